Source: an optimization exercise on an open RTL-to-GDS flow (aim: small area). Production flows keep margins and buffers that such runs may drop. RTL that was checked went through simulation tests only; none was proved equivalent to the original. The runs stand in the order in which they began. Some may have run side by side, so a run need not build on the results above it, and the first need not be the original design. The series may have gaps, and a smaller design here may also do less where the tests do not look. Function not checked in runs 3 to 6: the RTL went through the layout flow alone. No driver is modelled on the clock port, so clocking that relies on it looks cheaper here than on a real chip. No activity file was given, so power comes from the tool's default toggle rates.

==> flow/design.v <==
module RandomGen (
    input        clk,
    input        reset_n,    
    output reg [31:0] rnd_out
);
    reg [31:0] lfsr;
    always @(posedge clk) begin
        if (!reset_n) begin
            lfsr <= 32'hA5A5_A5A5;  
            rnd_out <= 32'hA5A5_A5A5;
        end else begin
            lfsr <= { lfsr[30:0], lfsr[31] ^ lfsr[21] ^ lfsr[1] ^ lfsr[0] };
            rnd_out <= lfsr;
        end
    end
endmodule
module GameController(
    input clk,
    input run_enable,
    input [31:0] rnd,
    input [1:0] key_edge,
    input [1:0] key_state,
    output reg [7:0] score,
    output reg [1:0] led_out,
    output reg [1:0] led_flashing_out
);
    localparam S_IDLE    = 3'd0;
    localparam S_PREPARE = 3'd1;
    localparam S_ACTIVE  = 3'd2;
    localparam S_RESULT  = 3'd3;
    reg [2:0] state;
    reg [31:0] main_counter;
    reg [31:0] active_target;
    reg [31:0] off_target;
    reg [31:0] idle_target;
    reg [22:0] flash_ctr;
    reg flash_state;
    reg [1:0] chosen_led;
	 reg [1:0] idle_off_select;
    wire any_key_edge = |key_edge;
	 localparam MIN_ACTIVE = 32'd300;    
	 localparam MAX_ACTIVE = 32'd1500;   
	 localparam OFF_0 = 32'd250;      
  	 localparam OFF_1 = 32'd500;      
	 localparam OFF_2 = 32'd1000;     
	 localparam OFF_3 = 32'd1500;     
    always @(*) begin
        active_target = (score >= 33) ? MIN_ACTIVE : MIN_ACTIVE + ((MAX_ACTIVE - MIN_ACTIVE) * (99 - score) / 99);
		  case (rnd[1:0])
			  2'b00: off_target = OFF_0;
			  2'b01: off_target = OFF_1;
			  2'b10: off_target = OFF_2;
			  2'b11: off_target = OFF_3;
		 endcase
    end
    always @(posedge clk) begin
        if (!run_enable) begin
            state <= S_IDLE;
            score <= 8'd0;
            led_out <= 2'b00;
            led_flashing_out <= 2'b00;
            main_counter <= 32'd0;
            flash_ctr <= 23'd0;
            flash_state <= 1'b0;
            chosen_led <= 2'b00;
        end 
		  else begin
            case(state)
						S_IDLE: begin
							 led_out <= 2'b00;
							 led_flashing_out <= 2'b00;
							 main_counter <= main_counter + 1;
							 if (main_counter == 0) begin
								  idle_off_select <= rnd[1:0];
							 end
							 case (idle_off_select)
								  2'b00: idle_target = OFF_0;
								  2'b01: idle_target = OFF_1;
								  2'b10: idle_target = OFF_2;
								  2'b11: idle_target = OFF_3;
							 endcase
							 if (main_counter >= idle_target) begin
								  chosen_led <= rnd[0] ? 2'b10 : 2'b01;
								  main_counter <= active_target;
								  state <= S_ACTIVE;
							 end
						end
                S_ACTIVE: begin
                    led_out <= chosen_led;
                    led_flashing_out <= chosen_led;
                    if ((chosen_led==2'b01 && key_edge[0]) || (chosen_led==2'b10 && key_edge[1])) begin
                        if (score < 99) score <= score + 1;
                        main_counter <= 0;
                        state <= S_RESULT;
                    end
                    else if (any_key_edge) begin
                        if (score > 0) score <= score - 1;
                        main_counter <= 0;
                        state <= S_RESULT;
                    end
                    else if (main_counter == 0) begin
                        if (score > 0) score <= score - 1;
                        state <= S_RESULT;
                    end else begin
                        main_counter <= main_counter - 1;
                    end
                end
                S_RESULT: begin
                    led_out <= 2'b00;
                    led_flashing_out <= 2'b00;
                    main_counter <= 0;
                    state <= S_IDLE;
                end
                default: state <= S_IDLE;
            endcase
        end
    end
endmodule
module bin2bcd(
    input  [7:0] bin,
    output reg [3:0] tens,
    output reg [3:0] ones
);
    integer i;
    reg [19:0] shift;
    always @(*) begin
        shift = 20'd0;
        shift[7:0] = bin;
        for (i=0; i<8; i=i+1) begin
            if (shift[11:8] >= 5)
                shift[11:8] = shift[11:8] + 3;
            if (shift[15:12] >= 5)
                shift[15:12] = shift[15:12] + 3;
            shift = shift << 1;
        end
        tens = shift[15:12];
        ones = shift[11:8];
    end
endmodule
module lab2 (
input wire [3:0] x,
output wire [6:0] seg
);
	wire x3 = x[3];
	wire x2 = x[2];
	wire x1 = x[1];
	wire x0 = x[0];
	wire a_on = (x1 & x2) | (x1 & ~x3) | (x3 & ~x0) | (~x0 & ~x2) | (x0 & x2 & ~x3) | (x3 & ~x1 & ~x2);
	wire b_on = (~x0 & ~x2) | (~x2 & ~x3) | (x0 & x1 & ~x3) | (x0 & x3 & ~x1) | (~x0 & ~x1 & ~x3);
	wire c_on = (x0 & ~x1) | (x0 & ~x3) | (x2 & ~x3) | (x3 & ~x2) | (~x1 & ~x3);
	wire d_on = (x3 & ~x1) | (x0 & x1 & ~x2) | (x0 & x2 & ~x1) | (x1 & x2 & ~x0) | (~x0 & ~x2 & ~x3);
	wire e_on = (x3 & (x1 | x2)) | (~x0 & (x1 | ~x2));
	wire f_on = (x1 & x3) | (x2 & ~x0) | (x3 & ~x2) | (~x0 & ~x1) | (x2 & ~x1 & ~x3);
	wire g_on = (x0 & x3) | (x1 & ~x0) | (x1 & ~x2) | (x3 & ~x2) | (x2 & ~x1 & ~x3);
	assign seg[6] = ~g_on;
	assign seg[5] = ~f_on;
	assign seg[4] = ~e_on;
	assign seg[3] = ~d_on;
	assign seg[2] = ~c_on;
	assign seg[1] = ~b_on;
	assign seg[0] = ~a_on;
endmodule
module ReactionGame(
    input        CLOCK_50,    
    input        reset,       
    input  [1:0] KEY,         
    output [9:0] LEDR,        
    output [6:0] HEX0,        
    output [6:0] HEX1         
);
    wire run_enable = ~reset;
    reg [1:0] key_s1, key_s2, key_prev;
    always @(posedge CLOCK_50) begin
        if (!run_enable) begin
            key_s1   <= 2'b00;
            key_s2   <= 2'b00;
            key_prev <= 2'b00;
        end else begin
            key_s1   <= ~KEY;       
            key_s2   <= key_s1;
            key_prev <= key_s2;
        end
    end
    wire [1:0] key_edge = key_s2 & ~key_prev;  
    wire any_key_edge = |key_edge;
    wire [1:0] key_state = key_s2;  
    wire [31:0] rnd;
    RandomGen rng (
        .clk(CLOCK_50),
        .reset_n(run_enable),  
        .rnd_out(rnd)
    );
    wire [7:0] score;
    wire [1:0] led_out;           
    wire [1:0] led_flashing_out;  
	 assign LEDR[9:2] = 8'b0;              
    GameController ctrl (
        .clk(CLOCK_50),
        .run_enable(run_enable),
        .rnd(rnd),
        .key_edge(key_edge),
        .key_state(key_state),
        .score(score),
        .led_out(led_out),
        .led_flashing_out(led_flashing_out)
    );
    assign LEDR[1:0] = run_enable ? led_flashing_out : 2'b00;
    wire [3:0] tens, ones;
    bin2bcd b2b(.bin(score), .tens(tens), .ones(ones));
    lab2 seg0(.x(ones), .seg(HEX0));
    lab2 seg1(.x(tens), .seg(HEX1));
endmodule
==> flow/run.sh <==
#!/bin/bash
# synth_recipe.tcl (not shown) runs the flow's synth.tcl, then flattens the netlist and writes it again
# the make line also repeats each setting of config.mk as NAME=value (left out here)
make -C /OpenROAD-flow-scripts/flow DESIGN_CONFIG=/design/flow/config.mk WORK_HOME=/design/flow/orfs CLKGATE_MAP_FILE= SYNTH_SCRIPT=/design/flow/synth_recipe.tcl finish
==> flow/config.mk <==
export PLATFORM = sky130hd
export DESIGN_NAME = ReactionGame
export DESIGN_NICKNAME = ReactionGame
export VERILOG_FILES = /design/flow/design.v
export SDC_FILE = /design/flow/constraint.sdc
export NUM_CORES = 4
export LEC_CHECK = 0
export CAP_MARGIN = 20
export CORE_MARGIN = 2
export CORE_UTILIZATION = 40
export SLEW_MARGIN = 20
==> flow/constraint.sdc <==
create_clock -name core_clock -period 25.0 [get_ports {CLOCK_50}]
set_input_delay 5.0000 -clock core_clock [delete_from_list [all_inputs] [get_ports {CLOCK_50}]]
set_output_delay 5.0000 -clock core_clock [all_outputs]
set_load 0.01 [all_outputs]
==> summary.md, run 1 <==
| Metric | Value |
|---|---|
| Commonest cells post-synth | `nor2_1, nand2_1, a21oi_1` |
| Status | `complete, no violations` |
| Setup TNS | `0 ps` |
| CTS H-tree lvls | `3` |
| Syn Inst Count | `1713` |
| # DRC | `0` |
| CTS buffer count | `9` |
| Critical Path Source Type | `register` |
| Pin count of the biggest net entering global routing | `47` |
| Wire per inst | `between 15 and 20 um` |
| Mean number of vias per cell | `6.01` |
| WP depth | `65` |
| CP max stage delay | `670 ps` |
| Global-route wire length before repair | `56500 um` |
| Post-CTS Setup Inserts | `0` |
| Initial DRC Count | `955` |
| #FFs+latches synth | `88` |
| Worst EP arrival | `about 22000 ps` |
| Crit path buffers/inverters | `4` |
| RD Place Congestion | `0.890` |
| Final Cell Area | `13300 um^2` |
| GR Overflow Total | `0` |
| Cts hold-fix bufs | `0` |
| Top-count cell post-synth | `nor2_1` |
| Clock transition at the registers of the reported paths | `~70 ps` |
| Number of synthesized flops with an enable pin | `2` |
| Root buf cell | `clkbuf_16` |
| Share of synthesized flip-flops with an asynchronous set or reset | `0%` |
| Final Instance Count excl. Fillers | `2083` |
| Crit. End Element | `register` |
| Final Hold Viols | `0` |
| Nets | `around 1800` |
| Leading area contributor after synthesis | `dfxtp_1` |
| Pre-antenna DRT Iters | `5` |
| Dpl cells | `approximately 2100` |
| Finish-stage setup viols | `0` |
| Max Fclk | `0.0467 GHz` |
| RSZ-0062 raised after global routing | `false` |
| Most used cell along the critical path | `ha_1` |
| Worst slew pin tran | `approximately 1100 ps` |
| Final Hold Slack | `~410 ps` |
| Dominant cells by area after synthesis | `dfxtp_1, ha_1, xnor2_1` |
| DP Area | `13000 um^2` |
| Total wire length | `roughly 34000 um` |
| Max-slew violation count | `0` |
| FP Rows | `65` |
| Die Footprint | `approximately 33000 um^2` |
| CTS Buffer Depth | `2` |
| Layout cells sized above 1 | `7.26%` |
| Top cell type's share of synthesized area | `13.6%` |
| Initial Utilization | `40.4%` |
| Min cycle time layout | `21420 ps` |
| Antenna cells | `0` |
| GR Util All Layers | `20.0%` |
| HPWL Detailed | `between 20000 and 30000 um` |
| Die X | `182 um` |
| Slew HR | `27.6%` |
| Register area share after synthesis | `14.1%` |
| Routed Antenna Nets | `0` |
| Io pins | `28` |
| Number of port buffers | `19` |
| CP top delay family | `compound AO/OA/AOI/OAI gates` |
| Worst EP required | `25220 ps` |
| Post-cts resize count | `0` |
| Die Span Y | `182 um` |
| Clock Latency Late Sink | `350 ps` |
| Synth warn | `4` |
| Via count | `12500` |
| Core area | `31300 um^2` |
| Top fanout value on the critical path | `23` |
| Mapped Avg Cell Area | `7.39 um^2` |
| Post-synthesis instance area | `12700 um^2` |
| Critical path's slowest cell | `a221o_1` |
| Clock tree sinks | `88` |
| Max_cap viols | `0` |
| CTS tree | `done` |
| WHS Path Cells | `1` |
| Synthesis-to-finish area growth | `5.20%` |
| Min-Delay Path Class | `register to register` |
| Crit Path Class | `register to register` |
| Top FF cell, synth | `dfxtp_1` |
| Yosys cell types | `118` |
| Vias in the first global route | `about 11000` |
| Antenna violations before repair | `0` |
| Fin crit share | `85.7%` |
| FF-to-FF path depth | `65` |
| Final clock skew | `a little under 8 ps` |
cell type report:
| cell class | instances | area, um^2 |
|---|---|---|
| clock buffers | 10 | 229 |
| clock inverters | 6 | 48.8 |
| fillers | 3209 | 18000 |
| inverters | 79 | 297 |
| multi-input cells | 1471 | 10200 |
| flip-flops and latches | 88 | 1780 |
| well taps | 402 | 503 |
| repair buffers | 27 | 243 |
registers in the layout, indices dropped and copies added (netlist names):
signal,cells
ctrl.main_counter,32
ctrl.state,2
ctrl.score,8
rng.lfsr,32
key_s1,2
rng.rnd_out,2
ctrl.idle_off_select,2
key_prev,2
key_s2,2
ctrl.chosen_led,2
ctrl.led_flashing_out,2
per-layer routing:
| metal | global-route usage (%) | routed length (um) | up-vias |
|---|---|---|---|
| li1 | - | - | 6300 |
| met1 | 28.0 | 16700 | 5884 |
| met2 | 33.5 | 15700 | 298 |
| met3 | 1.52 | 1180 | 33 |
| met4 | 4.20 | 454 | 0 |
| met5 | 0 | 0 | - |
final timing paths:
kind	start	to	slack (ps)
hold / removal	rng.lfsr[17]	rng.lfsr[18]	410
setup / recovery	ctrl.score[5]	ctrl.main_counter[14]	3580
setup reg to reg	ctrl.score[5]	ctrl.main_counter[14]	3580
hold reg to reg	rng.lfsr[17]	rng.lfsr[18]	410
metrics by stage:
step                      setup slack, ps  utilization (%)
after floorplan                      7620                -
after global placement               3810             41.6
after detailed placement             3140             41.6
after CTS                            3120             42.4
after global routing                 1690             42.5
final                                3580             42.5
cell families after synthesis:
family,Yosys count,synth area share (%)
multiplexers,50,4.26
AO/OA/AOI/OAI,572,32.5
buffers and inverters,161,5.62
AND/OR/NAND/NOR,635,25.2
adder cells (fa/ha/maj),99,10.6
XOR/XNOR,107,7.67
flip-flops,88,14.1
other,1,0.0296
worst register-to-register path: cells and delay by family (launching register included):
| family | cells | cell delay, ps |
|---|---|---|
| AO/OA/AOI/OAI | 32 | 10950 |
| XOR/XNOR | 5 | 1110 |
| adder cells (fa/ha/maj) | 10 | 3300 |
| buffers and inverters | 4 | 560 |
| flip-flops | 1 | 610 |
| multiplexers | 5 | 2170 |
| AND/OR/NAND/NOR | 9 | 2610 |
cell usage in the layout (no fill, tap or decap), types with 9 or more instances in the layout:
master	synthesis	final
a211o_1	10	10
a211oi_1	21	21
a21o_1	38	38
a21oi_1	115	114
a221oi_1	10	10
a22oi_1	14	14
a31oi_1	32	30
and2_1	27	27
and3_1	21	21
clkbuf_16	0	9
clkdlybuf4s50_1	0	18
dfxtp_1	86	86
fa_1	14	14
ha_1	83	83
inv_1	76	76
mux2_2	12	12
mux2i_1	33	33
nand2_1	121	121
nand2b_1	20	20
nand3_1	51	51
nand4_1	21	21
nor2_1	173	173
nor2b_1	32	32
nor3_1	62	62
nor3b_1	9	9
nor4_1	18	18
o211ai_1	19	19
o21a_1	16	16
o21ai_0	85	85
o21ai_1	18	18
o22ai_1	18	18
o31ai_1	19	19
or2_2	25	25
or3_1	21	21
xnor2_1	82	82
xor2_1	22	22
Power of run 1 is not shown: default switching activity piles up to over one toggle a cycle in this logic, so the estimate is an artifact.
==> run 2: changes to the inputs <==
==> flow/design.v (replaced) <==
module lab2 (
input wire [3:0] x,
output wire [6:0] seg
);
	wire x3 = x[3];
	wire x2 = x[2];
	wire x1 = x[1];
	wire x0 = x[0];
	wire a_on = (x1 & x2) | (x1 & ~x3) | (x3 & ~x0) | (~x0 & ~x2) | (x0 & x2 & ~x3) | (x3 & ~x1 & ~x2);
	wire b_on = (~x0 & ~x2) | (~x2 & ~x3) | (x0 & x1 & ~x3) | (x0 & x3 & ~x1) | (~x0 & ~x1 & ~x3);
	wire c_on = (x0 & ~x1) | (x0 & ~x3) | (x2 & ~x3) | (x3 & ~x2) | (~x1 & ~x3);
	wire d_on = (x3 & ~x1) | (x0 & x1 & ~x2) | (x0 & x2 & ~x1) | (x1 & x2 & ~x0) | (~x0 & ~x2 & ~x3);
	wire e_on = (x3 & (x1 | x2)) | (~x0 & (x1 | ~x2));
	wire f_on = (x1 & x3) | (x2 & ~x0) | (x3 & ~x2) | (~x0 & ~x1) | (x2 & ~x1 & ~x3);
	wire g_on = (x0 & x3) | (x1 & ~x0) | (x1 & ~x2) | (x3 & ~x2) | (x2 & ~x1 & ~x3);
	assign seg[6] = ~g_on;
	assign seg[5] = ~f_on;
	assign seg[4] = ~e_on;
	assign seg[3] = ~d_on;
	assign seg[2] = ~c_on;
	assign seg[1] = ~b_on;
	assign seg[0] = ~a_on;
endmodule
module ReactionGame(
    input        CLOCK_50,
    input        reset,
    input  [1:0] KEY,
    output [9:0] LEDR,
    output [6:0] HEX0,
    output [6:0] HEX1
);
    reg [1:0] key_s1, key_s2, key_prev;
    always @(posedge CLOCK_50) begin
        key_s1   <= ~KEY;
        key_s2   <= key_s1;
        key_prev <= key_s2;
    end
    wire [1:0] key_edge = key_s2 & ~key_prev;
    reg [31:0] lfsr;
    always @(posedge CLOCK_50) begin
        if (reset) lfsr <= 32'hA5A5_A5A5;
        else       lfsr <= {lfsr[30:0], lfsr[31] ^ lfsr[21] ^ lfsr[1] ^ lfsr[0]};
    end
    localparam S_IDLE = 2'd0, S_AF = 2'd1, S_A = 2'd3, S_R = 2'd2;
    reg [1:0] state;
    reg       chosen;         
    reg [3:0] tens, ones;     
    reg [3:0] hi_t, hi_o, lo;
    wire lo_z = (lo == 4'd0);
    wire zero = lo_z && hi_t == 4'd12 && hi_o == 4'd5;
    wire correct  = chosen ? key_edge[1] : key_edge[0];
    wire any_edge = |key_edge;
    wire s99  = (tens == 4'd9) && (ones == 4'd9);
    wire s0   = (tens == 4'd0) && (ones == 4'd0);
    wire ge33 = (tens > 4'd3) || (tens == 4'd3 && ones >= 4'd3);
    wire [3:0] inc_t = (ones == 4'd9) ? tens + 4'd1 : tens;
    wire [3:0] inc_o = (ones == 4'd9) ? 4'd0 : ones + 4'd1;
    wire [3:0] dec_t = (ones == 4'd0) ? tens - 4'd1 : tens;
    wire [3:0] dec_o = (ones == 4'd0) ? 4'd9 : ones - 4'd1;
    reg [3:0] win_lo;
    always @(*) begin
        if (tens == 4'd0 && ones == 4'd0)                    win_lo = 4'd12;
        else if (tens == 4'd0 && ones <= 4'd8)               win_lo = 4'd11;
        else if (tens == 4'd0 || (tens == 4'd1 && ones <= 4'd6)) win_lo = 4'd10;
        else if (tens == 4'd1 || (tens == 4'd2 && ones <= 4'd4)) win_lo = 4'd9;
        else                                                 win_lo = 4'd8;
    end
    reg [11:0] idle_v;
    always @(*) begin
        case (reset ? 2'b01 : lfsr[1:0])
            2'b00:   idle_v = {4'd10, 4'd5, 4'd10};    
            2'b01:   idle_v = {4'd8,  4'd4, 4'd8};     
            2'b10:   idle_v = {4'd4,  4'd2, 4'd4};     
            default: idle_v = {4'd0,  4'd0, 4'd0};     
        endcase
    end
    always @(posedge CLOCK_50) begin
        if (reset || state == S_R) begin
            hi_t <= idle_v[11:8];
            hi_o <= idle_v[7:4];
            lo   <= idle_v[3:0];
        end else if (state == S_IDLE && zero) begin
            if (ge33) begin
                hi_t <= 4'd10; hi_o <= 4'd0; lo <= 4'd0;
            end else begin
                hi_t <= inc_t; hi_o <= inc_o; lo <= win_lo;
            end
        end else if (lo_z) begin
            lo <= 4'd11;
            if (hi_o == 4'd9) begin hi_o <= 4'd0; hi_t <= hi_t + 4'd1; end
            else hi_o <= hi_o + 4'd1;
        end else begin
            lo <= lo - 4'd1;
        end
        if (state == S_IDLE && zero)
            chosen <= lfsr[1];
        if (reset) begin
            state <= S_IDLE;
            tens <= 4'd0;
            ones <= 4'd0;
        end else begin
            case (state)
                S_IDLE: if (zero) state <= S_AF;
                S_R:    state <= S_IDLE;
                default: begin
                    if (correct) begin
                        if (!s99) begin tens <= inc_t; ones <= inc_o; end
                    end else if (any_edge || zero) begin
                        if (!s0) begin tens <= dec_t; ones <= dec_o; end
                    end
                    state <= (correct || any_edge || zero) ? S_R : S_A;
                end
            endcase
        end
    end
    wire lit = ~reset & state[1];    
    assign LEDR[9:2] = 8'b0;
    assign LEDR[1] = lit & chosen;
    assign LEDR[0] = lit & ~chosen;
    lab2 seg0(.x(ones), .seg(HEX0));
    lab2 seg1(.x(tens), .seg(HEX1));
endmodule
==> summary.md, run 2 <==
| Metric | Value |
|---|---|
| Max Fclk | `0.0857 GHz (+84%)` |
| Layout fillers | `746 (-77%)` |
| Slew HR | `52.5% (+25 points)` |
| Footprint of the multi-input gates | `1610 um^2 (-84%)` |
| Max FFs per register | `32` |
| Mean number of vias per cell | `5.12 (-15%)` |
| Top fanout value on the critical path | `47 (+100%)` |
| Number of port buffers | `19 (unchanged)` |
| Core area | `7650 um^2 (-76%)` |
| Io pins | `28 (unchanged)` |
| Max-slew violation count | `0 (unchanged)` |
| Top cell type's share of synthesized area | `33.4% (+20 points)` |
| Number of synthesized flops with an enable pin | `9 (+7)` |
| Utilization after layout | `46.2% (+3.7 points)` |
| Worst slew pin tran | `711 ps (-375 ps)` |
| Mapped Avg Cell Area | `9.00 um^2 (+22%)` |
| Top FF cell, synth | `dfxtp_1` |
| Min cycle time layout | `11670 ps (-9750 ps)` |
| HPWL Detailed | `4400 um (-83%)` |
| Syn Inst Count | `346 (-80%)` |
| Die X | `92.3 um (-49%)` |
| Wire per inst | `13.5 um (-17%)` |
| Post-synthesis instance area | `3120 um^2 (-75%)` |
| Initial DRC Count | `98 (-90%)` |
| Crit Path Class | `primary input to output pin` |
| Leading area contributor after synthesis | `dfxtp_1` |
| GR Overflow Total | `0 (unchanged)` |
| Routed Antenna Nets | `0 (unchanged)` |
| Crit. End Element | `output pin` |
| Antenna cells | `0 (unchanged)` |
| Worst EP required | `20000 ps (-5220 ps)` |
| #FFs+latches synth | `61 (-31%)` |
| Via count | `2377 (-81%)` |
| Synth warn | `1 (-3)` |
| Most used cell along the critical path | `clkdlybuf4s50_1` |
| Critical path's slowest cell | `clkdlybuf4s50_1` |
| Setup TNS | `0 ps (unchanged)` |
| Fin crit share | `46.7% (-39 points)` |
| Clock Latency Late Sink | `340 ps (about the same)` |
| CP top delay family | `buffers and inverters` |
| Yosys cell types | `66 (-44%)` |
| Xor/xnor share of the synthesized area | `2.81% (-4.9 points)` |
| Global-route wire length before repair | `10700 um (-81%)` |
| Clock transition at the registers of the reported paths | `70 ps (about the same)` |
| GR Util All Layers | `15.9% (-4.1 points)` |
| Mux cell area share after synthesis | `1.49% (-2.8 points)` |
| Most flops, register | `lfsr` |
| Largest family of logic cells by synthesized area | `simple AND/OR/NAND/NOR gates` |
| Initial Utilization | `40.7% (+0.34 points)` |
| Status | `complete, no violations` |
| Worst IR Drop VDD | `~40 uV` |
| Share of synthesized flip-flops with an asynchronous set or reset | `0% (unchanged)` |
| Crit path buffers/inverters | `4 (unchanged)` |
| Most common cell after layout, fill and taps aside | `dfxtp_1` |
| # DRC | `0 (unchanged)` |
| RD Place Congestion | `0.811 (-8.9%)` |
| Final Hold Viols | `0 (unchanged)` |
| Root buf cell | `clkbuf_8` |
| Pre-antenna DRT Iters | `5 (unchanged)` |
| Top-count cell post-synth | `dfxtp_1` |
| Nets | `371 (-79%)` |
| Register area share after synthesis | `42.1% (+28 points)` |
| CTS buffer count | `9 (unchanged)` |
| Die Span Y | `92.3 um (-49%)` |
| Final Hold Slack | `329 ps (-79.5 ps)` |
| Min-Delay Path Class | `register to register` |
| Total wire length | `6290 um (-82%)` |
| LEAKAGE | `1.36 nW` |
| Simple-gate portion of the synthesized area | `21.6% (-3.6 points)` |
| CTS tree | `done` |
| Post-CTS Setup Inserts | `0 (unchanged)` |
| CTS H-tree lvls | `3 (unchanged)` |
| Cts hold-fix bufs | `0 (unchanged)` |
| Pin count of the biggest net entering global routing | `48 (+2.1%)` |
| Synth Area in Adders | `4.02% (-6.6 points)` |
| Worst EP arrival | `6670 ps (-14970 ps)` |
| Max_cap viols | `0 (unchanged)` |
| FP Rows | `32 (-51%)` |
| Post-cts resize count | `0 (unchanged)` |
| Final clock skew | `9.46 ps (+1.57 ps)` |
| Finish-stage setup viols | `0 (unchanged)` |
| Commonest cells post-synth | `dfxtp_1, nor2_1, nor2b_1, o21ai_0, inv_1` |
| CP max stage delay | `470 ps (-200 ps)` |
| Critical Path Source Type | `primary input` |
| Commonest non-fill, non-tap cells in the layout | `dfxtp_1, nor2_1, nor2b_1, o21ai_0` |
| Register area | `1310 um^2 (-26%)` |
| RSZ-0062 raised after global routing | `false` |
| CP Cell Sequence | `clkdlybuf4s50_1 -> buf_4 -> inv_1 -> and3_1 -> clkdlybuf4s50_1` |
| CTS Buffer Depth | `2 (unchanged)` |
| Antenna violations before repair | `0 (unchanged)` |
| Pre-CTS WS | `13310 ps (+10170 ps)` |
| Layout cells sized above 1 | `13.3% (+6.0 points)` |
| Synthesis-to-finish area growth | `13.3%` |
| Compound-gate portion of the synthesized area | `20.7% (-12 points)` |
| Dominant cells by area after synthesis | `dfxtp_1, edfxtp_1, nor2b_1` |
| Clock tree sinks | `61 (-31%)` |
| Final setup margin | `13330 ps (+9750 ps)` |
| Vias in the first global route | `2235 (-80%)` |
| PwrDens | `61.4 nW/um^2` |
| Die Footprint | `8510 um^2 (-74%)` |
==> run 2: cell types whose count changed after synthesis, sizes merged, moves of 59 or more <==
cell   previous run  this run
o21ai           103        23
nand2           122        19
nor3             64         3
inv              78        19
nor2            173        26
xnor2            84         8
ha               83        10
a21oi           121        17
==> run 2: final timing paths <==
check / startpoint / to / slack (ps) / cells after the start
worst max-delay path: reset / LEDR[1] / 13330 / 5
worst min-delay path: key_s1[1] / key_s2[1] / 330 / 0
worst max register to register: lo[0] / tens[3] / 22350 / 7
worst min register to register: key_s1[1] / key_s2[1] / 330 / 0
==> run 2: final cells by class <==
class                           instances  share of cell area (%)
Clock buffer                            9                    3.51
Timing Repair Buffer                   22                    6.02
Inverter                               20                    2.13
Multi-Input combinational cell        243                    45.5
Tap cell                              102                    3.61
Clock inverter                          7                    2.06
Sequential cell                        61                    37.1
==> run 2: cell families (layout without fill, tap and decap cells) <==
logic type	count (synthesis)	count (layout)
compound gates	91	91
other cells	1	8
xor+xnor	10	10
simple gates	120	120
mux	4	4
flops	61	61
buf+inv	49	58
fa+ha+maj	10	10
==> run 2: where the power goes <==
| group | leakage (nW) | internal [mW] | total, mW | switching, mW |
|---|---|---|---|---|
| registers | 0.521 | 0.107 | 0.111 | 0.00389 |
| logic | 0.737 | 0.00945 | 0.0192 | 0.00970 |
| clock network | 0.100 | 0.0464 | 0.0866 | 0.0402 |
| total | 1.36 | 0.163 | 0.217 | 0.0538 |
==> run 2: metal layers <==
metal  vias up  part of all wire (%)  global-route usage (%)
met4         0                   2.1                    7.09
li1       1225                     -                       -
met1      1090                    50                    22.2
met3        13                   3.6                    3.37
met2        49                    44                    23.5
met5         -                     0                       0
==> run 2: through the flow <==
step | area, um^2 | power, mW | cells
floorplan | 3140 | 0.129 | 353
global placement | 3330 | 0.132 | 448
detailed placement | 3330 | 0.133 | 448
CTS | 3530 | 0.220 | 464
global route | 3530 | 0.227 | 464
finish | 3530 | 0.217 | 464
==> run 3: changes to the inputs <==
--- a/flow/design.v
+++ b/flow/design.v
@@ -36,10 +36,13 @@
         key_prev <= key_s2;
     end
     wire [1:0] key_edge = key_s2 & ~key_prev;
-    reg [31:0] lfsr;
+    localparam [31:0] SEED = 32'hA5A5_A5A5;
+    reg  [31:0] lfsr_q;
+    wire [31:0] lfsr = lfsr_q ^ SEED;
+    wire        fb = lfsr[31] ^ lfsr[21] ^ lfsr[1] ^ lfsr[0];
     always @(posedge CLOCK_50) begin
-        if (reset) lfsr <= 32'hA5A5_A5A5;
-        else       lfsr <= {lfsr[30:0], lfsr[31] ^ lfsr[21] ^ lfsr[1] ^ lfsr[0]};
+        if (reset) lfsr_q <= 32'd0;
+        else       lfsr_q <= {lfsr[30:0], fb} ^ SEED;
     end
     localparam S_IDLE = 2'd0, S_AF = 2'd1, S_A = 2'd3, S_R = 2'd2;
     reg [1:0] state;
@@ -47,7 +50,7 @@
     reg [3:0] tens, ones;     
     reg [3:0] hi_t, hi_o, lo;
     wire lo_z = (lo == 4'd0);
-    wire zero = lo_z && hi_t == 4'd12 && hi_o == 4'd5;
+    wire zero = lo_z && hi_t == 4'd12 && hi_o == 4'd4;
     wire correct  = chosen ? key_edge[1] : key_edge[0];
     wire any_edge = |key_edge;
     wire s99  = (tens == 4'd9) && (ones == 4'd9);
@@ -68,10 +71,10 @@
     reg [11:0] idle_v;
     always @(*) begin
         case (reset ? 2'b01 : lfsr[1:0])
-            2'b00:   idle_v = {4'd10, 4'd5, 4'd10};    
-            2'b01:   idle_v = {4'd8,  4'd4, 4'd8};     
-            2'b10:   idle_v = {4'd4,  4'd2, 4'd4};     
-            default: idle_v = {4'd0,  4'd0, 4'd0};     
+            2'b00:   idle_v = {4'd10, 4'd4, 4'd10};    
+            2'b01:   idle_v = {4'd8,  4'd3, 4'd8};     
+            2'b10:   idle_v = {4'd4,  4'd1, 4'd4};     
+            default: idle_v = {4'd0,  4'd0, 4'd12};    
         endcase
     end
     always @(posedge CLOCK_50) begin
@@ -81,9 +84,9 @@
             lo   <= idle_v[3:0];
         end else if (state == S_IDLE && zero) begin
             if (ge33) begin
-                hi_t <= 4'd10; hi_o <= 4'd0; lo <= 4'd0;
+                hi_t <= 4'd9; hi_o <= 4'd9; lo <= 4'd0;
             end else begin
-                hi_t <= inc_t; hi_o <= inc_o; lo <= win_lo;
+                hi_t <= tens; hi_o <= ones; lo <= win_lo;
             end
         end else if (lo_z) begin
             lo <= 4'd11;
==> flow/flow/run.sh (new file) <==
#!/bin/bash
# Own layout flow: the standard synthesis, an area re-mapping of its
# combinational logic (flip-flops untouched), then the standard layout.
set -euo pipefail
W=$(pwd)
F=$W/flow
R=$W/orfs/results/$FLOW_PLATFORM/ReactionGame/base
LIB=$FLOW_HOME/platforms/$FLOW_PLATFORM/lib/sky130_fd_sc_hd__tt_025C_1v80.lib
DONTUSE=$(cat "$F/dontuse.txt")

bash standard.sh synth > "$W/log_synth.txt" 2>&1
cp "$R/1_2_yosys.v" "$W/std.v"

subst() { sed -e "s|@LIB@|$LIB|g" -e "s|@TOP@|$FLOW_TOP|g" -e "s|@ABC@|$F/abc.script|g" -e "s|@DONTUSE@|$DONTUSE|g" "$1"; }
subst "$F/reopt.ys" > "$W/reopt.ys"
subst "$F/equiv.ys" > "$W/equiv.ys"
if yosys -s "$W/reopt.ys" > "$W/log_reopt.txt" 2>&1 &&
   yosys -s "$W/equiv.ys" > "$W/log_equiv.txt" 2>&1; then
  cp "$W/out.v" "$R/1_2_yosys.v"
else
  echo "re-mapping not proven; keeping the standard netlist" >> "$W/log_equiv.txt"
fi
rm -f "$R/1_synth.odb" "$R/1_synth.sdc"
bash standard.sh BUFFER_PORTS_ARGS="-buffer_cell sky130_fd_sc_hd__buf_1" finish > "$W/log_finish.txt" 2>&1
==> flow/flow/abc.script (new file) <==
strash
&get -n
&deepsyn -T 60
&put
dch
amap
topo
==> flow/flow/dontuse.txt (new file) <==
-dont_use sky130_fd_sc_hd__lpflow_bleeder_1 -dont_use sky130_fd_sc_hd__lpflow_clkbufkapwr_1 -dont_use sky130_fd_sc_hd__lpflow_clkbufkapwr_16 -dont_use sky130_fd_sc_hd__lpflow_clkbufkapwr_2 -dont_use sky130_fd_sc_hd__lpflow_clkbufkapwr_4 -dont_use sky130_fd_sc_hd__lpflow_clkbufkapwr_8 -dont_use sky130_fd_sc_hd__lpflow_clkinvkapwr_1 -dont_use sky130_fd_sc_hd__lpflow_clkinvkapwr_16 -dont_use sky130_fd_sc_hd__lpflow_clkinvkapwr_2 -dont_use sky130_fd_sc_hd__lpflow_clkinvkapwr_4 -dont_use sky130_fd_sc_hd__lpflow_clkinvkapwr_8 -dont_use sky130_fd_sc_hd__lpflow_decapkapwr_12 -dont_use sky130_fd_sc_hd__lpflow_decapkapwr_3 -dont_use sky130_fd_sc_hd__lpflow_decapkapwr_4 -dont_use sky130_fd_sc_hd__lpflow_decapkapwr_6 -dont_use sky130_fd_sc_hd__lpflow_decapkapwr_8 -dont_use sky130_fd_sc_hd__lpflow_inputiso0n_1 -dont_use sky130_fd_sc_hd__lpflow_inputiso0p_1 -dont_use sky130_fd_sc_hd__lpflow_inputiso1n_1 -dont_use sky130_fd_sc_hd__lpflow_inputiso1p_1 -dont_use sky130_fd_sc_hd__lpflow_inputisolatch_1 -dont_use sky130_fd_sc_hd__lpflow_isobufsrc_1 -dont_use sky130_fd_sc_hd__lpflow_isobufsrc_16 -dont_use sky130_fd_sc_hd__lpflow_isobufsrc_2 -dont_use sky130_fd_sc_hd__lpflow_isobufsrc_4 -dont_use sky130_fd_sc_hd__lpflow_isobufsrc_8 -dont_use sky130_fd_sc_hd__lpflow_isobufsrckapwr_16 -dont_use sky130_fd_sc_hd__lpflow_lsbuf_lh_hl_isowell_tap_1 -dont_use sky130_fd_sc_hd__lpflow_lsbuf_lh_hl_isowell_tap_2 -dont_use sky130_fd_sc_hd__lpflow_lsbuf_lh_hl_isowell_tap_4 -dont_use sky130_fd_sc_hd__lpflow_lsbuf_lh_isowell_4 -dont_use sky130_fd_sc_hd__lpflow_lsbuf_lh_isowell_tap_1 -dont_use sky130_fd_sc_hd__lpflow_lsbuf_lh_isowell_tap_2 -dont_use sky130_fd_sc_hd__lpflow_lsbuf_lh_isowell_tap_4 -dont_use sky130_fd_sc_hd__probe_p_8 -dont_use sky130_fd_sc_hd__probec_p_8 
==> flow/flow/equiv.ys (new file) <==
# Check that out.v computes what std.v computes, with the flip-flops paired
# by instance name (a combinational proof between the registers).
read_liberty -ignore_miss_func @LIB@
read_verilog std.v
rename @TOP@ gold
read_verilog out.v
rename @TOP@ gate
hierarchy -check
flatten gold gate
delete t:$scopeinfo
rename -hide gold/w:_* gate/w:_*
opt_clean
equiv_make gold gate eq
hierarchy -top eq
equiv_simple
equiv_status -assert
==> flow/flow/reopt.ys (new file) <==
# Re-map the combinational logic of the standard synthesis for area. The
# flip-flop instances (names and cell types) are kept as they are.
read_liberty -ignore_miss_func @LIB@
read_verilog std.v
hierarchy -top @TOP@
setattr -mod -set keep_hierarchy 1 sky130_fd_sc_hd__*df* sky130_fd_sc_hd__*dl*
flatten
delete t:$scopeinfo
opt_clean -purge
select @TOP@
opt -full
abc -liberty @LIB@ @DONTUSE@ -script @ABC@
opt_clean -purge
hilomap -singleton -hicell sky130_fd_sc_hd__conb_1 HI -locell sky130_fd_sc_hd__conb_1 LO
splitnets
opt_clean -purge
write_verilog -noattr -nohex -nodec -selected out.v
==> flow/standard.sh (new file) <==
#!/bin/bash
# synth_recipe.tcl (not shown) runs the flow's synth.tcl, then flattens the netlist and writes it again
# the make line also repeats each setting of config.mk as NAME=value (left out here)
make -C /OpenROAD-flow-scripts/flow DESIGN_CONFIG=/design/flow/config.mk WORK_HOME=/design/flow/orfs CLKGATE_MAP_FILE= SYNTH_SCRIPT=/design/flow/synth_recipe.tcl "${@:-finish}"
removed: flow/run.sh
==> summary.md, run 3 <==
| Metric | Value |
|---|---|
| Status | `complete, no violations` |
| Final setup margin | `13870 ps (+537 ps)` |
| CP startpoint | `reset` |
| Syn Inst Count | `284 (-18%)` |
| RD Place Congestion | `0.858 (+5.8%)` |
| Layout fillers | `558 (-25%)` |
| Antenna violations before repair | `0 (unchanged)` |
| Synthesis-to-finish area growth | `17.0%` |
| Footprint of the multi-input gates | `966 um^2 (-40%)` |
| PwrDens | `74.9 nW/um^2 (+22%)` |
| Routed Antenna Nets | `0 (unchanged)` |
| Reg-to-reg endpoint | `tens[3]` |
| Final Cell Area | `2800 um^2 (-21%)` |
| Max-slew violation count | `0 (unchanged)` |
| Worst EP required | `20000 ps (about the same)` |
| Mean number of vias per cell | `5.01 (-2.2%)` |
| Max FFs per register | `32 (unchanged)` |
| Pin count of the biggest net entering global routing | `42 (-13%)` |
| GR Util All Layers | `16.0% (+0.18 points)` |
| DP Area | `2590 um^2 (-22%)` |
| Crit path buffers/inverters | `4 (unchanged)` |
| Final clock skew | `5.26 ps (-4.20 ps)` |
| Pre-CTS WS | `13850 ps (+536 ps)` |
| Commonest non-fill, non-tap cells in the layout | `nor2_1, dfxtp_1, clkinv_1, buf_1, o21ai_0` |
| CP max stage delay | `360 ps (-110 ps)` |
| Initial DRC Count | `132 (+35%)` |
| CTS tree | `done` |
| Number of port buffers | `19 (unchanged)` |
| Wire per inst | `11.9 um (-12%)` |
| HPWL Detailed | `3430 um (-22%)` |
| Total wire length | `4750 um (-24%)` |
| RSZ-0062 raised after global routing | `false` |
| Global-route wire length before repair | `7910 um (-26%)` |
| CP top delay family | `buffers and inverters` |
| FP Rows | `28 (-13%)` |
| Nets | `326 (-12%)` |
| Vias in the first global route | `1745 (-22%)` |
| FF-to-FF path depth | `15 (+8)` |
| Clock tree sinks | `61 (unchanged)` |
| Io pins | `28 (unchanged)` |
| CTS Buffer Depth | `2 (unchanged)` |
| Final Hold Viols | `0 (unchanged)` |
| Worst EP arrival | `6130 ps (-540 ps)` |
| Critical path's slowest cell | `buf_4` |
| WHS Endpoint | `key_s2[0]` |
| Mapped Avg Cell Area | `8.43 um^2 (-6.4%)` |
| Critical Path Source Type | `primary input` |
| Most used cell along the critical path | `buf_1` |
| # DRC | `0 (unchanged)` |
| Finish-stage setup viols | `0 (unchanged)` |
| Min cycle time layout | `11130 ps (-537 ps)` |
| Die X | `81.4 um (-12%)` |
| Layout cells sized above 1 | `4.60% (-8.7 points)` |
| Post-synthesis instance area | `2390 um^2 (-23%)` |
| Register area | `1310 um^2 (unchanged)` |
| Crit. End Element | `output pin` |
| Cts hold-fix bufs | `0 (unchanged)` |
| GR Overflow Total | `0 (unchanged)` |
| Die Footprint | `6620 um^2 (-22%)` |
| Synth warn | `1 (unchanged)` |
| Max Fclk | `0.0898 GHz (+4.8%)` |
| Max_cap viols | `0 (unchanged)` |
| Worst IR Drop VDD | `50.8 uV (+24%)` |
| Root buf cell | `clkbuf_8` |
| Die Span Y | `81.4 um (-12%)` |
| Most common cell after layout, fill and taps aside | `nor2_1` |
| Top fanout value on the critical path | `41 (-13%)` |
| Via count | `2009 (-15%)` |
| Final Hold Slack | `330 ps (+0.666 ps)` |
| Fin crit share | `44.5% (-2.1 points)` |
| CP Cell Sequence | `buf_1 -> buf_4 -> clkinv_1 -> nand2_1 -> nor2_1 -> buf_1` |
| Pre-antenna DRT Iters | `4 (-1)` |
| Initial Utilization | `40.9% (+0.17 points)` |
| Clock Latency Late Sink | `330 ps (about the same)` |
| Crit Path Class | `primary input to output pin` |
| WHS Path Cells | `0 (unchanged)` |
| Clock transition at the registers of the reported paths | `60 ps (about the same)` |
| Post-cts resize count | `0 (unchanged)` |
| Antenna cells | `0 (unchanged)` |
| Total power draw | `210 uW (-3.3%)` |
| LEAKAGE | `1.07 nW (-21%)` |
| Slew HR | `62.1% (+9.6 points)` |
| Core area | `5850 um^2 (-23%)` |
| Min-Delay Path Class | `register to register` |
| Reg2Reg Launch Point | `lo[0]` |
| CTS H-tree lvls | `3 (unchanged)` |
| Post-CTS Setup Inserts | `0 (unchanged)` |
| CTS buffer count | `9 (unchanged)` |
| Setup TNS | `0 ps (unchanged)` |
| Min-delay src | `key_s1[0]` |
| Most flops, register | `lfsr_q` |
| Register-to-register setup slack | `21730 ps (-620 ps)` |
| Worst slew pin tran | `563 ps (-148 ps)` |
run 3: area by class of cell:
| type | instances | share of cell area (%) |
|---|---|---|
| repair buffers | 20 | 2.82 |
| flip-flops and latches | 61 | 46.8 |
| inverters | 38 | 5.09 |
| clock inverters | 3 | 1.47 |
| multi-input cells | 192 | 34.5 |
| clock buffers | 12 | 5.94 |
| well taps | 75 | 3.35 |
run 3: worst reg2reg max path: cells and delay by family, from the launching register on:
| family | cells | cell delay, ps |
|---|---|---|
| compound gates | 4 | 930 |
| flops | 1 | 320 |
| simple gates | 7 | 1470 |
| buf+inv | 4 | 480 |
run 3: worst max path at each step:
stage / to / depth (start not counted)
after floorplan: LEDR[0] / 3
after global placement: LEDR[0] / 6
after detailed placement: LEDR[0] / 6
after CTS: LEDR[0] / 6
after global routing: LEDR[0] / 6
final: LEDR[0] / 6
run 3: metal layers:
| layer | share of wire, % | GRT usage (%) | vias up |
|---|---|---|---|
| met5 | 0 | 0 | - |
| met4 | 1.9 | 5.76 | 0 |
| met3 | 5.6 | 6.67 | 10 |
| met2 | 44 | 23.4 | 39 |
| met1 | 48 | 21.2 | 920 |
| li1 | - | - | 1040 |
run 3: stage by stage:
stage          util [%]  instances
3_5_place_dp       44.3        386
3_3_place_gp       44.3        386
6_report           47.9        401
5_1_grt            47.9        401
4_1_cts            47.9        401
2_1_floorplan         -        291
run 3: power by group:
group | internal (mW) | switching [mW]
clock | 0.0542 | 0.0358
sequential | 0.106 | 0.00251
combinational | 0.00420 | 0.00727
total | 0.164 | 0.0456
==> run 4: changes to the inputs <==
==> flow/design.v (replaced) <==
module lab2 (
    input  wire [3:0] x,
    output wire [6:0] seg
);
    wire x3 = x[3];
    wire x2 = x[2];
    wire x1 = x[1];
    wire x0 = x[0];
    assign seg[0] = (~x3 & ~x2 & ~x1 & x0) | (x2 & ~x1 & ~x0);                  
    assign seg[1] = x2 & (x1 ^ x0);                                             
    assign seg[2] = ~x2 & x1 & ~x0;                                             
    assign seg[3] = (~x3 & ~x2 & ~x1 & x0) | (x2 & ~x1 & ~x0) | (x2 & x1 & x0);  
    assign seg[4] = x0 | (x2 & ~x1);                                            
    assign seg[5] = (~x2 & x1) | (~x3 & ~x2 & x0) | (x2 & x1 & x0);              
    assign seg[6] = (~x3 & ~x2 & ~x1) | (x2 & x1 & x0);                          
endmodule
module ReactionGame(
    input        CLOCK_50,
    input        reset,
    input  [1:0] KEY,
    output [9:0] LEDR,
    output [6:0] HEX0,
    output [6:0] HEX1
);
    reg [1:0] key_s1, key_s2, key_prev;
    always @(posedge CLOCK_50) begin
        key_s1   <= ~KEY;
        key_s2   <= key_s1;
        key_prev <= key_s2;
    end
    wire [1:0] key_edge = key_s2 & ~key_prev;
    localparam [31:0] SEED = 32'hA5A5_A5A5;
    reg  [31:0] lfsr_q;
    wire [31:0] lfsr = lfsr_q ^ SEED;
    wire        fb = lfsr[31] ^ lfsr[21] ^ lfsr[1] ^ lfsr[0];
    always @(posedge CLOCK_50) begin
        if (reset) lfsr_q <= 32'd0;
        else       lfsr_q <= {lfsr[30:0], fb} ^ SEED;
    end
    localparam S_IDLE = 2'd0, S_AF = 2'd1, S_A = 2'd3, S_R = 2'd2;
    reg [1:0] state;
    reg       chosen;         
    reg [3:0] tens, ones;     
    reg [3:0] hi_t, hi_o, lo;
    wire lo_wrap = (lo == 4'd11);
    wire zero = (lo == 4'd0) && hi_t == 4'd12 && hi_o == 4'd5;
    wire active   = state[0];
    wire idle     = (state == S_IDLE);
    wire correct  = chosen ? key_edge[1] : key_edge[0];
    wire any_edge = |key_edge;
    wire done     = any_edge || zero;
    wire s99  = (tens == 4'd9) && (ones == 4'd9);
    wire s0   = (tens == 4'd0) && (ones == 4'd0);
    wire ge33 = (tens > 4'd3) || (tens == 4'd3 && ones >= 4'd3);
    reg [3:0] win_lo;
    always @(*) begin
        if (tens == 4'd0 && ones == 4'd0)                        win_lo = 4'd0;
        else if (tens == 4'd0 && ones <= 4'd8)                   win_lo = 4'd1;
        else if (tens == 4'd0 || (tens == 4'd1 && ones <= 4'd6)) win_lo = 4'd2;
        else if (tens == 4'd1 || (tens == 4'd2 && ones <= 4'd4)) win_lo = 4'd3;
        else                                                     win_lo = 4'd4;
    end
    reg [11:0] idle_v;
    always @(*) begin
        case (reset ? 2'b01 : lfsr[1:0])
            2'b00:   idle_v = {4'd10, 4'd4, 4'd2};     
            2'b01:   idle_v = {4'd8,  4'd3, 4'd4};     
            2'b10:   idle_v = {4'd4,  4'd1, 4'd8};     
            default: idle_v = {4'd0,  4'd0, 4'd0};     
        endcase
    end
    always @(posedge CLOCK_50) begin
        if (reset || state == S_R) begin
            hi_t <= idle_v[11:8];
            hi_o <= idle_v[7:4];
            lo   <= idle_v[3:0];
        end else if (idle && zero) begin
            if (ge33) begin
                hi_t <= 4'd10; hi_o <= 4'd0; lo <= 4'd0;
            end else begin
                hi_t <= tens; hi_o <= ones; lo <= win_lo;
            end
        end else if (lo_wrap) begin
            lo <= 4'd0;
            if (hi_o == 4'd9) begin hi_o <= 4'd0; hi_t <= hi_t + 4'd1; end
            else hi_o <= hi_o + 4'd1;
        end else begin
            lo <= lo + 4'd1;
        end
        if (idle && zero)
            chosen <= lfsr[1];
        if (reset) begin
            state <= S_IDLE;
            tens <= 4'd0;
            ones <= 4'd0;
        end else begin
            if (active && correct) begin
                if (!s99) begin
                    if (ones == 4'd9) begin ones <= 4'd0; tens <= tens + 4'd1; end
                    else ones <= ones + 4'd1;
                end
            end else if (active && done) begin
                if (!s0) begin
                    if (ones == 4'd0) begin ones <= 4'd9; tens <= tens - 4'd1; end
                    else ones <= ones - 4'd1;
                end
            end
            state[1] <= active;
            state[0] <= active ? !done : (idle && zero);
        end
    end
    wire lit = ~reset & state[1];    
    assign LEDR[9:2] = 8'b0;
    assign LEDR[1] = lit & chosen;
    assign LEDR[0] = lit & ~chosen;
    lab2 seg0(.x(ones), .seg(HEX0));
    lab2 seg1(.x(tens), .seg(HEX1));
endmodule
--- a/flow/flow/run.sh
+++ b/flow/flow/run.sh
@@ -21,4 +21,4 @@
   echo "re-mapping not proven; keeping the standard netlist" >> "$W/log_equiv.txt"
 fi
 rm -f "$R/1_synth.odb" "$R/1_synth.sdc"
-bash standard.sh BUFFER_PORTS_ARGS="-buffer_cell sky130_fd_sc_hd__buf_1" finish > "$W/log_finish.txt" 2>&1
+bash standard.sh BUFFER_PORTS_ARGS="-buffer_cell sky130_fd_sc_hd__buf_1" SKIP_REPAIR_TIE_FANOUT=1 CTS_ARGS="-sink_clustering_enable -repair_clock_nets -dont_use_dummy_load -buf_list sky130_fd_sc_hd__clkbuf_4 -sink_clustering_size 20 -sink_clustering_max_diameter 60" finish > "$W/log_finish.txt" 2>&1
==> summary.md, run 4 <==
| Metric | Value |
|---|---|
| Worst EP arrival | `6270 ps (+140 ps)` |
| Min cycle time layout | `11270 ps (+141 ps)` |
| Reg2Reg Launch Point | `chosen` |
| Clock Latency Late Sink | `390 ps (+60 ps)` |
| Setup TNS | `0 ps (unchanged)` |
| Final clock skew | `29.2 ps (+24.0 ps)` |
| Initial DRC Count | `175 (+33%)` |
| Global-route wire length before repair | `7470 um (-5.6%)` |
| PwrDens | `64.6 nW/um^2 (-14%)` |
| Clock tree sinks | `61 (unchanged)` |
| Layout cells sized above 1 | `3.47% (-1.1 points)` |
| Most common cell after layout, fill and taps aside | `nor2_1` |
| Critical path's slowest cell | `clkbuf_2` |
| Io pins | `28 (unchanged)` |
| CP max stage delay | `590 ps (+230 ps)` |
| Worst EP required | `20000 ps (about the same)` |
| Min-delay src | `key_s1[0]` |
| Max-slew violation count | `0 (unchanged)` |
| Clock transition at the registers of the reported paths | `90 ps (+30 ps)` |
| Cts hold-fix bufs | `0 (unchanged)` |
| Slew HR | `48.1% (-14 points)` |
| FP Rows | `27 (-3.6%)` |
| Crit path buffers/inverters | `3 (-1)` |
| Post-CTS Setup Inserts | `0 (unchanged)` |
| RSZ-0062 raised after global routing | `false` |
| Utilization after layout | `45.4% (-2.4 points)` |
| Min-Delay Path Class | `register to register` |
| DP Area | `2430 um^2 (-6.1%)` |
| CTS H-tree lvls | `3 (unchanged)` |
| Pre-antenna DRT Iters | `4 (unchanged)` |
| Core area | `5510 um^2 (-5.9%)` |
| CTS buffer count | `9 (unchanged)` |
| CP Cell Sequence | `clkbuf_2 -> clkinv_1 -> nand2_1 -> nor2_1 -> buf_1` |
| Die X | `79.3 um (-2.5%)` |
| Max FFs per register | `32 (unchanged)` |
| Synthesis-to-finish area growth | `10.1%` |
| Fin crit share | `45.1% (+0.56 points)` |
| Routed Antenna Nets | `0 (unchanged)` |
| Commonest non-fill, non-tap cells in the layout | `nor2_1, dfxtp_1, clkinv_1, buf_1, nand2_1` |
| Nets | `294 (-9.8%)` |
| WHS Endpoint | `key_s2[0]` |
| Top fanout value on the critical path | `42 (+2.4%)` |
| HPWL Detailed | `3310 um (-3.6%)` |
| GR Overflow Total | `0 (unchanged)` |
| Post-synthesis instance area | `2270 um^2 (-5.1%)` |
| Die Span Y | `79.3 um (-2.5%)` |
| Root buf cell | `clkbuf_4` |
| # DRC | `0 (unchanged)` |
| Total wire length | `4550 um (-4.3%)` |
| Worst slew pin tran | `778 ps (+215 ps)` |
| Die Footprint | `6300 um^2 (-4.9%)` |
| Status | `complete, no violations` |
| Synth warn | `1 (unchanged)` |
| Wire per inst | `12.6 um (+6.6%)` |
| Mapped Avg Cell Area | `8.73 um^2 (+3.6%)` |
| CP top delay family | `buffers and inverters` |
| Final Cell Area | `2500 um^2 (-11%)` |
| Antenna violations before repair | `0 (unchanged)` |
| WHS Path Cells | `0 (unchanged)` |
| LEAKAGE | `0.928 nW (-13%)` |
| GR Util All Layers | `15.9% (-0.11 points)` |
| Final Hold Viols | `0 (unchanged)` |
| Crit. End Element | `output pin` |
| Register-to-register setup slack | `22070 ps (+340 ps)` |
| Antenna cells | `0 (unchanged)` |
| Syn Inst Count | `260 (-8.5%)` |
| FF-to-FF path depth | `16 (+1)` |
| Crit Path Class | `primary input to output pin` |
| Most flops, register | `lfsr_q` |
| Number of port buffers | `19 (unchanged)` |
| Post-cts resize count | `0 (unchanged)` |
| Mean number of vias per cell | `5.00 (-0.20%)` |
| Worst IR Drop VDD | `36.8 uV (-28%)` |
| Max_cap viols | `0 (unchanged)` |
| Via count | `1800 (-10%)` |
| Initial Utilization | `41.2% (+0.33 points)` |
| Finish-stage setup viols | `0 (unchanged)` |
| Critical Path Source Type | `primary input` |
| Pin count of the biggest net entering global routing | `43 (+2.4%)` |
| Max Fclk | `0.0887 GHz (-1.2%)` |
| CTS tree | `done` |
| Vias in the first global route | `1615 (-7.4%)` |
| Reg-to-reg endpoint | `tens[3]` |
| RD Place Congestion | `0.803 (-6.4%)` |
| CTS Buffer Depth | `2 (unchanged)` |
## run 4: final cells by class
class,count,area (um^2)
clock buffer,9,67.6
multi-input combinational,175,870
inverter,24,90.1
fill,564,3010
tap,72,90.1
timing repair buffer,19,72.6
sequential,61,1310
## run 4: how the worst max path moves through the flow
| stage | start | to | slack, ps | cells after the start |
|---|---|---|---|---|
| after global placement | reset | LEDR[0] | 13720 | 5 |
| after global routing | reset | LEDR[0] | 13520 | 5 |
| final | reset | LEDR[1] | 13730 | 5 |
| after detailed placement | reset | LEDR[1] | 13700 | 5 |
| after floorplan | reset | LEDR[0] | 14690 | 3 |
| after CTS | reset | LEDR[1] | 13700 | 5 |
## run 4: metrics by stage
step           instances  setup WS [ps]  hold slack (ps)  total power, mW
2_1_floorplan        260          14690              310            0.115
3_3_place_gp         351          13720              310            0.118
3_5_place_dp         351          13700              314            0.118
4_1_cts              360          13700              338            0.164
5_1_grt              360          13520              340            0.169
6_report             360          13730              337            0.162
## run 4: routing by layer
layer | track usage, % | wire length, um | vias up
li1 | - | - | 943
met1 | 22.4 | 2290 | 808
met2 | 21.3 | 1910 | 45
met3 | 5.45 | 309 | 4
met4 | 8.45 | 35 | 0
met5 | 0 | 0 | -
## run 4: report_power, final
part / leakage (nW) / total (mW) / internal (mW) / switching [mW]
clock: 0.0414 / 0.0457 / 0.0167 / 0.0291
combinational: 0.369 / 0.00861 / 0.00316 / 0.00544
sequential: 0.517 / 0.107 / 0.105 / 0.00227
total: 0.928 / 0.162 / 0.125 / 0.0368
## run 4: worst register-to-register path, stage by stage (launching register included)
cell and delay [ps]:
edfxtp_1 430, clkinv_1 80, o22ai_1 140, clkinv_1 90
nor2_1 40, and3_1 190, a31oi_1 130, nor3_1 60
nor3_1 260, clkinv_1 140, nor2_1 260, clkinv_1 180
nor2_1 180, o21ai_0 220, nor2_1 190, nor2_1 50
a211oi_1 190
==> run 5: changes to the inputs <==
--- a/flow/flow/run.sh
+++ b/flow/flow/run.sh
@@ -21,4 +21,4 @@
   echo "re-mapping not proven; keeping the standard netlist" >> "$W/log_equiv.txt"
 fi
 rm -f "$R/1_synth.odb" "$R/1_synth.sdc"
-bash standard.sh BUFFER_PORTS_ARGS="-buffer_cell sky130_fd_sc_hd__buf_1" SKIP_REPAIR_TIE_FANOUT=1 CTS_ARGS="-sink_clustering_enable -repair_clock_nets -dont_use_dummy_load -buf_list sky130_fd_sc_hd__clkbuf_4 -sink_clustering_size 20 -sink_clustering_max_diameter 60" finish > "$W/log_finish.txt" 2>&1
+bash standard.sh BUFFER_PORTS_ARGS="-buffer_cell sky130_fd_sc_hd__buf_1" SKIP_REPAIR_TIE_FANOUT=1 CTS_ARGS="-sink_clustering_enable -repair_clock_nets -dont_use_dummy_load -buf_list sky130_fd_sc_hd__clkbuf_4 -sink_clustering_size 32 -sink_clustering_max_diameter 150" finish > "$W/log_finish.txt" 2>&1
==> summary.md, run 5 <==
| Metric | Value |
|---|---|
| # DRC | `0 (unchanged)` |
| Slew HR | `48.1% (unchanged)` |
| Final Hold Slack | `337 ps (unchanged)` |
| GR Util All Layers | `15.9% (unchanged)` |
| Post-synthesis instance area | `2270 um^2 (unchanged)` |
| RD Place Congestion | `0.803 (unchanged)` |
| Register-to-register setup slack | `22070 ps (about the same)` |
| Switching share of power | `22.8% (unchanged)` |
| Layout fillers | `564 (unchanged)` |
| Crit Path Class | `primary input to output pin` |
| GR Overflow Total | `0 (unchanged)` |
| CTS H-tree lvls | `3 (unchanged)` |
| Synth warn | `1 (unchanged)` |
| FP Rows | `27 (unchanged)` |
| Mapped Avg Cell Area | `8.73 um^2 (unchanged)` |
| Reg-to-reg endpoint | `tens[3]` |
| Via count | `1800 (unchanged)` |
| Wire per inst | `12.6 um (unchanged)` |
| Layout cells sized above 1 | `3.47% (unchanged)` |
| Io pins | `28 (unchanged)` |
| CTS Buffer Depth | `2 (unchanged)` |
| Cts hold-fix bufs | `0 (unchanged)` |
| Nets | `294 (unchanged)` |
| Post-cts resize count | `0 (unchanged)` |
| Max Fclk | `0.0887 GHz (unchanged)` |
| Antenna cells | `0 (unchanged)` |
| Flop pwr share | `66.4% (about the same)` |
| Fin crit share | `45.1% (unchanged)` |
| Crit. End Element | `output pin` |
| FF-to-FF path depth | `16 (unchanged)` |
| Max FFs per register | `32 (unchanged)` |
| Most common cell after layout, fill and taps aside | `nor2_1` |
| PwrDens | `64.6 nW/um^2 (unchanged)` |
| Root buf cell | `clkbuf_4` |
| Int Pwr | `125 uW (unchanged)` |
| Pin count of the biggest net entering global routing | `43 (unchanged)` |
| Critical Path Source Type | `primary input` |
| Most flops, register | `lfsr_q` |
| Worst EP required | `20000 ps (about the same)` |
| Clock network fraction of total power | `28.3% (about the same)` |
| Core area | `5510 um^2 (unchanged)` |
| Die Span Y | `79.3 um (unchanged)` |
| Global-route wire length before repair | `7470 um (unchanged)` |
| Initial DRC Count | `175 (unchanged)` |
| Clock transition at the registers of the reported paths | `90 ps (about the same)` |
| HPWL Detailed | `3310 um (unchanged)` |
| Max-slew violation count | `0 (unchanged)` |
| Number of port buffers | `19 (unchanged)` |
| Reg2Reg Launch Point | `chosen` |
| Die Footprint | `6300 um^2 (unchanged)` |
| Clock tree sinks | `61 (unchanged)` |
| Comb power frac | `5.3% (about the same)` |
| Min-Delay Path Class | `register to register` |
| Synthesis-to-finish area growth | `10.1% (unchanged)` |
| CP max stage delay | `590 ps (about the same)` |
| Clock Latency Late Sink | `390 ps (about the same)` |
| Setup TNS | `0 ps (unchanged)` |
| Status | `complete, no violations` |
| Min cycle time layout | `11270 ps (unchanged)` |
| Max_cap viols | `0 (unchanged)` |
| Mean number of vias per cell | `5.00 (unchanged)` |
| Worst EP arrival | `6270 ps (about the same)` |
| LEAKAGE | `0.928 nW (unchanged)` |
| CTS buffer count | `9 (unchanged)` |
| Syn Inst Count | `260 (unchanged)` |
| Vias in the first global route | `1615 (unchanged)` |
| CP startpoint | `reset` |
| Critical path's slowest cell | `clkbuf_2` |
| Net Switching | `36.8 uW (unchanged)` |
| Post-CTS Setup Inserts | `0 (unchanged)` |
| CTS tree | `done` |
| Worst Setup EP | `LEDR[1]` |
| CP Cell Sequence | `clkbuf_2 -> clkinv_1 -> nand2_1 -> nor2_1 -> buf_1` |
| Total power draw | `162 uW (unchanged)` |
| Top fanout value on the critical path | `42 (unchanged)` |
| Final Hold Viols | `0 (unchanged)` |
| Total wire length | `4550 um (unchanged)` |
| Worst IR Drop VDD | `36.8 uV (unchanged)` |
| RSZ-0062 raised after global routing | `false` |
| Antenna violations before repair | `0 (unchanged)` |
| Routed Antenna Nets | `0 (unchanged)` |
| Worst slew pin tran | `778 ps (unchanged)` |
| Finish-stage setup viols | `0 (unchanged)` |
| Die X | `79.3 um (unchanged)` |
| Final clock skew | `29.2 ps (unchanged)` |
| Initial Utilization | `41.2% (unchanged)` |
| Commonest non-fill, non-tap cells in the layout | `nor2_1, dfxtp_1, clkinv_1, buf_1, nand2_1` |
| Pre-antenna DRT Iters | `4 (unchanged)` |
[run 5: power by group through the flow]
stage,Sequential [mW],Clock [mW],Combinational [mW]
2_1_floorplan,0.109,0,0.00630
4_1_cts,0.107,0.0478,0.00876
3_5_place_dp,0.110,0,0.00870
6_report,0.107,0.0457,0.00861
5_1_grt,0.108,0.0513,0.0100
3_3_place_gp,0.109,0,0.00856
[run 5: critical path: cells and delay by family]
family | cells | cell delay, ps
simple gates | 2 | 240
buf+inv | 3 | 1020
[run 5: cell type report]
class / instances / area, um^2 / area share [%]
sequential: 61 / 1310 / 52.4
multi-input combinational: 175 / 870 / 34.8
inverter: 24 / 90.1 / 3.60
tap: 72 / 90.1 / 3.60
timing repair buffer: 19 / 72.6 / 2.90
clock buffer: 9 / 67.6 / 2.70
[run 5: through the flow]
step | utilization, % | cell area (um^2) | cells | worst slack [ps]
final | 45.4 | 2500 | 360 | 13730
after CTS | 45.4 | 2500 | 360 | 13700
after floorplan | - | 2270 | 260 | 14690
after global routing | 45.4 | 2500 | 360 | 13520
after global placement | 44.2 | 2430 | 351 | 13720
after detailed placement | 44.2 | 2430 | 351 | 13700
[run 5: worst min path at each step]
stage	from	end	slack, ps	cells past startpoint
after floorplan	key_s1[0]	key_s2[0]	310	0
after global placement	key_s1[1]	key_s2[1]	310	0
after detailed placement	key_s1[0]	key_s2[0]	310	0
after CTS	key_s1[0]	key_s2[0]	340	0
after global routing	key_s1[0]	key_s2[0]	340	0
final	key_s1[0]	key_s2[0]	340	0
[run 5: metal layers]
layer  share of wire (%)  track usage (%)  vias up
met5                   0                0        -
met3                 6.8             5.45        4
met4                0.77             8.45        0
li1                    -                -      943
met2                  42             21.3       45
met1                  50             22.4      808
==> run 6: changes to the inputs <==
--- a/flow/flow/run.sh
+++ b/flow/flow/run.sh
@@ -21,4 +21,4 @@
   echo "re-mapping not proven; keeping the standard netlist" >> "$W/log_equiv.txt"
 fi
 rm -f "$R/1_synth.odb" "$R/1_synth.sdc"
-bash standard.sh BUFFER_PORTS_ARGS="-buffer_cell sky130_fd_sc_hd__buf_1" SKIP_REPAIR_TIE_FANOUT=1 CTS_ARGS="-sink_clustering_enable -repair_clock_nets -dont_use_dummy_load -buf_list sky130_fd_sc_hd__clkbuf_4 -sink_clustering_size 32 -sink_clustering_max_diameter 150" finish > "$W/log_finish.txt" 2>&1
+bash standard.sh BUFFER_PORTS_ARGS="-buffer_cell sky130_fd_sc_hd__buf_1" SKIP_REPAIR_TIE_FANOUT=1 CTS_ARGS="-sink_clustering_enable -repair_clock_nets -dont_use_dummy_load -buf_list {sky130_fd_sc_hd__clkbuf_4 sky130_fd_sc_hd__clkbuf_8} -sink_clustering_size 64 -sink_clustering_max_diameter 300" finish > "$W/log_finish.txt" 2>&1
==> summary.md, run 6 <==
| Metric | Value |
|---|---|
| Mean number of vias per cell | `5.00 (unchanged)` |
| Final Hold Viols | `0 (unchanged)` |
| Pre-antenna DRT Iters | `4 (unchanged)` |
| Commonest non-fill, non-tap cells in the layout | `nor2_1, dfxtp_1, clkinv_1, buf_1, nand2_1` |
| Nets | `294 (unchanged)` |
| Flop pwr share | `60.0% (-6.4 points)` |
| Finish-stage setup viols | `0 (unchanged)` |
| Final clock skew | `15.9 ps (-13.4 ps)` |
| Clock Latency Late Sink | `330 ps (-60 ps)` |
| Syn Inst Count | `260 (unchanged)` |
| Root buf cell | `clkbuf_8` |
| Max-slew violation count | `0 (unchanged)` |
| Number of port buffers | `19 (unchanged)` |
| Via count | `1800 (unchanged)` |
| Comb power frac | `4.8% (-0.5 points)` |
| Fin crit share | `45.1% (about the same)` |
| Max Fclk | `0.0887 GHz (about the same)` |
| Post-cts resize count | `0 (unchanged)` |
| Vias in the first global route | `1617 (+0.12%)` |
| Worst IR Drop VDD | `47.3 uV (+28%)` |
| Antenna cells | `0 (unchanged)` |
| Worst EP arrival | `6280 ps (about the same)` |
| Routed Antenna Nets | `0 (unchanged)` |
| Clock network fraction of total power | `35.1% (+6.8 points)` |
| Switching share of power | `21.7% (-1.1 points)` |
| Final setup margin | `13730 ps (-2.50 ps)` |
| CP startpoint | `reset` |
| Most flops, register | `lfsr_q` |
| Worst slew pin tran | `797 ps (+19.2 ps)` |
| Net Switching | `38.8 uW (+5.6%)` |
| Io pins | `28 (unchanged)` |
| Int Pwr | `140 uW (+12%)` |
| CTS tree | `done` |
| Synth warn | `1 (unchanged)` |
| Initial Utilization | `41.2% (unchanged)` |
| Clock transition at the registers of the reported paths | `60 ps (-30 ps)` |
| Die X | `79.3 um (unchanged)` |
| PwrDens | `70.0 nW/um^2 (+8.4%)` |
| LEAKAGE | `0.951 nW (+2.5%)` |
| Most common cell after layout, fill and taps aside | `nor2_1` |
| Global-route wire length before repair | `7590 um (+1.6%)` |
| Cts hold-fix bufs | `0 (unchanged)` |
| Status | `complete, no violations` |
| FP Rows | `27 (unchanged)` |
| Pre-CTS WS | `13700 ps (unchanged)` |
| RD Place Congestion | `0.803 (unchanged)` |
| Crit Path Class | `primary input to output pin` |
| CTS H-tree lvls | `3 (unchanged)` |
| Initial DRC Count | `162 (-7.4%)` |
| Post-CTS Setup Inserts | `0 (unchanged)` |
| Setup TNS | `0 ps (unchanged)` |
| CTS Buffer Depth | `2 (unchanged)` |
| Reg2Reg Launch Point | `key_s2[0]` |
| Post-synthesis instance area | `2270 um^2 (unchanged)` |
| Mapped Avg Cell Area | `8.73 um^2 (unchanged)` |
| Core area | `5510 um^2 (unchanged)` |
| Max_cap viols | `0 (unchanged)` |
| Critical Path Source Type | `primary input` |
| Clock tree sinks | `61 (unchanged)` |
| Wire per inst | `12.8 um (+1.0%)` |
| Worst EP required | `20000 ps (about the same)` |
| Pin count of the biggest net entering global routing | `43 (unchanged)` |
| Max FFs per register | `32 (unchanged)` |
| GR Util All Layers | `16.3% (+0.34 points)` |
| HPWL Detailed | `3310 um (unchanged)` |
| Min cycle time layout | `11280 ps (+2.50 ps)` |
| Crit. End Element | `output pin` |
| Top fanout value on the critical path | `42 (unchanged)` |
| Die Footprint | `6300 um^2 (unchanged)` |
| Slew HR | `46.9% (-1.3 points)` |
| Total wire length | `4600 um (+1.0%)` |
| Min-Delay Path Class | `register to register` |
| Min-delay src | `key_s1[0]` |
| # DRC | `0 (unchanged)` |
| Synthesis-to-finish area growth | `12.6%` |
| CTS buffer count | `9 (unchanged)` |
| Layout cells sized above 1 | `3.47% (unchanged)` |
| GR Overflow Total | `0 (unchanged)` |
| RSZ-0062 raised after global routing | `false` |
| Die Span Y | `79.3 um (unchanged)` |
| Antenna violations before repair | `0 (unchanged)` |
[run 6: metrics by stage]
stage	hold slack [ps]	instance area (um^2)	cells	util, %	power (mW)
after floorplan	310	2270	260	-	0.115
after global placement	310	2430	351	44.2	0.118
after detailed placement	314	2430	351	44.2	0.118
after CTS	330	2560	360	46.4	0.181
after global routing	331	2560	360	46.4	0.188
final	330	2560	360	46.4	0.179
[run 6: final cells by class]
type,count,area [um^2]
well taps,72,90.1
inverters,24,90.1
multi-input cells,175,870
flip-flops and latches,61,1310
fillers,552,2950
repair buffers,19,72.6
clock buffers,9,124
[run 6: final timing paths]
path,to,slack (ps),cells after the start
setup / recovery,LEDR[1],13730,5
hold reg to reg,key_s2[0],330,0
setup reg to reg,tens[3],22050,16
hold / removal,key_s2[0],330,0
[run 6: critical path, cell delays in order]
cell and delay (ps):
clkbuf_2 590, clkinv_1 320, nand2_1 180, nor2_1 50, buf_1 120
[run 6: power groups by stage]
stage               clock [mW]  combinational [mW]  sequential [mW]
finish                  0.0629             0.00865            0.108
global route            0.0695              0.0100            0.108
CTS                     0.0651             0.00876            0.108
detailed placement           0             0.00870            0.110
global placement             0             0.00856            0.109
floorplan                    0             0.00630            0.109
[run 6: routing by layer]
| layer | vias to the layer above | track usage [%] | part of all wire [%] |
|---|---|---|---|
| met3 | 6 | 4.77 | 6.5 |
| met1 | 812 | 22.7 | 50 |
| met5 | - | 0 | 0 |
| li1 | 942 | - | - |
| met4 | 0 | 10.5 | 1.4 |
| met2 | 40 | 21.6 | 42 |
==> run 7: changes to the inputs <==
==> flow/design.v (replaced) <==
module ReactionGame(
    input        CLOCK_50,
    input        reset,
    input  [1:0] KEY,
    output [9:0] LEDR,
    output [6:0] HEX0,
    output [6:0] HEX1
);
    reg [1:0] key_s1, key_s2, key_prev;
    always @(posedge CLOCK_50) begin
        key_s1   <= ~KEY;
        key_s2   <= key_s1;
        key_prev <= key_s2;
    end
    wire [1:0] key_edge = key_s2 & ~key_prev;
    localparam [31:0] SEED = 32'hA5A5_A5A5;
    reg  [31:0] lfsr_q;
    wire [31:0] lfsr = lfsr_q ^ SEED;
    wire        fb = lfsr[31] ^ lfsr[21] ^ lfsr[1] ^ lfsr[0];
    always @(posedge CLOCK_50) begin
        if (reset) lfsr_q <= 32'd0;
        else       lfsr_q <= {lfsr[30:0], fb} ^ SEED;
    end
    localparam S_IDLE = 2'd0, S_AF = 2'd1, S_A = 2'd3, S_R = 2'd2;
    reg [1:0] state;
    reg       chosen;         
    reg [3:0] tens, ones;     
    reg [3:0] hi_t, hi_o, lo;
    wire [3:0] o_inc, o_dec, t_inc, t_dec, ho_inc, ht_inc, lo_inc, lo_w;
    wire [6:0] seg_o, seg_t;
    wire ge33;
    assign o_inc[0] = (~ones[0]);
    assign o_inc[1] = (ones[1] & ~ones[0]) | (~ones[3] & ~ones[1] & ones[0]);
    assign o_inc[2] = (ones[2] & ~ones[0]) | (ones[2] & ~ones[1]) | (~ones[2] & ones[1] & ones[0]);
    assign o_inc[3] = (ones[3] & ~ones[0]) | (ones[2] & ones[1] & ones[0]);
    assign o_dec[0] = (~ones[0]);
    assign o_dec[1] = (ones[1] & ones[0]) | (ones[3] & ~ones[0]) | (ones[2] & ~ones[1] & ~ones[0]);
    assign o_dec[2] = (ones[2] & ones[0]) | (ones[3] & ~ones[0]) | (ones[2] & ones[1]);
    assign o_dec[3] = (ones[3] & ones[0]) | (~ones[3] & ~ones[2] & ~ones[1] & ~ones[0]);
    assign t_inc[0] = (~tens[0]);
    assign t_inc[1] = (~tens[1] & tens[0]) | (tens[1] & ~tens[0]);
    assign t_inc[2] = (tens[2] & ~tens[0]) | (tens[2] & ~tens[1]) | (~tens[2] & tens[1] & tens[0]);
    assign t_inc[3] = (tens[3]) | (tens[2] & tens[1] & tens[0]);
    assign t_dec[0] = (~tens[0]);
    assign t_dec[1] = (~tens[1] & ~tens[0]) | (tens[1] & tens[0]);
    assign t_dec[2] = (tens[2] & tens[0]) | (tens[3] & ~tens[0]) | (tens[2] & tens[1]);
    assign t_dec[3] = (tens[3] & tens[0]);
    assign ho_inc[0] = (~hi_o[0]);
    assign ho_inc[1] = (hi_o[1] & ~hi_o[0]) | (~hi_o[3] & ~hi_o[1] & hi_o[0]);
    assign ho_inc[2] = (hi_o[2] & ~hi_o[0]) | (hi_o[2] & ~hi_o[1]) | (~hi_o[2] & hi_o[1] & hi_o[0]);
    assign ho_inc[3] = (hi_o[3] & ~hi_o[0]) | (hi_o[2] & hi_o[1] & hi_o[0]);
    assign ht_inc[0] = (~hi_t[0]);
    assign ht_inc[1] = (~hi_t[1] & hi_t[0]) | (hi_t[1] & ~hi_t[0]);
    assign ht_inc[2] = (hi_t[2] & ~hi_t[0]) | (~hi_t[2] & hi_t[1] & hi_t[0]) | (hi_t[2] & ~hi_t[1]);
    assign ht_inc[3] = (hi_t[3]) | (hi_t[2] & hi_t[1] & hi_t[0]);
    assign lo_inc[0] = (~lo[0]);
    assign lo_inc[1] = (~lo[1] & lo[0]) | (lo[1] & ~lo[0]);
    assign lo_inc[2] = (lo[2] & ~lo[1]) | (lo[2] & ~lo[0]) | (~lo[3] & ~lo[2] & lo[1] & lo[0]);
    assign lo_inc[3] = (lo[3] & ~lo[1]) | (lo[3] & ~lo[0]) | (lo[2] & lo[1] & lo[0]);
    assign seg_o[0] = (ones[2] & ~ones[1] & ~ones[0]) | (~ones[3] & ~ones[2] & ~ones[1] & ones[0]);
    assign seg_o[1] = (ones[2] & ones[1] & ~ones[0]) | (ones[2] & ~ones[1] & ones[0]);
    assign seg_o[2] = (~ones[2] & ones[1] & ~ones[0]);
    assign seg_o[3] = (ones[2] & ~ones[1] & ~ones[0]) | (ones[2] & ones[1] & ones[0]) | (~ones[3] & ~ones[2] & ~ones[1] & ones[0]);
    assign seg_o[4] = (ones[0]) | (ones[2] & ~ones[1]);
    assign seg_o[5] = (~ones[2] & ones[1]) | (ones[1] & ones[0]) | (~ones[3] & ~ones[2] & ones[0]);
    assign seg_o[6] = (~ones[3] & ~ones[2] & ~ones[1]) | (ones[2] & ones[1] & ones[0]);
    assign seg_t[0] = (tens[2] & ~tens[1] & ~tens[0]) | (~tens[3] & ~tens[2] & ~tens[1] & tens[0]);
    assign seg_t[1] = (tens[2] & tens[1] & ~tens[0]) | (tens[2] & ~tens[1] & tens[0]);
    assign seg_t[2] = (~tens[2] & tens[1] & ~tens[0]);
    assign seg_t[3] = (tens[2] & ~tens[1] & ~tens[0]) | (tens[2] & tens[1] & tens[0]) | (~tens[3] & ~tens[2] & ~tens[1] & tens[0]);
    assign seg_t[4] = (tens[0]) | (tens[2] & ~tens[1]);
    assign seg_t[5] = (~tens[2] & tens[1]) | (tens[1] & tens[0]) | (~tens[3] & ~tens[2] & tens[0]);
    assign seg_t[6] = (~tens[3] & ~tens[2] & ~tens[1]) | (tens[2] & tens[1] & tens[0]);
    assign ge33 = (tens[2]) | (tens[3]) | (tens[1] & tens[0] & ones[2]) | (tens[1] & tens[0] & ones[3]) | (tens[1] & tens[0] & ones[1] & ones[0]);
    assign lo_w[0] = ~((tens[2]) | (tens[3]) | (tens[1] & tens[0]) | (tens[0] & ~ones[3] & ~ones[2]) | (tens[1] & ones[3]) | (tens[0] & ones[2] & ~ones[1]) | (tens[1] & ones[2] & ones[0]) | (~tens[0] & ones[3] & ones[0]) | (tens[1] & ones[2] & ones[1]) | (tens[0] & ~ones[3] & ~ones[0]) | (~tens[1] & ~ones[3] & ~ones[2] & ~ones[1] & ~ones[0]));
    assign lo_w[1] = (~tens[3] & ~tens[2] & ~tens[1] & tens[0]) | (~tens[2] & tens[1] & ~tens[0] & ~ones[3] & ~ones[2]) | (~tens[3] & ~tens[2] & ~tens[1] & ones[3] & ones[0]) | (~tens[2] & tens[1] & ~tens[0] & ones[2] & ~ones[1] & ~ones[0]);
    assign lo_w[2] = ~((~tens[1]) | (tens[2]) | (tens[0] & ones[2]) | (~tens[0] & ~ones[3] & ~ones[2]) | (tens[0] & ones[3]) | (ones[2] & ~ones[1] & ~ones[0]) | (~ones[2] & ones[1] & ones[0]));
    assign lo_w[3] = 1'b0;
    wire o9 = (ones[3] & ones[0]);
    wire o0 = (~ones[3] & ~ones[2] & ~ones[1] & ~ones[0]);
    wire t9 = (tens[3] & tens[0]);
    wire t0 = (~tens[3] & ~tens[2] & ~tens[1] & ~tens[0]);
    wire ho9 = (hi_o[3] & hi_o[0]);
    wire ho5 = (hi_o[2] & ~hi_o[1] & hi_o[0]);
    wire ht12 = (hi_t[3] & hi_t[2]);
    wire lo11 = (lo[3] & lo[1] & lo[0]);
    wire lo0 = (~lo[3] & ~lo[2] & ~lo[1] & ~lo[0]);
    wire zero     = lo0 & ht12 & ho5;
    wire active   = state[0];
    wire idle     = (state == S_IDLE);
    wire correct  = chosen ? key_edge[1] : key_edge[0];
    wire any_edge = |key_edge;
    wire done     = any_edge || zero;
    wire s99      = t9 & o9;
    wire s0       = t0 & o0;
    reg [11:0] idle_v;
    always @(*) begin
        case (reset ? 2'b01 : lfsr[1:0])
            2'b00:   idle_v = {4'd10, 4'd4, 4'd2};
            2'b01:   idle_v = {4'd8, 4'd3, 4'd4};
            2'b10:   idle_v = {4'd4, 4'd1, 4'd8};
            default: idle_v = {4'd0, 4'd0, 4'd0};
        endcase
    end
    always @(posedge CLOCK_50) begin
        if (reset || state == S_R) begin
            hi_t <= idle_v[11:8];
            hi_o <= idle_v[7:4];
            lo   <= idle_v[3:0];
        end else if (idle && zero) begin
            hi_t <= ge33 ? 4'd10 : tens;
            hi_o <= ge33 ? 4'd0 : ones;
            lo   <= lo_w;
        end else if (lo11) begin
            lo <= 4'd0;
            hi_o <= ho_inc;
            if (ho9) hi_t <= ht_inc;
        end else begin
            lo <= lo_inc;
        end
        if (idle && zero)
            chosen <= lfsr[1];
        if (reset) begin
            state <= S_IDLE;
            tens <= 4'd0;
            ones <= 4'd0;
        end else begin
            if (active && correct) begin
                if (!s99) begin
                    ones <= o_inc;
                    if (o9) tens <= t_inc;
                end
            end else if (active && done) begin
                if (!s0) begin
                    ones <= o_dec;
                    if (o0) tens <= t_dec;
                end
            end
            state[1] <= active;
            state[0] <= active ? !done : (idle && zero);
        end
    end
    wire lit = ~reset & state[1];    
    assign LEDR[9:2] = 8'b0;
    assign LEDR[1] = lit & chosen;
    assign LEDR[0] = lit & ~chosen;
    assign HEX0 = seg_o;
    assign HEX1 = seg_t;
endmodule
--- a/flow/flow/run.sh
+++ b/flow/flow/run.sh
@@ -15,10 +15,12 @@
 subst "$F/reopt.ys" > "$W/reopt.ys"
 subst "$F/equiv.ys" > "$W/equiv.ys"
 if yosys -s "$W/reopt.ys" > "$W/log_reopt.txt" 2>&1 &&
+   python3 "$F/cutff.py" "$W/std.v" "$W/std_cut.v" > "$W/log_cut.txt" 2>&1 &&
+   python3 "$F/cutff.py" "$W/out.v" "$W/out_cut.v" >> "$W/log_cut.txt" 2>&1 &&
    yosys -s "$W/equiv.ys" > "$W/log_equiv.txt" 2>&1; then
   cp "$W/out.v" "$R/1_2_yosys.v"
 else
   echo "re-mapping not proven; keeping the standard netlist" >> "$W/log_equiv.txt"
 fi
 rm -f "$R/1_synth.odb" "$R/1_synth.sdc"
-bash standard.sh BUFFER_PORTS_ARGS="-buffer_cell sky130_fd_sc_hd__buf_1" SKIP_REPAIR_TIE_FANOUT=1 CTS_ARGS="-sink_clustering_enable -repair_clock_nets -dont_use_dummy_load -buf_list {sky130_fd_sc_hd__clkbuf_4 sky130_fd_sc_hd__clkbuf_8} -sink_clustering_size 64 -sink_clustering_max_diameter 300" finish > "$W/log_finish.txt" 2>&1
+bash standard.sh BUFFER_PORTS_ARGS="-buffer_cell sky130_fd_sc_hd__buf_1" SKIP_REPAIR_TIE_FANOUT=1 CTS_ARGS="-sink_clustering_enable -repair_clock_nets -dont_use_dummy_load -buf_list sky130_fd_sc_hd__clkbuf_4 -sink_clustering_size 20 -sink_clustering_max_diameter 60" finish > "$W/log_finish.txt" 2>&1
==> flow/flow/cutff.py (new file) <==
#!/usr/bin/env python3
"""Cut the flip-flops of a Yosys-written gate netlist: each flip-flop
instance becomes an input (its current state, named after the instance)
and an output (its next state), so that two netlists with the same
flip-flop instances can be compared combinationally.
usage: cutff.py IN.v OUT.v"""
import re, sys
src = open(sys.argv[1]).read()
inst_re = re.compile(r'^\s*(sky130_fd_sc_hd__(e?dfxtp)_\d+)\s+(\S+)\s*\((.*?)\);\s*$', re.M | re.S)
pin_re = re.compile(r'\.(\w+)\(([^()]*)\)')
ins, outs, assigns = [], [], []
def canon(name):
    return "ff_" + re.sub(r'[^A-Za-z0-9_]', '_', name)
seen = set()
def repl(m):
    kind, name, body = m.group(2), m.group(3), m.group(4)
    pins = {p: n.strip() + " " for p, n in pin_re.findall(body)}
    c = canon(name)
    assert c not in seen, c
    seen.add(c)
    ins.append(c + "_q"); outs.append(c + "_n")
    assigns.append(f"  assign {pins['Q']} = {c}_q;")
    if kind == "edfxtp":
        assigns.append(f"  assign {c}_n = {pins['DE']} ? {pins['D']} : {c}_q;")
    else:
        assigns.append(f"  assign {c}_n = {pins['D']};")
    return ""
body = inst_re.sub(repl, src)
m = re.search(r'module\s+(\w+)\s*\(([^)]*)\);', body)
ports = m.group(2).strip()
newports = ", ".join([ports] + ins + outs)
decl = "\n".join([f"  input {x};" for x in ins] + [f"  output {x};" for x in outs])
body = body[:m.start()] + f"module {m.group(1)}({newports});\n{decl}\n" + body[m.end():]
body = body.replace("endmodule", "\n".join(assigns) + "\nendmodule", 1)
open(sys.argv[2], "w").write(body)
print(len(ins), "flip-flops cut", file=sys.stderr)
==> flow/flow/equiv.ys (replaced) <==
# Check that out.v computes what std.v computes: both with their flip-flops
# cut (cutff.py) and paired by instance name, compared by SAT.
read_liberty -ignore_miss_func @LIB@
read_verilog std_cut.v
rename @TOP@ gold
read_verilog out_cut.v
rename @TOP@ gate
hierarchy -check
flatten gold gate
delete t:$scopeinfo
opt_clean
miter -equiv -flatten -make_assert gold gate miter
hierarchy -top miter
sat -verify -prove-asserts
==> summary.md, run 7 <==
| Metric | Value |
|---|---|
| Status | `complete, no violations` |
| Die X | `79.8 um (+0.58%)` |
| Synthesis-to-finish area growth | `10.3%` |
| LEAKAGE | `0.938 nW (-1.4%)` |
| Clock transition at the registers of the reported paths | `80 ps (+20 ps)` |
| Worst EP required | `20000 ps (about the same)` |
| Io pins | `28 (unchanged)` |
| # DRC | `0 (unchanged)` |
| Pin count of the biggest net entering global routing | `44 (+2.3%)` |
| Reg-to-reg endpoint | `tens[1]` |
| WHS Endpoint | `key_s2[0]` |
| Post-synthesis instance area | `2300 um^2 (+1.2%)` |
| Top fanout value on the critical path | `43 (+2.4%)` |
| Max_cap viols | `0 (unchanged)` |
| Crit Path Class | `primary input to output pin` |
| Final Hold Viols | `0 (unchanged)` |
| Max-slew violation count | `0 (unchanged)` |
| Min-Delay Path Class | `register to register` |
| Min cycle time layout | `10980 ps (-300 ps)` |
| Layout cells sized above 1 | `3.34% (-0.13 points)` |
| Pre-CTS WS | `13990 ps (+297 ps)` |
| Reg2Reg Launch Point | `ones[0]` |
| CTS buffer count | `9 (unchanged)` |
| Final Instance Count excl. Fillers | `371 (+3.1%)` |
| Max FFs per register | `32 (unchanged)` |
| DP Area | `2470 um^2 (+1.4%)` |
| GR Util All Layers | `17.0% (+0.73 points)` |
| FF-to-FF path depth | `11 (-5)` |
| Worst EP arrival | `5980 ps (-300 ps)` |
| Total wire length | `4730 um (+2.9%)` |
| Root buf cell | `clkbuf_4` |
| Cts hold-fix bufs | `0 (unchanged)` |
| Fin crit share | `43.9% (-1.2 points)` |
| Wire length on met1 | `2280 um (-1.2%)` |
| Dpl cells | `362 (+3.1%)` |
| Post-CTS Setup Inserts | `0 (unchanged)` |
| Most flops, register | `lfsr_q` |
| Routed Antenna Nets | `0 (unchanged)` |
| Commonest non-fill, non-tap cells in the layout | `nor2_1, dfxtp_1, clkinv_1, nand2_1, buf_1` |
| RD Place Congestion | `0.923 (+15%)` |
| Nets | `305 (+3.7%)` |
| Die Span Y | `79.8 um (+0.58%)` |
| Total power draw | `162 uW (-9.4%)` |
| Synth warn | `1 (unchanged)` |
| Final clock skew | `36.5 ps (+20.6 ps)` |
| Via count | `1869 (+3.8%)` |
| Worst IR Drop VDD | `34.9 uV (-26%)` |
| Routed met2 length | `2100 um (+9.0%)` |
| Clock Latency Late Sink | `400 ps (+70 ps)` |
| Register-to-register setup slack | `22180 ps (+130 ps)` |
| Antenna violations before repair | `0 (unchanged)` |
| Most common cell after layout, fill and taps aside | `nor2_1` |
| Antenna cells | `0 (unchanged)` |
| Post-cts resize count | `0 (unchanged)` |
| CTS Buffer Depth | `2 (unchanged)` |
| Number of port buffers | `19 (unchanged)` |
| Final setup margin | `14020 ps (+300 ps)` |
| CTS tree | `done` |
| Initial Utilization | `41.5% (+0.25 points)` |
| Critical Path Source Type | `primary input` |
| Final Cell Area | `2530 um^2 (-0.88%)` |
| Final Hold Slack | `330 ps (+0.566 ps)` |
| Syn Inst Count | `270 (+3.8%)` |
| Wire per inst | `12.8 um (-0.14%)` |
| FP Rows | `27 (unchanged)` |
| Utilization after layout | `45.8% (-0.69 points)` |
| Min-delay src | `key_s1[0]` |
| Met3 WL | `273 um (-8.1%)` |
| RSZ-0062 raised after global routing | `false` |
| Setup TNS | `0 ps (unchanged)` |
| Global-route wire length before repair | `8200 um (+8.0%)` |
| Vias in the first global route | `1792 (+11%)` |
| PwrDens | `64.0 nW/um^2 (-8.6%)` |
| Mean number of vias per cell | `5.04 (+0.75%)` |
| CTS H-tree lvls | `3 (unchanged)` |
| Core area | `5540 um^2 (+0.61%)` |
| Max Fclk | `0.0911 GHz (+2.7%)` |
| WHS Path Cells | `0 (unchanged)` |
| Top layer in use | `met4` |
| Clock tree sinks | `61 (unchanged)` |
| HPWL Detailed | `3430 um (+3.8%)` |
| Mapped Avg Cell Area | `8.51 um^2 (-2.5%)` |
| Die Footprint | `6370 um^2 (+1.2%)` |
| Crit. End Element | `output pin` |
| GR Overflow Total | `0 (unchanged)` |
| Initial DRC Count | `73 (-55%)` |
| Pre-antenna DRT Iters | `4 (unchanged)` |
| Finish-stage setup viols | `0 (unchanged)` |
[run 7: cell type report]
class | instances | area, um^2
Inverter | 33 | 124
Tap cell | 72 | 90.1
Timing Repair Buffer | 20 | 78.8
Fill cell | 571 | 3010
Clock buffer | 9 | 67.6
Sequential cell | 61 | 1310
Multi-Input combinational cell | 176 | 863
[run 7: report_power, final]
group,total (mW),leakage [nW],switching [mW],internal (mW)
Sequential,0.108,0.517,0.00238,0.105
Clock,0.0455,0.0414,0.0288,0.0167
Combinational,0.00937,0.379,0.00602,0.00335
[run 7: worst max-delay path by stage]
stage / startpoint / end
4_1_cts: reset / LEDR[1]
5_1_grt: reset / LEDR[0]
3_3_place_gp: reset / LEDR[0]
3_5_place_dp: reset / LEDR[1]
2_1_floorplan: reset / LEDR[0]
6_report: reset / LEDR[1]
[run 7: metal layers]
layer / vias up / track usage [%]
met2: 31 / 26.3
met4: 0 / 7.63
li1: 970 / -
met5: - / 0
met1: 858 / 21.0
met3: 10 / 6.45
[run 7: worst max-delay path: stages]
cell	delay, ps
buf_1	60
buf_4	350
clkinv_1	210
nand2_1	160
nor2_1	50
buf_1	120
==> run 8: changes to the inputs <==
==> flow/flow/run.sh (replaced) <==
#!/bin/bash
# Own layout flow: the standard synthesis, an area re-mapping of its
# combinational logic (flip-flops untouched, proven equivalent), then the
# standard layout steps.
set -euo pipefail
W=$(pwd)
F=$W/flow
R=$W/orfs/results/$FLOW_PLATFORM/ReactionGame/base
LIB=$FLOW_HOME/platforms/$FLOW_PLATFORM/lib/sky130_fd_sc_hd__tt_025C_1v80.lib
DONTUSE=$(cat "$F/dontuse.txt")

bash standard.sh synth > "$W/log_synth.txt" 2>&1
cp "$R/1_2_yosys.v" "$W/std.v"
python3 "$F/cutff.py" "$W/std.v" "$W/std_cut.v" > "$W/log_cut.txt" 2>&1

# Several seeds of ABC's deep synthesis in parallel; keep the smallest
# re-mapping that is proven equivalent to the standard netlist.
subst() { sed -e "s|@LIB@|$LIB|g" -e "s|@TOP@|$FLOW_TOP|g" -e "s|@ABC@|$2/abc.script|g" -e "s|@SEED@|$3|g" -e "s|@DONTUSE@|$DONTUSE|g" "$1"; }
for s in 1 2 3 4; do
  D=$W/reopt_$s
  mkdir -p "$D"
  subst "$F/abc.script" "$D" $s > "$D/abc.script"
  subst "$F/reopt.ys" "$D" $s > "$D/reopt.ys"
  subst "$F/equiv.ys" "$D" $s > "$D/equiv.ys"
  ( cd "$D" && yosys -s reopt.ys > log_reopt.txt 2>&1 &&
    python3 "$F/cutff.py" out.v out_cut.v > log_cut.txt 2>&1 &&
    cp "$W/std_cut.v" std_cut.v &&
    yosys -s equiv.ys > log_equiv.txt 2>&1 &&
    python3 "$F/area.py" out.v "$LIB" | tail -1 | awk '{print $2}' > area.txt ) &
done
wait
best=""; besta=""
for s in 1 2 3 4; do
  a=$(cat "$W/reopt_$s/area.txt" 2>/dev/null || true)
  [[ -n "$a" ]] || continue
  if [[ -z "$besta" ]] || awk "BEGIN{exit !($a < $besta)}"; then best=$s; besta=$a; fi
done
echo "best seed: ${best:-none} area ${besta:-none}" > "$W/log_pick.txt"
if [[ -n "$best" ]]; then
  cp "$W/reopt_$best/out.v" "$W/out.v"
  cp "$W/out.v" "$R/1_2_yosys.v"
  rm -f "$R/1_synth.odb" "$R/1_synth.sdc"
fi
bash standard.sh BUFFER_PORTS_ARGS="-buffer_cell sky130_fd_sc_hd__buf_1" SKIP_REPAIR_TIE_FANOUT=1 CTS_ARGS="-sink_clustering_enable -repair_clock_nets -dont_use_dummy_load -buf_list sky130_fd_sc_hd__clkbuf_4 -sink_clustering_size 20 -sink_clustering_max_diameter 60" finish > "$W/log_finish.txt" 2>&1
==> flow/flow/abc.script (replaced) <==
strash
&get -n
&deepsyn -T 60 -S @SEED@
&put
dch
amap
topo
==> flow/flow/area.py (new file) <==
import re,sys,collections
lib=sys.argv[2]
A={}
cur=None
for line in open(lib):
    m=re.match(r'\s*cell\s*\(\s*"?(\w+)"?\s*\)',line)
    if m: cur=m.group(1); continue
    m=re.match(r'\s*area\s*:\s*([\d.]+)',line)
    if m and cur: A[cur]=float(m.group(1)); cur=None
c=collections.Counter(re.findall(r'^\s*(sky130_fd_sc_hd__\w+)\s',open(sys.argv[1]).read(),re.M))
tot=0
rows=[]
for k,n in c.items():
    if any(x in k for x in ['fill','tap','decap']): continue
    rows.append((A[k]*n,k,n)); tot+=A[k]*n
for a,k,n in sorted(rows,reverse=True): print(f"{k[16:]:16s} {n:4d} {a:8.1f}")
print("total",tot)
--- a/flow/flow/reopt.ys
+++ b/flow/flow/reopt.ys
@@ -1,7 +1,7 @@
 # Re-map the combinational logic of the standard synthesis for area. The
 # flip-flop instances (names and cell types) are kept as they are.
 read_liberty -ignore_miss_func @LIB@
-read_verilog std.v
+read_verilog ../std.v
 hierarchy -top @TOP@
 setattr -mod -set keep_hierarchy 1 sky130_fd_sc_hd__*df* sky130_fd_sc_hd__*dl*
 flatten
==> summary.md, run 8 <==
| Metric | Value |
|---|---|
| Status | `complete, no violations` |
| Die X | `79.4 um (-0.55%)` |
| Worst slew pin tran | `732 ps` |
| Max-slew violation count | `0 (unchanged)` |
| Vias in the first global route | `1745 (-2.6%)` |
| Worst IR Drop VDD | `50.6 uV (+45%)` |
| CTS H-tree lvls | `3 (unchanged)` |
| Switching share of power | `22.9% (about the same)` |
| Antenna violations before repair | `0 (unchanged)` |
| Number of port buffers | `19 (unchanged)` |
| Nets | `292 (-4.3%)` |
| Initial DRC Count | `100 (+37%)` |
| Net Switching | `37.2 uW (about the same)` |
| Max Fclk | `0.0911 GHz (about the same)` |
| Global-route wire length before repair | `7830 um (-4.5%)` |
| Layout cells sized above 1 | `3.50% (+0.15 points)` |
| Top fanout value on the critical path | `39 (-9.3%)` |
| Critical Path Source Type | `primary input` |
| Worst EP required | `20000 ps (about the same)` |
| RD Place Congestion | `0.881 (-4.5%)` |
| Post-cts resize count | `0 (unchanged)` |
| CTS tree | `done` |
| Clock transition at the registers of the reported paths | `90 ps (about the same)` |
| Final Hold Slack | `341 ps (+10.7 ps)` |
| Slew HR | `50.7%` |
| Final Hold Viols | `0 (unchanged)` |
| Most flops, register | `lfsr_q` |
| Crit. End Element | `output pin` |
| Finish-stage setup viols | `0 (unchanged)` |
| Die Footprint | `6300 um^2 (-1.1%)` |
| Clock Latency Late Sink | `400 ps (about the same)` |
| Min cycle time layout | `10970 ps (-3.50 ps)` |
| GR Util All Layers | `16.6% (-0.42 points)` |
| Core area | `5510 um^2 (-0.61%)` |
| Syn Inst Count | `257 (-4.8%)` |
| Root buf cell | `clkbuf_4` |
| Initial Utilization | `41.3% (-0.22 points)` |
| Comb power frac | `5.7% (about the same)` |
| PwrDens | `64.7 nW/um^2 (+1.1%)` |
| Min-Delay Path Class | `register to register` |
| Int Pwr | `125 uW (about the same)` |
| Antenna cells | `0 (unchanged)` |
| Crit Path Class | `primary input to output pin` |
| Routed Antenna Nets | `0 (unchanged)` |
| # DRC | `0 (unchanged)` |
| Post-CTS Setup Inserts | `0 (unchanged)` |
| CTS Buffer Depth | `2 (unchanged)` |
| HPWL Detailed | `3260 um (-4.9%)` |
| Die Span Y | `79.4 um (-0.55%)` |
| Synth warn | `1 (unchanged)` |
| Commonest non-fill, non-tap cells in the layout | `nor2_1, dfxtp_1, clkinv_1, buf_1, nand2_1` |
| Worst EP arrival | `5970 ps (about the same)` |
| FP Rows | `27 (unchanged)` |
| Pin count of the biggest net entering global routing | `40 (-9.1%)` |
| Cts hold-fix bufs | `0 (unchanged)` |
| Mapped Avg Cell Area | `8.84 um^2 (+3.9%)` |
| LEAKAGE | `0.917 nW (-2.2%)` |
| Wire per inst | `12.6 um (-1.4%)` |
| Max FFs per register | `32 (unchanged)` |
| RSZ-0062 raised after global routing | `false` |
| Total wire length | `4500 um (-4.8%)` |
| Most common cell after layout, fill and taps aside | `nor2_1` |
| Total power draw | `162 uW (about the same)` |
| Max_cap viols | `0 (unchanged)` |
| Clock network fraction of total power | `28.1% (about the same)` |
| Pre-antenna DRT Iters | `4 (unchanged)` |
| Final clock skew | `18.6 ps (-17.9 ps)` |
| CTS buffer count | `9 (unchanged)` |
| Io pins | `28 (unchanged)` |
| Setup TNS | `0 ps (unchanged)` |
| Post-synthesis instance area | `2270 um^2 (-1.1%)` |
| Mean number of vias per cell | `5.10 (+1.2%)` |
| Clock tree sinks | `61 (unchanged)` |
| Synthesis-to-finish area growth | `10.4%` |
| Fin crit share | `43.9% (about the same)` |
| Flop pwr share | `66.2% (about the same)` |
| GR Overflow Total | `0 (unchanged)` |
| Via count | `1826 (-2.3%)` |
==> run 8: area by class of cell <==
class / instances / area, um^2
inverters: 30 / 113
repair buffers: 20 / 78.8
well taps: 72 / 90.1
multi-input cells: 166 / 848
clock buffers: 9 / 67.6
fillers: 548 / 3000
flip-flops and latches: 61 / 1310
==> run 8: layer usage <==
metal,track usage [%],wire length (um),part of all wire [%],up-vias
li1,-,-,-,937
met1,20.6,2080,46,815
met2,24.2,1910,42,58
met3,6.56,333,7.4,16
met4,9.66,180,4.0,0
met5,0,0,0,-
==> run 8: power by group through the flow <==
stage          combinational, mW  clock [mW]  sequential, mW
6_report                 0.00928      0.0457           0.107
5_1_grt                   0.0108      0.0516           0.108
4_1_cts                  0.00940      0.0485           0.107
3_5_place_dp             0.00935           0           0.110
3_3_place_gp             0.00922           0           0.110
2_1_floorplan            0.00675           0           0.109
==> run 8: stage by stage <==
stage / instance area [um^2] / std cells / util [%] / worst slack [ps]
final: 2510 / 358 / 45.6 / 14030
after global routing: 2510 / 358 / 45.6 / 13880
after CTS: 2510 / 358 / 45.6 / 14000
after detailed placement: 2440 / 349 / 44.3 / 14010
after global placement: 2440 / 349 / 44.3 / 14040
after floorplan: 2270 / 257 / - / 14700
==> run 8: final timing paths <==
| check | startpoint | endpoint | slack [ps] | cells after the start |
|---|---|---|---|---|
| max | reset | LEDR[0] | 14030 | 6 |
| min | key_s1[0] | key_s2[0] | 340 | 0 |
| max reg2reg | lo[0] | tens[3] | 21870 | 12 |
| min reg2reg | key_s1[0] | key_s2[0] | 340 | 0 |
==> run 8: critical path, cell delays in order <==
cell and delay [ps]:
buf_1 70, buf_4 330, clkinv_1 230, nand2_1 160, nor2_1 50, buf_1 120
==> run 9: changes to the inputs <==
--- a/flow/flow/run.sh
+++ b/flow/flow/run.sh
@@ -41,4 +41,4 @@
   cp "$W/out.v" "$R/1_2_yosys.v"
   rm -f "$R/1_synth.odb" "$R/1_synth.sdc"
 fi
-bash standard.sh BUFFER_PORTS_ARGS="-buffer_cell sky130_fd_sc_hd__buf_1" SKIP_REPAIR_TIE_FANOUT=1 CTS_ARGS="-sink_clustering_enable -repair_clock_nets -dont_use_dummy_load -buf_list sky130_fd_sc_hd__clkbuf_4 -sink_clustering_size 20 -sink_clustering_max_diameter 60" finish > "$W/log_finish.txt" 2>&1
+bash standard.sh BUFFER_PORTS_ARGS="-buffer_cell sky130_fd_sc_hd__buf_1" SKIP_REPAIR_TIE_FANOUT=1 PRE_CTS_TCL="$F/cts_pre.tcl" CTS_ARGS="-sink_clustering_enable -repair_clock_nets -dont_use_dummy_load -buf_list sky130_fd_sc_hd__clkbuf_4 -sink_clustering_size 20 -sink_clustering_max_diameter 60" finish > "$W/log_finish.txt" 2>&1
==> flow/flow/cts_pre.tcl (new file) <==
# Manual clock tree: the flip-flops are split into K clusters by position
# (k-means); each cluster gets a clkbuf_4 at its centre, all fed by one
# root buffer next to the clock port.
proc my_cts { K leafcell rootcell } {
  set block [ord::get_db_block]
  set pts {}
  foreach it [[$block findNet CLOCK_50] getITerms] {
    set inst [$it getInst]
    set bb [$inst getBBox]
    lappend pts [list [$inst getName]/[[$it getMTerm] getName] [expr {([$bb xMin]+[$bb xMax])/2.0}] [expr {([$bb yMin]+[$bb yMax])/2.0}]]
  }
  set n [llength $pts]
  # k-means, initial centres from the sorted x order
  set sorted [lsort -real -index 1 $pts]
  set cs {}
  for {set k 0} {$k < $K} {incr k} {
    set p [lindex $sorted [expr {int(($k + 0.5) * $n / $K)}]]
    lappend cs [list [lindex $p 1] [lindex $p 2]]
  }
  for {set iter 0} {$iter < 50} {incr iter} {
    set asg {}
    foreach p $pts {
      set best 0; set bd 1e30
      for {set k 0} {$k < $K} {incr k} {
        set c [lindex $cs $k]
        set d [expr {abs([lindex $p 1]-[lindex $c 0]) + abs([lindex $p 2]-[lindex $c 1])}]
        if {$d < $bd} { set bd $d; set best $k }
      }
      lappend asg $best
    }
    set ncs {}
    for {set k 0} {$k < $K} {incr k} {
      set sx 0; set sy 0; set m 0
      foreach p $pts a $asg { if {$a == $k} { set sx [expr {$sx+[lindex $p 1]}]; set sy [expr {$sy+[lindex $p 2]}]; incr m } }
      if {$m > 0} { lappend ncs [list [expr {$sx/$m}] [expr {$sy/$m}]] } else { lappend ncs [lindex $cs $k] }
    }
    set cs $ncs
  }
  set dbu [$block getDbUnitsPerMicron]
  set leafins {}
  for {set k 0} {$k < $K} {incr k} {
    set pins {}
    foreach p $pts a $asg { if {$a == $k} { lappend pins [get_pins [lindex $p 0]] } }
    if {[llength $pins] == 0} continue
    set c [lindex $cs $k]
    insert_buffer -buffer_cell $leafcell -net CLOCK_50 -load_pins $pins \
      -location [list [expr {[lindex $c 0]/$dbu}] [expr {[lindex $c 1]/$dbu}]] \
      -buffer_name clkleaf_$k -net_name clknet_leaf_$k
    lappend leafins [get_pins clkleaf_$k/A]
    puts "my_cts: cluster $k [llength $pins] sinks"
  }
  if {$rootcell ne ""} {
    set sx 0; set sy 0
    foreach c $cs { set sx [expr {$sx+[lindex $c 0]}]; set sy [expr {$sy+[lindex $c 1]}] }
    insert_buffer -buffer_cell $rootcell -net CLOCK_50 -load_pins $leafins \
      -location [list [expr {$sx/$K/$dbu}] [expr {$sy/$K/$dbu}]] \
      -buffer_name clkroot -net_name clknet_root
  }
}

my_cts 4 sky130_fd_sc_hd__clkbuf_8 {}
==> summary.md, run 9 <==
| Metric | Value |
|---|---|
| Gr busiest metal | `met2` |
| Wire per inst | `12.6 um (about the same)` |
| Final Cell Area | `2590 um^2 (+3.3%)` |
| Most common cell after layout, fill and taps aside | `nor2_1` |
| Critical path's slowest cell | `buf_4` |
| CP top delay family | `buffers and inverters` |
| Comb power frac | `4.7% (-1.0 points)` |
| Max Fclk | `0.0912 GHz (about the same)` |
| Clock Latency Late Sink | `680 ps (+280 ps)` |
| Die X | `79.1 um (-0.37%)` |
| LEAKAGE | `0.970 nW (+5.8%)` |
| Final Instance Count excl. Fillers | `370 (+3.4%)` |
| Pin count of the biggest net entering global routing | `41 (+2.5%)` |
| Global-route wire length before repair | `7830 um (unchanged)` |
| Synth warn | `1 (unchanged)` |
| CP startpoint | `reset` |
| RSZ-0062 raised after global routing | `false` |
| Core area | `5470 um^2 (-0.61%)` |
| Finish-stage setup viols | `0 (unchanged)` |
| Worst EP required | `20000 ps (about the same)` |
| Switching share of power | `22.8% (-0.090 points)` |
| PwrDens | `74.7 nW/um^2 (+15%)` |
| Antenna cells | `0 (unchanged)` |
| GR Util All Layers | `16.4% (-0.18 points)` |
| GR Overflow Total | `0 (unchanged)` |
| RD Place Congestion | `0.831 (-5.6%)` |
| Antenna violations before repair | `0 (unchanged)` |
| CP max stage delay | `340 ps (about the same)` |
| Io pins | `28 (unchanged)` |
| FP Rows | `27 (unchanged)` |
| Fin crit share | `43.8% (about the same)` |
| Initial DRC Count | `110 (+10%)` |
| Die Span Y | `79.1 um (-0.37%)` |
| Max FFs per register | `32 (unchanged)` |
| Layout cells sized above 1 | `6.71% (+3.2 points)` |
| Max_cap viols | `0 (unchanged)` |
| CTS tree | `done` |
| DP Area | `2420 um^2 (-0.72%)` |
| Final Hold Viols | `0 (unchanged)` |
| Min-Delay Path Class | `register to register` |
| Total wire length | `4650 um (+3.3%)` |
| # DRC | `0 (unchanged)` |
| HPWL Detailed | `3170 um (-2.9%)` |
| Top fanout value on the critical path | `40 (+2.6%)` |
| Crit path buffers/inverters | `4 (unchanged)` |
| Worst EP arrival | `5960 ps (about the same)` |
| Pre-CTS WS | `14000 ps (-1.50 ps)` |
| Post-CTS Setup Inserts | `0 (unchanged)` |
| Layout fillers | `581 (+6.0%)` |
| Min-delay src | `key_s1[0]` |
| Reg2Reg Launch Point | `lo[0]` |
| Met2 usage | `24.2% (unchanged)` |
| Post-synthesis instance area | `2250 um^2 (-0.77%)` |
| Worst IR Drop VDD | `44.5 uV (-12%)` |
| Syn Inst Count | `259 (+0.78%)` |
| CP Cell Sequence | `buf_1 -> buf_4 -> clkinv_1 -> nand2_1 -> nor2_1 -> buf_1` |
| Commonest non-fill, non-tap cells in the layout | `nor2_1, dfxtp_1, clkinv_1, o21ai_0, buf_1` |
| Min cycle time layout | `10960 ps (-9.50 ps)` |
| Final setup margin | `14040 ps (+9.50 ps)` |
| Synthesis-to-finish area growth | `14.9%` |
| Mapped Avg Cell Area | `8.71 um^2 (-1.5%)` |
| Number of port buffers | `19 (unchanged)` |
| Final clock skew | `21.8 ps (+3.19 ps)` |
| Utilization after layout | `47.3% (+1.8 points)` |
| Mean number of vias per cell | `4.97 (-2.6%)` |
| Setup TNS | `0 ps (unchanged)` |
| Worst slew pin tran | `681 ps (-50.7 ps)` |
| Nets | `304 (+4.1%)` |
| Critical Path Source Type | `primary input` |
| Clock network fraction of total power | `39.9% (+12 points)` |
| Post-cts resize count | `0 (unchanged)` |
| Status | `complete, no violations` |
| Initial Utilization | `41.2% (-0.065 points)` |
| Crit. End Element | `output pin` |
| Flop pwr share | `55.5% (-11 points)` |
| Slew HR | `54.1% (+3.4 points)` |
| Routed Antenna Nets | `0 (unchanged)` |
| Pre-antenna DRT Iters | `4 (unchanged)` |
| Int Pwr | `150 uW (+19%)` |
| Net Switching | `44.1 uW (+19%)` |
| GR Util met1 | `19.3% (-1.4 points)` |
| Die Footprint | `6250 um^2 (-0.74%)` |
| Cts hold-fix bufs | `0 (unchanged)` |
| Clock transition at the registers of the reported paths | `80 ps (about the same)` |
| Met3 usage | `7.27% (+0.71 points)` |
| Most flops, register | `lfsr_q` |
| Most used cell along the critical path | `buf_1` |
| Crit Path Class | `primary input to output pin` |
| Max-slew violation count | `0 (unchanged)` |
| Vias in the first global route | `1787 (+2.4%)` |
| Via count | `1838 (+0.66%)` |
| Dpl cells | `351 (+0.57%)` |
==> run 9: through the flow <==
step / hold slack, ps / total power, mW
after floorplan: 310 / 0.116
after global placement: 312 / 0.119
after detailed placement: 312 / 0.119
after CTS: 337 / 0.198
after global routing: 345 / 0.204
final: 331 / 0.194
==> run 9: layout make-up, without the clock buffers <==
type	instances	area [um^2]	area share [%]
Multi-Input combinational cell	168	831	32.1
Timing Repair Buffer	20	78.8	3.04
Tap cell	72	90.1	3.48
Inverter	30	113	4.35
Sequential cell	61	1310	50.6
==> run 9: path summary, 6_finish.rpt <==
kind,endpoint,slack (ps),cells past startpoint
worst max-delay path,LEDR[0],14040,6
worst min-delay path,key_s2[0],330,0
worst max register to register,tens[2],22190,10
worst min register to register,key_s2[0],330,0
==> run 9: worst reg2reg max path, delay by kind of cell (launching register included) <==
kind / cells / cell delay, ps
and+or+nand+nor: 3 / 720
AOI/OAI and AO/OA: 6 / 1550
buffers and inverters: 1 / 110
DFF: 1 / 330
==> run 9: power groups by stage <==
stage          combinational, mW  sequential (mW)  clock (mW)
6_report                 0.00902            0.107      0.0772
3_3_place_gp             0.00886            0.110           0
4_1_cts                  0.00908            0.108      0.0809
5_1_grt                   0.0105            0.108      0.0849
3_5_place_dp             0.00904            0.110           0
2_1_floorplan            0.00650            0.109           0
==> run 9: metal layers <==
metal / vias to the layer above / part of all wire [%]
li1: 960 / -
met4: 0 / 2.7
met2: 52 / 45
met3: 17 / 5.5
met5: - / 0
met1: 809 / 47
==> run 10: changes to the inputs <==
--- a/flow/flow/run.sh
+++ b/flow/flow/run.sh
@@ -41,4 +41,4 @@
   cp "$W/out.v" "$R/1_2_yosys.v"
   rm -f "$R/1_synth.odb" "$R/1_synth.sdc"
 fi
-bash standard.sh BUFFER_PORTS_ARGS="-buffer_cell sky130_fd_sc_hd__buf_1" SKIP_REPAIR_TIE_FANOUT=1 PRE_CTS_TCL="$F/cts_pre.tcl" CTS_ARGS="-sink_clustering_enable -repair_clock_nets -dont_use_dummy_load -buf_list sky130_fd_sc_hd__clkbuf_4 -sink_clustering_size 20 -sink_clustering_max_diameter 60" finish > "$W/log_finish.txt" 2>&1
+bash standard.sh BUFFER_PORTS_ARGS="-buffer_cell sky130_fd_sc_hd__buf_1" SKIP_REPAIR_TIE_FANOUT=1 PRE_CTS_TCL="$F/cts_pre.tcl" CTS_ARGS="-sink_clustering_enable -repair_clock_nets -dont_use_dummy_load -buf_list sky130_fd_sc_hd__clkbuf_8 -sink_clustering_size 20 -sink_clustering_max_diameter 60" finish > "$W/log_finish.txt" 2>&1
--- a/flow/flow/cts_pre.tcl
+++ b/flow/flow/cts_pre.tcl
@@ -1,6 +1,6 @@
 # Manual clock tree: the flip-flops are split into K clusters by position
-# (k-means); each cluster gets a clkbuf_4 at its centre, all fed by one
-# root buffer next to the clock port.
+# (k-means); each cluster gets a leaf buffer at its centre, fed by an
+# optional root buffer or straight from the clock port.
 proc my_cts { K leafcell rootcell } {
   set block [ord::get_db_block]
   set pts {}
==> summary.md, run 10 <==
| Metric | Value |
|---|---|
| Final clock skew | `27.3 ps (+5.45 ps)` |
| Max-slew violation count | `0 (unchanged)` |
| Max_cap viols | `0 (unchanged)` |
| Wire per inst | `12.3 um (-2.0%)` |
| Crit. End Element | `output pin` |
| Global-route wire length before repair | `7360 um (-6.1%)` |
| Layout cells sized above 1 | `1.77% (-4.9 points)` |
| Synth warn | `1 (unchanged)` |
| Final Hold Viols | `0 (unchanged)` |
| Routed Antenna Nets | `0 (unchanged)` |
| Min-Delay Path Class | `register to register` |
| Slew HR | `54.4% (+0.29 points)` |
| GR Util All Layers | `14.0% (-2.4 points)` |
| Finish-stage setup viols | `0 (unchanged)` |
| Io pins | `28 (unchanged)` |
| Commonest non-fill, non-tap cells in the layout | `nor2_1, dfxtp_1, clkinv_1, o21ai_0, buf_1` |
| Pin count of the biggest net entering global routing | `41 (unchanged)` |
| Utilization after layout | `45.3% (-2.1 points)` |
| Die X | `79.1 um (unchanged)` |
| Nets | `289 (-4.9%)` |
| CP Cell Sequence | `buf_1 -> buf_4 -> clkinv_1 -> nand2_1 -> nor2_1 -> buf_1` |
| HPWL Detailed | `3170 um (unchanged)` |
| Clock Latency Late Sink | `160 ps (-520 ps)` |
| Worst EP arrival | `5980 ps (+20 ps)` |
| Core area | `5470 um^2 (unchanged)` |
| Pre-CTS WS | `14000 ps (unchanged)` |
| Max Fclk | `0.0911 GHz (-0.15%)` |
| RD Place Congestion | `0.831 (unchanged)` |
| Post-cts resize count | `0 (unchanged)` |
| Top fanout value on the critical path | `40 (unchanged)` |
| FP Rows | `27 (unchanged)` |
| Status | `complete, no violations` |
| Die Footprint | `6250 um^2 (unchanged)` |
| Critical path's slowest cell | `buf_4` |
| Post-CTS Setup Inserts | `0 (unchanged)` |
| Antenna cells | `0 (unchanged)` |
| Pre-antenna DRT Iters | `4 (unchanged)` |
| Max FFs per register | `32 (unchanged)` |
| Die Span Y | `79.1 um (unchanged)` |
| Syn Inst Count | `259 (unchanged)` |
| Vias in the first global route | `1607 (-10%)` |
| Most flops, register | `lfsr_q` |
| Worst IR Drop VDD | `41.2 uV (-7.4%)` |
| Crit Path Class | `primary input to output pin` |
| Setup TNS | `0 ps (unchanged)` |
| Synthesis-to-finish area growth | `9.93%` |
| Worst slew pin tran | `677 ps (-4.24 ps)` |
| Total wire length | `4370 um (-6.0%)` |
| Antenna violations before repair | `0 (unchanged)` |
| Fin crit share | `43.9% (+0.064 points)` |
| CP max stage delay | `340 ps (about the same)` |
| Critical Path Source Type | `primary input` |
| Clock transition at the registers of the reported paths | `110 ps (+30 ps)` |
| Final Hold Slack | `342 ps (+11.4 ps)` |
| Final setup margin | `14020 ps (-16.1 ps)` |
| Via count | `1746 (-5.0%)` |
| Most used cell along the critical path | `buf_1` |
| Cts hold-fix bufs | `0 (unchanged)` |
| Mean number of vias per cell | `4.92 (-0.99%)` |
| Post-synthesis instance area | `2250 um^2 (unchanged)` |
| Worst EP required | `20000 ps (about the same)` |
| RSZ-0062 raised after global routing | `false` |
| Crit path buffers/inverters | `4 (unchanged)` |
| Min cycle time layout | `10980 ps (+16.1 ps)` |
| Number of port buffers | `19 (unchanged)` |
| # DRC | `0 (unchanged)` |
| Mapped Avg Cell Area | `8.71 um^2 (unchanged)` |
| CP top delay family | `buffers and inverters` |
| GR Overflow Total | `0 (unchanged)` |
| LEAKAGE | `0.901 nW (-7.1%)` |
| PwrDens | `62.6 nW/um^2 (-16%)` |
| Initial Utilization | `41.2% (unchanged)` |
| Initial DRC Count | `148 (+35%)` |
| Most common cell after layout, fill and taps aside | `nor2_1` |
## run 10: power breakdown
part,switching (mW),internal (mW),total [mW]
registers,0.00239,0.105,0.107
logic,0.00569,0.00330,0.00899
clock network,0.0238,0.0148,0.0386
## run 10: worst reg2reg max path: cells and delay by family (launching register included)
family                 cells  cell delay (ps)
AOI/OAI and AO/OA          6             1500
and+or+nand+nor            3              710
DFF                        1              340
buffers and inverters      1              110
## run 10: worst paths after layout
check | start | endpoint | slack (ps) | cells past startpoint
worst min-delay path | key_s1[1] | key_s2[1] | 340 | 0
worst min register to register | key_s1[1] | key_s2[1] | 340 | 0
worst max register to register | lo[0] | tens[2] | 22250 | 10
worst max-delay path | reset | LEDR[0] | 14020 | 6
## run 10: per-stage QoR
step	total power [mW]	instance area, um^2	std cells
floorplan	0.116	2250	259
global placement	0.119	2420	351
detailed placement	0.119	2420	351
CTS	0.148	2480	355
global route	0.162	2480	355
finish	0.155	2480	355
## run 10: metal layers
layer | up-vias | global-route usage, % | wire, um
met2 | 38 | 23.4 | 1960
li1 | 917 | - | -
met3 | 10 | 1.25 | 180
met4 | 0 | 3.45 | 99
met5 | - | 0 | 0
met1 | 781 | 19.7 | 2130
## run 10: area by class of cell, without the clock buffers
class                      count  area [um^2]
inverter                      30          113
fill                         585         2990
tap                           72         90.1
multi-input combinational    168          831
sequential                    61         1310
timing repair buffer          20         78.8
==> run 11: changes to the inputs <==
--- a/flow/design.v
+++ b/flow/design.v
@@ -8,11 +8,11 @@
 );
     reg [1:0] key_s1, key_s2, key_prev;
     always @(posedge CLOCK_50) begin
-        key_s1   <= ~KEY;
+        key_s1   <= KEY;
         key_s2   <= key_s1;
         key_prev <= key_s2;
     end
-    wire [1:0] key_edge = key_s2 & ~key_prev;
+    wire [1:0] key_edge = ~key_s2 & key_prev;
     localparam [31:0] SEED = 32'hA5A5_A5A5;
     reg  [31:0] lfsr_q;
     wire [31:0] lfsr = lfsr_q ^ SEED;
--- a/flow/flow/run.sh
+++ b/flow/flow/run.sh
@@ -16,7 +16,7 @@
 # Several seeds of ABC's deep synthesis in parallel; keep the smallest
 # re-mapping that is proven equivalent to the standard netlist.
 subst() { sed -e "s|@LIB@|$LIB|g" -e "s|@TOP@|$FLOW_TOP|g" -e "s|@ABC@|$2/abc.script|g" -e "s|@SEED@|$3|g" -e "s|@DONTUSE@|$DONTUSE|g" "$1"; }
-for s in 1 2 3 4; do
+for s in 1 2 3 4 5 6 7 8; do
   D=$W/reopt_$s
   mkdir -p "$D"
   subst "$F/abc.script" "$D" $s > "$D/abc.script"
@@ -27,10 +27,11 @@
     cp "$W/std_cut.v" std_cut.v &&
     yosys -s equiv.ys > log_equiv.txt 2>&1 &&
     python3 "$F/area.py" out.v "$LIB" | tail -1 | awk '{print $2}' > area.txt ) &
+  if [[ $s == 4 ]]; then wait; fi
 done
 wait
 best=""; besta=""
-for s in 1 2 3 4; do
+for s in 1 2 3 4 5 6 7 8; do
   a=$(cat "$W/reopt_$s/area.txt" 2>/dev/null || true)
   [[ -n "$a" ]] || continue
   if [[ -z "$besta" ]] || awk "BEGIN{exit !($a < $besta)}"; then best=$s; besta=$a; fi
==> flow/flow/abc.script (replaced) <==
strash
&get -n
&deepsyn -T 45 -S @SEED@
&put
dch
amap
topo
--- a/flow/flow/cts_pre.tcl
+++ b/flow/flow/cts_pre.tcl
@@ -17,16 +17,24 @@
     set p [lindex $sorted [expr {int(($k + 0.5) * $n / $K)}]]
     lappend cs [list [lindex $p 1] [lindex $p 2]]
   }
+  set cap [expr {($n + $K - 1) / $K + 1}]
   for {set iter 0} {$iter < 50} {incr iter} {
-    set asg {}
-    foreach p $pts {
-      set best 0; set bd 1e30
+    # capacitated assignment: closest (sink, cluster) pairs first
+    set pairs {}
+    for {set i 0} {$i < $n} {incr i} {
+      set p [lindex $pts $i]
       for {set k 0} {$k < $K} {incr k} {
         set c [lindex $cs $k]
-        set d [expr {abs([lindex $p 1]-[lindex $c 0]) + abs([lindex $p 2]-[lindex $c 1])}]
-        if {$d < $bd} { set bd $d; set best $k }
+        lappend pairs [list [expr {abs([lindex $p 1]-[lindex $c 0]) + abs([lindex $p 2]-[lindex $c 1])}] $i $k]
       }
-      lappend asg $best
+    }
+    set asg [lrepeat $n -1]
+    set cnt [lrepeat $K 0]
+    foreach pr [lsort -real -index 0 $pairs] {
+      lassign $pr d i k
+      if {[lindex $asg $i] >= 0 || [lindex $cnt $k] >= $cap} continue
+      lset asg $i $k
+      lset cnt $k [expr {[lindex $cnt $k] + 1}]
     }
     set ncs {}
     for {set k 0} {$k < $K} {incr k} {
==> summary.md, run 11 <==
| Metric | Value |
|---|---|
| Status | `complete, no violations` |
| Routed Antenna Nets | `0 (unchanged)` |
| Pin count of the biggest net entering global routing | `40 (-2.4%)` |
| Global-route wire length before repair | `7340 um (-0.19%)` |
| Syn Inst Count | `257 (-0.77%)` |
| FP Rows | `27 (unchanged)` |
| Clock Latency Late Sink | `150 ps (about the same)` |
| Finish-stage setup viols | `0 (unchanged)` |
| Post-cts resize count | `0 (unchanged)` |
| Die Footprint | `6230 um^2 (-0.32%)` |
| Worst IR Drop VDD | `53.7 uV (+30%)` |
| Reg-to-reg endpoint | `tens[2]` |
| Total power draw | `154 uW (-0.71%)` |
| FF-to-FF path depth | `12 (+2)` |
| Register-to-register setup slack | `21850 ps (-400 ps)` |
| Synthesis-to-finish area growth | `9.97% (about the same)` |
| Synth warn | `1 (unchanged)` |
| Layout cells sized above 1 | `1.78% (+0.013 points)` |
| Final Hold Viols | `0 (unchanged)` |
| Max_cap viols | `0 (unchanged)` |
| Max FFs per register | `32 (unchanged)` |
| Worst slew pin tran | `559 ps (-118 ps)` |
| Comb power frac | `5.7% (about the same)` |
| RSZ-0062 raised after global routing | `false` |
| WHS Endpoint | `key_s2[0]` |
| Commonest non-fill, non-tap cells in the layout | `nor2_1, dfxtp_1, clkinv_1, buf_1, nand2_1` |
| Antenna violations before repair | `0 (unchanged)` |
| RD Place Congestion | `0.859 (+3.3%)` |
| Most common cell after layout, fill and taps aside | `nor2_1` |
| Worst EP required | `20000 ps (about the same)` |
| Clock transition at the registers of the reported paths | `90 ps (-20 ps)` |
| LEAKAGE | `0.911 nW (+1.2%)` |
| Min cycle time layout | `11000 ps (+23.2 ps)` |
| Most flops, register | `lfsr_q` |
| Worst EP arrival | `6000 ps (+20 ps)` |
| PwrDens | `62.3 nW/um^2 (-0.41%)` |
| Int Pwr | `123 uW (about the same)` |
| Min-delay src | `key_s1[0]` |
| HPWL Detailed | `3270 um (+3.2%)` |
| # DRC | `0 (unchanged)` |
| Core area | `5470 um^2 (unchanged)` |
| Total wire length | `4420 um (+1.1%)` |
| Io pins | `28 (unchanged)` |
| Post-CTS Setup Inserts | `0 (unchanged)` |
| Max-slew violation count | `0 (unchanged)` |
| Initial Utilization | `41.1% (-0.14 points)` |
| Mapped Avg Cell Area | `8.74 um^2 (+0.44%)` |
| Number of port buffers | `19 (unchanged)` |
| Critical Path Source Type | `primary input` |
| GR Util All Layers | `14.3% (+0.24 points)` |
| Initial DRC Count | `176 (+19%)` |
| Post-synthesis instance area | `2250 um^2 (-0.33%)` |
| Switching share of power | `20.0% (-0.51 points)` |
| Setup TNS | `0 ps (unchanged)` |
| Die X | `79.0 um (-0.16%)` |
| Reg2Reg Launch Point | `ones[0]` |
| Crit. End Element | `output pin` |
| Via count | `1768 (+1.3%)` |
| Antenna cells | `0 (unchanged)` |
| GR Overflow Total | `0 (unchanged)` |
| Nets | `287 (-0.69%)` |
| Top fanout value on the critical path | `39 (-2.5%)` |
| Wire per inst | `12.5 um (+1.7%)` |
| Crit Path Class | `primary input to output pin` |
| Clock network fraction of total power | `24.4% (-0.5 points)` |
| Final clock skew | `8.76 ps (-18.5 ps)` |
| Slew HR | `62.3% (+7.9 points)` |
| Net Switching | `30.9 uW (-3.2%)` |
| Die Span Y | `79.0 um (-0.16%)` |
| Cts hold-fix bufs | `0 (unchanged)` |
| Fin crit share | `44.0% (+0.093 points)` |
| Max Fclk | `0.0909 GHz (-0.21%)` |
| Min-Delay Path Class | `register to register` |
| Vias in the first global route | `1552 (-3.4%)` |
| Flop pwr share | `70.0% (+0.7 points)` |
| WHS Path Cells | `0 (unchanged)` |
| Mean number of vias per cell | `5.01 (+1.8%)` |
| Pre-antenna DRT Iters | `4 (unchanged)` |
==> run 11: metrics by stage <==
stage          hold WS, ps  instance area, um^2  util (%)  instances  setup slack (ps)
2_1_floorplan          310                 2250         -        257             14680
5_1_grt                349                 2470      45.2        353             13890
3_3_place_gp           320                 2420      44.1        349             14000
6_report               336                 2470      45.2        353             14000
4_1_cts                321                 2470      45.2        353             13960
3_5_place_dp           322                 2420      44.1        349             13970
==> run 11: critical path, cell delays in order <==
cell,delay [ps]
buf_1,60
buf_4,340
clkinv_1,250
nand2_1,170
nor2_1,50
buf_1,120
==> run 11: layout make-up, without the clock buffers <==
type	instances	area (um^2)
Sequential cell	61	1310
Multi-Input combinational cell	169	835
Inverter	27	101
Tap cell	72	90.1
Timing Repair Buffer	20	78.8
Fill cell	570	3000
==> run 11: layer usage <==
| layer | track usage [%] | routed length, um | part of all wire (%) |
|---|---|---|---|
| met5 | 0 | 0 | 0 |
| met4 | 3.45 | 78 | 1.8 |
| met1 | 22.5 | 2280 | 52 |
| met3 | 0.909 | 246 | 5.6 |
| met2 | 21.3 | 1820 | 41 |
==> run 11: how the worst max path moves through the flow <==
stage | cells past startpoint | endpoint | from
2_1_floorplan | 3 | LEDR[0] | reset
3_3_place_gp | 6 | LEDR[0] | reset
3_5_place_dp | 6 | LEDR[1] | reset
4_1_cts | 6 | LEDR[0] | reset
5_1_grt | 6 | LEDR[0] | reset
6_report | 6 | LEDR[0] | reset
==> run 11: power by group through the flow <==
| stage | Sequential (mW) | Combinational [mW] | Clock (mW) |
|---|---|---|---|
| 5_1_grt | 0.108 | 0.0101 | 0.0419 |
| 2_1_floorplan | 0.109 | 0.00627 | 0 |
| 4_1_cts | 0.110 | 0.00880 | 0.0293 |
| 3_5_place_dp | 0.110 | 0.00871 | 0 |
| 6_report | 0.108 | 0.00871 | 0.0375 |
| 3_3_place_gp | 0.110 | 0.00862 | 0 |
==> run 12: changes to the inputs <==
--- a/flow/flow/run.sh
+++ b/flow/flow/run.sh
@@ -42,4 +42,4 @@
   cp "$W/out.v" "$R/1_2_yosys.v"
   rm -f "$R/1_synth.odb" "$R/1_synth.sdc"
 fi
-bash standard.sh BUFFER_PORTS_ARGS="-buffer_cell sky130_fd_sc_hd__buf_1" SKIP_REPAIR_TIE_FANOUT=1 PRE_CTS_TCL="$F/cts_pre.tcl" CTS_ARGS="-sink_clustering_enable -repair_clock_nets -dont_use_dummy_load -buf_list sky130_fd_sc_hd__clkbuf_8 -sink_clustering_size 20 -sink_clustering_max_diameter 60" finish > "$W/log_finish.txt" 2>&1
+bash standard.sh BUFFER_PORTS_ARGS="-buffer_cell sky130_fd_sc_hd__buf_1" SKIP_REPAIR_TIE_FANOUT=1 PRE_CTS_TCL="$F/cts_pre.tcl" CTS_ARGS="-sink_clustering_enable -repair_clock_nets -dont_use_dummy_load -buf_list sky130_fd_sc_hd__buf_6 -sink_clustering_size 20 -sink_clustering_max_diameter 60" finish > "$W/log_finish.txt" 2>&1
--- a/flow/flow/cts_pre.tcl
+++ b/flow/flow/cts_pre.tcl
@@ -66,4 +66,4 @@
   }
 }
 
-my_cts 4 sky130_fd_sc_hd__clkbuf_8 {}
+my_cts 4 sky130_fd_sc_hd__buf_6 {}
==> summary.md, run 12 <==
| Metric | Value |
|---|---|
| Final clock skew | `12.3 ps (+3.55 ps)` |
| Antenna violations before repair | `0 (unchanged)` |
| Layout cells sized above 1 | `1.78% (unchanged)` |
| Pre-antenna DRT Iters | `4 (unchanged)` |
| CP Cell Sequence | `buf_1 -> buf_4 -> clkinv_1 -> nand2_1 -> nor2_1 -> buf_1` |
| Max-slew violation count | `0 (unchanged)` |
| Io pins | `28 (unchanged)` |
| Synthesis-to-finish area growth | `9.52%` |
| RSZ-0062 raised after global routing | `false` |
| Die X | `79.0 um (unchanged)` |
| Min cycle time layout | `11010 ps (+11.1 ps)` |
| Most used cell along the critical path | `buf_1` |
| Worst EP required | `20000 ps (about the same)` |
| GR Util met1 | `22.5% (unchanged)` |
| Critical Path Source Type | `primary input` |
| Post-cts resize count | `0 (unchanged)` |
| CP max stage delay | `350 ps (about the same)` |
| Worst IR Drop VDD | `47.8 uV (-11%)` |
| Global-route wire length before repair | `7340 um (unchanged)` |
| Slew HR | `62.3% (about the same)` |
| Mean number of vias per cell | `5.05 (+0.90%)` |
| Fin crit share | `44.1% (+0.044 points)` |
| Clock Latency Late Sink | `130 ps (-20 ps)` |
| Finish-stage setup viols | `0 (unchanged)` |
| Max_cap viols | `0 (unchanged)` |
| Antenna cells | `0 (unchanged)` |
| LEAKAGE | `0.907 nW (-0.50%)` |
| Die Footprint | `6230 um^2 (unchanged)` |
| Post-CTS Setup Inserts | `0 (unchanged)` |
| Setup TNS | `0 ps (unchanged)` |
| Commonest non-fill, non-tap cells in the layout | `nor2_1, dfxtp_1, clkinv_1, buf_1, nand2_1` |
| Max FFs per register | `32 (unchanged)` |
| Vias in the first global route | `1552 (unchanged)` |
| PwrDens | `61.8 nW/um^2 (-0.86%)` |
| Met3 usage | `0.909% (unchanged)` |
| Crit Path Class | `primary input to output pin` |
| Wire per inst | `12.6 um (+0.81%)` |
| Worst EP arrival | `6010 ps (about the same)` |
| Pre-CTS WS | `13970 ps (unchanged)` |
| Nets | `287 (unchanged)` |
| Pin count of the biggest net entering global routing | `40 (unchanged)` |
| Final setup margin | `13990 ps (-11.1 ps)` |
| Final Hold Viols | `0 (unchanged)` |
| GR Overflow Total | `0 (unchanged)` |
| Via count | `1784 (+0.90%)` |
| Number of port buffers | `19 (unchanged)` |
| Post-synthesis instance area | `2250 um^2 (unchanged)` |
| Syn Inst Count | `257 (unchanged)` |
| Min-Delay Path Class | `register to register` |
| # DRC | `0 (unchanged)` |
| Routed Antenna Nets | `0 (unchanged)` |
| FP Rows | `27 (unchanged)` |
| Initial Utilization | `41.1% (unchanged)` |
| Most common cell after layout, fill and taps aside | `nor2_1` |
| Gr busiest metal | `met1` |
| Die Span Y | `79.0 um (unchanged)` |
| Met2 usage | `21.3% (unchanged)` |
| Clock transition at the registers of the reported paths | `90 ps (about the same)` |
| Mapped Avg Cell Area | `8.74 um^2 (unchanged)` |
| Max Fclk | `0.0908 GHz (-0.10%)` |
| Synth warn | `1 (unchanged)` |
| Most flops, register | `lfsr_q` |
| Worst slew pin tran | `560 ps (+0.558 ps)` |
| HPWL Detailed | `3270 um (unchanged)` |
| GR Util All Layers | `14.3% (unchanged)` |
| RD Place Congestion | `0.859 (unchanged)` |
| Status | `complete, no violations` |
| Crit. End Element | `output pin` |
| Critical path's slowest cell | `buf_4` |
| Cts hold-fix bufs | `0 (unchanged)` |
| Core area | `5470 um^2 (unchanged)` |
| Top fanout value on the critical path | `39 (unchanged)` |
| Total wire length | `4460 um (+0.81%)` |
| Initial DRC Count | `155 (-12%)` |
## run 12: cell count changes in the layout (fill, tap and decap cells not counted), sizes merged
cell / change
clkbuf: -4
buf: +4
## run 12: area by class of cell, without the clock buffers
type                            instances  area, um^2
Multi-Input combinational cell        169         835
Tap cell                               72        90.1
Timing Repair Buffer                   20        78.8
Sequential cell                        61        1310
Inverter                               27         101
Fill cell                             571        3010
## run 12: per-layer routing
metal	share of wire, %	wire [um]
met1	52	2310
met2	41	1830
met3	5.2	233
met4	1.9	84
met5	0	0
## run 12: power by group
| group | total (mW) | switching (mW) | internal (mW) |
|---|---|---|---|
| clock network | 0.0355 | 0.0226 | 0.0129 |
| logic | 0.00875 | 0.00560 | 0.00315 |
| registers | 0.108 | 0.00255 | 0.105 |
## run 12: critical path, delay by kind of cell
kind | cells | cell delay [ps]
buffers and inverters | 4 | 780
and+or+nand+nor | 2 | 220
## run 12: through the flow
step	hold slack, ps	std cells	instance area (um^2)	util [%]	power, mW
2_1_floorplan	310	257	2250	-	0.116
3_3_place_gp	320	349	2420	44.1	0.119
3_5_place_dp	322	349	2420	44.1	0.119
4_1_cts	321	353	2460	45.0	0.146
5_1_grt	351	353	2460	45.0	0.159
6_report	338	353	2460	45.0	0.152
## run 12: worst paths after layout
path / start / end / slack [ps] / cells after the start
max: reset / LEDR[0] / 13990 / 6
min: key_s1[0] / key_s2[0] / 340 / 0
max reg2reg: ones[0] / tens[2] / 21860 / 12
min reg2reg: key_s1[0] / key_s2[0] / 340 / 0
==> run 13: changes to the inputs <==
--- a/flow/design.v
+++ b/flow/design.v
@@ -112,13 +112,13 @@
             hi_o <= ge33 ? 4'd0 : ones;
             lo   <= lo_w;
         end else if (lo11) begin
-            lo <= 4'd0;
+            lo <= lo_inc;
             hi_o <= ho_inc;
             if (ho9) hi_t <= ht_inc;
         end else begin
             lo <= lo_inc;
         end
-        if (idle && zero)
+        if (idle)
             chosen <= lfsr[1];
         if (reset) begin
             state <= S_IDLE;
--- a/flow/flow/run.sh
+++ b/flow/flow/run.sh
@@ -15,23 +15,27 @@
 
 # Several seeds of ABC's deep synthesis in parallel; keep the smallest
 # re-mapping that is proven equivalent to the standard netlist.
-subst() { sed -e "s|@LIB@|$LIB|g" -e "s|@TOP@|$FLOW_TOP|g" -e "s|@ABC@|$2/abc.script|g" -e "s|@SEED@|$3|g" -e "s|@DONTUSE@|$DONTUSE|g" "$1"; }
-for s in 1 2 3 4 5 6 7 8; do
+# Runs 1..6 start deep synthesis from the netlist as it is, runs 7..12 from
+# a &synch2 &dc2 rewrite of it, each with its own seed.
+subst() { sed -e "s|@LIB@|$LIB|g" -e "s|@TOP@|$FLOW_TOP|g" -e "s|@ABC@|$2/abc.script|g" -e "s|@SEED@|$3|g" -e "s|@PRE@|$4|g" -e "s|@DONTUSE@|$DONTUSE|g" "$1"; }
+RUNS="1 2 3 4 5 6 7 8 9 10 11 12"
+for s in $RUNS; do
   D=$W/reopt_$s
+  if (( s > 6 )); then PRE="\&synch2; \&dc2"; SEED=$((s - 6)); else PRE=""; SEED=$s; fi
   mkdir -p "$D"
-  subst "$F/abc.script" "$D" $s > "$D/abc.script"
-  subst "$F/reopt.ys" "$D" $s > "$D/reopt.ys"
-  subst "$F/equiv.ys" "$D" $s > "$D/equiv.ys"
+  subst "$F/abc.script" "$D" $SEED "$PRE" | tr ';' '\n' > "$D/abc.script"
+  subst "$F/reopt.ys" "$D" $SEED "" > "$D/reopt.ys"
+  subst "$F/equiv.ys" "$D" $SEED "" > "$D/equiv.ys"
   ( cd "$D" && yosys -s reopt.ys > log_reopt.txt 2>&1 &&
     python3 "$F/cutff.py" out.v out_cut.v > log_cut.txt 2>&1 &&
     cp "$W/std_cut.v" std_cut.v &&
     yosys -s equiv.ys > log_equiv.txt 2>&1 &&
     python3 "$F/area.py" out.v "$LIB" | tail -1 | awk '{print $2}' > area.txt ) &
-  if [[ $s == 4 ]]; then wait; fi
+  if (( s % 4 == 0 )); then wait; fi
 done
 wait
 best=""; besta=""
-for s in 1 2 3 4 5 6 7 8; do
+for s in $RUNS; do
   a=$(cat "$W/reopt_$s/area.txt" 2>/dev/null || true)
   [[ -n "$a" ]] || continue
   if [[ -z "$besta" ]] || awk "BEGIN{exit !($a < $besta)}"; then best=$s; besta=$a; fi
==> flow/flow/abc.script (replaced) <==
strash
&get -n
@PRE@
&deepsyn -T 40 -S @SEED@
&put
dch
amap
topo
==> summary.md, run 13 <==
| Metric | Value |
|---|---|
| GR Util met1 | `19.9% (-2.6 points)` |
| Post-CTS Setup Inserts | `0 (unchanged)` |
| Finish-stage setup viols | `0 (unchanged)` |
| Top fanout value on the critical path | `42 (+7.7%)` |
| Status | `complete, no violations` |
| RSZ-0062 raised after global routing | `false` |
| Die X | `79.1 um (+0.24%)` |
| Pin count of the biggest net entering global routing | `43 (+7.5%)` |
| Post-synthesis instance area | `2260 um^2 (+0.50%)` |
| Critical path's slowest cell | `buf_4` |
| Min-delay src | `key_s1[0]` |
| Layout cells sized above 1 | `1.76% (-0.019 points)` |
| Setup TNS | `0 ps (unchanged)` |
| Crit path buffers/inverters | `4 (unchanged)` |
| FF-to-FF path depth | `8 (-4)` |
| Most flops, register | `lfsr_q` |
| Final Hold Slack | `338 ps (+0.221 ps)` |
| Min cycle time layout | `10950 ps (-61.5 ps)` |
| Min-Delay Path Class | `register to register` |
| Die Footprint | `6260 um^2 (+0.48%)` |
| Final Cell Area | `2470 um^2 (+0.46%)` |
| Slew HR | `44.7% (-18 points)` |
| Global-route wire length before repair | `7280 um (-0.84%)` |
| Initial Utilization | `41.3% (+0.21 points)` |
| CP max stage delay | `350 ps (about the same)` |
| LEAKAGE | `0.920 nW (+1.5%)` |
| CP Cell Sequence | `buf_1 -> buf_4 -> clkinv_1 -> nand2_1 -> nor2_1 -> buf_1` |
| Reg-to-reg endpoint | `hi_t[0]` |
| # DRC | `0 (unchanged)` |
| Antenna violations before repair | `0 (unchanged)` |
| Worst EP required | `20000 ps (about the same)` |
| WHS Path Cells | `0 (unchanged)` |
| Clock Latency Late Sink | `130 ps (about the same)` |
| FP Rows | `27 (unchanged)` |
| Total power draw | `159 uW (+4.5%)` |
| Routed Antenna Nets | `0 (unchanged)` |
| Met2 usage | `22.5% (+1.2 points)` |
| GR Util All Layers | `13.8% (-0.43 points)` |
| DP Area | `2430 um^2 (+0.47%)` |
| Final Hold Viols | `0 (unchanged)` |
| Via count | `1757 (-1.5%)` |
| Layout fillers | `567 (-0.70%)` |
| Mean number of vias per cell | `4.94 (-2.3%)` |
| Synthesis-to-finish area growth | `9.47% (about the same)` |
| Clock transition at the registers of the reported paths | `100 ps (about the same)` |
| HPWL Detailed | `3160 um (-3.4%)` |
| Mapped Avg Cell Area | `8.69 um^2 (-0.66%)` |
| WHS Endpoint | `key_s2[0]` |
| Core area | `5470 um^2 (unchanged)` |
| Register-to-register setup slack | `22160 ps (+300 ps)` |
| Total wire length | `4370 um (-2.0%)` |
| Crit. End Element | `output pin` |
| Crit Path Class | `primary input to output pin` |
| Gr busiest metal | `met2` |
| Reg2Reg Launch Point | `lo[0]` |
| Worst slew pin tran | `823 ps (+263 ps)` |
| Pre-antenna DRT Iters | `5 (+1)` |
| Io pins | `28 (unchanged)` |
| Worst IR Drop VDD | `44.5 uV (-6.9%)` |
| CP startpoint | `reset` |
| Nets | `290 (+1.0%)` |
| RD Place Congestion | `0.860 (+0.14%)` |
| Worst EP arrival | `5950 ps (-60 ps)` |
| Max_cap viols | `0 (unchanged)` |
| Antenna cells | `0 (unchanged)` |
| Most common cell after layout, fill and taps aside | `nor2_1` |
| Max-slew violation count | `0 (unchanged)` |
| GR Overflow Total | `0 (unchanged)` |
| Initial DRC Count | `92 (-41%)` |
| Fin crit share | `43.8% (-0.25 points)` |
| CP top delay family | `buffers and inverters` |
| Number of port buffers | `19 (unchanged)` |
| Die Span Y | `79.1 um (+0.24%)` |
| Wire per inst | `12.3 um (-2.8%)` |
| Final clock skew | `21.8 ps (+9.54 ps)` |
| Utilization after layout | `45.2% (+0.21 points)` |
| Critical Path Source Type | `primary input` |
| Syn Inst Count | `260 (+1.2%)` |
| Synth warn | `1 (unchanged)` |
| Post-cts resize count | `0 (unchanged)` |
| Vias in the first global route | `1630 (+5.0%)` |
| Met3 usage | `1.70% (+0.80 points)` |
| Max FFs per register | `32 (unchanged)` |
| Most used cell along the critical path | `buf_1` |
| Commonest non-fill, non-tap cells in the layout | `nor2_1, dfxtp_1, clkinv_1, o21ai_0, buf_1` |
| PwrDens | `64.2 nW/um^2 (+4.0%)` |
| Max Fclk | `0.0913 GHz (+0.56%)` |
| Cts hold-fix bufs | `0 (unchanged)` |
run 13: changes by cell type in the layout (fill, tap and decap cells not counted), moves of 3 or more:
cell      change
nand2_1       -6
o22ai_1       -5
o21ai_0       +4
a211oi_1      +3
nor2_1        +3
run 13: report_power, final:
part / switching [mW] / total [mW] / internal (mW)
clock network: 0.0232 / 0.0360 / 0.0129
logic: 0.00879 / 0.0134 / 0.00463
registers: 0.00322 / 0.109 / 0.106
total: 0.0352 / 0.159 / 0.124
run 13: worst max-delay path by stage:
stage                     cells past startpoint      end
final                                         6  LEDR[0]
after CTS                                     6  LEDR[0]
after detailed placement                      6  LEDR[0]
after floorplan                               3  LEDR[0]
after global routing                          6  LEDR[0]
after global placement                        6  LEDR[0]
run 13: layer usage:
metal | vias to the layer above | part of all wire (%)
li1 | 925 | -
met1 | 798 | 51
met2 | 26 | 44
met3 | 8 | 3.3
met4 | 0 | 1.6
met5 | - | 0
run 13: area by class of cell, without the clock buffers:
class	count	area, um^2	share of cell area, %
multi-input cells	170	838	33.9
flip-flops and latches	61	1310	53.0
well taps	72	90.1	3.64
repair buffers	20	78.8	3.19
inverters	29	109	4.40
run 13: through the flow:
step / instances / setup WS (ps)
after floorplan: 260 / 14710
after global placement: 352 / 14080
after detailed placement: 352 / 14060
after CTS: 356 / 14060
after global routing: 356 / 13950
final: 356 / 14050
==> run 14: changes to the inputs <==
--- a/flow/design.v
+++ b/flow/design.v
@@ -13,19 +13,23 @@
         key_prev <= key_s2;
     end
     wire [1:0] key_edge = ~key_s2 & key_prev;
+    reg [3:0] hi_t, hi_o, lo;
     localparam [31:0] SEED = 32'hA5A5_A5A5;
     reg  [31:0] lfsr_q;
-    wire [31:0] lfsr = lfsr_q ^ SEED;
-    wire        fb = lfsr[31] ^ lfsr[21] ^ lfsr[1] ^ lfsr[0];
+    wire [31:0] lfsr = lfsr_q ^ {20'd0, SEED[11:0]};
+    reg         fresh;    
+    wire        fill;
+    wire        fb = fill ? ~(lo[1] ^ lo[0])
+                          : lfsr[31] ^ lfsr[21] ^ lfsr[1] ^ lfsr[0];
     always @(posedge CLOCK_50) begin
-        if (reset) lfsr_q <= 32'd0;
-        else       lfsr_q <= {lfsr[30:0], fb} ^ SEED;
+        lfsr_q[31:12] <= lfsr[30:11];
+        if (reset) lfsr_q[11:0] <= 12'd0;
+        else       lfsr_q[11:0] <= {lfsr[10:0], fb} ^ SEED[11:0];
     end
     localparam S_IDLE = 2'd0, S_AF = 2'd1, S_A = 2'd3, S_R = 2'd2;
     reg [1:0] state;
     reg       chosen;         
     reg [3:0] tens, ones;     
-    reg [3:0] hi_t, hi_o, lo;
     wire [3:0] o_inc, o_dec, t_inc, t_dec, ho_inc, ht_inc, lo_inc, lo_w;
     wire [6:0] seg_o, seg_t;
     wire ge33;
@@ -86,6 +90,7 @@
     wire lo11 = (lo[3] & lo[1] & lo[0]);
     wire lo0 = (~lo[3] & ~lo[2] & ~lo[1] & ~lo[0]);
     wire zero     = lo0 & ht12 & ho5;
+    assign fill   = fresh & (hi_t == 4'd8) & (hi_o == 4'd3 || hi_o == 4'd4);
     wire active   = state[0];
     wire idle     = (state == S_IDLE);
     wire correct  = chosen ? key_edge[1] : key_edge[0];
@@ -120,6 +125,7 @@
         end
         if (idle)
             chosen <= lfsr[1];
+        fresh <= reset | (fresh & ~(idle & zero));
         if (reset) begin
             state <= S_IDLE;
             tens <= 4'd0;
==> summary.md, run 14 <==
| Metric | Value |
|---|---|
| Status | `complete, no violations` |
| Antenna cells | `0 (unchanged)` |
| Final Instance Count excl. Fillers | `345 (-3.1%)` |
| Most common cell after layout, fill and taps aside | `nor2_1` |
| Crit path buffers/inverters | `4 (unchanged)` |
| Finish-stage setup viols | `0 (unchanged)` |
| Commonest non-fill, non-tap cells in the layout | `nor2_1, dfxtp_1, clkinv_1, o21ai_0` |
| Io pins | `28 (unchanged)` |
| Setup TNS | `0 ps (unchanged)` |
| FP Rows | `27 (unchanged)` |
| Crit Path Class | `primary input to output pin` |
| Max FFs per register | `32 (unchanged)` |
| Mapped Avg Cell Area | `8.93 um^2 (+2.9%)` |
| Vias in the first global route | `1675 (+2.8%)` |
| Layout cells sized above 1 | `1.83% (+0.071 points)` |
| Routed Antenna Nets | `0 (unchanged)` |
| Antenna violations before repair | `0 (unchanged)` |
| Global-route wire length before repair | `7820 um (+7.5%)` |
| GR Overflow Total | `0 (unchanged)` |
| Worst EP required | `20000 ps (about the same)` |
| Clock Latency Late Sink | `130 ps (about the same)` |
| Most used cell along the critical path | `buf_1` |
| RSZ-0062 raised after global routing | `false` |
| CP max stage delay | `250 ps (-100 ps)` |
| Critical path's slowest cell | `buf_4` |
| Nets | `279 (-3.8%)` |
| Most flops, register | `lfsr_q` |
| Worst EP arrival | `5810 ps (-140 ps)` |
| LEAKAGE | `0.898 nW (-2.4%)` |
| Die X | `78.6 um (-0.71%)` |
| Min-Delay Path Class | `register to register` |
| # DRC | `0 (unchanged)` |
| HPWL Detailed | `3300 um (+4.5%)` |
| Post-synthesis instance area | `2220 um^2 (-1.5%)` |
| CP Cell Sequence | `buf_1 -> buf_4 -> clkinv_1 -> nand2_1 -> nor2_1 -> buf_1` |
| Critical Path Source Type | `primary input` |
| Min cycle time layout | `10810 ps (-142 ps)` |
| Dpl cells | `341 (-3.1%)` |
| PwrDens | `64.9 nW/um^2 (+1.0%)` |
| Worst slew pin tran | `575 ps (-247 ps)` |
| Post-CTS Setup Inserts | `0 (unchanged)` |
| Clock transition at the registers of the reported paths | `100 ps (about the same)` |
| GR Util All Layers | `15.1% (+1.3 points)` |
| Synth warn | `1 (unchanged)` |
| Die Span Y | `78.6 um (-0.71%)` |
| Slew HR | `61.2% (+17 points)` |
| Cts hold-fix bufs | `0 (unchanged)` |
| Pre-antenna DRT Iters | `4 (-1)` |
| Pin count of the biggest net entering global routing | `25 (-42%)` |
| Post-cts resize count | `0 (unchanged)` |
| Max_cap viols | `0 (unchanged)` |
| Wire per inst | `13.0 um (+5.7%)` |
| Final Hold Viols | `0 (unchanged)` |
| Max Fclk | `0.0925 GHz (+1.3%)` |
| Final clock skew | `11.3 ps (-10.6 ps)` |
| Total wire length | `4480 um (+2.5%)` |
| Synthesis-to-finish area growth | `9.62%` |
| RD Place Congestion | `0.825 (-4.1%)` |
| Worst IR Drop VDD | `44.3 uV (-0.48%)` |
| Initial DRC Count | `105 (+14%)` |
| Syn Inst Count | `249 (-4.2%)` |
| Utilization after layout | `44.8% (-0.34 points)` |
| Via count | `1745 (-0.68%)` |
| Max-slew violation count | `0 (unchanged)` |
| CP top delay family | `buffers and inverters` |
| Fin crit share | `43.2% (-0.57 points)` |
| Crit. End Element | `output pin` |
| Top fanout value on the critical path | `24 (-43%)` |
| Mean number of vias per cell | `5.06 (+2.5%)` |
| Number of port buffers | `19 (unchanged)` |
| Initial Utilization | `40.9% (-0.36 points)` |
| Core area | `5440 um^2 (-0.62%)` |
| Die Footprint | `6170 um^2 (-1.4%)` |
## run 14: changes by cell type in the layout (fill, tap and decap cells not counted), sizes merged, moves of 3 or more
cell | before | now
or3 | 3 | 0
nor2b | 9 | 6
nor2 | 71 | 58
nand2 | 12 | 19
## run 14: metrics by stage
step / total power, mW / hold slack (ps) / cell area [um^2] / worst slack (ps)
3_5_place_dp: 0.124 / 312 / 2390 / 14180
4_1_cts: 0.152 / 312 / 2440 / 14180
3_3_place_gp: 0.124 / 311 / 2390 / 14200
6_report: 0.158 / 321 / 2440 / 14190
2_1_floorplan: 0.120 / 310 / 2220 / 14710
5_1_grt: 0.167 / 332 / 2440 / 14110
## run 14: final timing paths
path	startpoint	end	slack, ps	cells past startpoint
worst max register to register	tens[0]	tens[2]	22170	10
worst min register to register	key_s1[1]	key_s2[1]	320	0
worst min-delay path	key_s1[1]	key_s2[1]	320	0
worst max-delay path	reset	LEDR[0]	14190	6
## run 14: power breakdown
part / switching, mW / leakage [nW] / total (mW) / internal, mW
sequential: 0.00327 / 0.528 / 0.111 / 0.108
combinational: 0.00683 / 0.346 / 0.0108 / 0.00397
clock: 0.0235 / 0.0242 / 0.0364 / 0.0129
total: 0.0336 / 0.898 / 0.158 / 0.125
## run 14: layout make-up, without the clock buffers
| class | instances | area (um^2) |
|---|---|---|
| fill | 544 | 3000 |
| tap | 72 | 90.1 |
| inverter | 29 | 109 |
| multi-input combinational | 158 | 785 |
| timing repair buffer | 20 | 78.8 |
| sequential | 62 | 1330 |
## run 14: layer usage
metal	track usage, %	vias to the layer above	routed length [um]
met4	2.11	0	72
met1	21.9	802	2180
met2	25.2	38	2040
met3	1.15	7	182
met5	0	-	0
li1	-	898	-
==> run 15: changes to the inputs <==
--- a/flow/design.v
+++ b/flow/design.v
@@ -14,18 +14,12 @@
     end
     wire [1:0] key_edge = ~key_s2 & key_prev;
     reg [3:0] hi_t, hi_o, lo;
-    localparam [31:0] SEED = 32'hA5A5_A5A5;
-    reg  [31:0] lfsr_q;
-    wire [31:0] lfsr = lfsr_q ^ {20'd0, SEED[11:0]};
+    reg  [31:0] lfsr;
     reg         fresh;    
-    wire        fill;
-    wire        fb = fill ? ~(lo[1] ^ lo[0])
-                          : lfsr[31] ^ lfsr[21] ^ lfsr[1] ^ lfsr[0];
-    always @(posedge CLOCK_50) begin
-        lfsr_q[31:12] <= lfsr[30:11];
-        if (reset) lfsr_q[11:0] <= 12'd0;
-        else       lfsr_q[11:0] <= {lfsr[10:0], fb} ^ SEED[11:0];
-    end
+    wire        fill, fill_bit;
+    wire        fb = fill ? fill_bit : lfsr[31] ^ lfsr[21] ^ lfsr[1] ^ lfsr[0];
+    always @(posedge CLOCK_50)
+        lfsr <= {lfsr[30:0], fb};
     localparam S_IDLE = 2'd0, S_AF = 2'd1, S_A = 2'd3, S_R = 2'd2;
     reg [1:0] state;
     reg       chosen;         
@@ -90,7 +84,8 @@
     wire lo11 = (lo[3] & lo[1] & lo[0]);
     wire lo0 = (~lo[3] & ~lo[2] & ~lo[1] & ~lo[0]);
     wire zero     = lo0 & ht12 & ho5;
-    assign fill   = fresh & (hi_t == 4'd8) & (hi_o == 4'd3 || hi_o == 4'd4);
+    assign fill     = fresh & (hi_t == 4'd8) & (hi_o == 4'd3 || hi_o == 4'd4 || hi_o == 4'd5);
+    assign fill_bit = (hi_o == 4'd5 && lo >= 4'd4) ? (lo == 4'd10) : ~(lo[1] ^ lo[0]);
     wire active   = state[0];
     wire idle     = (state == S_IDLE);
     wire correct  = chosen ? key_edge[1] : key_edge[0];
==> summary.md, run 15 <==
| Metric | Value |
|---|---|
| Final Hold Slack | `316 ps (-5.30 ps)` |
| Die X | `78.1 um (-0.59%)` |
| Comb power frac | `11.6% (+4.8 points)` |
| Layout cells sized above 1 | `1.54% (-0.29 points)` |
| Pre-antenna DRT Iters | `4 (unchanged)` |
| Fin crit share | `43.9% (+0.62 points)` |
| Io pins | `28 (unchanged)` |
| Initial Utilization | `42.2% (+1.3 points)` |
| Commonest non-fill, non-tap cells in the layout | `dfxtp_1, nor2_1, clkinv_1, buf_1, o21ai_0` |
| Syn Inst Count | `237 (-4.8%)` |
| Flop pwr share | `71.0% (+0.8 points)` |
| Post-cts resize count | `0 (unchanged)` |
| RD Place Congestion | `0.908 (+10%)` |
| Net Switching | `48.0 uW (+43%)` |
| Synthesis-to-finish area growth | `9.28%` |
| Wire per inst | `12.6 um (-2.9%)` |
| Setup TNS | `0 ps (unchanged)` |
| CP top delay family | `buffers and inverters` |
| Die Footprint | `6100 um^2 (-1.2%)` |
| Clock network fraction of total power | `17.4% (-5.6 points)` |
| Max FFs per register | `32 (unchanged)` |
| Mapped Avg Cell Area | `9.27 um^2 (+3.8%)` |
| RSZ-0062 raised after global routing | `false` |
| Int Pwr | `156 uW (+25%)` |
| Global-route wire length before repair | `7050 um (-9.9%)` |
| Finish-stage setup viols | `0 (unchanged)` |
| Switching share of power | `23.5% (+2.3 points)` |
| Worst EP arrival | `5970 ps (+160 ps)` |
| Critical Path Source Type | `primary input` |
| PwrDens | `85.0 nW/um^2 (+31%)` |
| Worst EP required | `20000 ps (about the same)` |
| Final Hold Viols | `0 (unchanged)` |
| Min cycle time layout | `10970 ps (+156 ps)` |
| Crit path buffers/inverters | `3 (-1)` |
| Layout fillers | `508 (-6.6%)` |
| Number of port buffers | `19 (unchanged)` |
| Routed Antenna Nets | `0 (unchanged)` |
| Antenna violations before repair | `0 (unchanged)` |
| Die Span Y | `78.1 um (-0.59%)` |
| Crit Path Class | `primary input to output pin` |
| Most flops, register | `lfsr` |
| LEAKAGE | `0.858 nW (-4.5%)` |
| Core area | `5200 um^2 (-4.3%)` |
| Initial DRC Count | `91 (-13%)` |
| Cts hold-fix bufs | `0 (unchanged)` |
| Crit. End Element | `output pin` |
| Final Instance Count excl. Fillers | `330 (-4.3%)` |
| Max_cap viols | `0 (unchanged)` |
| GR Overflow Total | `0 (unchanged)` |
| Most common cell after layout, fill and taps aside | `dfxtp_1` |
| Worst IR Drop VDD | `60.1 uV (+36%)` |
| FP Rows | `26 (-3.7%)` |
| Critical path's slowest cell | `buf_1` |
| Post-CTS Setup Inserts | `0 (unchanged)` |
| Max Fclk | `0.0912 GHz (-1.4%)` |
| Max-slew violation count | `0 (unchanged)` |
| Mean number of vias per cell | `4.91 (-2.9%)` |
| Most used cell along the critical path | `buf_1` |
| Dpl cells | `326 (-4.4%)` |
| Via count | `1621 (-7.1%)` |
| CP Cell Sequence | `buf_1 -> clkinv_1 -> nand2_1 -> nor2_1 -> buf_1` |
| Antenna cells | `0 (unchanged)` |
| Status | `complete, no violations` |
| Vias in the first global route | `1543 (-7.9%)` |
| Total power draw | `204 uW (+29%)` |
| Synth warn | `1 (unchanged)` |
| HPWL Detailed | `3210 um (-2.7%)` |
| Nets | `266 (-4.7%)` |
| Clock Latency Late Sink | `140 ps (about the same)` |
| Pin count of the biggest net entering global routing | `18 (-28%)` |
| Top fanout value on the critical path | `9 (-63%)` |
| Register-to-register setup slack | `21940 ps (-230 ps)` |
| Final clock skew | `18.6 ps (+7.36 ps)` |
| Post-synthesis instance area | `2200 um^2 (-1.2%)` |
| Total wire length | `4160 um (-7.1%)` |
| Clock transition at the registers of the reported paths | `100 ps (about the same)` |
| # DRC | `0 (unchanged)` |
| Min-Delay Path Class | `register to register` |
| GR Util All Layers | `13.9% (-1.2 points)` |
| CP max stage delay | `330 ps (+80 ps)` |
run 15: stage by stage:
stage,util [%],area [um^2],setup slack [ps]
global route,46.1,2400,13900
finish,46.1,2400,14030
CTS,46.1,2400,14020
global placement,45.3,2360,14110
floorplan,-,2200,14690
detailed placement,45.3,2360,14020
run 15: final cells by class, without the clock buffers:
class	instances	area, um^2	share of cell area [%]
sequential	62	1330	55.4
multi-input combinational	146	757	31.5
inverter	29	109	4.53
tap	70	87.6	3.65
timing repair buffer	19	71.3	2.97
run 15: routing by layer:
layer  routed length (um)  GRT usage (%)  vias to the layer above  share of wire, %
li1                     -              -                      864                 -
met2                 1780           22.7                       23                43
met3                  139           1.49                        2               3.3
met1                 2210           20.1                      732                53
met4                   32           2.63                        0              0.77
met5                    0              0                        -                 0
run 15: final timing paths:
kind | cells after the start | startpoint | to
setup / recovery | 5 | reset | LEDR[0]
hold / removal | 0 | lfsr[17] | lfsr[18]
setup reg to reg | 13 | hi_o[0] | tens[2]
hold reg to reg | 0 | lfsr[17] | lfsr[18]
run 15: power groups by stage:
stage | clock network [mW] | logic, mW | registers, mW
global placement | 0 | 0.0239 | 0.147
CTS | 0.0277 | 0.0238 | 0.148
floorplan | 0 | 0.0193 | 0.143
global route | 0.0404 | 0.0269 | 0.149
detailed placement | 0 | 0.0237 | 0.147
finish | 0.0355 | 0.0236 | 0.145
==> run 16: changes to the inputs <==
--- a/flow/design.v
+++ b/flow/design.v
@@ -15,7 +15,6 @@
     wire [1:0] key_edge = ~key_s2 & key_prev;
     reg [3:0] hi_t, hi_o, lo;
     reg  [31:0] lfsr;
-    reg         fresh;    
     wire        fill, fill_bit;
     wire        fb = fill ? fill_bit : lfsr[31] ^ lfsr[21] ^ lfsr[1] ^ lfsr[0];
     always @(posedge CLOCK_50)
@@ -47,9 +46,9 @@
     assign ho_inc[1] = (hi_o[1] & ~hi_o[0]) | (~hi_o[3] & ~hi_o[1] & hi_o[0]);
     assign ho_inc[2] = (hi_o[2] & ~hi_o[0]) | (hi_o[2] & ~hi_o[1]) | (~hi_o[2] & hi_o[1] & hi_o[0]);
     assign ho_inc[3] = (hi_o[3] & ~hi_o[0]) | (hi_o[2] & hi_o[1] & hi_o[0]);
-    assign ht_inc[0] = (~hi_t[0]);
-    assign ht_inc[1] = (~hi_t[1] & hi_t[0]) | (hi_t[1] & ~hi_t[0]);
-    assign ht_inc[2] = (hi_t[2] & ~hi_t[0]) | (~hi_t[2] & hi_t[1] & hi_t[0]) | (hi_t[2] & ~hi_t[1]);
+    assign ht_inc[0] = (~hi_t[0]) | (hi_t[3] & hi_t[2]);
+    assign ht_inc[1] = ~((~hi_t[1] & ~hi_t[0]) | (hi_t[1] & hi_t[0]) | (hi_t[3] & hi_t[2]));
+    assign ht_inc[2] = (hi_t[2] & ~hi_t[0]) | (~hi_t[2] & hi_t[1] & hi_t[0]) | (~hi_t[3] & hi_t[2] & ~hi_t[1]);
     assign ht_inc[3] = (hi_t[3]) | (hi_t[2] & hi_t[1] & hi_t[0]);
     assign lo_inc[0] = (~lo[0]);
     assign lo_inc[1] = (~lo[1] & lo[0]) | (lo[1] & ~lo[0]);
@@ -80,11 +79,11 @@
     wire t0 = (~tens[3] & ~tens[2] & ~tens[1] & ~tens[0]);
     wire ho9 = (hi_o[3] & hi_o[0]);
     wire ho5 = (hi_o[2] & ~hi_o[1] & hi_o[0]);
-    wire ht12 = (hi_t[3] & hi_t[2]);
+    wire ht12 = (hi_t[3] & hi_t[2] & ~hi_t[0]);
     wire lo11 = (lo[3] & lo[1] & lo[0]);
     wire lo0 = (~lo[3] & ~lo[2] & ~lo[1] & ~lo[0]);
     wire zero     = lo0 & ht12 & ho5;
-    assign fill     = fresh & (hi_t == 4'd8) & (hi_o == 4'd3 || hi_o == 4'd4 || hi_o == 4'd5);
+    assign fill     = (hi_t == 4'd13) & (hi_o == 4'd3 || hi_o == 4'd4 || hi_o == 4'd5);
     assign fill_bit = (hi_o == 4'd5 && lo >= 4'd4) ? (lo == 4'd10) : ~(lo[1] ^ lo[0]);
     wire active   = state[0];
     wire idle     = (state == S_IDLE);
@@ -95,12 +94,13 @@
     wire s0       = t0 & o0;
     reg [11:0] idle_v;
     always @(*) begin
-        case (reset ? 2'b01 : lfsr[1:0])
+        case (lfsr[1:0])
             2'b00:   idle_v = {4'd10, 4'd4, 4'd2};
             2'b01:   idle_v = {4'd8, 4'd3, 4'd4};
             2'b10:   idle_v = {4'd4, 4'd1, 4'd8};
             default: idle_v = {4'd0, 4'd0, 4'd0};
         endcase
+        if (reset) idle_v = {4'd13, 4'd3, 4'd4};
     end
     always @(posedge CLOCK_50) begin
         if (reset || state == S_R) begin
@@ -120,7 +120,6 @@
         end
         if (idle)
             chosen <= lfsr[1];
-        fresh <= reset | (fresh & ~(idle & zero));
         if (reset) begin
             state <= S_IDLE;
             tens <= 4'd0;
==> summary.md, run 16 <==
| Metric | Value |
|---|---|
| Status | `complete, no violations` |
| Mean number of vias per cell | `5.09 (+3.7%)` |
| PwrDens | `82.1 nW/um^2 (-3.4%)` |
| Setup TNS | `0 ps (unchanged)` |
| Final clock skew | `32.0 ps (+13.4 ps)` |
| Finish-stage setup viols | `0 (unchanged)` |
| Worst EP required | `20000 ps (about the same)` |
| Max Fclk | `0.0907 GHz (-0.54%)` |
| Mapped Avg Cell Area | `9.17 um^2 (-1.0%)` |
| Most common cell after layout, fill and taps aside | `dfxtp_1` |
| Via count | `1686 (+4.0%)` |
| Wire per inst | `12.7 um (+0.97%)` |
| Reg2Reg Launch Point | `hi_o[0]` |
| Clock transition at the registers of the reported paths | `100 ps (about the same)` |
| # DRC | `0 (unchanged)` |
| GR Util All Layers | `14.1% (+0.18 points)` |
| FF-to-FF path depth | `14 (+1)` |
| Pre-antenna DRT Iters | `4 (unchanged)` |
| Min-Delay Path Class | `register to register` |
| Slew HR | `62.0%` |
| Worst slew pin tran | `around 560 ps` |
| Layout cells sized above 1 | `1.53% (-0.0059 points)` |
| GR Overflow Total | `0 (unchanged)` |
| Most used cell along the critical path | `buf_1` |
| RD Place Congestion | `0.827 (-8.8%)` |
| Min-delay src | `lfsr[28]` |
| Post-cts resize count | `0 (unchanged)` |
| Min cycle time layout | `11020 ps (+59.7 ps)` |
| Syn Inst Count | `238 (+0.42%)` |
| Io pins | `28 (unchanged)` |
| Total wire length | `4210 um (+1.3%)` |
| Vias in the first global route | `1470 (-4.7%)` |
| Final Hold Viols | `0 (unchanged)` |
| Synth warn | `1 (unchanged)` |
| WHS Path Cells | `0 (unchanged)` |
| Core area | `5170 um^2 (-0.62%)` |
| Antenna cells | `0 (unchanged)` |
| Worst EP arrival | `6020 ps (+50 ps)` |
| Crit. End Element | `output pin` |
| Critical Path Source Type | `primary input` |
| Utilization after layout | `46.2% (about the same)` |
| CP Cell Sequence | `buf_1 -> clkinv_1 -> nand2_1 -> nor2_1 -> buf_1` |
| Critical path's slowest cell | `buf_1` |
| Routed Antenna Nets | `0 (unchanged)` |
| Max-slew violation count | `0 (unchanged)` |
| CP top delay family | `buffers and inverters` |
| Max_cap viols | `0 (unchanged)` |
| FP Rows | `26 (unchanged)` |
| Initial DRC Count | `152 (+67%)` |
| Worst IR Drop VDD | `63.3 uV (+5.3%)` |
| Global-route wire length before repair | `7160 um (+1.6%)` |
| Top fanout value on the critical path | `12 (+3)` |
| Crit path buffers/inverters | `3 (unchanged)` |
| Post-synthesis instance area | `2180 um^2 (-0.63%)` |
| Antenna violations before repair | `0 (unchanged)` |
| Fin crit share | `44.1% (+0.24 points)` |
| Max FFs per register | `32 (unchanged)` |
| Cts hold-fix bufs | `0 (unchanged)` |
| LEAKAGE | `0.865 nW (+0.83%)` |
| HPWL Detailed | `3180 um (-1.0%)` |
| WHS Endpoint | `lfsr[29]` |
| Pin count of the biggest net entering global routing | `18 (unchanged)` |
| Die Span Y | `77.9 um (-0.30%)` |
| Register-to-register setup slack | `21670 ps (-270 ps)` |
| Number of port buffers | `19 (unchanged)` |
| RSZ-0062 raised after global routing | `false` |
| Nets | `267 (+0.38%)` |
| CP max stage delay | `390 ps (+60 ps)` |
| Synthesis-to-finish area growth | `9.34% (about the same)` |
| Initial Utilization | `42.2% (about the same)` |
| Commonest non-fill, non-tap cells in the layout | `dfxtp_1, nor2_1, clkinv_1, nand2_1, buf_1` |
| Reg-to-reg endpoint | `tens[2]` |
| Die X | `77.9 um (-0.30%)` |
| Post-CTS Setup Inserts | `0 (unchanged)` |
| Crit Path Class | `primary input to output pin` |
| Final Hold Slack | `310 ps (-6.60 ps)` |
| Most flops, register | `lfsr` |
| Clock Latency Late Sink | `140 ps (about the same)` |
| Die Footprint | `6070 um^2 (-0.60%)` |
## run 16: layout make-up, without the clock buffers
cell class / instances / area [um^2]
Fill cell: 491 / 2790
Inverter: 32 / 120
Multi-Input combinational cell: 145 / 752
Sequential cell: 61 / 1310
Tap cell: 70 / 87.6
Timing Repair Buffer: 19 / 71.3
## run 16: power breakdown
part	internal (mW)	switching [mW]	total (mW)
logic	0.00713	0.0136	0.0207
registers	0.130	0.00968	0.140
clock network	0.0129	0.0227	0.0356
total	0.150	0.0460	0.196
## run 16: metal layers
layer	global-route usage [%]	vias up	share of wire [%]
met1	21.9	769	51
met2	21.7	43	43
li1	-	869	-
met5	0	-	0
met4	1.96	0	1.4
met3	1.05	5	4.8
## run 16: worst max path at each step
stage,startpoint,end,slack [ps],cells past startpoint
finish,reset,LEDR[0],13980,5
global route,reset,LEDR[1],13820,5
CTS,reset,LEDR[0],13950,5
detailed placement,reset,LEDR[0],13950,5
global placement,reset,LEDR[0],14000,5
floorplan,reset,LEDR[0],14720,3
## run 16: through the flow
stage	total power, mW	cells	setup WS [ps]	area (um^2)
floorplan	0.154	238	14720	2180
global placement	0.162	327	14000	2340
detailed placement	0.162	327	13950	2340
CTS	0.191	331	13950	2390
global route	0.208	331	13820	2390
finish	0.196	331	13980	2390
==> run 17: changes to the inputs <==
--- a/flow/flow/run.sh
+++ b/flow/flow/run.sh
@@ -15,13 +15,13 @@
 
 # Several seeds of ABC's deep synthesis in parallel; keep the smallest
 # re-mapping that is proven equivalent to the standard netlist.
-# Runs 1..6 start deep synthesis from the netlist as it is, runs 7..12 from
+# Runs 1..8 start deep synthesis from the netlist as it is, runs 9..16 from
 # a &synch2 &dc2 rewrite of it, each with its own seed.
 subst() { sed -e "s|@LIB@|$LIB|g" -e "s|@TOP@|$FLOW_TOP|g" -e "s|@ABC@|$2/abc.script|g" -e "s|@SEED@|$3|g" -e "s|@PRE@|$4|g" -e "s|@DONTUSE@|$DONTUSE|g" "$1"; }
-RUNS="1 2 3 4 5 6 7 8 9 10 11 12"
+RUNS="1 2 3 4 5 6 7 8 9 10 11 12 13 14 15 16"
 for s in $RUNS; do
   D=$W/reopt_$s
-  if (( s > 6 )); then PRE="\&synch2; \&dc2"; SEED=$((s - 6)); else PRE=""; SEED=$s; fi
+  if (( s > 8 )); then PRE="\&synch2; \&dc2"; SEED=$((s - 8)); else PRE=""; SEED=$s; fi
   mkdir -p "$D"
   subst "$F/abc.script" "$D" $SEED "$PRE" | tr ';' '\n' > "$D/abc.script"
   subst "$F/reopt.ys" "$D" $SEED "" > "$D/reopt.ys"
==> summary.md, run 17 <==
| Metric | Value |
|---|---|
| CP max stage delay | `390 ps (about the same)` |
| Critical Path Source Type | `primary input` |
| Max_cap viols | `0 (unchanged)` |
| HPWL Detailed | `3180 um (unchanged)` |
| CP top delay family | `buffers and inverters` |
| Post-synthesis instance area | `2180 um^2 (unchanged)` |
| Fin crit share | `44.1% (unchanged)` |
| CP startpoint | `reset` |
| Max-slew violation count | `0 (unchanged)` |
| Most common cell after layout, fill and taps aside | `dfxtp_1` |
| Mean number of vias per cell | `5.09 (unchanged)` |
| Most used cell along the critical path | `buf_1` |
| Reg-to-reg endpoint | `tens[2]` |
| Synthesis-to-finish area growth | `9.34% (unchanged)` |
| WP depth | `5 (unchanged)` |
| WHS Path Cells | `0 (unchanged)` |
| Total wire length | `4210 um (unchanged)` |
| Syn Inst Count | `238 (unchanged)` |
| Crit Path Class | `primary input to output pin` |
| Final Hold Viols | `0 (unchanged)` |
| Cts hold-fix bufs | `0 (unchanged)` |
| CP Cell Sequence | `buf_1 -> clkinv_1 -> nand2_1 -> nor2_1 -> buf_1` |
| Worst EP arrival | `6020 ps (about the same)` |
| Finish-stage setup viols | `0 (unchanged)` |
| Min-Delay Path Class | `register to register` |
| GR Util All Layers | `14.1% (unchanged)` |
| LEAKAGE | `0.865 nW (unchanged)` |
| Top fanout value on the critical path | `12 (unchanged)` |
| Clock transition at the registers of the reported paths | `100 ps (about the same)` |
| Die Span Y | `77.9 um (unchanged)` |
| FF-to-FF path depth | `14 (unchanged)` |
| Setup TNS | `0 ps (unchanged)` |
| Final clock skew | `32.0 ps (unchanged)` |
| Max FFs per register | `32 (unchanged)` |
| Core area | `5170 um^2 (unchanged)` |
| WHS Endpoint | `lfsr[29]` |
| Min cycle time layout | `11020 ps (unchanged)` |
| Synth warn | `1 (unchanged)` |
| RSZ-0062 raised after global routing | `false` |
| Antenna violations before repair | `0 (unchanged)` |
| Critical path's slowest cell | `buf_1` |
| Max Fclk | `0.0907 GHz (unchanged)` |
| Global-route wire length before repair | `7160 um (unchanged)` |
| Routed Antenna Nets | `0 (unchanged)` |
| FP Rows | `26 (unchanged)` |
| # DRC | `0 (unchanged)` |
| Worst EP required | `20000 ps (about the same)` |
| Via count | `1686 (unchanged)` |
| Crit path buffers/inverters | `3 (unchanged)` |
| Status | `complete, no violations` |
| Wire per inst | `12.7 um (unchanged)` |
| Register-to-register setup slack | `21670 ps (about the same)` |
| Post-cts resize count | `0 (unchanged)` |
| GR Overflow Total | `0 (unchanged)` |
| Antenna cells | `0 (unchanged)` |
| Commonest non-fill, non-tap cells in the layout | `dfxtp_1, nor2_1, clkinv_1, nand2_1, buf_1` |
| Nets | `267 (unchanged)` |
| Reg2Reg Launch Point | `hi_o[0]` |
| Crit. End Element | `output pin` |
| Worst IR Drop VDD | `63.3 uV (unchanged)` |
| Io pins | `28 (unchanged)` |
| Die Footprint | `6070 um^2 (unchanged)` |
| PwrDens | `82.1 nW/um^2 (unchanged)` |
| Post-CTS Setup Inserts | `0 (unchanged)` |
| Die X | `77.9 um (unchanged)` |
| Pre-antenna DRT Iters | `4 (unchanged)` |
| Min-delay src | `lfsr[28]` |
| Worst slew pin tran | `564 ps (unchanged)` |
| Number of port buffers | `19 (unchanged)` |
| Initial DRC Count | `152 (unchanged)` |
| Total power draw | `196 uW (unchanged)` |
| Layout cells sized above 1 | `1.53% (unchanged)` |
| Most flops, register | `lfsr` |
| Slew HR | `62.0% (unchanged)` |
| Initial Utilization | `42.2% (unchanged)` |
| RD Place Congestion | `0.827 (unchanged)` |
| Vias in the first global route | `1470 (unchanged)` |
| Pin count of the biggest net entering global routing | `18 (unchanged)` |
| Mapped Avg Cell Area | `9.17 um^2 (unchanged)` |
| Clock Latency Late Sink | `140 ps (about the same)` |
| Layout fillers | `491 (unchanged)` |
==> run 17: report_power, final <==
part           leakage [nW]  internal (mW)  switching (mW)
logic                 0.322        0.00713          0.0136
clock network        0.0242         0.0129          0.0227
registers             0.518          0.130         0.00968
==> run 17: routing by layer <==
layer / vias up / part of all wire (%) / track usage, %
met4: 0 / 1.4 / 1.96
met5: - / 0 / 0
met2: 43 / 43 / 21.7
li1: 869 / - / -
met1: 769 / 51 / 21.9
met3: 5 / 4.8 / 1.05
==> run 17: how the worst max path moves through the flow <==
stage	endpoint	slack [ps]
floorplan	LEDR[0]	14720
global placement	LEDR[0]	14000
detailed placement	LEDR[0]	13950
CTS	LEDR[0]	13950
global route	LEDR[1]	13820
finish	LEDR[0]	13980
==> run 17: per-stage QoR <==
stage | util (%) | cell area, um^2 | hold slack [ps] | setup WS (ps) | cells
floorplan | - | 2180 | 310 | 14720 | 238
global placement | 45.3 | 2340 | 311 | 14000 | 327
detailed placement | 45.3 | 2340 | 312 | 13950 | 327
CTS | 46.2 | 2390 | 313 | 13950 | 331
global route | 46.2 | 2390 | 325 | 13820 | 331
finish | 46.2 | 2390 | 310 | 13980 | 331
==> run 17: final cells by class, without the clock buffers <==
class	instances	area, um^2	share of cell area, %
Tap cell	70	87.6	3.67
Inverter	32	120	5.03
Multi-Input combinational cell	145	752	31.5
Timing Repair Buffer	19	71.3	2.99
Sequential cell	61	1310	54.9
==> run 17: worst reg2reg max path, delay by kind of cell, from the launching register on <==
family | cells | cell delay [ps]
flops | 1 | 420
compound gates | 5 | 1010
simple gates | 6 | 1390
buf+inv | 3 | 400
==> run 18: changes to the inputs <==
--- a/flow/design.v
+++ b/flow/design.v
@@ -13,7 +13,9 @@
         key_prev <= key_s2;
     end
     wire [1:0] key_edge = ~key_s2 & key_prev;
-    reg [3:0] hi_t, hi_o, lo;
+    reg [3:0] hi_o, lo;
+    reg [3:0] hi_t_q;    
+    wire [3:0] hi_t = hi_t_q ^ 4'b1111;
     reg  [31:0] lfsr;
     wire        fill, fill_bit;
     wire        fb = fill ? fill_bit : lfsr[31] ^ lfsr[21] ^ lfsr[1] ^ lfsr[0];
@@ -104,17 +106,17 @@
     end
     always @(posedge CLOCK_50) begin
         if (reset || state == S_R) begin
-            hi_t <= idle_v[11:8];
+            hi_t_q <= (idle_v[11:8]) ^ 4'b1111;
             hi_o <= idle_v[7:4];
             lo   <= idle_v[3:0];
         end else if (idle && zero) begin
-            hi_t <= ge33 ? 4'd10 : tens;
+            hi_t_q <= (ge33 ? 4'd10 : tens) ^ 4'b1111;
             hi_o <= ge33 ? 4'd0 : ones;
             lo   <= lo_w;
         end else if (lo11) begin
             lo <= lo_inc;
             hi_o <= ho_inc;
-            if (ho9) hi_t <= ht_inc;
+            if (ho9) hi_t_q <= (ht_inc) ^ 4'b1111;
         end else begin
             lo <= lo_inc;
         end
==> summary.md, run 18 <==
| Metric | Value |
|---|---|
| Status | `complete, no violations` |
| Min-Delay Path Class | `register to register` |
| Final Instance Count excl. Fillers | `328 (-0.91%)` |
| Io pins | `28 (unchanged)` |
| RSZ-0062 raised after global routing | `false` |
| Worst EP arrival | `6000 ps (-20 ps)` |
| # DRC | `0 (unchanged)` |
| Worst EP required | `20000 ps (about the same)` |
| Vias in the first global route | `1557 (+5.9%)` |
| Worst Setup EP | `LEDR[0]` |
| Most used cell along the critical path | `buf_1` |
| Setup TNS | `0 ps (unchanged)` |
| Flop pwr share | `72.1% (+0.8 points)` |
| Worst IR Drop VDD | `52.2 uV (-18%)` |
| Antenna violations before repair | `0 (unchanged)` |
| Top fanout value on the critical path | `13 (+1)` |
| Max FFs per register | `32 (unchanged)` |
| CP startpoint | `reset` |
| Critical path's slowest cell | `buf_1` |
| Layout cells sized above 1 | `1.55% (+0.018 points)` |
| Syn Inst Count | `235 (-1.3%)` |
| Cts hold-fix bufs | `0 (unchanged)` |
| CP top delay family | `buffers and inverters` |
| Synthesis-to-finish area growth | `9.43% (about the same)` |
| LEAKAGE | `0.871 nW (+0.73%)` |
| Wire per inst | `12.9 um (+1.7%)` |
| RD Place Congestion | `0.881 (+6.5%)` |
| Antenna cells | `0 (unchanged)` |
| Finish-stage setup viols | `0 (unchanged)` |
| GR Util All Layers | `14.1% (about the same)` |
| DP Area | `2320 um^2 (-0.85%)` |
| Worst slew pin tran | `590 ps (+25.8 ps)` |
| Nets | `264 (-1.1%)` |
| Die X | `77.5 um (-0.44%)` |
| Reg-to-reg endpoint | `tens[2]` |
| Comb power frac | `9.7% (-0.8 points)` |
| Core area | `5170 um^2 (unchanged)` |
| Switching share of power | `23.2% (-0.18 points)` |
| Pre-antenna DRT Iters | `5 (+1)` |
| HPWL Detailed | `3190 um (+0.25%)` |
| Utilization after layout | `45.8% (-0.39 points)` |
| Final Cell Area | `2370 um^2 (-0.84%)` |
| Max-slew violation count | `0 (unchanged)` |
| GR Overflow Total | `0 (unchanged)` |
| Synth warn | `1 (unchanged)` |
| Crit path buffers/inverters | `3 (unchanged)` |
| CP max stage delay | `440 ps (+50 ps)` |
| Min cycle time layout | `11000 ps (-24.2 ps)` |
| Most flops, register | `lfsr` |
| Clock Latency Late Sink | `130 ps (about the same)` |
| Crit Path Class | `primary input to output pin` |
| Die Footprint | `6010 um^2 (-0.87%)` |
| PwrDens | `82.7 nW/um^2 (+0.67%)` |
| Dpl cells | `324 (-0.92%)` |
| Number of port buffers | `19 (unchanged)` |
| Post-CTS Setup Inserts | `0 (unchanged)` |
| Post-synthesis instance area | `2160 um^2 (-0.92%)` |
| Clock network fraction of total power | `18.2% (about the same)` |
| Layout fillers | `496 (+1.0%)` |
| Routed Antenna Nets | `0 (unchanged)` |
| Mean number of vias per cell | `5.13 (+0.62%)` |
| Final clock skew | `23.0 ps (-9.07 ps)` |
| Final Hold Slack | `328 ps (+18.2 ps)` |
| WP depth | `5 (unchanged)` |
| FP Rows | `26 (unchanged)` |
| Register area | `1310 um^2 (unchanged)` |
| Initial Utilization | `41.8% (-0.39 points)` |
| Post-cts resize count | `0 (unchanged)` |
| FF-to-FF path depth | `14 (unchanged)` |
| Clock transition at the registers of the reported paths | `100 ps (about the same)` |
| Pin count of the biggest net entering global routing | `18 (unchanged)` |
| Commonest non-fill, non-tap cells in the layout | `dfxtp_1, nor2_1, clkinv_1, o21ai_0, buf_1` |
| Max_cap viols | `0 (unchanged)` |
| Via count | `1681 (-0.30%)` |
| Crit. End Element | `output pin` |
| Initial DRC Count | `116 (-24%)` |
| Slew HR | `60.4% (-1.6 points)` |
| Register-to-register setup slack | `21680 ps (about the same)` |
| Die Span Y | `77.5 um (-0.44%)` |
| Net Switching | `45.5 uW (-0.96%)` |
| CP Cell Sequence | `buf_1 -> clkinv_1 -> nand2_1 -> nor2_1 -> buf_1` |
| Most common cell after layout, fill and taps aside | `dfxtp_1` |
| Reg2Reg Launch Point | `hi_o[0]` |
| Total wire length | `4240 um (+0.78%)` |
| Int Pwr | `150 uW (about the same)` |
| Max Fclk | `0.0909 GHz (+0.22%)` |
| Mapped Avg Cell Area | `9.21 um^2 (+0.35%)` |
| Footprint of the multi-input gates | `732 um^2 (-2.7%)` |
| Final Hold Viols | `0 (unchanged)` |
| Fin crit share | `44.0% (-0.097 points)` |
| Global-route wire length before repair | `7160 um (about the same)` |
| Critical Path Source Type | `primary input` |
## run 18: metrics by stage
| stage | total power, mW | setup WS [ps] |
|---|---|---|
| 3_3_place_gp | 0.161 | 14060 |
| 2_1_floorplan | 0.154 | 14720 |
| 6_report | 0.196 | 14000 |
| 3_5_place_dp | 0.162 | 14000 |
| 5_1_grt | 0.207 | 13910 |
| 4_1_cts | 0.191 | 14000 |
## run 18: area by class of cell, without the clock buffers
type                       instances  area share [%]
sequential                        61            55.4
multi-input combinational        142            30.9
inverter                          32            5.07
tap                               70            3.70
timing repair buffer              19            3.01
## run 18: worst min-delay path by stage
| stage | to | start | cells past startpoint | slack (ps) |
|---|---|---|---|---|
| 2_1_floorplan | key_s2[0] | key_s1[0] | 0 | 310 |
| 3_3_place_gp | key_s2[0] | key_s1[0] | 0 | 310 |
| 3_5_place_dp | key_s2[1] | key_s1[1] | 0 | 310 |
| 4_1_cts | key_s2[1] | key_s1[1] | 0 | 310 |
| 5_1_grt | lfsr[21] | lfsr[20] | 0 | 340 |
| 6_report | lfsr[21] | lfsr[20] | 0 | 330 |
## run 18: power by group through the flow
stage	combinational [mW]	sequential, mW	clock [mW]
final	0.0189	0.141	0.0357
after global routing	0.0212	0.145	0.0408
after CTS	0.0188	0.144	0.0275
after detailed placement	0.0187	0.144	0
after global placement	0.0183	0.143	0
after floorplan	0.0145	0.139	0
## run 18: layer usage
| layer | up-vias | share of wire, % | track usage [%] |
|---|---|---|---|
| met5 | - | 0 | 0 |
| met4 | 0 | 1.5 | 2.50 |
| met3 | 6 | 5.4 | 1.40 |
| met2 | 47 | 44 | 22.7 |
| met1 | 755 | 50 | 20.7 |
| li1 | 873 | - | - |
==> run 19: changes to the inputs <==
--- a/flow/flow/run.sh
+++ b/flow/flow/run.sh
@@ -15,17 +15,19 @@
 
 # Several seeds of ABC's deep synthesis in parallel; keep the smallest
 # re-mapping that is proven equivalent to the standard netlist.
-# Runs 1..8 start deep synthesis from the netlist as it is, runs 9..16 from
-# a &synch2 &dc2 rewrite of it, each with its own seed.
-subst() { sed -e "s|@LIB@|$LIB|g" -e "s|@TOP@|$FLOW_TOP|g" -e "s|@ABC@|$2/abc.script|g" -e "s|@SEED@|$3|g" -e "s|@PRE@|$4|g" -e "s|@DONTUSE@|$DONTUSE|g" "$1"; }
-RUNS="1 2 3 4 5 6 7 8 9 10 11 12 13 14 15 16"
+# 24 runs: deep synthesis from the netlist as it is or from a &synch2 &dc2
+# rewrite of it, mapped after dch or dch -f, with seeds 1..6.
+subst() { sed -e "s|@LIB@|$LIB|g" -e "s|@TOP@|$FLOW_TOP|g" -e "s|@ABC@|$2/abc.script|g" -e "s|@SEED@|$3|g" -e "s|@PRE@|$4|g" -e "s|@MAP@|$5|g" -e "s|@DONTUSE@|$DONTUSE|g" "$1"; }
+RUNS=$(seq 1 24)
 for s in $RUNS; do
   D=$W/reopt_$s
-  if (( s > 8 )); then PRE="\&synch2; \&dc2"; SEED=$((s - 8)); else PRE=""; SEED=$s; fi
+  SEED=$(( (s - 1) % 6 + 1 ))
+  if (( (s - 1) / 6 % 2 == 1 )); then PRE="\&synch2; \&dc2"; else PRE=""; fi
+  if (( (s - 1) / 12 == 1 )); then MAP="dch -f"; else MAP="dch"; fi
   mkdir -p "$D"
-  subst "$F/abc.script" "$D" $SEED "$PRE" | tr ';' '\n' > "$D/abc.script"
-  subst "$F/reopt.ys" "$D" $SEED "" > "$D/reopt.ys"
-  subst "$F/equiv.ys" "$D" $SEED "" > "$D/equiv.ys"
+  subst "$F/abc.script" "$D" $SEED "$PRE" "$MAP" | tr ';' '\n' > "$D/abc.script"
+  subst "$F/reopt.ys" "$D" $SEED "" "" > "$D/reopt.ys"
+  subst "$F/equiv.ys" "$D" $SEED "" "" > "$D/equiv.ys"
   ( cd "$D" && yosys -s reopt.ys > log_reopt.txt 2>&1 &&
     python3 "$F/cutff.py" out.v out_cut.v > log_cut.txt 2>&1 &&
     cp "$W/std_cut.v" std_cut.v &&
==> flow/flow/abc.script (replaced) <==
strash
&get -n
@PRE@
&deepsyn -T 40 -S @SEED@
&put
@MAP@
amap
topo
==> summary.md, run 19 <==
| Metric | Value |
|---|---|
| Status | `complete, no violations` |
| Crit path buffers/inverters | `3 (unchanged)` |
| Vias in the first global route | `1616 (+3.8%)` |
| Mean number of vias per cell | `5.09 (-0.65%)` |
| Mapped Avg Cell Area | `9.23 um^2 (+0.25%)` |
| Number of port buffers | `19 (unchanged)` |
| Final Cell Area | `2360 um^2 (-0.16%)` |
| FP Rows | `26 (unchanged)` |
| Layout cells sized above 1 | `1.56% (+0.0060 points)` |
| WP depth | `5 (unchanged)` |
| Synthesis-to-finish area growth | `9.44% (about the same)` |
| Initial Utilization | `41.8% (-0.073 points)` |
| GR Overflow Total | `0 (unchanged)` |
| Antenna cells | `0 (unchanged)` |
| CP max stage delay | `450 ps (about the same)` |
| Via count | `1665 (-0.95%)` |
| Crit Path Class | `primary input to output pin` |
| Syn Inst Count | `234 (-0.43%)` |
| FF-to-FF path depth | `12 (-2)` |
| Post-cts resize count | `0 (unchanged)` |
| Post-CTS Setup Inserts | `0 (unchanged)` |
| Wire per inst | `12.9 um (-0.66%)` |
| Critical path's slowest cell | `buf_1` |
| HPWL Detailed | `3150 um (-1.2%)` |
| Layout fillers | `515 (+3.8%)` |
| Cts hold-fix bufs | `0 (unchanged)` |
| Core area | `5170 um^2 (unchanged)` |
| Min cycle time layout | `10980 ps (-18.3 ps)` |
| Most flops, register | `lfsr` |
| Final clock skew | `8.69 ps (-14.3 ps)` |
| Clock Latency Late Sink | `130 ps (about the same)` |
| RD Place Congestion | `0.858 (-2.6%)` |
| Pin count of the biggest net entering global routing | `18 (unchanged)` |
| Worst Setup EP | `LEDR[0]` |
| Max_cap viols | `0 (unchanged)` |
| CP top delay family | `buffers and inverters` |
| Worst IR Drop VDD | `43.0 uV (-17%)` |
| Total wire length | `4200 um (-0.97%)` |
| WHS Path Cells | `0 (unchanged)` |
| Register-to-register setup slack | `21710 ps (+30 ps)` |
| GR Util All Layers | `14.4% (+0.33 points)` |
| Setup TNS | `0 ps (unchanged)` |
| Die X | `77.5 um (about the same)` |
| Initial DRC Count | `57 (-51%)` |
| Max Fclk | `0.0911 GHz (+0.17%)` |
| Antenna violations before repair | `0 (unchanged)` |
| Worst EP arrival | `5980 ps (-20 ps)` |
| Final Hold Viols | `0 (unchanged)` |
| Io pins | `28 (unchanged)` |
| Slew HR | `55.2% (-5.1 points)` |
| Reg-to-reg endpoint | `hi_t_q[0]` |
| LEAKAGE | `0.865 nW (-0.70%)` |
| Top fanout value on the critical path | `13 (unchanged)` |
| DP Area | `2320 um^2 (-0.16%)` |
| Crit. End Element | `output pin` |
| Most common cell after layout, fill and taps aside | `dfxtp_1` |
| Register area | `1310 um^2 (unchanged)` |
| Most used cell along the critical path | `buf_1` |
| PwrDens | `82.7 nW/um^2 (about the same)` |
| Min-Delay Path Class | `register to register` |
| Critical Path Source Type | `primary input` |
| Finish-stage setup viols | `0 (unchanged)` |
| Die Footprint | `6000 um^2 (-0.17%)` |
| Footprint of the multi-input gates | `732 um^2 (unchanged)` |
| Die Span Y | `77.5 um (about the same)` |
| Post-synthesis instance area | `2160 um^2 (-0.17%)` |
| Worst EP required | `20000 ps (about the same)` |
| Clock transition at the registers of the reported paths | `100 ps (about the same)` |
| Pre-antenna DRT Iters | `4 (-1)` |
| Global-route wire length before repair | `7330 um (+2.4%)` |
| RSZ-0062 raised after global routing | `false` |
| Reg2Reg Launch Point | `hi_o[0]` |
| Commonest non-fill, non-tap cells in the layout | `dfxtp_1, nor2_1, clkinv_1, buf_1` |
| CP Cell Sequence | `buf_1 -> clkinv_1 -> nand2_1 -> nor2_1 -> buf_1` |
| Worst slew pin tran | `664 ps (+74.6 ps)` |
| # DRC | `0 (unchanged)` |
| Max FFs per register | `32 (unchanged)` |
| CP startpoint | `reset` |
| Max-slew violation count | `0 (unchanged)` |
| Fin crit share | `43.9% (-0.073 points)` |
| Routed Antenna Nets | `0 (unchanged)` |
| Synth warn | `1 (unchanged)` |
| Nets | `263 (-0.38%)` |
[run 19: layout make-up, without the clock buffers]
| cell class | instances | share of cell area [%] |
|---|---|---|
| Timing Repair Buffer | 19 | 3.02 |
| Multi-Input combinational cell | 142 | 31.0 |
| Tap cell | 70 | 3.71 |
| Inverter | 31 | 4.92 |
| Sequential cell | 61 | 55.5 |
[run 19: power by group]
| part | switching (mW) | leakage [nW] | internal, mW |
|---|---|---|---|
| clock | 0.0227 | 0.0242 | 0.0129 |
| sequential | 0.0104 | 0.524 | 0.130 |
| combinational | 0.0122 | 0.317 | 0.00695 |
[run 19: per-layer routing]
layer | up-vias | part of all wire [%] | track usage, %
li1 | 862 | - | -
met1 | 756 | 50 | 20.7
met2 | 39 | 45 | 24.2
met3 | 8 | 4.1 | 1.28
met4 | 0 | 1.5 | 2.14
met5 | - | 0 | 0
[run 19: stage by stage]
stage          hold slack (ps)  instances  utilization (%)  worst slack [ps]  total power, mW
6_report                   328        327             45.7             14020            0.196
5_1_grt                    340        327             45.7             13890            0.208
4_1_cts                    312        327             45.7             14030            0.191
3_5_place_dp               312        323             44.8             14030            0.162
3_3_place_gp               311        323             44.8             14060            0.162
2_1_floorplan              310        234                -             14720            0.154
[run 19: worst reg2reg max path, stage by stage, from the launching register on]
cell and delay, ps:
edfxtp_1 430, clkinv_1 110, nor2_1 190, o21ai_0 150, nor3_1 180, a21oi_1 80, nor3_1 270, nand2_1 280
clkinv_1 150, nor2_1 70, o21ai_0 200, o21ai_0 230, o21ai_0 590
[run 19: worst min-delay path by stage]
stage / to / slack (ps) / start
after floorplan: key_s2[0] / 310 / key_s1[0]
after global routing: lfsr[7] / 340 / lfsr[6]
after detailed placement: lfsr[23] / 310 / lfsr[22]
after CTS: lfsr[13] / 310 / lfsr[12]
after global placement: key_s2[0] / 310 / key_s1[0]
final: lfsr[9] / 330 / lfsr[8]

==> afterwards: timing with drivers on the ports <==
Ports are ideal in the flow. The routed layouts listed here were re-timed in OpenROAD.
Step 1 sets driving cells, clkbuf_16 on the clock port and buf_2 on the other inputs (assumed; they add their load-dependent delay and slew).
Step 2 times the ports against the registers' clock, not the clock port: input delays grow and output delays shrink by t, the midpoint of the rising clock arrivals with the driver on.
Three values: ideal, step 1, step 2; two values: the first two.
run | t (ns) | setup slack, ns | cell pins on the clock port's net
run 1 | 0.380 | 3.581 / 3.581 / 3.581 | 1
run 2 | 0.361 | 13.331 / 13.306 / 13.306 | 1
run 3 | 0.354 | 13.868 / 13.846 / 13.846 | 1
run 4 | 0.405 | 13.728 / 13.705 / 13.705 | 1
run 5 | 0.405 | 13.728 / 13.705 / 13.705 | 1
run 6 | 0.352 | 13.725 / 13.702 / 13.702 | 1
run 7 | 0.405 | 14.025 / 14.003 / 14.003 | 1
run 8 | 0.411 | 14.028 / 14.005 / 14.005 | 1
run 9 | 0.690 | 14.038 / 14.017 / 14.017 | 1
run 10 | 0.200 | 14.022 / 14.001 / 14.001 | 4
run 11 | 0.202 | 13.998 / 13.976 / 13.976 | 4
run 12 | 0.183 | 13.987 / 13.965 / 13.965 | 4
run 13 | 0.178 | 14.049 / 14.027 / 14.027 | 4
run 14 | 0.181 | 14.191 / 14.167 / 14.167 | 4
run 15 | 0.184 | 14.035 / 14.011 / 14.011 | 4
run 16 | 0.178 | 13.975 / 13.946 / 13.946 | 4
run 17 | 0.178 | 13.975 / 13.946 / 13.946 | 4
run 18 | 0.182 | 13.999 / 13.977 / 13.977 | 4
run 19 | 0.180 | 14.018 / 13.995 / 13.995 | 4
After both steps every run listed still meets setup and hold.
